Background: an optimization exercise with open tools, aiming at small area. Do not read the settings as production practice. At most, simulation tests tie the RTL to the original design; equivalence was not proved. Runs are listed by start time; runs that overlapped did not see each other's results, and the first one shown may already differ from the original design. The series may have gaps, and a smaller design here may also do less where the tests do not look. For runs 5 to 8, only the layout was checked, not whether the RTL still works. No activity file was given, so power comes from the tool's default toggle rates. The flow treats the clock pin as an ideal source, which a real chip does not have.

==> design/flow/design.v <==
module jt6295_sh_rst #(parameter WIDTH=5, STAGES=32, RSTVAL=1'b0 )
(
	input					rst,	
	input 					clk,
	input					clk_en  ,
	input		[WIDTH-1:0]	din,
   	output		[WIDTH-1:0]	drop
);
reg [STAGES-1:0] bits[WIDTH-1:0];
genvar i;
generate
	for (i=0; i < WIDTH; i=i+1) begin: bit_shifter
		always @(posedge clk, posedge rst) 
			if( rst ) begin
				bits[i] <= {STAGES{RSTVAL}};
			end else if(clk_en) begin
				bits[i] <= {bits[i][STAGES-2:0], din[i]};
			end
		assign drop[i] = bits[i][STAGES-1];
	end
endgenerate
endmodule
module jt6295_timing(
    input       rst,
    input       clk,
    input       cen,
    input       ss,
    output reg  cen_sr,    
    output reg  cen_sr4,   
    output reg  cen_sr4b,  
    output reg  cen_sr32,
    output reg  cen_48k    
);
localparam [7:0] N48=8'd6, D48=8'd125;
reg  [2:0] base;
reg  [5:0] cnt;
wire [2:0] lim = ss ? 3'h3 : 3'h4;
reg  [7:0] cnt48;
wire       over48 = cnt48>=D48;
always @(posedge clk) begin
    if( rst ) begin
        cnt48   <= 8'd0;
        cen_48k <= 1'b0;
    end else begin
        if(cen) cnt48 <= over48 ? cnt48-(D48-N48) : cnt48+N48;
        cen_48k <= over48 && cen;
    end
end
always @(posedge clk) begin
    if( rst ) begin
        base <= 3'd0;
        cnt  <= 6'd0;
    end
    cen_sr4 <= 1'd0;
    cen_sr4b<= 1'd0;
    cen_sr  <= 1'd0;
    cen_sr32<= 1'b0;
    if( cen && !rst ) begin
        base    <= (base==lim) ? 3'd0 : base+3'd1;
        if(base==3'd0) cnt <= (cnt==6'd32) ? 6'd0 : cnt+6'd1;
        cen_sr32<= !cnt[5] && base==3'd0;
        cen_sr4 <= !cnt[5] && cnt[2:0] == 3'b000 && base == 3'd0;
        cen_sr4b<= !cnt[5] && cnt[2:0] == 3'b100 && base == 3'd0;
        cen_sr  <= {cnt,base} == 9'd0;
    end
end
endmodule
module jt6295_rom(
    input             rst,
    input             clk,
    input             cen4,
    input             cen32,
    input      [17:0] adpcm_addr,
    input      [17:0] ctrl_addr,
    output reg [ 7:0] adpcm_dout,
    output reg [ 7:0] ctrl_dout,
    output reg        ctrl_ok,
    output reg [17:0] rom_addr,
    input      [ 7:0] rom_data,
    input             rom_ok
);
reg [7:0] st;
reg [1:0] wait2;
always @(posedge clk) begin
    if( rst ) st <= 8'h0;
    else if(cen4 ) st <= 8'h80;
    else if(cen32) st <= { st[6:0], st[7] };
end
wire new_addr = rom_addr != ctrl_addr;
always @(posedge clk) begin
    case(st)
        8'b1,8'b10: begin
            rom_addr   <= adpcm_addr;
            adpcm_dout <= rom_data;
            ctrl_ok    <= 1'b0;
            wait2      <= 2'b0;
        end
        default: begin
            rom_addr   <= ctrl_addr;
            if(wait2==2'b11 && !new_addr) begin
                ctrl_ok   <= rom_ok;
                ctrl_dout <= rom_data;
            end else ctrl_ok <= 1'b0;
            if( new_addr )
                wait2 <= 2'b0;
            else
                wait2 <= {wait2[0],1'b1};
        end
    endcase
    if( rst ) begin
        ctrl_ok <= 1'b0;
        wait2   <= 2'b0;
    end
end
endmodule
module jt6295_ctrl(
    input                  rst,
    input                  clk,
    input                  cen4,
    input                  cen1,
    input                  wrn,
    input      [ 7:0]      din,
    output reg [17:0]      start_addr,
    output reg [17:0]      stop_addr,
    output reg [ 3:0]      att,
    output     [ 9:0]      rom_addr,
    input      [ 7:0]      rom_data,
    input                  rom_ok,
    output reg [ 3:0]      start,
    output reg [ 3:0]      stop,
    input      [ 3:0]      busy,
    input      [ 3:0]      ack,
    input                  zero
);
reg  last_wrn;
wire negedge_wrn  = !wrn && last_wrn;
reg [6:0] phrase;
reg       push, pull;
reg [3:0] ch, new_att;
reg       cmd;
always @(posedge clk) begin
    last_wrn <= wrn;
end
reg stop_clr;
always @(posedge clk) begin
    if( rst ) begin
        cmd      <= 1'b0;
        stop     <= 4'd0;
        ch       <= 4'd0;
        pull     <= 1'b1;
        phrase   <= 7'd0;
        new_att  <= 0;
    end else begin
        if( cen4 ) begin
            stop <= stop & busy;
        end
        if( push ) pull <= 1'b0;
        if( negedge_wrn  ) begin  
            if( cmd ) begin  
                ch      <= din[7:4];
                new_att <= din[3:0];
                cmd     <= 1'b0;
                pull    <= 1'b1;
            end
            else if( din[7] ) begin  
                phrase <= din[6:0];
                cmd    <= 1'b1;  
                stop   <= 4'd0;
            end else begin  
                stop   <= din[6:3];
            end
        end
    end
end
reg [17:0] new_start;
reg [17:8] new_stop;
reg [ 2:0] st, addr_lsb;
reg        wrom;
assign rom_addr = { phrase, addr_lsb };
always @(posedge clk) begin
    if( rst ) begin
        st         <= 7;
        att        <= 0;
        start_addr <= 0;
        stop_addr  <= 0;
        start      <= 0;
        push       <= 0;
        addr_lsb   <= 0;
    end else begin
        if( st!=7 ) begin
            wrom <= 0;
            if( !wrom && rom_ok ) begin
                st       <= st+3'd1;
                addr_lsb <= st;
                wrom     <= 1;
            end
        end
        case( st )
            7: begin
                start    <= start & ~ack;
                addr_lsb <= 0;
                if(pull) begin
                    st       <= 0;
                    wrom     <= 1;
                    push     <= 1;
                end
            end
            0:;
            1: new_start[17:16] <= rom_data[1:0];
            2: new_start[15: 8] <= rom_data;
            3: new_start[ 7: 0] <= rom_data;
            4: new_stop [17:16] <= rom_data[1:0];
            5: new_stop [15: 8] <= rom_data;
            6: begin
                start       <= ch;
                start_addr  <= new_start;
                stop_addr   <= {new_stop[17:8], rom_data} ;
                att         <= new_att;
                push        <= 0;
            end
        endcase
    end
end
endmodule
module jt6295_serial(
    input               rst,
    input               clk,
    input               cen,
    input               cen4,
    input      [17:0]   start_addr,
    input      [17:0]   stop_addr,
    input      [ 3:0]   att,
    input      [ 3:0]   start,
    input      [ 3:0]   stop,
    output reg [ 3:0]   busy,
    output reg [ 3:0]   ack,
    output              zero,
    output     [17:0]   rom_addr,
    input      [ 7:0]   rom_data,
    output reg          pipe_en,
    output reg [ 3:0]   pipe_att,
    output reg [ 3:0]   pipe_data
);
localparam CSRW = 18+19+4+1;
reg  [ 3:0] ch;
wire [ 3:0] att_in, att_out;
wire [18:0] cnt, cnt_next, cnt_in;
wire [17:0] ch_end, stop_in, stop_out;
wire        update;
wire        over, busy_in, busy_out, cont;
reg         up_start, up_stop;
always @(posedge clk, posedge rst) begin
    if(rst)
        ch <= 4'b1;
    else begin
        if(cen4) ch <= { ch[2:0], ch[3]  };
    end
end
always @(*) begin
    case( ch )
        4'b0001: { up_start, up_stop } = { start[0], stop[0] };
        4'b0010: { up_start, up_stop } = { start[1], stop[1] };
        4'b0100: { up_start, up_stop } = { start[2], stop[2] };
        4'b1000: { up_start, up_stop } = { start[3], stop[3] };
        default: { up_start, up_stop } = 2'b00;
    endcase
end
always @(posedge clk, posedge rst ) begin
    if( rst ) begin
        busy <= 4'd0;
        ack  <= 4'd0;
    end else begin
        case( ch )
            4'b0001: busy[0] <= busy_in;
            4'b0010: busy[1] <= busy_in;
            4'b0100: busy[2] <= busy_in;
            4'b1000: busy[3] <= busy_in;
            default: busy    <= 4'd0;
        endcase
        if( cen4 ) begin
            case( ch )
                4'b0001: ack <= up_start ? ch : 4'b0;
                4'b0010: ack <= up_start ? ch : 4'b0;
                4'b0100: ack <= up_start ? ch : 4'b0;
                4'b1000: ack <= up_start ? ch : 4'b0;
                default: ack <= 4'd0;
            endcase
        end
    end
end
assign zero     = ch[0];
assign update   = up_start | up_stop;
assign cont     = busy_out & ~over;
assign cnt_next = cont      ? cnt+19'd1 : cnt;
assign stop_in  = up_start  ? stop_addr : stop_out;
assign cnt_in   = up_start  ? {start_addr, 1'b0} : cnt_next;
assign att_in   = up_start  ? att : att_out;
assign busy_in  = update    ? (up_start & ~up_stop) : cont;
wire [CSRW-1:0] csr_in, csr_out;
assign csr_in = { stop_in, cnt_in, att_in, busy_in };
assign {stop_out, cnt, att_out, busy_out } = csr_out;
assign rom_addr = cnt[18:1];
assign over     = rom_addr >= stop_out;
jt6295_sh_rst #(.WIDTH(CSRW), .STAGES(4) ) u_cnt(
    .rst    ( rst       ),
    .clk    ( clk       ),
    .clk_en ( cen4      ),
    .din    ( csr_in    ),
    .drop   ( csr_out   )
);
always @(posedge clk, posedge rst) begin
    if(rst) begin
        pipe_data<= 4'd0;
        pipe_en  <= 1'b0;
        pipe_att <= 4'd0;
    end else if(cen4) begin
        pipe_data <= !cnt[0] ? rom_data[7:4] : rom_data[3:0];
        pipe_att  <= att_out;
        pipe_en   <= busy_out;
    end
end
endmodule
module jt6295_adpcm(
    input                    rst,
    input                    clk,
    input                    cen,
    input                    en,
    input             [ 3:0] att,
    input             [ 3:0] data,
    output reg signed [11:0] sound
);
reg [10:0] lut_I;
always @(*) begin
    case( delta_idx_I )
        6'd0: lut_I = 11'd16;
        6'd1: lut_I = 11'd17;
        6'd2: lut_I = 11'd19;
        6'd3: lut_I = 11'd21;
        6'd4: lut_I = 11'd23;
        6'd5: lut_I = 11'd25;
        6'd6: lut_I = 11'd28;
        6'd7: lut_I = 11'd31;
        6'd8: lut_I = 11'd34;
        6'd9: lut_I = 11'd37;
        6'd10: lut_I = 11'd41;
        6'd11: lut_I = 11'd45;
        6'd12: lut_I = 11'd50;
        6'd13: lut_I = 11'd55;
        6'd14: lut_I = 11'd60;
        6'd15: lut_I = 11'd66;
        6'd16: lut_I = 11'd73;
        6'd17: lut_I = 11'd80;
        6'd18: lut_I = 11'd88;
        6'd19: lut_I = 11'd97;
        6'd20: lut_I = 11'd107;
        6'd21: lut_I = 11'd118;
        6'd22: lut_I = 11'd130;
        6'd23: lut_I = 11'd143;
        6'd24: lut_I = 11'd157;
        6'd25: lut_I = 11'd173;
        6'd26: lut_I = 11'd190;
        6'd27: lut_I = 11'd209;
        6'd28: lut_I = 11'd230;
        6'd29: lut_I = 11'd253;
        6'd30: lut_I = 11'd279;
        6'd31: lut_I = 11'd307;
        6'd32: lut_I = 11'd337;
        6'd33: lut_I = 11'd371;
        6'd34: lut_I = 11'd408;
        6'd35: lut_I = 11'd449;
        6'd36: lut_I = 11'd494;
        6'd37: lut_I = 11'd544;
        6'd38: lut_I = 11'd598;
        6'd39: lut_I = 11'd658;
        6'd40: lut_I = 11'd724;
        6'd41: lut_I = 11'd796;
        6'd42: lut_I = 11'd876;
        6'd43: lut_I = 11'd963;
        6'd44: lut_I = 11'd1060;
        6'd45: lut_I = 11'd1166;
        6'd46: lut_I = 11'd1282;
        6'd47: lut_I = 11'd1411;
        6'd48: lut_I = 11'd1552;
        default: lut_I = 11'd0;
    endcase
end
reg [ 5:0] idx_inc_II;
reg [ 5:0] delta_idx_I,delta_idx_II, delta_idx_III, delta_idx_IV;
reg [ 2:0] factor_II, factor_III;
reg        factor_IV;
reg        sign_II, sign_III, sign_IV, sign_V;
reg [11:0] dn_II, qn_II, dn_III, qn_III, dn_IV, qn_IV, qn_V;
always @(posedge clk, posedge rst ) begin
    if(rst) begin
        idx_inc_II    <= 6'd0;
        delta_idx_I   <= 6'd0;
        delta_idx_II  <= 6'd0;
        delta_idx_III <= 6'd0;
        delta_idx_IV  <= 6'd0;
        factor_II  <= 3'd0;
        factor_III <= 0;
        factor_IV  <= 1'd0;
        { sign_II, sign_III, sign_IV, sign_V } <=4'd0;
        dn_II   <= 12'd0;
        qn_II   <= 12'd0;
        dn_III  <= 12'd0;
        qn_III  <= 12'd0;
        dn_IV   <= 12'd0;
        qn_IV   <= 12'd0;
        qn_V    <= 12'd0;
    end else if(cen) begin
        case( data[1:0] )
            2'd0: idx_inc_II <= 6'd2;
            2'd1: idx_inc_II <= 6'd4;
            2'd2: idx_inc_II <= 6'd6;
            2'd3: idx_inc_II <= 6'd8;
        endcase
        sign_II      <= data[3];
        delta_idx_II <= en ? delta_idx_I : 6'd0;
        factor_II    <= en ? data[2:0] : 3'd0;
        qn_II        <= { 1'd0, lut_I>>3};    
        dn_II        <= { 1'b0, lut_I };      
        sign_III      <= sign_II;
        delta_idx_III <= factor_II[2] ? (delta_idx_II+idx_inc_II) : (delta_idx_II-6'd1);
        qn_III        <= factor_II[2] ? qn_II + dn_II : qn_II;
        dn_III        <= dn_II>>1;
        factor_III    <= factor_II;
        sign_IV      <= sign_III;
        qn_IV        <= factor_III[1] ? qn_III + dn_III : qn_III;
        dn_IV        <= dn_III>>1;
        factor_IV    <= factor_III[0];
        delta_idx_IV <=  delta_idx_III>6'd48 ?
            (factor_III[2] ? 6'd48 : 6'd0) :
            delta_idx_III;
        sign_V      <= sign_IV;
        qn_V        <= factor_IV ? qn_IV + dn_IV : qn_IV;
        delta_idx_I <= delta_idx_IV;
    end
end
wire en_V;
jt6295_sh_rst #(.WIDTH(1), .STAGES(4) ) u_enable
(
    .rst    ( rst       ),
    .clk    ( clk       ),
    .clk_en ( cen       ),
    .din    ( en        ),
    .drop   ( en_V      )
);
wire [3:0] att_V;
jt6295_sh_rst #(.WIDTH(4), .STAGES(4) ) u_att
(
    .rst    ( rst       ),
    .clk    ( clk       ),
    .clk_en ( cen       ),
    .din    ( att       ),
    .drop   ( att_V     )
);
wire signed [11:0] snd_out;
reg  signed [11:0] snd_V, snd_VI;
reg  signed [12:0] unlim_V;
reg  signed [ 6:0] gain_V;
always @(*) begin
    case( att_V )
        4'd0: gain_V = 7'd32;
        4'd1: gain_V = 7'd22;
        4'd2: gain_V = 7'd16;
        4'd3: gain_V = 7'd11;
        4'd4: gain_V = 7'd8;
        4'd5: gain_V = 7'd6;
        4'd6: gain_V = 7'd4;
        4'd7: gain_V = 7'd3;
        4'd8: gain_V = 7'd2;
        4'd9: gain_V = 7'd0;
        4'd10: gain_V = 7'd0;
        4'd11: gain_V = 7'd0;
        4'd12: gain_V = 7'd0;
        4'd13: gain_V = 7'd0;
        4'd14: gain_V = 7'd0;
        4'd15: gain_V = 7'd0;
    endcase
end
reg  signed [ 6:0] gain_VI;  
reg                ov_V;
wire signed [16:0] mul_VI = snd_VI * gain_VI;  
always @(*) begin
    unlim_V =  sign_V ? { snd_out[11], snd_out } - qn_V :
                        { snd_out[11], snd_out } + qn_V;
    ov_V  = &{snd_out[11],sign_V,~unlim_V[11]}|&{~snd_out[11],~sign_V,unlim_V[11]};  
    if( ^unlim_V[12:11] ) ov_V=1;
    snd_V = !en_V ? 12'd0 :
             ov_V ? {unlim_V[12],{11{~unlim_V[12]}}} : unlim_V[11:0];  
end
always @(posedge clk, posedge rst) begin
    if(rst) begin
        snd_VI  <= 12'd0;
        gain_VI <= 7'd0;
        sound   <= 12'd0;
    end else if(cen) begin
        snd_VI  <= snd_V;
        gain_VI <= gain_V;
        sound   <= mul_VI[16:5];
    end
end
jt6295_sh_rst #(.WIDTH(12), .STAGES(4) ) u_sound(
    .rst    ( rst       ),
    .clk    ( clk       ),
    .clk_en ( cen       ),
    .din    ( snd_V     ),
    .drop   ( snd_out   )
);
endmodule
module jt6295_acc(
    input                rst,
    input                clk,
    input                cen,
    input                cen4,
    input  signed [11:0] sound_in,
    output signed [13:0] sound_out,
    output               sample
);
/*verilator lint_off WIDTH*/
parameter INTERPOL=0;  
reg signed [13:0] acc, sum;
always @(posedge clk, posedge rst) begin
    if( rst ) begin
        acc <= 14'd0;
    end else if(cen4) begin
        acc <= cen ? sound_in : acc + sound_in;
    end
end
always @(posedge clk, posedge rst) begin
    if( rst ) begin
        sum <= 14'd0;
    end else if(cen) begin
        sum <= acc;
    end
end
assign sound_out = sum;
assign sample    = cen;
/*verilator lint_on WIDTH*/
endmodule
module jt6295(
    input                  rst,
    input                  clk,
    input                  cen  ,
    input                  ss,         
    input                  wrn,   
    input         [ 7:0]   din,
    output        [ 7:0]   dout,
    output        [17:0]   rom_addr,
    input         [ 7:0]   rom_data,
    input                  rom_ok,
    output signed [13:0]   sound,
    output                 sample    
);
parameter INTERPOL=0;  
parameter SAMPLE=0;    
wire        cen_sr;   
wire        cen_sr4, cen_sr4b;  
wire        cen_sr32,  
            cen_48k,   
            cen_eff;   
wire [ 3:0] busy, ack, start, stop;
wire [17:0] start_addr, stop_addr ,
            ch_addr;
wire [ 9:0] ctrl_addr;
wire [ 7:0] ch_data, ctrl_data;
wire [ 3:0] data0, data1, data2, data3, pipe_data;
wire [ 3:0] att, pipe_att;
wire        ctrl_ok, ctrl_cs, zero;
wire        pipe_en;
wire signed [11:0] pipe_snd;
assign dout   = { 4'hf, busy | start };
assign sample = SAMPLE==0 ? cen_48k : cen_eff;
jt6295_timing u_timing(
    .rst        ( rst       ),
    .clk        ( clk       ),
    .cen        ( cen       ),
    .ss         ( ss        ),
    .cen_sr     ( cen_sr    ),
    .cen_sr4    ( cen_sr4   ),
    .cen_sr4b   ( cen_sr4b  ),
    .cen_sr32   ( cen_sr32  ),
    .cen_48k    ( cen_48k   )
);
jt6295_rom u_rom(
    .rst        ( rst           ),
    .clk        ( clk           ),
    .cen4       ( cen_sr4       ),
    .cen32      ( cen_sr32      ),
    .adpcm_addr ( ch_addr       ),
    .ctrl_addr  ( { 8'd0, ctrl_addr } ),
    .adpcm_dout ( ch_data       ),
    .ctrl_dout  ( ctrl_data     ),
    .ctrl_ok    ( ctrl_ok       ),
    .rom_addr   ( rom_addr      ),
    .rom_data   ( rom_data      ),
    .rom_ok     ( rom_ok        )
);
jt6295_ctrl u_ctrl(
    .rst        ( rst           ),
    .clk        ( clk           ),
    .cen1       ( cen_sr        ),
    .cen4       ( cen_sr4       ),
    .wrn        ( wrn           ),
    .din        ( din           ),
    .start_addr ( start_addr    ),
    .stop_addr  ( stop_addr     ),
    .att        ( att           ),
    .rom_addr   ( ctrl_addr     ),
    .rom_data   ( ctrl_data     ),
    .rom_ok     ( ctrl_ok       ),
    .start      ( start         ),
    .stop       ( stop          ),
    .busy       ( busy          ),
    .ack        ( ack           ),
    .zero       ( zero          )
);
jt6295_serial u_serial(
    .rst        ( rst           ),
    .clk        ( clk           ),
    .cen        ( cen_sr        ),
    .cen4       ( cen_sr4       ),
    .start_addr ( start_addr    ),
    .stop_addr  ( stop_addr     ),
    .att        ( att           ),
    .start      ( start         ),
    .stop       ( stop          ),
    .busy       ( busy          ),
    .ack        ( ack           ),
    .zero       ( zero          ),
    .rom_addr   ( ch_addr       ),
    .rom_data   ( ch_data       ),
    .pipe_en    ( pipe_en       ),
    .pipe_att   ( pipe_att      ),
    .pipe_data  ( pipe_data     )
);
jt6295_adpcm u_adpcm(
    .rst        ( rst           ),
    .clk        ( clk           ),
    .cen        ( cen_sr4       ),
    .en         ( pipe_en       ),
    .att        ( pipe_att      ),
    .data       ( pipe_data     ),
    .sound      ( pipe_snd      )
);
jt6295_acc #(.INTERPOL(INTERPOL)) u_acc(
    .rst        ( rst           ),
    .clk        ( clk           ),
    .cen        ( cen_sr        ),
    .cen4       ( cen_sr4       ),
    .sound_in   ( pipe_snd      ),
    .sound_out  ( sound         ),
    .sample     ( cen_eff       )
);
endmodule
==> design/flow/run.sh <==
#!/bin/bash
# synth_recipe.tcl (not shown) runs the flow's synth.tcl, then flattens the netlist and writes it again
# the make line also repeats each setting of config.mk as NAME=value (left out here)
make -C /OpenROAD-flow-scripts/flow DESIGN_CONFIG=/design/flow/config.mk WORK_HOME=/design/flow/orfs CLKGATE_MAP_FILE= SYNTH_SCRIPT=/design/flow/synth_recipe.tcl finish
==> design/flow/config.mk <==
export PLATFORM = sky130hd
export DESIGN_NAME = jt6295
export DESIGN_NICKNAME = jt6295
export VERILOG_FILES = /design/flow/design.v
export SDC_FILE = /design/flow/constraint.sdc
export NUM_CORES = 4
export LEC_CHECK = 0
export CAP_MARGIN = 20
export CORE_MARGIN = 2
export CORE_UTILIZATION = 40
export SLEW_MARGIN = 20
==> design/flow/constraint.sdc <==
create_clock -name core_clock -period 10.0 [get_ports {clk}]
set_input_delay 2.0000 -clock core_clock [delete_from_list [all_inputs] [get_ports {clk}]]
set_output_delay 2.0000 -clock core_clock [all_outputs]
set_load 0.01 [all_outputs]
==> impl_metrics.sql, run 1 <==
INSERT INTO impl_metrics (metric_group, metric, value, unit) VALUES
('power_and_ir_drop', 'comb_power_share', '25.8', '%'),
('setup_path', 'worstPathMaxFanout', '13', ''),
('setup_path', 'critPathLaunchType', 'flip-flop', ''),
('clock_tree', 'clkSinkCount', '575', ''),
('final_layout', 'antenna_cells_inserted', '0', ''),
('power_and_ir_drop', 'internal-power', '5.13', 'mW'),
('final_layout', 'layout-area-overhead-vs-synth', '12.3', '%'),
('setup_path', 'crit_required', '10.52', 'ns'),
('timing', 'worst_pin_slew', '1.03', 'ns'),
('synth', 'number_of_enable_type_register_cells_in_the_synthesized_netlist', '48', ''),
('timing', 'finalHoldWorstSlack', '0.440', 'ns'),
('setup_path', 'timing.critical_path.buf_inv', '4', ''),
('clock_tree', 'h_tree_depth_reported_by_cts', '2', ''),
('timing', 'finalSetupViolCount', '0', ''),
('routing', 'via_count', '20017', ''),
('setup_path', 'crit_slowest_cell', 'a221oi_1', ''),
('clock_tree', 'clock_tree.buffer_depth', '3', ''),
('timing', 'fin_setup_tns', '0', 'ns'),
('placed_design', 'gp_congestion', '0.824', ''),
('final_layout', 'stdcell_count', '3782', ''),
('die', 'top_level_ports', '63', ''),
('routing', 'drc', '0', ''),
('global_routing', 'grt_pass1_wl', '107000', 'µm'),
('final_layout', 'num-nets-final', '2987', ''),
('routing', 'route.detailed.vias_per_inst', '5.29', ''),
('die', 'die_height', '273', 'µm'),
('die', 'rows', '98', ''),
('setup_path', 'cp-end-kind', 'flip-flop', ''),
('die', 'fp.dieArea', '0.0744', 'mm²'),
('synth', 'postSynthAreaPerCell', '10.4', 'µm²'),
('timing', 'final.min_clock_period', '5.26', 'ns'),
('routing', 'drt_first_iter_violations', '1385', ''),
('synth', 'yosysTopAreaCellShare', '35.2', '%'),
('synth', 'synth-seq-cells', '575', ''),
('timing', 'final.period_utilization', '52.6', '%'),
('timing', 'timing.final.hold_violations', '0', ''),
('power_and_ir_drop', 'power.switching_fraction', '32.1', '%'),
('clock_tree', 'clk_pin_slew_worst_paths', '0.06', 'ns'),
('synth', 'syn-cell-area', '0.0289', 'mm²'),
('setup_path', 'critPathMaxStageDelay', '0.60', 'ns'),
('global_routing', 'vias_in_the_first_global_route', '20624', ''),
('synth', 'asyncSetResetFlopFracSynth', '70.8', '%'),
('power_and_ir_drop', 'max-vdd-ir-drop', '0.000145', 'V'),
('placed_design', 'dp.cells', '3668', ''),
('power_and_ir_drop', 'sequentialPowerShare', '42.4', '%'),
('synth', 'synthDistinctLibCells', '87', ''),
('setup_path', 'critical_path.top_delay_family', 'adder cells', ''),
('synth', 'library_cell_with_the_largest_summed_area_after_synthesis', 'dfrtp_1', ''),
('synth', 'most_frequently_used_flop_master_after_synthesis', 'dfrtp_1', ''),
('synth', 'ys_seq_area_share', '48.6', '%'),
('final_layout', 'fillcell_total', '6620', ''),
('power_and_ir_drop', 'power.density_cell_area', '233', 'mW/mm²'),
('die', 'core', '0.0715', 'mm²'),
('clock_tree', 'root_buffer', 'clkbuf_16', ''),
('clock_tree', 'cts_tree', 'yes', ''),
('hold_path', 'min-delay-path-class', 'flip-flop to flip-flop', ''),
('synth', 'ys_warn_count', '14', ''),
('clock_tree', 'post-cts-setup-buffer-count', '0', ''),
('clock_tree', 'cts_made_buffers', '61', ''),
('routing', 'detail_route.wl_per_cell', '16.9', 'µm'),
('timing', 'layout_setup_ws', '4.74', 'ns'),
('routing', 'route.final.wire_length', '64000', 'µm'),
('run_status', 'outcome', 'no timing/DRC/antenna violations', ''),
('placed_design', 'io_buffer_count', '58', ''),
('final_layout', 'final_layout_size_suffix_gt1_share', '13.4', '%'),
('global_routing', 'number_of_antenna_violations_at_the_first_check_in_global_routing', '0', ''),
('placed_design', 'preCtsSetupSlack', '4.69', 'ns'),
('timing', 'drv_slew', '0', ''),
('placed_design', 'dp_hpwl', '42900', 'µm'),
('timing', 'slew_headroom', '31.3', '%'),
('routing', 'postRouteAntennaNets', '0', '');
## tightest hold or removal path, delay by kind of cell (launching register included)
family | cells | cell delay (ns)
flip-flops | 1 | 0.31
AND/OR/NAND/NOR | 2 | 0.08
## layout by cell type, fill, tap and decap left out, types with 63 or more instances in the layout
master     n
dfrtp_1  406
a21oi_1  183
mux2_2   220
nand2_1  296
xnor2_1   73
inv_1    167
o21ai_0  144
ha_1     133
dfxtp_1  118
nor2_1   180
and2_1    69
nand3_1   63
## cells in the mapped netlist (all sizes together) (14+ instances only)
master	instances
a211oi	21
a21o	14
a21oi	183
a31oi	34
and2	71
and3	36
buf	27
clkbuf	115
dfrtp	406
dfxtp	120
edfxtp	48
fa	51
ha	133
inv	169
mux2	222
mux2i	49
nand2	297
nand2b	19
nand3	63
nand4	15
nor2	180
nor2b	20
nor3	45
o211ai	17
o21a	15
o21ai	150
xnor2	73
xor2	20
## registers in the layout (all words and copies together) (netlist names), 12 cells and up
signal	cells
u_adpcm.u_sound.bits	48
u_ctrl.new_start	18
u_adpcm.qn_V	12
u_adpcm.qn_IV	12
u_ctrl.stop_addr	18
u_acc.sum	14
u_acc.acc	14
u_adpcm.u_att.bits	16
u_ctrl.start_addr	18
u_rom.rom_addr	18
u_adpcm.sound	12
u_serial.u_cnt.bits	168
u_adpcm.qn_III	12
## power by group through the flow
stage | clock, mW | sequential, mW | combinational, mW
after floorplan | 0 | 3.08 | 1.56
after global placement | 0 | 3.23 | 1.89
after detailed placement | 0 | 3.24 | 1.95
after CTS | 2.47 | 3.21 | 1.96
after global routing | 2.56 | 3.27 | 2.22
final | 2.40 | 3.20 | 1.94
## worst paths after layout
| check | from | to | slack [ns] | depth (start not counted) |
|---|---|---|---|---|
| worst max-delay path | u_adpcm.gain_VI[3]$_DFFE_PP0P_ | u_adpcm.sound[9]$_DFFE_PP0P_ | 4.74 | 18 |
| worst min-delay path | u_rom.wait2[0]$_SDFF_PP0_ | u_rom.wait2[1]$_SDFF_PP0_ | 0.44 | 2 |
| worst max register to register | u_adpcm.gain_VI[3]$_DFFE_PP0P_ | u_adpcm.sound[9]$_DFFE_PP0P_ | 4.74 | 18 |
| worst min register to register | u_rom.wait2[0]$_SDFF_PP0_ | u_rom.wait2[1]$_SDFF_PP0_ | 0.44 | 2 |
| max in group asynchronous | rst | u_acc.sum[1]$_DFFE_PP0P_ | 6.15 | 5 |
| min in group asynchronous | rst | u_serial.u_cnt.bits[24][1]$_DFFE_PP0P_ | 1.80 | 3 |
## per-layer routing
metal / track usage (%) / share of wire (%) / up-vias
met5: 0 / 0 / -
met2: 29.8 / 48 / 387
li1: - / - / 9635
met4: 4.73 / 2.1 / 0
met3: 2.29 / 3.9 / 91
met1: 23.4 / 46 / 9904
## final cells by class
type / instances / area (µm²) / area share, %
repair buffers: 77 / 756 / 2.33
clock inverters: 33 / 454 / 1.40
well taps: 950 / 1190 / 3.67
inverters: 170 / 646 / 1.99
flip-flops and latches: 575 / 14000 / 43.3
clock buffers: 81 / 1690 / 5.22
multi-input cells: 1896 / 13700 / 42.1
## metrics by stage
step / total power, mW / area [µm²]
2_1_floorplan: 4.64 / 28900
3_3_place_gp: 5.12 / 30300
3_5_place_dp: 5.19 / 30300
4_1_cts: 7.64 / 32400
5_1_grt: 8.05 / 32400
6_report: 7.55 / 32400
## logic make-up after synthesis
group	count (synthesis)	share of synthesized area, %
flops	575	48.6
buf+inv	312	4.25
compound gates	540	11.6
fa+ha+maj	184	9.30
simple gates	803	13.1
mux	272	10.4
other cells	1	0.0130
xor+xnor	93	2.82
==> inputs of run 2 (changes only) <==
==> design/flow/design.v (replaced) <==
module jt6295_timing(
    input            rst,
    input            clk,
    input            cen,
    input            ss,
    output           cen_sr,      
    output           cen_sr4,     
    output           adpcm_slot,  
    output     [1:0] ch,          
    output reg       cen_48k
);
localparam [7:0] N48=8'd6, D48=8'd125;
reg  [2:0] base;
reg  [5:0] cnt;
reg        cen32;
wire [2:0] lim = ss ? 3'h3 : 3'h4;
reg  [7:0] cnt48;
wire       over48 = cnt48>=D48;
always @(posedge clk) begin
    if( rst ) begin
        cnt48   <= 8'd0;
        cen_48k <= 1'b0;
    end else begin
        if(cen) cnt48 <= over48 ? cnt48-(D48-N48) : cnt48+N48;
        cen_48k <= over48 && cen;
    end
end
always @(posedge clk) begin
    if( rst ) begin
        base  <= 3'd0;
        cnt   <= 6'd0;
        cen32 <= 1'b0;
    end else begin
        cen32 <= cen && !cnt[5] && base==3'd0;
        if( cen ) begin
            base <= (base==lim) ? 3'd0 : base+3'd1;
            if(base==3'd0) cnt <= (cnt==6'd32) ? 6'd0 : cnt+6'd1;
        end
    end
end
wire [4:0] q  = cnt[4:0] - {4'd0, cen32};
wire [4:0] qc = q + 5'd7;
assign cen_sr4    = cen32 && cnt[2:0]==3'd1;
assign cen_sr     = cen32 && cnt[4:0]==5'd1;
assign adpcm_slot = q[2:1]==2'b01;
assign ch         = qc[4:3];
endmodule
module jt6295_rom(
    input             rst,
    input             clk,
    input             adpcm_slot,
    input             nib_sel,
    input      [17:0] adpcm_addr,
    input      [ 9:0] ctrl_addr,
    output reg [ 3:0] adpcm_nib,
    output reg [ 7:0] ctrl_dout,
    output reg        ctrl_ok,
    output     [17:0] rom_addr,
    input      [ 7:0] rom_data,
    input             rom_ok
);
reg       slot_d;
reg [9:0] caddr_d;
reg [1:0] wait2;
assign rom_addr = slot_d ? adpcm_addr : { 8'd0, caddr_d };
wire new_addr = rom_addr != { 8'd0, ctrl_addr };
always @(posedge clk) begin
    slot_d  <= adpcm_slot;
    caddr_d <= ctrl_addr;
    if( adpcm_slot ) begin
        adpcm_nib <= nib_sel ? rom_data[3:0] : rom_data[7:4];
        ctrl_ok   <= 1'b0;
        wait2     <= 2'b0;
    end else begin
        if(wait2==2'b11 && !new_addr) begin
            ctrl_ok   <= rom_ok;
            ctrl_dout <= rom_data;
        end else ctrl_ok <= 1'b0;
        if( new_addr )
            wait2 <= 2'b0;
        else
            wait2 <= {wait2[0],1'b1};
    end
    if( rst ) begin
        ctrl_ok <= 1'b0;
        wait2   <= 2'b0;
    end
end
endmodule
module jt6295_ctrl(
    input                  rst,
    input                  clk,
    input                  cen4,
    input                  wrn,
    input      [ 7:0]      din,
    output reg [17:0]      start_addr,
    output reg [17:0]      stop_addr,
    output reg [ 3:0]      att,
    output     [ 9:0]      rom_addr,
    input      [ 7:0]      rom_data,
    input                  rom_ok,
    output reg [ 3:0]      start,
    output reg [ 3:0]      stop,
    input      [ 3:0]      busy,
    input      [ 3:0]      ack
);
reg  last_wrn;
wire negedge_wrn  = !wrn && last_wrn;
reg [6:0] phrase;
reg       push, pull;
reg [3:0] ch, new_att;
reg       cmd;
always @(posedge clk) begin
    last_wrn <= wrn;
end
always @(posedge clk) begin
    if( rst ) begin
        cmd      <= 1'b0;
        stop     <= 4'd0;
        ch       <= 4'd0;
        pull     <= 1'b1;
        phrase   <= 7'd0;
    end else begin
        if( cen4 ) begin
            stop <= stop & busy;
        end
        if( push ) pull <= 1'b0;
        if( negedge_wrn  ) begin  
            if( cmd ) begin  
                ch      <= din[7:4];
                cmd     <= 1'b0;
                pull    <= 1'b1;
            end
            else if( din[7] ) begin  
                phrase <= din[6:0];
                cmd    <= 1'b1;  
                stop   <= 4'd0;
            end else begin  
                stop   <= din[6:3];
            end
        end
    end
end
always @(posedge clk) begin
    if( negedge_wrn && cmd ) new_att <= din[3:0];
end
reg [17:0] new_start;
reg [17:8] new_stop;
reg [ 2:0] st, addr_lsb;
reg        wrom;
assign rom_addr = { phrase, addr_lsb };
always @(posedge clk) begin
    if( rst ) begin
        st         <= 7;
        start      <= 0;
        push       <= 0;
        addr_lsb   <= 0;
    end else begin
        if( st!=7 ) begin
            wrom <= 0;
            if( !wrom && rom_ok ) begin
                st       <= st+3'd1;
                addr_lsb <= st;
                wrom     <= 1;
            end
        end
        case( st )
            7: begin
                start    <= start & ~ack;
                addr_lsb <= 0;
                if(pull) begin
                    st       <= 0;
                    wrom     <= 1;
                    push     <= 1;
                end
            end
            6: begin
                start       <= ch;
                push        <= 0;
            end
            default:;
        endcase
    end
end
always @(posedge clk) begin
    case( st )
        1: new_start[17:16] <= rom_data[1:0];
        2: new_start[15: 8] <= rom_data;
        3: new_start[ 7: 0] <= rom_data;
        4: new_stop [17:16] <= rom_data[1:0];
        5: new_stop [15: 8] <= rom_data;
        6: begin
            start_addr  <= new_start;
            stop_addr   <= {new_stop[17:8], rom_data} ;
            att         <= new_att;
        end
        default:;
    endcase
end
endmodule
module jt6295_serial(
    input               rst,
    input               clk,
    input               cen4,
    input      [ 1:0]   ch,
    input      [17:0]   start_addr,
    input      [17:0]   stop_addr,
    input      [ 3:0]   att,
    input      [ 3:0]   start,
    input      [ 3:0]   stop,
    output reg [ 3:0]   busy,
    output reg          ack,
    output     [17:0]   rom_addr,
    output              nib_sel,
    input      [ 3:0]   rom_nib,
    output reg          pipe_en,
    output reg [ 3:0]   pipe_att,
    output reg [ 3:0]   pipe_data
);
reg  [75:0] cnt_sh;
reg  [71:0] stop_sh;
reg  [15:0] att_sh;
reg  [ 3:0] busy_sh;
wire [18:0] cnt      = cnt_sh[75:57];
wire [17:0] stop_out = stop_sh[71:54];
wire [ 3:0] att_out  = att_sh[15:12];
wire        busy_out = busy_sh[3];
wire        up_start = start[ch];
wire        up_stop  = stop[ch];
wire        update   = up_start | up_stop;
wire        over     = rom_addr >= stop_out;
wire        cont     = busy_out & ~over;
wire [18:0] cnt_next = cont      ? cnt+19'd1 : cnt;
wire [17:0] stop_in  = up_start  ? stop_addr : stop_out;
wire [18:0] cnt_in   = up_start  ? {start_addr, 1'b0} : cnt_next;
wire [ 3:0] att_in   = up_start  ? att : att_out;
wire        busy_in  = update    ? (up_start & ~up_stop) : cont;
assign rom_addr = cnt[18:1];
assign nib_sel  = cnt[0];
always @(posedge clk, posedge rst) begin
    if( rst ) begin
        busy <= 4'd0;
    end else begin
        busy[ch] <= busy_in;
    end
end
always @(posedge clk, posedge rst) begin
    if( rst ) begin
        cnt_sh  <= 76'd0;
        busy_sh <= 4'd0;
        ack     <= 1'b0;
        pipe_en <= 1'b0;
    end else if( cen4 ) begin
        cnt_sh  <= { cnt_sh[56:0], cnt_in };
        busy_sh <= { busy_sh[2:0], busy_in };
        ack     <= up_start;
        pipe_en <= busy_out;
    end
end
always @(posedge clk) begin
    if( cen4 ) begin
        stop_sh   <= { stop_sh[53:0], stop_in };
        att_sh    <= { att_sh[11:0], att_in };
        pipe_data <= rom_nib;
        pipe_att  <= att_out;
    end
end
endmodule
module jt6295_adpcm(
    input                    rst,
    input                    clk,
    input                    cen,
    input                    en,
    input             [ 3:0] att,
    input             [ 3:0] data,
    output reg signed [11:0] sound
);
reg        in_en;
reg  [3:0] in_data, in_att;
reg [23:0] idx_sh;
reg [47:0] snd_sh;
reg [15:0] att_sh;
wire [ 5:0] idx     = idx_sh[23:18];
wire [11:0] snd_old = snd_sh[47:36];
wire [11:0] snd_mul = snd_sh[47:36];
wire [ 3:0] att_mul = att_sh[15:12];
reg [10:0] lut;
always @(*) begin
    case( idx )
        6'd0: lut = 11'd16;
        6'd1: lut = 11'd17;
        6'd2: lut = 11'd19;
        6'd3: lut = 11'd21;
        6'd4: lut = 11'd23;
        6'd5: lut = 11'd25;
        6'd6: lut = 11'd28;
        6'd7: lut = 11'd31;
        6'd8: lut = 11'd34;
        6'd9: lut = 11'd37;
        6'd10: lut = 11'd41;
        6'd11: lut = 11'd45;
        6'd12: lut = 11'd50;
        6'd13: lut = 11'd55;
        6'd14: lut = 11'd60;
        6'd15: lut = 11'd66;
        6'd16: lut = 11'd73;
        6'd17: lut = 11'd80;
        6'd18: lut = 11'd88;
        6'd19: lut = 11'd97;
        6'd20: lut = 11'd107;
        6'd21: lut = 11'd118;
        6'd22: lut = 11'd130;
        6'd23: lut = 11'd143;
        6'd24: lut = 11'd157;
        6'd25: lut = 11'd173;
        6'd26: lut = 11'd190;
        6'd27: lut = 11'd209;
        6'd28: lut = 11'd230;
        6'd29: lut = 11'd253;
        6'd30: lut = 11'd279;
        6'd31: lut = 11'd307;
        6'd32: lut = 11'd337;
        6'd33: lut = 11'd371;
        6'd34: lut = 11'd408;
        6'd35: lut = 11'd449;
        6'd36: lut = 11'd494;
        6'd37: lut = 11'd544;
        6'd38: lut = 11'd598;
        6'd39: lut = 11'd658;
        6'd40: lut = 11'd724;
        6'd41: lut = 11'd796;
        6'd42: lut = 11'd876;
        6'd43: lut = 11'd963;
        6'd44: lut = 11'd1060;
        6'd45: lut = 11'd1166;
        6'd46: lut = 11'd1282;
        6'd47: lut = 11'd1411;
        6'd48: lut = 11'd1552;
        default: lut = 11'd0;
    endcase
end
wire [2:0] factor = in_en ? in_data[2:0] : 3'd0;
wire [5:0] idx_en = in_en ? idx : 6'd0;
wire [5:0] idx_inc = { 3'd0, in_data[1:0], 1'b0 } + 6'd2;
wire [5:0] idx_sum = factor[2] ? idx_en + idx_inc : idx_en - 6'd1;
wire [5:0] idx_new = idx_sum > 6'd48 ? (factor[2] ? 6'd48 : 6'd0) : idx_sum;
wire [11:0] step = { 1'b0, lut };
wire [11:0] qn = (step>>3) + (in_data[2] ? step : 12'd0)
               + (in_data[1] ? step>>1 : 12'd0) + (in_data[0] ? step>>2 : 12'd0);
reg  [12:0] unlim;
reg         ov;
reg  [11:0] snd_new;
always @(*) begin
    unlim = in_data[3] ? { snd_old[11], snd_old } - { 1'b0, qn } :
                         { snd_old[11], snd_old } + { 1'b0, qn };
    ov = &{snd_old[11],in_data[3],~unlim[11]}|&{~snd_old[11],~in_data[3],unlim[11]};
    if( ^unlim[12:11] ) ov=1;
    snd_new = !in_en ? 12'd0 :
              ov ? {unlim[12],{11{~unlim[12]}}} : unlim[11:0];  
end
wire signed [16:0] s1 = { {5{snd_mul[11]}}, snd_mul };
reg  signed [16:0] prod;
always @(*) begin
    case( att_mul )
        4'd0: prod = s1<<5;
        4'd1: prod = (s1<<4) + (s1<<2) + (s1<<1);
        4'd2: prod = s1<<4;
        4'd3: prod = (s1<<3) + (s1<<1) + s1;
        4'd4: prod = s1<<3;
        4'd5: prod = (s1<<2) + (s1<<1);
        4'd6: prod = s1<<2;
        4'd7: prod = (s1<<1) + s1;
        4'd8: prod = s1<<1;
        default: prod = 17'd0;
    endcase
end
always @(posedge clk, posedge rst) begin
    if(rst) begin
        in_en  <= 1'b0;
        snd_sh <= 48'd0;
        sound  <= 12'd0;
    end else if(cen) begin
        in_en  <= en;
        snd_sh <= { snd_sh[35:0], snd_new };
        sound  <= prod[16:5];
    end
end
always @(posedge clk) begin
    if(cen) begin
        in_data <= data;
        in_att  <= att;
        idx_sh  <= { idx_sh[17:0], idx_new };
        att_sh  <= { att_sh[11:0], in_att };
    end
end
endmodule
module jt6295_acc(
    input                rst,
    input                clk,
    input                cen,
    input                cen4,
    input  signed [11:0] sound_in,
    output signed [13:0] sound_out
);
reg signed [13:0] acc, sum;
always @(posedge clk, posedge rst) begin
    if( rst ) begin
        acc <= 14'd0;
    end else if(cen4) begin
        acc <= cen ? sound_in : acc + sound_in;
    end
end
always @(posedge clk, posedge rst) begin
    if( rst ) begin
        sum <= 14'd0;
    end else if(cen) begin
        sum <= acc;
    end
end
assign sound_out = sum;
endmodule
module jt6295(
    input                  rst,
    input                  clk,
    input                  cen  ,
    input                  ss,         
    input                  wrn,   
    input         [ 7:0]   din,
    output        [ 7:0]   dout,
    output        [17:0]   rom_addr,
    input         [ 7:0]   rom_data,
    input                  rom_ok,
    output signed [13:0]   sound,
    output                 sample    
);
wire        cen_sr, cen_sr4, cen_48k, adpcm_slot;
wire [ 1:0] ch;
wire [ 3:0] busy, start, stop;
reg  [ 3:0] ack;
wire        ack_bit;
wire [17:0] start_addr, stop_addr, ch_addr;
wire [ 9:0] ctrl_addr;
wire [ 7:0] ctrl_data;
wire [ 3:0] ch_nib, pipe_data;
wire [ 3:0] att, pipe_att;
wire        ctrl_ok, nib_sel;
wire        pipe_en;
wire signed [11:0] pipe_snd;
assign dout   = { 4'hf, busy | start };
assign sample = cen_48k;
always @(*) begin
    case( ch )
        2'd0: ack = { ack_bit, 3'd0 };
        2'd1: ack = { 3'd0, ack_bit };
        2'd2: ack = { 2'd0, ack_bit, 1'd0 };
        2'd3: ack = { 1'd0, ack_bit, 2'd0 };
    endcase
end
jt6295_timing u_timing(
    .rst        ( rst       ),
    .clk        ( clk       ),
    .cen        ( cen       ),
    .ss         ( ss        ),
    .cen_sr     ( cen_sr    ),
    .cen_sr4    ( cen_sr4   ),
    .adpcm_slot ( adpcm_slot),
    .ch         ( ch        ),
    .cen_48k    ( cen_48k   )
);
jt6295_rom u_rom(
    .rst        ( rst           ),
    .clk        ( clk           ),
    .adpcm_slot ( adpcm_slot    ),
    .nib_sel    ( nib_sel       ),
    .adpcm_addr ( ch_addr       ),
    .ctrl_addr  ( ctrl_addr     ),
    .adpcm_nib  ( ch_nib        ),
    .ctrl_dout  ( ctrl_data     ),
    .ctrl_ok    ( ctrl_ok       ),
    .rom_addr   ( rom_addr      ),
    .rom_data   ( rom_data      ),
    .rom_ok     ( rom_ok        )
);
jt6295_ctrl u_ctrl(
    .rst        ( rst           ),
    .clk        ( clk           ),
    .cen4       ( cen_sr4       ),
    .wrn        ( wrn           ),
    .din        ( din           ),
    .start_addr ( start_addr    ),
    .stop_addr  ( stop_addr     ),
    .att        ( att           ),
    .rom_addr   ( ctrl_addr     ),
    .rom_data   ( ctrl_data     ),
    .rom_ok     ( ctrl_ok       ),
    .start      ( start         ),
    .stop       ( stop          ),
    .busy       ( busy          ),
    .ack        ( ack           )
);
jt6295_serial u_serial(
    .rst        ( rst           ),
    .clk        ( clk           ),
    .cen4       ( cen_sr4       ),
    .ch         ( ch            ),
    .start_addr ( start_addr    ),
    .stop_addr  ( stop_addr     ),
    .att        ( att           ),
    .start      ( start         ),
    .stop       ( stop          ),
    .busy       ( busy          ),
    .ack        ( ack_bit       ),
    .rom_addr   ( ch_addr       ),
    .nib_sel    ( nib_sel       ),
    .rom_nib    ( ch_nib        ),
    .pipe_en    ( pipe_en       ),
    .pipe_att   ( pipe_att      ),
    .pipe_data  ( pipe_data     )
);
jt6295_adpcm u_adpcm(
    .rst        ( rst           ),
    .clk        ( clk           ),
    .cen        ( cen_sr4       ),
    .en         ( pipe_en       ),
    .att        ( pipe_att      ),
    .data       ( pipe_data     ),
    .sound      ( pipe_snd      )
);
jt6295_acc u_acc(
    .rst        ( rst           ),
    .clk        ( clk           ),
    .cen        ( cen_sr        ),
    .cen4       ( cen_sr4       ),
    .sound_in   ( pipe_snd      ),
    .sound_out  ( sound         )
);
endmodule
==> impl_metrics.sql, run 2 <==
INSERT INTO impl_metrics (metric_group, metric, value, unit) VALUES
('run_status', 'outcome', 'no timing/DRC/antenna violations', ''),
('clock_tree', 'root_buffer', 'clkbuf_16', ''),
('timing', 'worst_clock_skew', '0.0268', 'ns'),
('setup_path', 'critPathMaxStageDelay', '0.68', 'ns'),
('clock_tree', 'clkSinkCount', '477', ''),
('synth', 'ys_warn_count', '7', ''),
('die', 'core', '0.0578', 'mm²'),
('hold_path', 'hold_end', 'u_rom.caddr_d[8]$_DFF_P_', ''),
('final_layout', 'largest_reg_flops', '76', ''),
('placed_design', 'gp_congestion', '0.881', ''),
('global_routing', 'number_of_antenna_violations_at_the_first_check_in_global_routing', '1', ''),
('power_and_ir_drop', 'total_leakage_power', '11.3', 'nW'),
('synth', 'synth_top_cells_by_area', 'edfxtp_1 29%, dfrtp_1 19%, nand2_1 8.4%', ''),
('final_layout', 'num-nets-final', '2452', ''),
('placed_design', 'preCtsSetupSlack', '3.13', 'ns'),
('synth', 'postSynthAreaPerCell', '10.4', 'µm²'),
('timing', 'fin_setup_tns', '0', 'ns'),
('clock_tree', 'cts_made_buffers', '51', ''),
('timing', 'finalSetupViolCount', '0', ''),
('setup_path', 'worstPathMaxFanout', '24', ''),
('final_layout', 'final_design_area_no_fill', '0.0265', 'mm²'),
('routing', 'via_count', '16355', ''),
('clock_tree', 'cts_tree', 'yes', ''),
('hold_path', 'min-delay-path-class', 'flip-flop to flip-flop', ''),
('final_layout', 'antenna_cells_inserted', '0', ''),
('synth', 'synth-seq-cells', '477', ''),
('synth', 'library_cell_with_the_largest_summed_area_after_synthesis', 'edfxtp_1', ''),
('power_and_ir_drop', 'power.density_cell_area', '183', 'mW/mm²'),
('timing', 'timing.final.hold_violations', '0', ''),
('timing', 'maximum_operating_frequency', '0.144', 'GHz'),
('final_layout', 'max_flop_register', 'u_serial.cnt_sh', ''),
('placed_design', 'place_area', '0.0248', 'mm²'),
('die', 'die_height', '246', 'µm'),
('routing', 'postRouteAntennaNets', '0', ''),
('timing', 'finalHoldWorstSlack', '0.383', 'ns'),
('timing', 'drv_slew', '0', ''),
('synth', 'ys_seq_area_share', '54.3', '%'),
('placed_design', 'dp_hpwl', '33800', 'µm'),
('setup_path', 'crit_slowest_cell', 'edfxtp_1', ''),
('routing', 'route.final.wire_length', '50700', 'µm'),
('synth', 'synthDistinctLibCells', '82', ''),
('die', 'starting_density_of_the_core', '40.5', '%'),
('job', 'maxCapViolations', '0', ''),
('synth', 'yosysTopAreaCellShare', '29.3', '%'),
('power_and_ir_drop', 'max-vdd-ir-drop', '0.000125', 'V'),
('global_routing', 'grt_pass1_wl', '83600', 'µm'),
('final_layout', 'mostFrequentLayoutCell', 'nand2_1', ''),
('routing', 'detail_route.wl_per_cell', '16.4', 'µm'),
('die', 'top_level_ports', '63', ''),
('synth', 'syn-cell-area', '0.0234', 'mm²'),
('synth', 'asyncSetResetFlopFracSynth', '36.7', '%'),
('synth', 'synth.top_cells.by_count', '524 x nand2_1, 229 x edfxtp_1, 175 x dfrtp_1', ''),
('setup_path', 'timing.critical_path.mode_cell', 'fa_1', ''),
('hold_path', 'whs_path_depth', '0', ''),
('setup_path', 'worstReg2RegEnd', 'u_adpcm.snd_sh[10]$_DFFE_PP0P_', ''),
('final_layout', 'stdcell_count', '3095', ''),
('synth', 'synthMostInstantiatedCell', 'nand2_1', ''),
('die', 'fp.dieArea', '0.0605', 'mm²'),
('setup_path', 'crit_chain', 'and2_1 > fa_1 > inv_1 > fa_1 > inv_1 > ha_1 > fa_1 > a21o_1 > a21oi_1 > xnor2_1 > a2111oi_4 > and3_2 > nand2_1 > o21ai_0 > xor2_1 > ha_1 > or3_1 > a211oi_1 > or2_1 > nor4_1 > or4_1 > o211a_1 > a221o_2', ''),
('die', 'rows', '88', ''),
('routing', 'drc', '0', ''),
('synth', 'syn-instance-count', '2254', ''),
('setup_path', 'critPathLaunchType', 'flip-flop', ''),
('global_routing', 'maximum_number_of_pins_on_one_net_before_global_route_repair', '120', ''),
('synth', 'most_frequently_used_flop_master_after_synthesis', 'edfxtp_1', ''),
('setup_path', 'crit_required', '10.49', 'ns'),
('clock_tree', 'clock_tree.buffer_depth', '3', ''),
('setup_path', 'cp-end-kind', 'flip-flop', ''),
('setup_path', 'critical_path.top_delay_family', 'compound AO/OA/AOI/OAI gates', ''),
('setup_path', 'worst_r2r_startpoint', 'u_adpcm.in_data[2]$_DFFE_PP_', ''),
('setup_path', 'timing.critical_path.buf_inv', '2', ''),
('timing', 'slew_headroom', '34.8', '%'),
('clock_tree', 'h_tree_depth_reported_by_cts', '2', ''),
('timing', 'final.period_utilization', '69.3', '%'),
('final_layout', 'final_cell_mix', '524 x nand2_1, 229 x edfxtp_1, 175 x dfrtp_1', ''),
('placed_design', 'dp.cells', '3000', ''),
('final_layout', 'layout-area-overhead-vs-synth', '13.1', '%'),
('setup_path', 'worst-endpoint-arrival', '7.41', 'ns'),
('clock_tree', 'clk_pin_slew_worst_paths', '0.06', 'ns'),
('final_layout', 'finalCoreUtilization', '45.9', '%'),
('routing', 'firstDrtPassIters', '6', ''),
('power_and_ir_drop', 'totalPowerFinal', '4.86', 'mW'),
('timing', 'worst_pin_slew', '0.978', 'ns'),
('timing', 'layout_setup_ws', '3.07', 'ns'),
('global_routing', 'vias_in_the_first_global_route', '15949', ''),
('final_layout', 'biggestRegsByFlops', 'u_serial.cnt_sh (76), u_serial.stop_sh (72), u_adpcm.snd_sh (48)', ''),
('timing', 'final.min_clock_period', '6.93', 'ns'),
('setup_path', 'timing.reg2reg.worst_path_depth', '23', ''),
('clock_tree', 'clkLatencyLatePin', '0.60', 'ns'),
('clock_tree', 'cts-resized-gates', '0', ''),
('clock_tree', 'holdBufCountCts', '0', ''),
('die', 'chipWidth', '246', 'µm'),
('routing', 'route.detailed.vias_per_inst', '5.28', ''),
('global_routing', 'grt.total_usage', '16.9', '%'),
('placed_design', 'io_buffer_count', '58', ''),
('setup_path', 'timing.setup.critical_path_class', 'flip-flop to flip-flop', ''),
('routing', 'drt_first_iter_violations', '1248', ''),
('timing', 'rsz_0062_raised_after_global_routing', 'no', ''),
('final_layout', 'final_layout_size_suffix_gt1_share', '6.70', '%'),
('clock_tree', 'post-cts-setup-buffer-count', '0', ''),
('setup_path', 'timing.reg2reg.setup_slack', '3.07', 'ns'),
('synth', 'number_of_enable_type_register_cells_in_the_synthesized_netlist', '229', ''),
('hold_path', 'beginning_of_the_worst_hold_path', 'u_ctrl.phrase[5]$_SDFFE_PP0P_', ''),
('global_routing', 'grt-ovfl-total', '0', '');
run 2: changes by cell type in the layout (fill, tap and decap cells not counted), sizes merged, moves of 62 or more:
cell / before / now
nand2: 297 / 524
a21oi: 183 / 87
inv: 170 / 108
mux2: 222 / 21
edfxtp: 48 / 229
dfrtp: 406 / 175
nor2: 180 / 107
run 2: worst max path at each step:
stage	startpoint	slack, ns	end	cells past startpoint
finish	u_adpcm.in_data[2]$_DFFE_PP_	3.07	u_adpcm.snd_sh[10]$_DFFE_PP0P_	23
global route	u_adpcm.in_data[2]$_DFFE_PP_	2.65	u_adpcm.snd_sh[10]$_DFFE_PP0P_	23
CTS	u_adpcm.in_data[2]$_DFFE_PP_	3.11	u_adpcm.snd_sh[10]$_DFFE_PP0P_	23
detailed placement	u_adpcm.in_data[2]$_DFFE_PP_	3.13	u_adpcm.snd_sh[10]$_DFFE_PP0P_	23
global placement	u_adpcm.in_data[2]$_DFFE_PP_	3.29	u_adpcm.snd_sh[10]$_DFFE_PP0P_	23
floorplan	rst	2.94	u_timing.cnt[0]$_SDFFE_PP0P_	4
run 2: kinds of logic (layout without fill, tap and decap cells):
| group | count (synthesis) | after routing | share of synthesized area [%] |
|---|---|---|---|
| flip-flops | 477 | 477 | 54.3 |
| AO/OA/AOI/OAI | 414 | 414 | 11.6 |
| AND/OR/NAND/NOR | 875 | 875 | 16.5 |
| adder cells (fa/ha/maj) | 142 | 142 | 8.51 |
| XOR/XNOR | 94 | 94 | 3.54 |
| buffers and inverters | 202 | 275 | 3.35 |
| multiplexers | 49 | 49 | 2.20 |
| other | 1 | 4 | 0.0160 |
run 2: power breakdown:
group	internal (mW)	switching, mW	total, mW
combinational	0.222	0.365	0.587
clock	1.16	0.796	1.95
sequential	2.23	0.0918	2.32
total	3.61	1.25	4.86
run 2: final cells by class:
cell class	count	area [µm²]
fill	5397	31300
sequential	477	12700
multi-input combinational	1578	9980
clock buffer	72	1430
tap	765	957
timing repair buffer	76	711
inverter	104	405
clock inverter	23	314
run 2: worst reg2reg max path: stages (launching register included):
cell and delay [ns]:
edfxtp_1 0.68, and2_1 0.29, fa_1 0.54, inv_1 0.05, fa_1 0.49, inv_1 0.04, ha_1 0.21, fa_1 0.44
a21o_1 0.21, a21oi_1 0.18, xnor2_1 0.18, a2111oi_4 0.47, and3_2 0.27, nand2_1 0.05, o21ai_0 0.19, xor2_1 0.10
ha_1 0.23, or3_1 0.36, a211oi_1 0.37, or2_1 0.26, nor4_1 0.08, or4_1 0.49, o211a_1 0.28, a221o_2 0.39
run 2: layer usage:
metal  vias to the layer above  share of wire, %  global-route usage, %
li1                       7974                 -                      -
met1                      7972                47                   23.4
met2                       316                47                   27.2
met3                        91               3.9                   2.69
met4                         2               2.4                   4.90
met5                         -             0.026                      0
==> inputs of run 3 (changes only) <==
--- a/design/flow/design.v
+++ b/design/flow/design.v
@@ -5,23 +5,45 @@
     input            ss,
     output           cen_sr,      
     output           cen_sr4,     
+    output reg       cen32,       
+    output     [2:0] slot,        
     output           adpcm_slot,  
     output     [1:0] ch,          
     output reg       cen_48k
 );
 localparam [7:0] N48=8'd6, D48=8'd125;
+function [19:0] radd(input [19:0] a, input [19:0] b, input ci);
+    integer i;
+    reg c;
+    begin
+        c = ci;
+        for( i=0; i<20; i=i+1 ) begin
+            radd[i] = a[i]^b[i]^c;
+            c = (a[i]&b[i]) | (c&(a[i]^b[i]));
+        end
+    end
+endfunction
+function rge(input [19:0] a, input [19:0] b);
+    integer i;
+    reg c;
+    begin
+        c = 1'b1;
+        for( i=0; i<20; i=i+1 )
+            c = (a[i]&~b[i]) | (c&~(a[i]^b[i]));
+        rge = c;
+    end
+endfunction
 reg  [2:0] base;
 reg  [5:0] cnt;
-reg        cen32;
 wire [2:0] lim = ss ? 3'h3 : 3'h4;
 reg  [7:0] cnt48;
-wire       over48 = cnt48>=D48;
+wire       over48 = rge( cnt48, D48 );
 always @(posedge clk) begin
     if( rst ) begin
         cnt48   <= 8'd0;
         cen_48k <= 1'b0;
     end else begin
-        if(cen) cnt48 <= over48 ? cnt48-(D48-N48) : cnt48+N48;
+        if(cen) cnt48 <= radd( cnt48, over48 ? 8'd137 : N48, 1'b0 );
         cen_48k <= over48 && cen;
     end
 end
@@ -33,17 +55,18 @@
     end else begin
         cen32 <= cen && !cnt[5] && base==3'd0;
         if( cen ) begin
-            base <= (base==lim) ? 3'd0 : base+3'd1;
-            if(base==3'd0) cnt <= (cnt==6'd32) ? 6'd0 : cnt+6'd1;
+            base <= (base==lim) ? 3'd0 : radd( base, 3'd0, 1'b1 );
+            if(base==3'd0) cnt <= (cnt==6'd32) ? 6'd0 : radd( cnt, 6'd0, 1'b1 );
         end
     end
 end
-wire [4:0] q  = cnt[4:0] - {4'd0, cen32};
-wire [4:0] qc = q + 5'd7;
+wire [4:0] q  = radd( cnt[4:0], {5{cen32}}, 1'b0 );
+wire [4:0] qc = radd( q, 5'd7, 1'b0 );
 assign cen_sr4    = cen32 && cnt[2:0]==3'd1;
 assign cen_sr     = cen32 && cnt[4:0]==5'd1;
 assign adpcm_slot = q[2:1]==2'b01;
 assign ch         = qc[4:3];
+assign slot       = cnt[2:0];
 endmodule
 module jt6295_rom(
     input             rst,
@@ -217,6 +240,27 @@
     output reg [ 3:0]   pipe_att,
     output reg [ 3:0]   pipe_data
 );
+function [19:0] radd(input [19:0] a, input [19:0] b, input ci);
+    integer i;
+    reg c;
+    begin
+        c = ci;
+        for( i=0; i<20; i=i+1 ) begin
+            radd[i] = a[i]^b[i]^c;
+            c = (a[i]&b[i]) | (c&(a[i]^b[i]));
+        end
+    end
+endfunction
+function rge(input [19:0] a, input [19:0] b);
+    integer i;
+    reg c;
+    begin
+        c = 1'b1;
+        for( i=0; i<20; i=i+1 )
+            c = (a[i]&~b[i]) | (c&~(a[i]^b[i]));
+        rge = c;
+    end
+endfunction
 reg  [75:0] cnt_sh;
 reg  [71:0] stop_sh;
 reg  [15:0] att_sh;
@@ -228,9 +272,9 @@
 wire        up_start = start[ch];
 wire        up_stop  = stop[ch];
 wire        update   = up_start | up_stop;
-wire        over     = rom_addr >= stop_out;
+wire        over     = rge( rom_addr, stop_out );
 wire        cont     = busy_out & ~over;
-wire [18:0] cnt_next = cont      ? cnt+19'd1 : cnt;
+wire [18:0] cnt_next = radd( cnt, 20'd0, cont );
 wire [17:0] stop_in  = up_start  ? stop_addr : stop_out;
 wire [18:0] cnt_in   = up_start  ? {start_addr, 1'b0} : cnt_next;
 wire [ 3:0] att_in   = up_start  ? att : att_out;
@@ -270,11 +314,34 @@
     input                    rst,
     input                    clk,
     input                    cen,
+    input                    cen32,
+    input             [ 2:0] slot,
     input                    en,
     input             [ 3:0] att,
     input             [ 3:0] data,
     output reg signed [11:0] sound
 );
+function [19:0] radd(input [19:0] a, input [19:0] b, input ci);
+    integer i;
+    reg c;
+    begin
+        c = ci;
+        for( i=0; i<20; i=i+1 ) begin
+            radd[i] = a[i]^b[i]^c;
+            c = (a[i]&b[i]) | (c&(a[i]^b[i]));
+        end
+    end
+endfunction
+function rge(input [19:0] a, input [19:0] b);
+    integer i;
+    reg c;
+    begin
+        c = 1'b1;
+        for( i=0; i<20; i=i+1 )
+            c = (a[i]&~b[i]) | (c&~(a[i]^b[i]));
+        rge = c;
+    end
+endfunction
 reg        in_en;
 reg  [3:0] in_data, in_att;
 reg [23:0] idx_sh;
@@ -282,8 +349,8 @@
 reg [15:0] att_sh;
 wire [ 5:0] idx     = idx_sh[23:18];
 wire [11:0] snd_old = snd_sh[47:36];
-wire [11:0] snd_mul = snd_sh[47:36];
 wire [ 3:0] att_mul = att_sh[15:12];
+wire [11:0] snd_mul = snd_sh[47:36];
 reg [10:0] lut;
 always @(*) begin
     case( idx )
@@ -342,37 +409,33 @@
 wire [2:0] factor = in_en ? in_data[2:0] : 3'd0;
 wire [5:0] idx_en = in_en ? idx : 6'd0;
 wire [5:0] idx_inc = { 3'd0, in_data[1:0], 1'b0 } + 6'd2;
-wire [5:0] idx_sum = factor[2] ? idx_en + idx_inc : idx_en - 6'd1;
-wire [5:0] idx_new = idx_sum > 6'd48 ? (factor[2] ? 6'd48 : 6'd0) : idx_sum;
+wire [5:0] idx_sum = radd( idx_en, factor[2] ? idx_inc : 6'h3f, 1'b0 );
+wire [5:0] idx_new = rge( idx_sum, 6'd49 ) ? (factor[2] ? 6'd48 : 6'd0) : idx_sum;
 wire [11:0] step = { 1'b0, lut };
-wire [11:0] qn = (step>>3) + (in_data[2] ? step : 12'd0)
-               + (in_data[1] ? step>>1 : 12'd0) + (in_data[0] ? step>>2 : 12'd0);
+wire [11:0] qa = radd( step>>3, in_data[2] ? step : 12'd0, 1'b0 );
+wire [11:0] qb = radd( qa, in_data[1] ? step>>1 : 12'd0, 1'b0 );
+wire [11:0] qn = radd( qb, in_data[0] ? step>>2 : 12'd0, 1'b0 );
 reg  [12:0] unlim;
 reg         ov;
 reg  [11:0] snd_new;
 always @(*) begin
-    unlim = in_data[3] ? { snd_old[11], snd_old } - { 1'b0, qn } :
-                         { snd_old[11], snd_old } + { 1'b0, qn };
+    unlim = radd( { snd_old[11], snd_old }, { 1'b0, qn } ^ {13{in_data[3]}}, in_data[3] );
     ov = &{snd_old[11],in_data[3],~unlim[11]}|&{~snd_old[11],~in_data[3],unlim[11]};
     if( ^unlim[12:11] ) ov=1;
     snd_new = !in_en ? 12'd0 :
               ov ? {unlim[12],{11{~unlim[12]}}} : unlim[11:0];  
 end
-wire signed [16:0] s1 = { {5{snd_mul[11]}}, snd_mul };
-reg  signed [16:0] prod;
-always @(*) begin
-    case( att_mul )
-        4'd0: prod = s1<<5;
-        4'd1: prod = (s1<<4) + (s1<<2) + (s1<<1);
-        4'd2: prod = s1<<4;
-        4'd3: prod = (s1<<3) + (s1<<1) + s1;
-        4'd4: prod = s1<<3;
-        4'd5: prod = (s1<<2) + (s1<<1);
-        4'd6: prod = s1<<2;
-        4'd7: prod = (s1<<1) + s1;
-        4'd8: prod = s1<<1;
-        default: prod = 17'd0;
-    endcase
+wire [16:0] s1   = { {5{snd_mul[11]}}, snd_mul };
+wire [16:0] s3   = radd( s1, s1<<1, 1'b0 );
+wire [16:0] m11  = radd( s3, !att_mul[2] ? s1<<3 : 17'd0, 1'b0 );
+wire        pow2 = !att_mul[0];
+wire        mute = att_mul>4'd8;
+wire [11:0] load = mute ? 12'd0 : pow2 ? snd_mul : m11[15:4];
+wire [ 2:0] sh_load = pow2 ? att_mul[3:1] : { 2'b0, att_mul[1] };
+reg  [ 2:0] sh;
+wire        do_shift = cen32 && slot>=3'd2 && (slot-3'd2) < sh;
+always @(posedge clk) begin
+    if( cen ) sh <= sh_load;
 end
 always @(posedge clk, posedge rst) begin
     if(rst) begin
@@ -382,7 +445,9 @@
     end else if(cen) begin
         in_en  <= en;
         snd_sh <= { snd_sh[35:0], snd_new };
-        sound  <= prod[16:5];
+        sound  <= load;
+    end else if( do_shift ) begin
+        sound  <= { sound[11], sound[11:1] };
     end
 end
 always @(posedge clk) begin
@@ -402,12 +467,34 @@
     input  signed [11:0] sound_in,
     output signed [13:0] sound_out
 );
+function [19:0] radd(input [19:0] a, input [19:0] b, input ci);
+    integer i;
+    reg c;
+    begin
+        c = ci;
+        for( i=0; i<20; i=i+1 ) begin
+            radd[i] = a[i]^b[i]^c;
+            c = (a[i]&b[i]) | (c&(a[i]^b[i]));
+        end
+    end
+endfunction
+function rge(input [19:0] a, input [19:0] b);
+    integer i;
+    reg c;
+    begin
+        c = 1'b1;
+        for( i=0; i<20; i=i+1 )
+            c = (a[i]&~b[i]) | (c&~(a[i]^b[i]));
+        rge = c;
+    end
+endfunction
 reg signed [13:0] acc, sum;
+wire [13:0] acc_sum = radd( acc, { {2{sound_in[11]}}, sound_in }, 1'b0 );
 always @(posedge clk, posedge rst) begin
     if( rst ) begin
         acc <= 14'd0;
     end else if(cen4) begin
-        acc <= cen ? sound_in : acc + sound_in;
+        acc <= cen ? { {2{sound_in[11]}}, sound_in } : acc_sum;
     end
 end
 always @(posedge clk, posedge rst) begin
@@ -433,7 +520,8 @@
     output signed [13:0]   sound,
     output                 sample    
 );
-wire        cen_sr, cen_sr4, cen_48k, adpcm_slot;
+wire        cen_sr, cen_sr4, cen_sr32, cen_48k, adpcm_slot;
+wire [ 2:0] slot;
 wire [ 1:0] ch;
 wire [ 3:0] busy, start, stop;
 reg  [ 3:0] ack;
@@ -463,6 +551,8 @@
     .ss         ( ss        ),
     .cen_sr     ( cen_sr    ),
     .cen_sr4    ( cen_sr4   ),
+    .cen32      ( cen_sr32  ),
+    .slot       ( slot      ),
     .adpcm_slot ( adpcm_slot),
     .ch         ( ch        ),
     .cen_48k    ( cen_48k   )
@@ -521,6 +611,8 @@
     .rst        ( rst           ),
     .clk        ( clk           ),
     .cen        ( cen_sr4       ),
+    .cen32      ( cen_sr32      ),
+    .slot       ( slot          ),
     .en         ( pipe_en       ),
     .att        ( pipe_att      ),
     .data       ( pipe_data     ),
==> impl_metrics.sql, run 3 <==
INSERT INTO impl_metrics (metric_group, metric, value, unit) VALUES
('run_status', 'outcome', 'no timing/DRC/antenna violations', ''),
('hold_path', 'min-delay-path-class', 'flip-flop to flip-flop', ''),
('power_and_ir_drop', 'power.switching_fraction', '25.9', '%'),
('global_routing', 'grt-ovfl-total', '0', ''),
('setup_path', 'timing.setup.critical_path_class', 'flip-flop to flip-flop', ''),
('power_and_ir_drop', 'power.density_cell_area', '197', 'mW/mm²'),
('final_layout', 'largest_reg_flops', '76', ''),
('final_layout', 'biggestRegsByFlops', 'u_serial.cnt_sh (76), u_serial.stop_sh (72), u_adpcm.snd_sh (48)', ''),
('placed_design', 'io_buffer_count', '58', ''),
('final_layout', 'num-nets-final', '2069', ''),
('setup_path', 'crit_slowest_cell', 'edfxtp_1', ''),
('routing', 'drt_first_iter_violations', '928', ''),
('final_layout', 'final_layout_size_suffix_gt1_share', '7.46', '%'),
('clock_tree', 'holdBufCountCts', '0', ''),
('placed_design', 'preCtsSetupSlack', '1.27', 'ns'),
('routing', 'wl_met1', '20800', 'µm'),
('global_routing', 'grt_pass1_wl', '69700', 'µm'),
('setup_path', 'critPathMaxStageDelay', '0.68', 'ns'),
('power_and_ir_drop', 'sequentialPowerShare', '49.5', '%'),
('clock_tree', 'cts_tree', 'yes', ''),
('final_layout', 'antenna_cells_inserted', '0', ''),
('synth', 'postSynthAreaPerCell', '11.7', 'µm²'),
('synth', 'library_cell_with_the_largest_summed_area_after_synthesis', 'edfxtp_1', ''),
('synth', 'synthMostInstantiatedCell', 'nand2_1', ''),
('clock_tree', 'clkSinkCount', '480', ''),
('die', 'die_height', '236', 'µm'),
('timing', 'final.period_utilization', '86.8', '%'),
('die', 'fp.dieArea', '0.0559', 'mm²'),
('clock_tree', 'h_tree_depth_reported_by_cts', '2', ''),
('power_and_ir_drop', 'max-vdd-ir-drop', '0.000135', 'V'),
('synth', 'synth-seq-cells', '480', ''),
('final_layout', 'finalCoreUtilization', '45.6', '%'),
('timing', 'timing.final.hold_violations', '0', ''),
('clock_tree', 'clock_tree.buffer_depth', '3', ''),
('timing', 'layout_setup_ws', '1.32', 'ns'),
('power_and_ir_drop', 'total_leakage_power', '10.2', 'nW'),
('synth', 'syn-cell-area', '0.0216', 'mm²'),
('setup_path', 'worstPathMaxFanout', '17', ''),
('power_and_ir_drop', 'internal-power', '3.58', 'mW'),
('setup_path', 'setup.worst_path.start', 'u_adpcm.in_data[2]$_DFFE_PP_', ''),
('power_and_ir_drop', 'clock_power_share', '38.2', '%'),
('synth', 'synth_top_cells_by_area', 'edfxtp_1 32%, dfrtp_1 20%, nand2_1 7.9%', ''),
('timing', 'maximum_operating_frequency', '0.115', 'GHz'),
('timing', 'worst_pin_slew', '1.09', 'ns'),
('power_and_ir_drop', 'comb_power_share', '12.3', '%'),
('final_layout', 'mostFrequentLayoutCell', 'nand2_1', ''),
('final_layout', 'max_flop_register', 'u_serial.cnt_sh', ''),
('die', 'starting_density_of_the_core', '40.3', '%'),
('clock_tree', 'cts-resized-gates', '0', ''),
('placed_design', 'dp.cells', '2535', ''),
('setup_path', 'timing.reg2reg.worst_path_depth', '24', ''),
('clock_tree', 'clkLatencyLatePin', '0.59', 'ns'),
('setup_path', 'timing.critical_path.mode_cell', 'fa_1', ''),
('setup_path', 'worst_r2r_startpoint', 'u_adpcm.in_data[2]$_DFFE_PP_', ''),
('global_routing', 'number_of_antenna_violations_at_the_first_check_in_global_routing', '1', ''),
('setup_path', 'worst-endpoint-arrival', '9.17', 'ns'),
('routing', 'via_count', '13036', ''),
('synth', 'yosysTopAreaCellShare', '32.3', '%'),
('job', 'maxCapViolations', '0', ''),
('routing', 'highest-signal-layer', 'met4', ''),
('routing', 'route.detailed.vias_per_inst', '4.96', ''),
('routing', 'drc', '0', ''),
('clock_tree', 'post-cts-setup-buffer-count', '0', ''),
('timing', 'finalSetupViolCount', '0', ''),
('timing', 'drv_slew', '0', ''),
('routing', 'met3RoutedLength', '1690', 'µm'),
('routing', 'detail_route.wl_per_cell', '16.2', 'µm'),
('synth', 'most_frequently_used_flop_master_after_synthesis', 'edfxtp_1', ''),
('global_routing', 'vias_in_the_first_global_route', '12907', ''),
('setup_path', 'cp-end-kind', 'flip-flop', ''),
('setup_path', 'crit_required', '10.49', 'ns'),
('setup_path', 'critPathLaunchType', 'flip-flop', ''),
('setup_path', 'worst_setup_path_endpoint', 'u_adpcm.snd_sh[6]$_DFFE_PP0P_', ''),
('timing', 'rsz_0062_raised_after_global_routing', 'no', ''),
('clock_tree', 'cts_made_buffers', '49', ''),
('timing', 'worst_clock_skew', '0.0228', 'ns'),
('placed_design', 'gp_congestion', '0.813', ''),
('clock_tree', 'clk_pin_slew_worst_paths', '0.06', 'ns'),
('die', 'chipWidth', '236', 'µm'),
('die', 'rows', '85', ''),
('timing', 'slew_headroom', '26.8', '%'),
('routing', 'firstDrtPassIters', '6', ''),
('synth', 'ys_seq_area_share', '59.3', '%'),
('synth', 'number_of_enable_type_register_cells_in_the_synthesized_netlist', '232', ''),
('power_and_ir_drop', 'power_switching', '1.25', 'mW'),
('setup_path', 'crit_chain', 'and2_1 > ha_1 > inv_1 > fa_1 > fa_1 > fa_1 > inv_1 > fa_1 > fa_1 > fa_1 > fa_1 > fa_1 > fa_1 > fa_1 > xor2_1 > fa_1 > inv_1 > fa_1 > fa_1 > fa_1 > xnor2_1 > a21oi_1 > o21ai_0 > o21ai_0', ''),
('synth', 'syn-instance-count', '1851', ''),
('placed_design', 'dp_hpwl', '28200', 'µm'),
('global_routing', 'maximum_number_of_pins_on_one_net_before_global_route_repair', '207', ''),
('power_and_ir_drop', 'totalPowerFinal', '4.82', 'mW'),
('die', 'core', '0.0536', 'mm²'),
('synth', 'asyncSetResetFlopFracSynth', '36.5', '%'),
('setup_path', 'worstReg2RegEnd', 'u_adpcm.snd_sh[6]$_DFFE_PP0P_', ''),
('timing', 'final.min_clock_period', '8.68', 'ns'),
('die', 'top_level_ports', '63', ''),
('final_layout', 'final_cell_mix', '455 x nand2_1, 232 x edfxtp_1, 175 x dfrtp_1', ''),
('routing', 'postRouteAntennaNets', '0', ''),
('setup_path', 'timing.reg2reg.setup_slack', '1.32', 'ns'),
('final_layout', 'layout-area-overhead-vs-synth', '13.2', '%'),
('global_routing', 'grt.total_usage', '15.6', '%'),
('synth', 'synth.top_cells.by_count', '455 x nand2_1, 232 x edfxtp_1, 175 x dfrtp_1', ''),
('synth', 'ys_warn_count', '7', ''),
('routing', 'route.final.wire_length', '42600', 'µm'),
('routing', 'dr_wl_met2', '19400', 'µm'),
('clock_tree', 'root_buffer', 'clkbuf_16', ''),
('synth', 'synthDistinctLibCells', '66', ''),
('final_layout', 'stdcell_count', '2626', ''),
('timing', 'fin_setup_tns', '0', 'ns');
==> run 3: changes by cell type in the layout (fill, tap and decap cells not counted), sizes merged, moves of 22 or more <==
cell   previous run  this run
xnor2            53        13
nand2           524       455
a21oi            87        62
nor2            107        73
ha              113        80
nor3             32        10
fa               29        77
==> run 3: cell type report <==
type                       instances  area, µm²
clock buffer                      70       1470
fill                            4889      29200
sequential                       480      12800
clock inverter                    21        181
multi-input combinational       1181       8010
timing repair buffer              71        686
tap                              696        871
inverter                         107        417
==> run 3: kinds of logic after synthesis <==
logic type	share of synthesized area (%)
AOI/OAI and AO/OA	7.39
xor gates and xnor gates	1.48
adders and majority gates	11.8
buffers and inverters	3.69
DFF	59.3
muxes	3.41
other	0.0174
and+or+nand+nor	12.9
==> run 3: worst min-delay path by stage <==
stage,from,end,slack [ns],cells after the start
after floorplan,u_ctrl.addr_lsb[0]$_SDFFE_PP0P_,u_rom.caddr_d[0]$_DFF_P_,0.36,0
after global placement,u_ctrl.phrase[0]$_SDFFE_PP0P_,u_rom.caddr_d[3]$_DFF_P_,0.37,0
after detailed placement,u_ctrl.addr_lsb[0]$_SDFFE_PP0P_,u_rom.caddr_d[0]$_DFF_P_,0.38,0
after CTS,u_ctrl.addr_lsb[0]$_SDFFE_PP0P_,u_rom.caddr_d[0]$_DFF_P_,0.39,0
after global routing,u_ctrl.addr_lsb[2]$_SDFFE_PP0P_,u_rom.caddr_d[2]$_DFF_P_,0.40,0
final,u_ctrl.addr_lsb[0]$_SDFFE_PP0P_,u_rom.caddr_d[0]$_DFF_P_,0.39,0
==> run 3: power by group through the flow <==
stage               combinational, mW  clock [mW]  sequential (mW)
floorplan                       0.428           0             2.40
global placement                0.587           0             2.42
detailed placement              0.603           0             2.43
CTS                             0.607        1.89             2.39
global route                    0.687        1.97             2.41
finish                          0.595        1.84             2.39
==> run 3: metal layers <==
metal	GRT usage, %	vias to the layer above
met4	4.22	0
li1	-	6342
met3	2.29	50
met2	24.3	229
met5	0	-
met1	22.8	6415
==> run 3: worst max-delay path: cells and delay by family, from the launching register on <==
kind,cells,cell delay (ns)
xor+xnor,2,0.38
buf+inv,3,0.15
compound gates,3,0.85
simple gates,1,0.21
flops,1,0.68
fa+ha+maj,15,6.32
==> run 3: metrics by stage <==
| stage | area [µm²] | hold WS (ns) |
|---|---|---|
| final | 24400 | 0.388 |
| after global routing | 24400 | 0.396 |
| after CTS | 24400 | 0.387 |
| after detailed placement | 22800 | 0.381 |
| after global placement | 22800 | 0.375 |
| after floorplan | 21600 | 0.362 |
==> inputs of run 4 (changes only) <==
--- a/design/flow/config.mk
+++ b/design/flow/config.mk
@@ -8,4 +8,5 @@
 export CAP_MARGIN = 20
 export CORE_MARGIN = 2
 export CORE_UTILIZATION = 40
+export CTS_BUF_LIST = sky130_fd_sc_hd__clkbuf_4
 export SLEW_MARGIN = 20
==> impl_metrics.sql, run 4 <==
INSERT INTO impl_metrics (metric_group, metric, value, unit) VALUES
('run_status', 'outcome', 'no timing/DRC/antenna violations', ''),
('hold_path', 'beginning_of_the_worst_hold_path', 'u_ctrl.phrase[1]$_SDFFE_PP0P_', ''),
('timing', 'worst_clock_skew', '0.0784', 'ns'),
('routing', 'firstDrtPassIters', '5', ''),
('final_layout', 'num-nets-final', '2139', ''),
('synth', 'syn-cell-area', '0.0216', 'mm²'),
('placed_design', 'dp_hpwl', '28200', 'µm'),
('clock_tree', 'post-cts-setup-buffer-count', '0', ''),
('global_routing', 'grt-ovfl-total', '0', ''),
('timing', 'rsz_0062_raised_after_global_routing', 'no', ''),
('final_layout', 'final_layout_size_suffix_gt1_share', '12.9', '%'),
('timing', 'maximum_operating_frequency', '0.116', 'GHz'),
('power_and_ir_drop', 'power.density_cell_area', '191', 'mW/mm²'),
('routing', 'route.final.wire_length', '43100', 'µm'),
('power_and_ir_drop', 'total_leakage_power', '10.4', 'nW'),
('synth', 'number_of_enable_type_register_cells_in_the_synthesized_netlist', '232', ''),
('die', 'core', '0.0536', 'mm²'),
('setup_path', 'timing.reg2reg.setup_slack', '1.35', 'ns'),
('power_and_ir_drop', 'power.switching_fraction', '26.7', '%'),
('routing', 'drc', '0', ''),
('synth', 'synth.top_cells.by_count', '455 x nand2_1, 232 x edfxtp_1, 175 x dfrtp_1', ''),
('global_routing', 'maximum_number_of_pins_on_one_net_before_global_route_repair', '207', ''),
('clock_tree', 'clock_tree.buffer_depth', '3', ''),
('synth', 'synthDistinctLibCells', '66', ''),
('die', 'fp.dieArea', '0.0559', 'mm²'),
('synth', 'synthMostInstantiatedCell', 'nand2_1', ''),
('final_layout', 'finalCoreUtilization', '45.5', '%'),
('clock_tree', 'h_tree_depth_reported_by_cts', '3', ''),
('timing', 'worst_pin_slew', '1.05', 'ns'),
('power_and_ir_drop', 'max-vdd-ir-drop', '0.000115', 'V'),
('global_routing', 'vias_in_the_first_global_route', '13520', ''),
('setup_path', 'crit_required', '10.72', 'ns'),
('setup_path', 'critPathMaxStageDelay', '0.67', 'ns'),
('final_layout', 'largest_reg_flops', '76', ''),
('clock_tree', 'holdBufCountCts', '0', ''),
('setup_path', 'timing.reg2reg.worst_path_depth', '24', ''),
('final_layout', 'mostFrequentLayoutCell', 'nand2_1', ''),
('final_layout', 'biggestRegsByFlops', 'u_serial.cnt_sh (76), u_serial.stop_sh (72), u_adpcm.snd_sh (48)', ''),
('synth', 'ys_seq_area_share', '59.3', '%'),
('setup_path', 'worstPathMaxFanout', '17', ''),
('routing', 'route.detailed.vias_per_inst', '4.91', ''),
('routing', 'via_count', '13541', ''),
('synth', 'asyncSetResetFlopFracSynth', '36.5', '%'),
('power_and_ir_drop', 'comb_power_share', '12.8', '%'),
('synth', 'library_cell_with_the_largest_summed_area_after_synthesis', 'edfxtp_1', ''),
('global_routing', 'grt_pass1_wl', '70900', 'µm'),
('timing', 'slew_headroom', '29.5', '%'),
('die', 'starting_density_of_the_core', '40.3', '%'),
('final_layout', 'layout-area-overhead-vs-synth', '13.0', '%'),
('setup_path', 'worst_setup_path_endpoint', 'u_adpcm.snd_sh[0]$_DFFE_PP0P_', ''),
('die', 'chipWidth', '236', 'µm'),
('synth', 'synth_top_cells_by_area', 'edfxtp_1 32%, dfrtp_1 20%, nand2_1 7.9%', ''),
('global_routing', 'number_of_antenna_violations_at_the_first_check_in_global_routing', '3', ''),
('synth', 'postSynthAreaPerCell', '11.7', 'µm²'),
('final_layout', 'max_flop_register', 'u_serial.cnt_sh', ''),
('power_and_ir_drop', 'clock_power_share', '36.1', '%'),
('global_routing', 'grt.total_usage', '15.9', '%'),
('setup_path', 'setup.worst_path.start', 'u_adpcm.in_data[2]$_DFFE_PP_', ''),
('timing', 'final.min_clock_period', '8.65', 'ns'),
('timing', 'timing.final.hold_violations', '0', ''),
('synth', 'syn-instance-count', '1851', ''),
('setup_path', 'cp-end-kind', 'flip-flop', ''),
('setup_path', 'critPathLaunchType', 'flip-flop', ''),
('setup_path', 'cp_num_cells', '24', ''),
('clock_tree', 'cts_tree', 'yes', ''),
('placed_design', 'io_buffer_count', '58', ''),
('clock_tree', 'clkSinkCount', '480', ''),
('power_and_ir_drop', 'power_switching', '1.24', 'mW'),
('routing', 'drt_first_iter_violations', '1004', ''),
('timing', 'fin_setup_tns', '0', 'ns'),
('clock_tree', 'clk_pin_slew_worst_paths', '0.06', 'ns'),
('synth', 'yosysTopAreaCellShare', '32.3', '%'),
('synth', 'most_frequently_used_flop_master_after_synthesis', 'edfxtp_1', ''),
('job', 'maxCapViolations', '0', ''),
('die', 'die_height', '236', 'µm'),
('clock_tree', 'root_buffer', 'clkbuf_4', ''),
('setup_path', 'timing.setup.critical_path_class', 'flip-flop to flip-flop', ''),
('timing', 'final.period_utilization', '86.5', '%'),
('die', 'rows', '85', ''),
('final_layout', 'final_cell_mix', '455 x nand2_1, 232 x edfxtp_1, 195 x clkbuf_4', ''),
('timing', 'drv_slew', '0', ''),
('placed_design', 'gp_congestion', '0.813', ''),
('setup_path', 'crit_slowest_cell', 'edfxtp_1', ''),
('routing', 'detail_route.wl_per_cell', '15.6', 'µm'),
('hold_path', 'min-delay-path-class', 'flip-flop to flip-flop', ''),
('setup_path', 'crit_chain', 'and2_1 > ha_1 > inv_1 > fa_1 > fa_1 > fa_1 > inv_1 > fa_1 > fa_1 > fa_1 > fa_1 > fa_1 > fa_1 > fa_1 > xor2_1 > fa_1 > inv_1 > fa_1 > fa_1 > fa_1 > xnor2_1 > a21oi_1 > o21ai_0 > o21ai_0', ''),
('setup_path', 'worst-endpoint-arrival', '9.36', 'ns'),
('setup_path', 'timing.critical_path.buf_inv', '3', ''),
('die', 'top_level_ports', '63', ''),
('synth', 'synth-seq-cells', '480', ''),
('setup_path', 'worstReg2RegEnd', 'u_adpcm.snd_sh[0]$_DFFE_PP0P_', ''),
('setup_path', 'worst_r2r_startpoint', 'u_adpcm.in_data[2]$_DFFE_PP_', ''),
('synth', 'ys_warn_count', '7', ''),
('power_and_ir_drop', 'internal-power', '3.42', 'mW'),
('timing', 'finalSetupViolCount', '0', ''),
('clock_tree', 'cts-resized-gates', '0', ''),
('setup_path', 'timing.critical_path.mode_cell', 'fa_1', ''),
('routing', 'postRouteAntennaNets', '0', ''),
('setup_path', 'critical_path.top_delay_family', 'adder cells', ''),
('power_and_ir_drop', 'sequentialPowerShare', '51.1', '%'),
('clock_tree', 'clkLatencyLatePin', '0.87', 'ns'),
('clock_tree', 'cts_made_buffers', '119', '');
## run 4: how the worst min path moves through the flow
stage,to,cells past startpoint
after floorplan,u_rom.caddr_d[0]$_DFF_P_,0
after global placement,u_rom.caddr_d[3]$_DFF_P_,0
after detailed placement,u_rom.caddr_d[0]$_DFF_P_,0
after CTS,u_rom.caddr_d[4]$_DFF_P_,0
after global routing,u_rom.caddr_d[4]$_DFF_P_,0
final,u_rom.caddr_d[4]$_DFF_P_,0
## run 4: cells by family after synthesis
| logic type | Yosys count | share of synthesized area, % |
|---|---|---|
| AOI/OAI and AO/OA | 265 | 7.39 |
| and+or+nand+nor | 655 | 12.9 |
| other | 1 | 0.0174 |
| DFF | 480 | 59.3 |
| buffers and inverters | 193 | 3.69 |
| muxes | 66 | 3.41 |
| adders and majority gates | 157 | 11.8 |
| xor gates and xnor gates | 34 | 1.48 |
## run 4: cell type report
type / count / area [µm²]
clock buffer: 195 / 1460
sequential: 480 / 12800
clock inverter: 25 / 139
tap: 696 / 871
timing repair buffer: 71 / 686
fill: 4996 / 29200
antenna: 2 / 5.00
multi-input combinational: 1181 / 8010
inverter: 107 / 417
## run 4: metal layers
layer	global-route usage, %	part of all wire [%]
met1	22.4	49
met5	0	0
met2	24.4	46
met4	4.64	1.5
met3	3.63	4.2
## run 4: power by group through the flow
| stage | combinational, mW | sequential (mW) | clock [mW] |
|---|---|---|---|
| floorplan | 0.428 | 2.40 | 0 |
| global placement | 0.587 | 2.42 | 0 |
| detailed placement | 0.603 | 2.43 | 0 |
| CTS | 0.607 | 2.39 | 1.74 |
| global route | 0.687 | 2.41 | 1.85 |
| finish | 0.595 | 2.38 | 1.68 |
## run 4: through the flow
| step | cell area [µm²] | worst slack (ns) | std cells | hold slack, ns | power [mW] |
|---|---|---|---|---|---|
| floorplan | 21600 | 1.63 | 1854 | 0.362 | 2.83 |
| global placement | 22800 | 1.42 | 2535 | 0.375 | 3.01 |
| detailed placement | 22800 | 1.27 | 2535 | 0.381 | 3.03 |
| CTS | 24400 | 1.28 | 2755 | 0.387 | 4.74 |
| global route | 24400 | 0.810 | 2757 | 0.394 | 4.94 |
| finish | 24400 | 1.35 | 2757 | 0.380 | 4.66 |
==> inputs of run 5 (changes only) <==
--- a/design/flow/design.v
+++ b/design/flow/design.v
@@ -290,18 +290,20 @@
 end
 always @(posedge clk, posedge rst) begin
     if( rst ) begin
-        cnt_sh  <= 76'd0;
-        busy_sh <= 4'd0;
         ack     <= 1'b0;
         pipe_en <= 1'b0;
     end else if( cen4 ) begin
-        cnt_sh  <= { cnt_sh[56:0], cnt_in };
-        busy_sh <= { busy_sh[2:0], busy_in };
         ack     <= up_start;
         pipe_en <= busy_out;
     end
 end
 always @(posedge clk) begin
+    if( cen4 || rst ) begin
+        cnt_sh  <= { cnt_sh[56:0], rst ? 19'd0 : cnt_in };
+        busy_sh <= { busy_sh[2:0], busy_in & ~rst };
+    end
+end
+always @(posedge clk) begin
     if( cen4 ) begin
         stop_sh   <= { stop_sh[53:0], stop_in };
         att_sh    <= { att_sh[11:0], att_in };
@@ -403,7 +405,7 @@
         6'd46: lut = 11'd1282;
         6'd47: lut = 11'd1411;
         6'd48: lut = 11'd1552;
-        default: lut = 11'd0;
+        default: lut = 11'bx;  
     endcase
 end
 wire [2:0] factor = in_en ? in_data[2:0] : 3'd0;
@@ -422,7 +424,7 @@
     unlim = radd( { snd_old[11], snd_old }, { 1'b0, qn } ^ {13{in_data[3]}}, in_data[3] );
     ov = &{snd_old[11],in_data[3],~unlim[11]}|&{~snd_old[11],~in_data[3],unlim[11]};
     if( ^unlim[12:11] ) ov=1;
-    snd_new = !in_en ? 12'd0 :
+    snd_new = (!in_en || rst) ? 12'd0 :
               ov ? {unlim[12],{11{~unlim[12]}}} : unlim[11:0];  
 end
 wire [16:0] s1   = { {5{snd_mul[11]}}, snd_mul };
@@ -437,14 +439,15 @@
 always @(posedge clk) begin
     if( cen ) sh <= sh_load;
 end
+always @(posedge clk) begin
+    if( cen || rst ) snd_sh <= { snd_sh[35:0], snd_new };
+end
 always @(posedge clk, posedge rst) begin
     if(rst) begin
         in_en  <= 1'b0;
-        snd_sh <= 48'd0;
         sound  <= 12'd0;
     end else if(cen) begin
         in_en  <= en;
-        snd_sh <= { snd_sh[35:0], snd_new };
         sound  <= load;
     end else if( do_shift ) begin
         sound  <= { sound[11], sound[11:1] };
--- a/design/flow/config.mk
+++ b/design/flow/config.mk
@@ -8,5 +8,6 @@
 export CAP_MARGIN = 20
 export CORE_MARGIN = 2
 export CORE_UTILIZATION = 40
-export CTS_BUF_LIST = sky130_fd_sc_hd__clkbuf_4
+export CTS_CLUSTER_DIAMETER = 150
+export CTS_CLUSTER_SIZE = 30
 export SLEW_MARGIN = 20
==> impl_metrics.sql, run 5 <==
INSERT INTO impl_metrics (metric_group, metric, value, unit) VALUES
('clock_tree', 'h_tree_depth_reported_by_cts', '1', ''),
('synth', 'syn-cell-area', '0.0209', 'mm²'),
('final_layout', 'final_design_area_no_fill', '0.0227', 'mm²'),
('setup_path', 'cp-end-kind', 'flip-flop', ''),
('final_layout', 'final_cell_mix', '360 x edfxtp_1, 212 x nand2_1, 107 x inv_1', ''),
('setup_path', 'crit_slowest_cell', 'edfxtp_1', ''),
('timing', 'timing.final.hold_violations', '0', ''),
('timing', 'final.min_clock_period', '8.79', 'ns'),
('run_status', 'outcome', 'no timing/DRC/antenna violations', ''),
('setup_path', 'timing.reg2reg.setup_slack', '1.21', 'ns'),
('timing', 'worst_pin_slew', '1.03', 'ns'),
('final_layout', 'largest_reg_flops', '76', ''),
('timing', 'slew_headroom', '31.0', '%'),
('timing', 'finalHoldWorstSlack', '0.386', 'ns'),
('synth', 'library_cell_with_the_largest_summed_area_after_synthesis', 'edfxtp_1', ''),
('synth', 'synth.top_cells.by_count', '360 x edfxtp_1, 213 x nand2_1, 108 x inv_1', ''),
('setup_path', 'critPathMaxStageDelay', '0.68', 'ns'),
('placed_design', 'gp_congestion', '0.822', ''),
('global_routing', 'grt.total_usage', '14.2', '%'),
('hold_path', 'beginning_of_the_worst_hold_path', 'u_ctrl.addr_lsb[2]$_SDFFE_PP0P_', ''),
('clock_tree', 'clkSinkCount', '480', ''),
('setup_path', 'worstPathMaxFanout', '17', ''),
('setup_path', 'timing.setup.critical_path_class', 'flip-flop to flip-flop', ''),
('setup_path', 'critPathLaunchType', 'flip-flop', ''),
('final_layout', 'multi_input_comb_area', '0.00683', 'mm²'),
('routing', 'route.final.wire_length', '37600', 'µm'),
('setup_path', 'timing.reg2reg.worst_path_depth', '24', ''),
('final_layout', 'num-nets-final', '1749', ''),
('routing', 'route.detailed.vias_per_inst', '4.99', ''),
('die', 'fp.dieArea', '0.0541', 'mm²'),
('synth', 'synth-seq-cells', '480', ''),
('placed_design', 'io_buffer_count', '58', ''),
('power_and_ir_drop', 'power.density_cell_area', '183', 'mW/mm²'),
('power_and_ir_drop', 'max-vdd-ir-drop', '0.000125', 'V'),
('synth', 'synth_top_cells_by_area', 'edfxtp_1 52%, fa_1 7.4%, dfxtp_1 7.0%', ''),
('final_layout', 'max_flop_register', 'u_serial.cnt_sh', ''),
('placed_design', 'dp_hpwl', '25700', 'µm'),
('timing', 'layout_setup_ws', '1.21', 'ns'),
('final_layout', 'final_layout_size_suffix_gt1_share', '5.06', '%'),
('setup_path', 'timing.critical_path.mode_cell', 'fa_1', ''),
('timing', 'maximum_operating_frequency', '0.114', 'GHz'),
('die', 'die_height', '233', 'µm'),
('final_layout', 'register_area', '0.0134', 'mm²'),
('setup_path', 'worstReg2RegEnd', 'u_adpcm.snd_sh[0]$_SDFFCE_PP0P_', ''),
('synth', 'asyncSetResetFlopFracSynth', '9.79', '%'),
('clock_tree', 'cts-resized-gates', '0', ''),
('clock_tree', 'holdBufCountCts', '0', ''),
('die', 'rows', '83', ''),
('power_and_ir_drop', 'total_leakage_power', '8.59', 'nW'),
('timing', 'rsz_0062_raised_after_global_routing', 'no', ''),
('timing', 'worst_clock_skew', '0.0205', 'ns'),
('job', 'maxCapViolations', '0', ''),
('final_layout', 'finalCoreUtilization', '44.1', '%'),
('clock_tree', 'post-cts-setup-buffer-count', '0', ''),
('placed_design', 'preCtsSetupSlack', '1.09', 'ns'),
('routing', 'via_count', '11290', ''),
('synth', 'most_frequently_used_flop_master_after_synthesis', 'edfxtp_1', ''),
('placed_design', 'place_area', '0.0222', 'mm²'),
('timing', 'fin_setup_tns', '0', 'ns'),
('clock_tree', 'clk_pin_slew_worst_paths', '0.12', 'ns'),
('synth', 'postSynthAreaPerCell', '13.6', 'µm²'),
('die', 'starting_density_of_the_core', '40.6', '%'),
('setup_path', 'crit_chain', 'and2_1 > ha_1 > inv_1 > fa_1 > inv_1 > fa_1 > fa_1 > xnor2_1 > fa_1 > fa_1 > fa_1 > fa_1 > fa_1 > fa_1 > fa_1 > fa_1 > fa_1 > inv_1 > fa_1 > fa_1 > nor2b_1 > mux2i_1 > nor2_1 > o21a_1', ''),
('final_layout', 'antenna_cells_inserted', '0', ''),
('routing', 'drc', '0', ''),
('synth', 'synthDistinctLibCells', '65', ''),
('synth', 'yosysTopAreaCellShare', '51.7', '%'),
('global_routing', 'maximum_number_of_pins_on_one_net_before_global_route_repair', '87', ''),
('hold_path', 'hold_end', 'u_rom.caddr_d[2]$_DFF_P_', ''),
('final_layout', 'biggestRegsByFlops', 'u_serial.cnt_sh (76), u_serial.stop_sh (72), u_adpcm.snd_sh (48)', ''),
('synth', 'ys_seq_area_share', '64.3', '%'),
('synth', 'number_of_enable_type_register_cells_in_the_synthesized_netlist', '360', ''),
('clock_tree', 'cts_tree', 'yes', ''),
('global_routing', 'vias_in_the_first_global_route', '11284', ''),
('clock_tree', 'cts_made_buffers', '19', ''),
('final_layout', 'mostFrequentLayoutCell', 'edfxtp_1', ''),
('hold_path', 'min-delay-path-class', 'flip-flop to flip-flop', ''),
('die', 'chipWidth', '233', 'µm'),
('synth', 'syn-instance-count', '1538', ''),
('setup_path', 'critical_path.top_delay_family', 'adder cells', ''),
('hold_path', 'whs_path_depth', '0', ''),
('global_routing', 'number_of_antenna_violations_at_the_first_check_in_global_routing', '0', ''),
('synth', 'ys_warn_count', '7', ''),
('setup_path', 'setup.worst_path.start', 'u_adpcm.in_data[2]$_DFFE_PP_', ''),
('global_routing', 'grt_pass1_wl', '61300', 'µm'),
('timing', 'drv_slew', '0', ''),
('clock_tree', 'clkLatencyLatePin', '0.55', 'ns'),
('final_layout', 'layout-area-overhead-vs-synth', '8.67', '%'),
('routing', 'postRouteAntennaNets', '0', ''),
('timing', 'finalSetupViolCount', '0', ''),
('die', 'core', '0.0515', 'mm²'),
('setup_path', 'crit_required', '10.32', 'ns'),
('routing', 'detail_route.wl_per_cell', '16.6', 'µm'),
('die', 'top_level_ports', '63', ''),
('timing', 'final.period_utilization', '87.9', '%'),
('clock_tree', 'root_buffer', 'clkbuf_16', ''),
('routing', 'drt_first_iter_violations', '912', ''),
('routing', 'firstDrtPassIters', '5', ''),
('clock_tree', 'clock_tree.buffer_depth', '3', ''),
('setup_path', 'worst-endpoint-arrival', '9.11', 'ns'),
('setup_path', 'timing.critical_path.buf_inv', '3', ''),
('synth', 'synthMostInstantiatedCell', 'edfxtp_1', ''),
('setup_path', 'worst_r2r_startpoint', 'u_adpcm.in_data[2]$_DFFE_PP_', ''),
('global_routing', 'grt-ovfl-total', '0', ''),
('final_layout', 'fillcell_total', '4719', '');
## run 5: cell count changes after synthesis, sizes merged, moves of 4 or more
| cell | before | now |
|---|---|---|
| nand3 | 25 | 18 |
| a211oi | 5 | 9 |
| o21ai | 109 | 67 |
| xnor2 | 13 | 20 |
| nand2 | 455 | 213 |
| o21a | 2 | 13 |
| dfrtp | 175 | 47 |
| mux2i | 38 | 31 |
| clkbuf | 60 | 36 |
| edfxtp | 232 | 360 |
| xor2 | 21 | 14 |
| a22oi | 12 | 0 |
| o22ai | 17 | 13 |
| mux2 | 26 | 35 |
## run 5: report_power, final
part | internal [mW] | leakage [nW] | switching [mW]
registers | 2.37 | 4.63 | 0.111
logic | 0.307 | 3.71 | 0.422
clock network | 0.369 | 0.255 | 0.575
## run 5: kinds of logic (layout without fill, tap and decap cells)
kind of cell	count (synthesis)	in the layout	synth area share (%)
compound gates	224	224	6.61
xor+xnor	34	34	1.55
fa+ha+maj	158	158	12.2
buf+inv	170	211	3.20
flops	480	480	64.3
mux	66	66	3.40
other cells	1	4	0.0179
simple gates	405	405	8.70
## run 5: metrics by stage
| step | power, mW | instances |
|---|---|---|
| 2_1_floorplan | 3.03 | 1541 |
| 3_3_place_gp | 3.24 | 2228 |
| 3_5_place_dp | 3.27 | 2228 |
| 4_1_cts | 4.22 | 2262 |
| 5_1_grt | 4.40 | 2262 |
| 6_report | 4.15 | 2262 |
## run 5: worst max-delay path by stage
| stage | end | slack, ns | cells after the start |
|---|---|---|---|
| after floorplan | u_adpcm.snd_sh[0]$_SDFFCE_PP0P_ | 1.66 | 27 |
| after global placement | u_adpcm.snd_sh[0]$_SDFFCE_PP0P_ | 1.41 | 24 |
| after detailed placement | u_adpcm.snd_sh[0]$_SDFFCE_PP0P_ | 1.09 | 24 |
| after CTS | u_adpcm.snd_sh[0]$_SDFFCE_PP0P_ | 1.09 | 24 |
| after global routing | u_adpcm.snd_sh[0]$_SDFFCE_PP0P_ | 0.64 | 24 |
| final | u_adpcm.snd_sh[0]$_SDFFCE_PP0P_ | 1.21 | 24 |
## run 5: layout make-up
class | count | area share [%]
clock buffer | 33 | 2.32
inverter | 109 | 1.82
multi-input combinational | 891 | 30.0
timing repair buffer | 68 | 2.86
clock inverter | 1 | 0.0385
tap | 680 | 3.74
sequential | 480 | 59.2
## run 5: routing by layer
layer / part of all wire, % / wire (µm) / up-vias / GRT usage (%)
met4: 1.2 / 442 / 0 / 2.73
met2: 47 / 17700 / 180 / 23.1
met1: 48 / 18200 / 5645 / 20.8
li1: - / - / 5430 / -
met5: 0 / 0 / - / 0
met3: 3.2 / 1200 / 35 / 1.37
==> inputs of run 6 (changes only) <==
--- a/design/flow/config.mk
+++ b/design/flow/config.mk
@@ -9,5 +9,5 @@
 export CORE_MARGIN = 2
 export CORE_UTILIZATION = 40
 export CTS_CLUSTER_DIAMETER = 150
-export CTS_CLUSTER_SIZE = 30
+export CTS_CLUSTER_SIZE = 25
 export SLEW_MARGIN = 20
==> impl_metrics.sql, run 6 <==
INSERT INTO impl_metrics (metric_group, metric, value, unit) VALUES
('final_layout', 'num-nets-final', '1753', ''),
('setup_path', 'timing.critical_path.buf_inv', '3', ''),
('power_and_ir_drop', 'sequentialPowerShare', '58.0', '%'),
('clock_tree', 'cts_made_buffers', '23', ''),
('synth', 'ys_seq_area_share', '64.3', '%'),
('global_routing', 'grt_pass1_wl', '61600', 'µm'),
('final_layout', 'final_cell_mix', '360 x edfxtp_1, 212 x nand2_1, 107 x inv_1', ''),
('synth', 'most_frequently_used_flop_master_after_synthesis', 'edfxtp_1', ''),
('power_and_ir_drop', 'comb_power_share', '17.1', '%'),
('setup_path', 'crit_chain', 'and2_1 > ha_1 > inv_1 > fa_1 > fa_1 > fa_1 > fa_1 > fa_1 > fa_1 > inv_1 > fa_1 > fa_1 > fa_1 > fa_1 > ha_1 > xnor2_1 > fa_1 > inv_1 > fa_1 > fa_1 > xor2_1 > mux2i_1 > nor2_1 > o21a_1', ''),
('timing', 'maximum_operating_frequency', '0.113', 'GHz'),
('timing', 'drv_slew', '0', ''),
('power_and_ir_drop', 'max-vdd-ir-drop', '0.000133', 'V'),
('clock_tree', 'post-cts-setup-buffer-count', '0', ''),
('routing', 'postRouteAntennaNets', '0', ''),
('placed_design', 'dp_hpwl', '25700', 'µm'),
('synth', 'syn-cell-area', '0.0209', 'mm²'),
('setup_path', 'worstPathMaxFanout', '17', ''),
('routing', 'drc', '0', ''),
('power_and_ir_drop', 'power.density_cell_area', '187', 'mW/mm²'),
('final_layout', 'stdcell_count', '2270', ''),
('setup_path', 'cp-end-kind', 'flip-flop', ''),
('hold_path', 'min-delay-path-class', 'flip-flop to flip-flop', ''),
('clock_tree', 'holdBufCountCts', '0', ''),
('setup_path', 'crit_slowest_cell', 'mux2i_1', ''),
('final_layout', 'fillcell_total', '4709', ''),
('power_and_ir_drop', 'total_leakage_power', '8.66', 'nW'),
('clock_tree', 'clkLatencyLatePin', '0.58', 'ns'),
('timing', 'fin_setup_tns', '0', 'ns'),
('synth', 'ys_warn_count', '7', ''),
('synth', 'synthMostInstantiatedCell', 'edfxtp_1', ''),
('die', 'chipWidth', '233', 'µm'),
('clock_tree', 'clk_pin_slew_worst_paths', '0.10', 'ns'),
('setup_path', 'critPathLaunchType', 'flip-flop', ''),
('final_layout', 'final_layout_size_suffix_gt1_share', '5.35', '%'),
('clock_tree', 'root_buffer', 'clkbuf_16', ''),
('timing', 'worst_clock_skew', '0.0281', 'ns'),
('die', 'fp.dieArea', '0.0541', 'mm²'),
('power_and_ir_drop', 'totalPowerFinal', '4.27', 'mW'),
('synth', 'syn-instance-count', '1538', ''),
('die', 'starting_density_of_the_core', '40.6', '%'),
('setup_path', 'worst-endpoint-arrival', '9.16', 'ns'),
('routing', 'detail_route.wl_per_cell', '16.6', 'µm'),
('timing', 'worst_pin_slew', '1.04', 'ns'),
('timing', 'slew_headroom', '30.4', '%'),
('clock_tree', 'cts_tree', 'yes', ''),
('synth', 'asyncSetResetFlopFracSynth', '9.79', '%'),
('routing', 'route.final.wire_length', '37700', 'µm'),
('synth', 'synth-seq-cells', '480', ''),
('setup_path', 'timing.critical_path.mode_cell', 'fa_1', ''),
('job', 'maxCapViolations', '0', ''),
('timing', 'finalSetupViolCount', '0', ''),
('setup_path', 'critPathMaxStageDelay', '0.78', 'ns'),
('setup_path', 'timing.setup.critical_path_class', 'flip-flop to flip-flop', ''),
('final_layout', 'largest_reg_flops', '76', ''),
('power_and_ir_drop', 'power_switching', '1.15', 'mW'),
('final_layout', 'mostFrequentLayoutCell', 'edfxtp_1', ''),
('global_routing', 'vias_in_the_first_global_route', '11314', ''),
('synth', 'postSynthAreaPerCell', '13.6', 'µm²'),
('clock_tree', 'cts-resized-gates', '0', ''),
('timing', 'final.min_clock_period', '8.82', 'ns'),
('clock_tree', 'h_tree_depth_reported_by_cts', '1', ''),
('die', 'die_height', '233', 'µm'),
('placed_design', 'dp.cells', '2228', ''),
('final_layout', 'antenna_cells_inserted', '0', ''),
('synth', 'synthDistinctLibCells', '65', ''),
('die', 'top_level_ports', '63', ''),
('final_layout', 'max_flop_register', 'u_serial.cnt_sh', ''),
('final_layout', 'biggestRegsByFlops', 'u_serial.cnt_sh (76), u_serial.stop_sh (72), u_adpcm.snd_sh (48)', ''),
('final_layout', 'layout-area-overhead-vs-synth', '9.36', '%'),
('run_status', 'outcome', 'no timing/DRC/antenna violations', ''),
('global_routing', 'maximum_number_of_pins_on_one_net_before_global_route_repair', '87', ''),
('routing', 'firstDrtPassIters', '5', ''),
('routing', 'route.detailed.vias_per_inst', '4.97', ''),
('die', 'rows', '83', ''),
('setup_path', 'critical_path.top_delay_family', 'adder cells', ''),
('power_and_ir_drop', 'internal-power', '3.13', 'mW'),
('global_routing', 'grt.total_usage', '14.3', '%'),
('timing', 'timing.final.hold_violations', '0', ''),
('placed_design', 'gp_congestion', '0.822', ''),
('global_routing', 'grt-ovfl-total', '0', ''),
('setup_path', 'crit_required', '10.33', 'ns'),
('synth', 'yosysTopAreaCellShare', '51.7', '%'),
('synth', 'library_cell_with_the_largest_summed_area_after_synthesis', 'edfxtp_1', ''),
('synth', 'synth_top_cells_by_area', 'edfxtp_1 52%, fa_1 7.4%, dfxtp_1 7.0%', ''),
('routing', 'via_count', '11290', ''),
('clock_tree', 'clock_tree.buffer_depth', '3', ''),
('clock_tree', 'clkSinkCount', '480', ''),
('power_and_ir_drop', 'power.switching_fraction', '26.9', '%'),
('timing', 'final.period_utilization', '88.2', '%'),
('routing', 'drt_first_iter_violations', '775', ''),
('die', 'core', '0.0515', 'mm²'),
('final_layout', 'multi_input_comb_area', '0.00683', 'mm²'),
('timing', 'rsz_0062_raised_after_global_routing', 'no', ''),
('global_routing', 'number_of_antenna_violations_at_the_first_check_in_global_routing', '0', ''),
('placed_design', 'io_buffer_count', '58', ''),
('synth', 'number_of_enable_type_register_cells_in_the_synthesized_netlist', '360', ''),
('final_layout', 'register_area', '0.0134', 'mm²'),
('power_and_ir_drop', 'clock_power_share', '24.9', '%'),
('synth', 'synth.top_cells.by_count', '360 x edfxtp_1, 213 x nand2_1, 108 x inv_1', '');
[run 6: cell types whose count changed in the layout (fill, tap and decap cells not counted), sizes merged]
cell    change
clkbuf      +7
inv         +1
[run 6: layout make-up]
type | instances | share of cell area, %
Clock buffer | 40 | 2.80
Multi-Input combinational cell | 891 | 29.9
Tap cell | 680 | 3.72
Clock inverter | 2 | 0.175
Inverter | 109 | 1.81
Timing Repair Buffer | 68 | 2.84
Sequential cell | 480 | 58.8
[run 6: layer usage]
layer | vias up | share of wire [%] | track usage, %
li1 | 5438 | - | -
met1 | 5637 | 48 | 20.9
met2 | 182 | 47 | 23.2
met3 | 33 | 3.3 | 1.50
met4 | 0 | 1.3 | 2.85
met5 | - | 0 | 0
[run 6: cell families (layout without fill, tap and decap cells)]
family                     count (synthesis)  in the layout  share of synthesized area, %
muxes                                     66             66                          3.40
AOI/OAI and AO/OA                        224            224                          6.61
buffers and inverters                    170            219                          3.20
and+or+nand+nor                          405            405                          8.70
other                                      1              4                        0.0179
xor gates and xnor gates                  34             34                          1.55
adders and majority gates                158            158                          12.2
DFF                                      480            480                          64.3
[run 6: path summary, 6_finish.rpt]
check                                                   start                               to  slack (ns)  depth (start not counted)
min in group asynchronous                                 rst     u_serial.pipe_en$_DFFE_PP0P_        2.15                          4
worst min register to register  u_ctrl.phrase[2]$_SDFFE_PP0P_         u_rom.caddr_d[5]$_DFF_P_        0.39                          0
worst max register to register   u_adpcm.in_data[2]$_DFFE_PP_  u_adpcm.snd_sh[0]$_SDFFCE_PP0P_        1.18                         24
worst max-delay path             u_adpcm.in_data[2]$_DFFE_PP_  u_adpcm.snd_sh[0]$_SDFFCE_PP0P_        1.18                         24
max in group asynchronous                                 rst         u_acc.sum[1]$_DFFE_PP0P_        7.37                          4
worst min-delay path            u_ctrl.phrase[2]$_SDFFE_PP0P_         u_rom.caddr_d[5]$_DFF_P_        0.39                          0
[run 6: metrics by stage]
stage | setup slack (ns) | hold slack (ns) | cell area [µm²] | utilization [%]
after global placement | 1.41 | 0.373 | 22200 | 43.1
after global routing | 0.630 | 0.400 | 22900 | 44.4
after CTS | 1.08 | 0.392 | 22900 | 44.4
after floorplan | 1.66 | 0.362 | 20900 | -
final | 1.18 | 0.389 | 22900 | 44.4
after detailed placement | 1.09 | 0.379 | 22200 | 43.1
[run 6: power groups by stage]
stage | combinational (mW) | clock [mW] | sequential, mW
floorplan | 0.547 | 0 | 2.48
global placement | 0.722 | 0 | 2.52
detailed placement | 0.741 | 0 | 2.53
CTS | 0.746 | 1.11 | 2.48
global route | 0.843 | 1.17 | 2.50
finish | 0.729 | 1.06 | 2.48
==> inputs of run 7 (changes only) <==
==> design/flow/flow/run.sh (new file) <==
#!/bin/bash
# Standard layout, with the smallest buffer on the ports.
set -euo pipefail
bash standard.sh "BUFFER_PORTS_ARGS=-buffer_cell sky130_fd_sc_hd__buf_1" finish > standard.log 2>&1
==> design/flow/standard.sh (new file) <==
#!/bin/bash
# synth_recipe.tcl (not shown) runs the flow's synth.tcl, then flattens the netlist and writes it again
# the make line also repeats each setting of config.mk as NAME=value (left out here)
make -C /OpenROAD-flow-scripts/flow DESIGN_CONFIG=/design/flow/config.mk WORK_HOME=/design/flow/orfs CLKGATE_MAP_FILE= SYNTH_SCRIPT=/design/flow/synth_recipe.tcl "${@:-finish}"
removed: design/flow/run.sh
==> impl_metrics.sql, run 7 <==
INSERT INTO impl_metrics (metric_group, metric, value, unit) VALUES
('die', 'starting_density_of_the_core', '40.6', '%'),
('final_layout', 'largest_reg_flops', '76', ''),
('setup_path', 'worst_r2r_startpoint', 'u_adpcm.in_data[2]$_DFFE_PP_', ''),
('clock_tree', 'clkLatencyLatePin', '0.58', 'ns'),
('clock_tree', 'clock_tree.buffer_depth', '3', ''),
('timing', 'finalSetupViolCount', '0', ''),
('synth', 'post_synth_xor_area_fraction', '1.55', '%'),
('synth', 'compound_gate_portion_of_the_synthesized_area', '6.61', '%'),
('synth', 'postSynthAreaPerCell', '13.6', 'µm²'),
('global_routing', 'number_of_antenna_violations_at_the_first_check_in_global_routing', '0', ''),
('timing', 'fin_setup_tns', '0', 'ns'),
('routing', 'route.detailed.vias_per_inst', '5.00', ''),
('timing', 'slew_headroom', '29.4', '%'),
('global_routing', 'grt_pass1_wl', '61100', 'µm'),
('routing', 'firstDrtPassIters', '5', ''),
('synth', 'synth_simple_gate_area_share', '8.70', '%'),
('hold_path', 'whs_path_depth', '0', ''),
('synth', 'ys_warn_count', '7', ''),
('job', 'maxCapViolations', '0', ''),
('synth', 'library_cell_with_the_largest_summed_area_after_synthesis', 'edfxtp_1', ''),
('die', 'rows', '83', ''),
('setup_path', 'worstReg2RegEnd', 'u_adpcm.snd_sh[10]$_SDFFCE_PP0P_', ''),
('final_layout', 'fillcell_total', '4765', ''),
('synth', 'synth_top_cells_by_area', 'edfxtp_1 52%, fa_1 7.4%, dfxtp_1 7.0%', ''),
('setup_path', 'timing.reg2reg.worst_path_depth', '24', ''),
('synth', 'yosysTopAreaCellShare', '51.7', '%'),
('timing', 'layout_setup_ws', '1.20', 'ns'),
('routing', 'route.final.wire_length', '38100', 'µm'),
('run_status', 'outcome', 'no timing/DRC/antenna violations', ''),
('synth', 'synth.top_cells.by_count', '360 x edfxtp_1, 213 x nand2_1, 108 x inv_1', ''),
('power_and_ir_drop', 'total_leakage_power', '8.52', 'nW'),
('hold_path', 'beginning_of_the_worst_hold_path', 'u_ctrl.phrase[0]$_SDFFE_PP0P_', ''),
('final_layout', 'biggestRegsByFlops', 'u_serial.cnt_sh (76), u_serial.stop_sh (72), u_adpcm.snd_sh (48)', ''),
('power_and_ir_drop', 'power.density_cell_area', '189', 'mW/mm²'),
('clock_tree', 'post-cts-setup-buffer-count', '0', ''),
('setup_path', 'critPathLaunchType', 'flip-flop', ''),
('clock_tree', 'root_buffer', 'clkbuf_16', ''),
('timing', 'rsz_0062_raised_after_global_routing', 'no', ''),
('timing', 'drv_slew', '0', ''),
('setup_path', 'crit_required', '10.34', 'ns'),
('final_layout', 'register_area', '0.0134', 'mm²'),
('synth', 'synthMuxAreaShare', '3.40', '%'),
('clock_tree', 'cts_made_buffers', '23', ''),
('placed_design', 'gp_congestion', '0.767', ''),
('die', 'core', '0.0515', 'mm²'),
('timing', 'final.min_clock_period', '8.80', 'ns'),
('global_routing', 'grt-ovfl-total', '0', ''),
('synth', 'syn-instance-count', '1538', ''),
('timing', 'worst_clock_skew', '0.0283', 'ns'),
('timing', 'timing.final.hold_violations', '0', ''),
('setup_path', 'timing.setup.critical_path_class', 'flip-flop to flip-flop', ''),
('clock_tree', 'clkSinkCount', '480', ''),
('setup_path', 'timing.reg2reg.setup_slack', '1.20', 'ns'),
('synth', 'syn-cell-area', '0.0209', 'mm²'),
('final_layout', 'final_cell_mix', '360 x edfxtp_1, 212 x nand2_1, 107 x inv_1', ''),
('final_layout', 'max_flop_register', 'u_serial.cnt_sh', ''),
('placed_design', 'preCtsSetupSlack', '1.15', 'ns'),
('clock_tree', 'clk_pin_slew_worst_paths', '0.11', 'ns'),
('clock_tree', 'holdBufCountCts', '0', ''),
('synth', 'most_frequently_used_flop_master_after_synthesis', 'edfxtp_1', ''),
('final_layout', 'antenna_cells_inserted', '0', ''),
('placed_design', 'dp_hpwl', '25800', 'µm'),
('global_routing', 'grt.total_usage', '14.2', '%'),
('setup_path', 'cp-end-kind', 'flip-flop', ''),
('synth', 'synthMostInstantiatedCell', 'edfxtp_1', ''),
('clock_tree', 'cts-resized-gates', '0', ''),
('die', 'chipWidth', '233', 'µm'),
('timing', 'final.period_utilization', '88.0', '%'),
('final_layout', 'num-nets-final', '1754', ''),
('global_routing', 'maximum_number_of_pins_on_one_net_before_global_route_repair', '88', ''),
('final_layout', 'final_layout_size_suffix_gt1_share', '5.47', '%'),
('synth', 'number_of_enable_type_register_cells_in_the_synthesized_netlist', '360', ''),
('final_layout', 'layout-area-overhead-vs-synth', '7.71', '%'),
('routing', 'via_count', '11349', ''),
('synth', 'synthAdderAreaFrac', '12.2', '%'),
('hold_path', 'min-delay-path-class', 'flip-flop to flip-flop', ''),
('routing', 'drc', '0', ''),
('routing', 'drt_first_iter_violations', '902', ''),
('synth', 'synth-seq-cells', '480', ''),
('setup_path', 'worst-endpoint-arrival', '9.14', 'ns'),
('synth', 'ys_seq_area_share', '64.3', '%'),
('final_layout', 'mostFrequentLayoutCell', 'edfxtp_1', ''),
('hold_path', 'hold_end', 'u_rom.caddr_d[3]$_DFF_P_', ''),
('clock_tree', 'cts_tree', 'yes', ''),
('routing', 'postRouteAntennaNets', '0', ''),
('synth', 'combinational_family_with_the_most_area_after_synthesis', 'adder cells', ''),
('final_layout', 'finalCoreUtilization', '43.7', '%'),
('clock_tree', 'h_tree_depth_reported_by_cts', '1', ''),
('die', 'die_height', '233', 'µm'),
('die', 'top_level_ports', '63', ''),
('routing', 'detail_route.wl_per_cell', '16.8', 'µm'),
('synth', 'asyncSetResetFlopFracSynth', '9.79', '%'),
('timing', 'maximum_operating_frequency', '0.114', 'GHz'),
('final_layout', 'multi_input_comb_area', '0.00683', 'mm²'),
('synth', 'synthDistinctLibCells', '65', ''),
('power_and_ir_drop', 'max-vdd-ir-drop', '0.000154', 'V'),
('timing', 'worst_pin_slew', '1.06', 'ns'),
('placed_design', 'io_buffer_count', '58', ''),
('global_routing', 'vias_in_the_first_global_route', '11192', ''),
('setup_path', 'worstPathMaxFanout', '17', ''),
('die', 'fp.dieArea', '0.0541', 'mm²');
run 7: cell counts after synthesis:
No cell type changed its count.
run 7: cells by family (layout without fill, tap and decap cells):
kind of cell,Yosys count,after routing
other,1,4
AOI/OAI and AO/OA,224,224
muxes,66,66
and+or+nand+nor,405,405
adders and majority gates,158,158
DFF,480,480
buffers and inverters,170,220
xor gates and xnor gates,34,34
run 7: worst max-delay path by stage:
stage,startpoint,end,cells after the start
floorplan,u_adpcm.in_data[2]$_DFFE_PP_,u_adpcm.snd_sh[0]$_SDFFCE_PP0P_,27
global placement,u_adpcm.in_data[2]$_DFFE_PP_,u_adpcm.snd_sh[0]$_SDFFCE_PP0P_,24
detailed placement,u_adpcm.in_data[2]$_DFFE_PP_,u_adpcm.snd_sh[10]$_SDFFCE_PP0P_,24
CTS,u_adpcm.in_data[2]$_DFFE_PP_,u_adpcm.snd_sh[6]$_SDFFCE_PP0P_,24
global route,u_adpcm.in_data[2]$_DFFE_PP_,u_adpcm.snd_sh[6]$_SDFFCE_PP0P_,24
finish,u_adpcm.in_data[2]$_DFFE_PP_,u_adpcm.snd_sh[10]$_SDFFCE_PP0P_,24
run 7: through the flow:
step                std cells  power, mW  area (µm²)  hold WS (ns)
floorplan                1541       3.03       20900         0.362
global placement         2229       3.21       21800         0.376
detailed placement       2229       3.24       21800         0.375
CTS                      2271       4.31       22500         0.389
global route             2271       4.49       22500         0.395
finish                   2271       4.25       22500         0.385
run 7: routing by layer:
| metal | up-vias | global-route usage, % | wire length [µm] |
|---|---|---|---|
| met4 | 0 | 3.11 | 545 |
| met2 | 186 | 22.6 | 17800 |
| met3 | 35 | 1.51 | 1220 |
| li1 | 5449 | - | - |
| met5 | - | 0 | 0 |
| met1 | 5679 | 21.1 | 18500 |
run 7: cell type report:
type                            instances  area share, %
Timing Repair Buffer                   69           1.34
Sequential cell                       480           59.7
Tap cell                              680           3.78
Clock inverter                          2          0.178
Clock buffer                           40           2.84
Inverter                              109           1.84
Multi-Input combinational cell        891           30.3
run 7: critical path, cell delays in order (launching register included):
cell and delay, ns:
edfxtp_1 0.70, and2_1 0.21, ha_1 0.14, inv_1 0.05, fa_1 0.41, fa_1 0.44, fa_1 0.43, fa_1 0.42
fa_1 0.51, inv_1 0.05, fa_1 0.51, fa_1 0.51, xnor2_1 0.16, fa_1 0.47, fa_1 0.42, fa_1 0.42
fa_1 0.42, fa_1 0.39, inv_1 0.09, fa_1 0.21, fa_1 0.43, nor2b_1 0.15, mux2i_1 0.69, nor2b_1 0.11
o21a_1 0.20
run 7: power by group:
group | switching (mW) | internal, mW | leakage, nW
registers | 0.110 | 2.37 | 4.63
logic | 0.424 | 0.278 | 3.57
clock network | 0.622 | 0.450 | 0.323
==> inputs of run 8 (changes only) <==
==> design/flow/flow/run.sh (replaced) <==
#!/bin/bash
# Standard layout, with the smallest buffer on the ports and no dummy clock loads.
set -euo pipefail
bash standard.sh "BUFFER_PORTS_ARGS=-buffer_cell sky130_fd_sc_hd__buf_1" \
  "CTS_ARGS=-sink_clustering_enable -repair_clock_nets -dont_use_dummy_load -sink_clustering_size 30 -sink_clustering_max_diameter 150" \
  finish > standard.log 2>&1
--- a/design/flow/config.mk
+++ b/design/flow/config.mk
@@ -9,5 +9,5 @@
 export CORE_MARGIN = 2
 export CORE_UTILIZATION = 40
 export CTS_CLUSTER_DIAMETER = 150
-export CTS_CLUSTER_SIZE = 25
+export CTS_CLUSTER_SIZE = 30
 export SLEW_MARGIN = 20
==> impl_metrics.sql, run 8 <==
INSERT INTO impl_metrics (metric_group, metric, value, unit) VALUES
('run_status', 'outcome', 'no timing/DRC/antenna violations', ''),
('power_and_ir_drop', 'internal-power', '2.99', 'mW'),
('synth', 'yosysTopAreaCellShare', '51.7', '%'),
('final_layout', 'num-nets-final', '1750', ''),
('placed_design', 'io_buffer_count', '58', ''),
('power_and_ir_drop', 'sequentialPowerShare', '60.5', '%'),
('timing', 'final.min_clock_period', '8.82', 'ns'),
('timing', 'worst_clock_skew', '0.0364', 'ns'),
('setup_path', 'crit_required', '10.30', 'ns'),
('final_layout', 'finalCoreUtilization', '43.3', '%'),
('timing', 'timing.final.hold_violations', '0', ''),
('routing', 'postRouteAntennaNets', '0', ''),
('clock_tree', 'root_buffer', 'clkbuf_16', ''),
('die', 'starting_density_of_the_core', '40.6', '%'),
('final_layout', 'mostFrequentLayoutCell', 'edfxtp_1', ''),
('clock_tree', 'cts-resized-gates', '0', ''),
('power_and_ir_drop', 'total_leakage_power', '8.43', 'nW'),
('timing', 'fin_setup_tns', '0', 'ns'),
('final_layout', 'largest_reg_flops', '76', ''),
('hold_path', 'whs_path_depth', '0', ''),
('final_layout', 'biggestRegsByFlops', 'u_serial.cnt_sh (76), u_serial.stop_sh (72), u_adpcm.snd_sh (48)', ''),
('final_layout', 'final_cell_mix', '360 x edfxtp_1, 212 x nand2_1, 107 x inv_1', ''),
('hold_path', 'hold_end', 'u_rom.caddr_d[3]$_DFF_P_', ''),
('synth', 'synthDistinctLibCells', '65', ''),
('die', 'chipWidth', '233', 'µm'),
('setup_path', 'worstReg2RegEnd', 'u_adpcm.snd_sh[6]$_SDFFCE_PP0P_', ''),
('clock_tree', 'clkSinkCount', '480', ''),
('routing', 'route.detailed.vias_per_inst', '5.02', ''),
('synth', 'combinational_family_with_the_most_area_after_synthesis', 'adder cells', ''),
('timing', 'worst_pin_slew', '1.05', 'ns'),
('synth', 'synth_simple_gate_area_share', '8.70', '%'),
('synth', 'ys_warn_count', '7', ''),
('synth', 'compound_gate_portion_of_the_synthesized_area', '6.61', '%'),
('timing', 'drv_slew', '0', ''),
('timing', 'slew_headroom', '30.1', '%'),
('clock_tree', 'post-cts-setup-buffer-count', '0', ''),
('global_routing', 'number_of_antenna_violations_at_the_first_check_in_global_routing', '0', ''),
('timing', 'rsz_0062_raised_after_global_routing', 'no', ''),
('die', 'fp.dieArea', '0.0541', 'mm²'),
('setup_path', 'timing.reg2reg.worst_path_depth', '24', ''),
('setup_path', 'critPathLaunchType', 'flip-flop', ''),
('power_and_ir_drop', 'comb_power_share', '17.2', '%'),
('synth', 'synthMuxAreaShare', '3.40', '%'),
('die', 'core', '0.0515', 'mm²'),
('power_and_ir_drop', 'power.switching_fraction', '26.9', '%'),
('final_layout', 'final_design_area_no_fill', '0.0223', 'mm²'),
('synth', 'synth.top_cells.by_count', '360 x edfxtp_1, 213 x nand2_1, 108 x inv_1', ''),
('synth', 'ys_seq_area_share', '64.3', '%'),
('synth', 'asyncSetResetFlopFracSynth', '9.79', '%'),
('clock_tree', 'clk_pin_slew_worst_paths', '0.12', 'ns'),
('placed_design', 'dp_hpwl', '25800', 'µm'),
('timing', 'final.period_utilization', '88.2', '%'),
('synth', 'synth_top_cells_by_area', 'edfxtp_1 52%, fa_1 7.4%, dfxtp_1 7.0%', ''),
('job', 'maxCapViolations', '0', ''),
('global_routing', 'grt-ovfl-total', '0', ''),
('synth', 'library_cell_with_the_largest_summed_area_after_synthesis', 'edfxtp_1', ''),
('synth', 'synthMostInstantiatedCell', 'edfxtp_1', ''),
('die', 'die_height', '233', 'µm'),
('power_and_ir_drop', 'max-vdd-ir-drop', '0.000126', 'V'),
('clock_tree', 'h_tree_depth_reported_by_cts', '1', ''),
('global_routing', 'grt_pass1_wl', '60800', 'µm'),
('routing', 'drc', '0', ''),
('timing', 'finalSetupViolCount', '0', ''),
('power_and_ir_drop', 'power.density_cell_area', '184', 'mW/mm²'),
('setup_path', 'worstPathMaxFanout', '17', ''),
('setup_path', 'worst_r2r_startpoint', 'u_adpcm.in_data[2]$_DFFE_PP_', ''),
('routing', 'detail_route.wl_per_cell', '16.9', 'µm'),
('power_and_ir_drop', 'clock_power_share', '22.3', '%'),
('final_layout', 'max_flop_register', 'u_serial.cnt_sh', ''),
('routing', 'drt_first_iter_violations', '874', ''),
('synth', 'syn-cell-area', '0.0209', 'mm²'),
('die', 'top_level_ports', '63', ''),
('power_and_ir_drop', 'power_switching', '1.10', 'mW'),
('timing', 'finalHoldWorstSlack', '0.387', 'ns'),
('global_routing', 'vias_in_the_first_global_route', '11219', ''),
('synth', 'number_of_enable_type_register_cells_in_the_synthesized_netlist', '360', ''),
('clock_tree', 'cts_made_buffers', '19', ''),
('setup_path', 'timing.setup.critical_path_class', 'flip-flop to flip-flop', ''),
('setup_path', 'worst-endpoint-arrival', '9.12', 'ns'),
('synth', 'synth-seq-cells', '480', ''),
('setup_path', 'timing.reg2reg.setup_slack', '1.18', 'ns'),
('final_layout', 'antenna_cells_inserted', '0', ''),
('synth', 'post_synth_xor_area_fraction', '1.55', '%'),
('global_routing', 'maximum_number_of_pins_on_one_net_before_global_route_repair', '88', ''),
('hold_path', 'beginning_of_the_worst_hold_path', 'u_ctrl.phrase[0]$_SDFFE_PP0P_', ''),
('placed_design', 'gp_congestion', '0.767', ''),
('routing', 'route.final.wire_length', '37900', 'µm'),
('setup_path', 'setup.worst_path.start', 'u_adpcm.in_data[2]$_DFFE_PP_', ''),
('die', 'rows', '83', ''),
('placed_design', 'place_area', '0.0218', 'mm²'),
('clock_tree', 'clkLatencyLatePin', '0.56', 'ns'),
('synth', 'postSynthAreaPerCell', '13.6', 'µm²'),
('final_layout', 'final_layout_size_suffix_gt1_share', '5.17', '%'),
('synth', 'syn-instance-count', '1538', ''),
('setup_path', 'cp-end-kind', 'flip-flop', ''),
('synth', 'synthAdderAreaFrac', '12.2', '%'),
('clock_tree', 'clock_tree.buffer_depth', '3', ''),
('global_routing', 'grt.total_usage', '14.1', '%'),
('synth', 'most_frequently_used_flop_master_after_synthesis', 'edfxtp_1', ''),
('clock_tree', 'holdBufCountCts', '0', ''),
('routing', 'via_count', '11291', ''),
('routing', 'firstDrtPassIters', '5', ''),
('clock_tree', 'cts_tree', 'yes', ''),
('hold_path', 'min-delay-path-class', 'flip-flop to flip-flop', ''),
('final_layout', 'layout-area-overhead-vs-synth', '6.73', '%'),
('timing', 'maximum_operating_frequency', '0.113', 'GHz');
## run 8: stage by stage
stage                     std cells  power [mW]  setup WS [ns]
after CTS                      2248        4.15           1.12
after detailed placement       2229        3.24           1.15
after global routing           2248        4.32          0.641
after global placement         2229        3.21           1.40
final                          2248        4.10           1.18
after floorplan                1541        3.03           1.66
## run 8: cells by family (layout without fill, tap and decap cells)
family | count (synthesis) | after routing
buffers and inverters | 170 | 197
AOI/OAI and AO/OA | 224 | 224
and+or+nand+nor | 405 | 405
DFF | 480 | 480
adders and majority gates | 158 | 158
xor gates and xnor gates | 34 | 34
other | 1 | 4
muxes | 66 | 66
## run 8: worst max-delay path by stage
| stage | endpoint | cells after the start |
|---|---|---|
| 2_1_floorplan | u_adpcm.snd_sh[0]$_SDFFCE_PP0P_ | 27 |
| 3_3_place_gp | u_adpcm.snd_sh[0]$_SDFFCE_PP0P_ | 24 |
| 3_5_place_dp | u_adpcm.snd_sh[10]$_SDFFCE_PP0P_ | 24 |
| 4_1_cts | u_adpcm.snd_sh[6]$_SDFFCE_PP0P_ | 24 |
| 5_1_grt | u_adpcm.snd_sh[6]$_SDFFCE_PP0P_ | 24 |
| 6_report | u_adpcm.snd_sh[6]$_SDFFCE_PP0P_ | 24 |
## run 8: area by class of cell
class,count,area (µm²)
sequential,480,13400
inverter,109,414
multi-input combinational,891,6830
fill,4769,29200
timing repair buffer,69,302
clock buffer,19,475
tap,680,851
## run 8: power by group through the flow
stage	clock network [mW]	logic (mW)	registers [mW]
3_3_place_gp	0	0.694	2.52
4_1_cts	0.952	0.719	2.48
3_5_place_dp	0	0.715	2.52
5_1_grt	1.00	0.813	2.50
6_report	0.915	0.703	2.48
2_1_floorplan	0	0.547	2.48
## run 8: per-layer routing
metal  global-route usage, %  part of all wire, %  up-vias
met3                    1.36                  3.1       37
li1                        -                    -     5417
met2                    22.9                   47      151
met4                    3.24                  1.6        0
met1                    20.7                   49     5686
met5                       0                    0        -
## run 8: critical path: stages, from the launching register on
cell	delay, ns
edfxtp_1	0.70
and2_1	0.21
ha_1	0.14
inv_1	0.05
fa_1	0.41
fa_1	0.44
fa_1	0.43
fa_1	0.42
fa_1	0.51
inv_1	0.05
fa_1	0.51
fa_1	0.51
xnor2_1	0.16
fa_1	0.47
fa_1	0.42
fa_1	0.42
fa_1	0.42
fa_1	0.39
inv_1	0.09
fa_1	0.21
fa_1	0.43
nor2b_1	0.15
mux2i_1	0.69
nor2_1	0.10
o21a_1	0.20
==> inputs of run 9 (changes only) <==
--- a/design/flow/design.v
+++ b/design/flow/design.v
@@ -405,7 +405,7 @@
         6'd46: lut = 11'd1282;
         6'd47: lut = 11'd1411;
         6'd48: lut = 11'd1552;
-        default: lut = 11'bx;  
+        default: lut = 11'd1552;  
     endcase
 end
 wire [2:0] factor = in_en ? in_data[2:0] : 3'd0;
==> design/flow/flow/run.sh (replaced) <==
#!/bin/bash
# The standard layout, with two changes: the smallest buffer on the ports
# (buf_1), and a clock tree with larger sink clusters and no dummy loads.
set -euo pipefail
bash standard.sh "BUFFER_PORTS_ARGS=-buffer_cell sky130_fd_sc_hd__buf_1" \
  "CTS_ARGS=-sink_clustering_enable -repair_clock_nets -dont_use_dummy_load -sink_clustering_size 27 -sink_clustering_max_diameter 150" \
  finish > standard.log 2>&1
--- a/design/flow/config.mk
+++ b/design/flow/config.mk
@@ -8,6 +8,4 @@
 export CAP_MARGIN = 20
 export CORE_MARGIN = 2
 export CORE_UTILIZATION = 40
-export CTS_CLUSTER_DIAMETER = 150
-export CTS_CLUSTER_SIZE = 30
 export SLEW_MARGIN = 20
==> impl_metrics.sql, run 9 <==
INSERT INTO impl_metrics (metric_group, metric, value, unit) VALUES
('run_status', 'outcome', 'no timing/DRC/antenna violations', ''),
('clock_tree', 'clk_pin_slew_worst_paths', '0.10', 'ns'),
('setup_path', 'critPathLaunchType', 'flip-flop', ''),
('timing', 'timing.final.hold_violations', '0', ''),
('die', 'chipWidth', '233', 'µm'),
('placed_design', 'gp_congestion', '0.767', ''),
('die', 'rows', '83', ''),
('setup_path', 'worstPathMaxFanout', '17', ''),
('power_and_ir_drop', 'total_leakage_power', '8.46', 'nW'),
('routing', 'via_count', '11338', ''),
('synth', 'synth_top_cells_by_area', 'edfxtp_1 52%, fa_1 7.4%, dfxtp_1 7.0%', ''),
('job', 'maxCapViolations', '0', ''),
('final_layout', 'antenna_cells_inserted', '0', ''),
('clock_tree', 'root_buffer', 'clkbuf_16', ''),
('final_layout', 'mostFrequentLayoutCell', 'edfxtp_1', ''),
('timing', 'rsz_0062_raised_after_global_routing', 'no', ''),
('power_and_ir_drop', 'totalPowerFinal', '4.14', 'mW'),
('hold_path', 'whs_path_depth', '0', ''),
('clock_tree', 'cts_made_buffers', '21', ''),
('global_routing', 'grt-ovfl-total', '0', ''),
('synth', 'number_of_enable_type_register_cells_in_the_synthesized_netlist', '360', ''),
('synth', 'postSynthAreaPerCell', '13.6', 'µm²'),
('routing', 'firstDrtPassIters', '5', ''),
('clock_tree', 'cts-resized-gates', '0', ''),
('synth', 'library_cell_with_the_largest_summed_area_after_synthesis', 'edfxtp_1', ''),
('die', 'fp.dieArea', '0.0541', 'mm²'),
('synth', 'ys_warn_count', '7', ''),
('routing', 'drt_first_iter_violations', '1011', ''),
('setup_path', 'timing.setup.critical_path_class', 'flip-flop to flip-flop', ''),
('global_routing', 'grt_pass1_wl', '60800', 'µm'),
('synth', 'syn-cell-area', '0.0209', 'mm²'),
('final_layout', 'final_cell_mix', '360 x edfxtp_1, 212 x nand2_1, 107 x inv_1', ''),
('final_layout', 'max_flop_register', 'u_serial.cnt_sh', ''),
('timing', 'final.min_clock_period', '8.82', 'ns'),
('timing', 'fin_setup_tns', '0', 'ns'),
('synth', 'most_frequently_used_flop_master_after_synthesis', 'edfxtp_1', ''),
('setup_path', 'critPathMaxStageDelay', '0.71', 'ns'),
('global_routing', 'number_of_antenna_violations_at_the_first_check_in_global_routing', '0', ''),
('routing', 'postRouteAntennaNets', '0', ''),
('synth', 'yosysTopAreaCellShare', '51.7', '%'),
('timing', 'slew_headroom', '29.6', '%'),
('die', 'die_height', '233', 'µm'),
('routing', 'route.detailed.vias_per_inst', '5.04', ''),
('clock_tree', 'cts_tree', 'yes', ''),
('timing', 'drv_slew', '0', ''),
('timing', 'final.period_utilization', '88.2', '%'),
('synth', 'synthMostInstantiatedCell', 'edfxtp_1', ''),
('timing', 'worst_pin_slew', '1.06', 'ns'),
('global_routing', 'maximum_number_of_pins_on_one_net_before_global_route_repair', '88', ''),
('clock_tree', 'clkLatencyLatePin', '0.56', 'ns'),
('setup_path', 'cp-end-kind', 'flip-flop', ''),
('synth', 'syn-instance-count', '1538', ''),
('clock_tree', 'h_tree_depth_reported_by_cts', '1', ''),
('routing', 'route.final.wire_length', '37900', 'µm'),
('global_routing', 'grt.total_usage', '14.2', '%'),
('synth', 'synth.top_cells.by_count', '360 x edfxtp_1, 213 x nand2_1, 108 x inv_1', ''),
('die', 'top_level_ports', '63', ''),
('clock_tree', 'clock_tree.buffer_depth', '3', ''),
('final_layout', 'biggestRegsByFlops', 'u_serial.cnt_sh (76), u_serial.stop_sh (72), u_adpcm.snd_sh (48)', ''),
('clock_tree', 'clkSinkCount', '480', ''),
('global_routing', 'vias_in_the_first_global_route', '11184', ''),
('timing', 'maximum_operating_frequency', '0.113', 'GHz'),
('hold_path', 'min-delay-path-class', 'flip-flop to flip-flop', ''),
('synth', 'synthDistinctLibCells', '65', ''),
('setup_path', 'timing.reg2reg.worst_path_depth', '24', ''),
('timing', 'worst_clock_skew', '0.0289', 'ns'),
('setup_path', 'crit_required', '10.30', 'ns'),
('power_and_ir_drop', 'max-vdd-ir-drop', '0.000127', 'V'),
('synth', 'asyncSetResetFlopFracSynth', '9.79', '%'),
('final_layout', 'final_layout_size_suffix_gt1_share', '5.29', '%'),
('synth', 'synth-seq-cells', '480', ''),
('die', 'starting_density_of_the_core', '40.6', '%'),
('setup_path', 'crit_chain', 'and2_1 > ha_1 > inv_1 > fa_1 > fa_1 > fa_1 > fa_1 > fa_1 > inv_1 > fa_1 > fa_1 > xnor2_1 > fa_1 > fa_1 > fa_1 > fa_1 > fa_1 > inv_1 > fa_1 > fa_1 > nor2b_1 > mux2i_1 > nor2_1 > o21a_1', ''),
('power_and_ir_drop', 'power.density_cell_area', '185', 'mW/mm²'),
('placed_design', 'dp_hpwl', '25800', 'µm'),
('timing', 'finalSetupViolCount', '0', ''),
('setup_path', 'worst-endpoint-arrival', '9.12', 'ns'),
('final_layout', 'layout-area-overhead-vs-synth', '6.97', '%'),
('routing', 'drc', '0', ''),
('setup_path', 'timing.critical_path.mode_cell', 'fa_1', ''),
('clock_tree', 'post-cts-setup-buffer-count', '0', ''),
('placed_design', 'io_buffer_count', '58', ''),
('setup_path', 'crit_slowest_cell', 'edfxtp_1', ''),
('routing', 'detail_route.wl_per_cell', '16.8', 'µm'),
('synth', 'ys_seq_area_share', '64.3', '%'),
('final_layout', 'largest_reg_flops', '76', ''),
('final_layout', 'num-nets-final', '1752', ''),
('clock_tree', 'holdBufCountCts', '0', ''),
('die', 'core', '0.0515', 'mm²');
-- run 9: logic make-up after synthesis --
group | share of synthesized area, %
xor gates and xnor gates | 1.55
other | 0.0179
adders and majority gates | 12.2
DFF | 64.3
buffers and inverters | 3.20
muxes | 3.40
and+or+nand+nor | 8.70
AOI/OAI and AO/OA | 6.61
-- run 9: path summary, 6_finish.rpt --
| kind | slack, ns | start | endpoint |
|---|---|---|---|
| worst max-delay path | 1.18 | u_adpcm.in_data[2]$_DFFE_PP_ | u_adpcm.snd_sh[6]$_SDFFCE_PP0P_ |
| worst min-delay path | 0.39 | u_ctrl.phrase[0]$_SDFFE_PP0P_ | u_rom.caddr_d[3]$_DFF_P_ |
| worst max register to register | 1.18 | u_adpcm.in_data[2]$_DFFE_PP_ | u_adpcm.snd_sh[6]$_SDFFCE_PP0P_ |
| worst min register to register | 0.39 | u_ctrl.phrase[0]$_SDFFE_PP0P_ | u_rom.caddr_d[3]$_DFF_P_ |
| max in group asynchronous | 7.43 | rst | u_acc.acc[0]$_DFFE_PP0P_ |
| min in group asynchronous | 2.08 | rst | u_serial.busy[2]$_DFF_PP0_ |
-- run 9: final cells by class --
| cell class | instances | area, µm² |
|---|---|---|
| multi-input cells | 891 | 6830 |
| well taps | 680 | 851 |
| repair buffers | 69 | 302 |
| clock buffers | 21 | 526 |
| fillers | 4764 | 29100 |
| flip-flops and latches | 480 | 13400 |
| inverters | 109 | 414 |
-- run 9: metal layers --
layer  global-route usage [%]  vias to the layer above  share of wire [%]  routed length, µm
li1                         -                     5428                  -                  -
met2                     22.7                      148                 47              17800
met5                        0                        -                  0                  0
met3                     1.37                       39                2.8               1080
met4                     3.24                        0                1.6                601
met1                     20.9                     5723                 49              18400
-- run 9: per-stage QoR --
stage | instances | utilization (%) | setup WS [ns] | cell area (µm²) | hold slack, ns
2_1_floorplan | 1541 | - | 1.66 | 20900 | 0.362
3_3_place_gp | 2229 | 42.4 | 1.40 | 21800 | 0.376
3_5_place_dp | 2229 | 42.4 | 1.15 | 21800 | 0.375
4_1_cts | 2250 | 43.4 | 1.12 | 22400 | 0.390
5_1_grt | 2250 | 43.4 | 0.644 | 22400 | 0.397
6_report | 2250 | 43.4 | 1.18 | 22400 | 0.386
-- run 9: critical path, delay by kind of cell (launching register included) --
| kind | cells | cell delay [ns] |
|---|---|---|
| adders and majority gates | 15 | 6.13 |
| DFF | 1 | 0.71 |
| muxes | 1 | 0.69 |
| and+or+nand+nor | 3 | 0.46 |
| AOI/OAI and AO/OA | 1 | 0.20 |
| buffers and inverters | 3 | 0.19 |
| xor gates and xnor gates | 1 | 0.16 |
-- run 9: report_power, final --
part | total (mW) | switching, mW | leakage (nW) | internal (mW)
sequential | 2.48 | 0.110 | 4.63 | 2.37
clock | 0.954 | 0.574 | 0.259 | 0.380
combinational | 0.704 | 0.425 | 3.57 | 0.278
==> inputs of run 10 (changes only) <==
--- a/design/flow/design.v
+++ b/design/flow/design.v
@@ -11,7 +11,6 @@
     output     [1:0] ch,          
     output reg       cen_48k
 );
-localparam [7:0] N48=8'd6, D48=8'd125;
 function [19:0] radd(input [19:0] a, input [19:0] b, input ci);
     integer i;
     reg c;
@@ -36,15 +35,16 @@
 reg  [2:0] base;
 reg  [5:0] cnt;
 wire [2:0] lim = ss ? 3'h3 : 3'h4;
-reg  [7:0] cnt48;
-wire       over48 = rge( cnt48, D48 );
+reg  [6:0] n48;
+wire       hit48 = n48==7'd0  || n48==7'd21 || n48==7'd42 ||
+                   n48==7'd63 || n48==7'd84 || n48==7'd105;
 always @(posedge clk) begin
     if( rst ) begin
-        cnt48   <= 8'd0;
+        n48     <= 7'd125;
         cen_48k <= 1'b0;
     end else begin
-        if(cen) cnt48 <= radd( cnt48, over48 ? 8'd137 : N48, 1'b0 );
-        cen_48k <= over48 && cen;
+        if(cen) n48 <= &n48[6:2] ? { 6'd0, n48[0] } : radd( n48, 7'd0, 1'b1 );
+        cen_48k <= hit48 && cen;
     end
 end
 always @(posedge clk) begin
@@ -431,7 +431,7 @@
 wire [16:0] s3   = radd( s1, s1<<1, 1'b0 );
 wire [16:0] m11  = radd( s3, !att_mul[2] ? s1<<3 : 17'd0, 1'b0 );
 wire        pow2 = !att_mul[0];
-wire        mute = att_mul>4'd8;
+wire        mute = att_mul>4'd8 || rst;
 wire [11:0] load = mute ? 12'd0 : pow2 ? snd_mul : m11[15:4];
 wire [ 2:0] sh_load = pow2 ? att_mul[3:1] : { 2'b0, att_mul[1] };
 reg  [ 2:0] sh;
@@ -445,9 +445,12 @@
 always @(posedge clk, posedge rst) begin
     if(rst) begin
         in_en  <= 1'b0;
-        sound  <= 12'd0;
     end else if(cen) begin
         in_en  <= en;
+    end
+end
+always @(posedge clk) begin
+    if( cen || rst ) begin
         sound  <= load;
     end else if( do_shift ) begin
         sound  <= { sound[11], sound[11:1] };
@@ -492,20 +495,13 @@
     end
 endfunction
 reg signed [13:0] acc, sum;
-wire [13:0] acc_sum = radd( acc, { {2{sound_in[11]}}, sound_in }, 1'b0 );
-always @(posedge clk, posedge rst) begin
-    if( rst ) begin
-        acc <= 14'd0;
-    end else if(cen4) begin
-        acc <= cen ? { {2{sound_in[11]}}, sound_in } : acc_sum;
-    end
+wire        restart = cen | rst;
+wire [13:0] acc_sum = radd( restart ? 14'd0 : acc, { {2{sound_in[11]}}, sound_in }, 1'b0 );
+always @(posedge clk) begin
+    if( cen4 || rst ) acc <= acc_sum;
 end
-always @(posedge clk, posedge rst) begin
-    if( rst ) begin
-        sum <= 14'd0;
-    end else if(cen) begin
-        sum <= acc;
-    end
+always @(posedge clk) begin
+    if( cen || rst ) sum <= acc;
 end
 assign sound_out = sum;
 endmodule
==> impl_metrics.sql, run 10 <==
INSERT INTO impl_metrics (metric_group, metric, value, unit) VALUES
('die', 'top_level_ports', '63', ''),
('final_layout', 'stdcell_count', '2121', ''),
('synth', 'synth.top_cells.by_count', '400 x edfxtp_1, 107 x nand2_1, 96 x inv_1', ''),
('routing', 'firstDrtPassIters', '5', ''),
('synth', 'postSynthAreaPerCell', '14.7', 'µm²'),
('placed_design', 'dp.cells', '2099', ''),
('final_layout', 'register_area', '0.0136', 'mm²'),
('global_routing', 'grt.total_usage', '13.9', '%'),
('job', 'maxCapViolations', '0', ''),
('clock_tree', 'clkSinkCount', '479', ''),
('synth', 'synthMostInstantiatedCell', 'edfxtp_1', ''),
('power_and_ir_drop', 'power.switching_fraction', '26.6', '%'),
('global_routing', 'grt-ovfl-total', '0', ''),
('clock_tree', 'h_tree_depth_reported_by_cts', '1', ''),
('routing', 'postRouteAntennaNets', '0', ''),
('routing', 'route.final.wire_length', '36800', 'µm'),
('synth', 'number_of_enable_type_register_cells_in_the_synthesized_netlist', '400', ''),
('clock_tree', 'clkLatencyLatePin', '0.57', 'ns'),
('timing', 'worst_pin_slew', '0.915', 'ns'),
('synth', 'library_cell_with_the_largest_summed_area_after_synthesis', 'edfxtp_1', ''),
('power_and_ir_drop', 'internal-power', '3.07', 'mW'),
('power_and_ir_drop', 'max-vdd-ir-drop', '0.000115', 'V'),
('clock_tree', 'cts_tree', 'yes', ''),
('setup_path', 'worst-endpoint-arrival', '8.97', 'ns'),
('power_and_ir_drop', 'sequentialPowerShare', '60.1', '%'),
('routing', 'detail_route.wl_per_cell', '17.3', 'µm'),
('hold_path', 'beginning_of_the_worst_hold_path', 'u_ctrl.phrase[0]$_SDFFE_PP0P_', ''),
('clock_tree', 'post-cts-setup-buffer-count', '0', ''),
('die', 'starting_density_of_the_core', '40.3', '%'),
('synth', 'synth-seq-cells', '479', ''),
('synth', 'syn-cell-area', '0.0206', 'mm²'),
('placed_design', 'gp_congestion', '0.806', ''),
('synth', 'ys_seq_area_share', '66.2', '%'),
('synth', 'synthDistinctLibCells', '67', ''),
('clock_tree', 'cts_made_buffers', '21', ''),
('power_and_ir_drop', 'power_switching', '1.11', 'mW'),
('setup_path', 'setup.worst_path.start', 'u_adpcm.in_data[2]$_DFFE_PP_', ''),
('setup_path', 'critPathLaunchType', 'flip-flop', ''),
('timing', 'finalSetupViolCount', '0', ''),
('routing', 'via_count', '10507', ''),
('global_routing', 'maximum_number_of_pins_on_one_net_before_global_route_repair', '87', ''),
('die', 'core', '0.0511', 'mm²'),
('power_and_ir_drop', 'clock_power_share', '22.7', '%'),
('clock_tree', 'clock_tree.buffer_depth', '3', ''),
('clock_tree', 'clk_pin_slew_worst_paths', '0.10', 'ns'),
('die', 'fp.dieArea', '0.0533', 'mm²'),
('timing', 'drv_slew', '0', ''),
('synth', 'yosysTopAreaCellShare', '58.4', '%'),
('die', 'rows', '83', ''),
('global_routing', 'number_of_antenna_violations_at_the_first_check_in_global_routing', '3', ''),
('timing', 'rsz_0062_raised_after_global_routing', 'no', ''),
('final_layout', 'multi_input_comb_area', '0.00637', 'mm²'),
('run_status', 'outcome', 'no timing/DRC/antenna violations', ''),
('die', 'die_height', '231', 'µm'),
('global_routing', 'grt_pass1_wl', '58400', 'µm'),
('placed_design', 'dp_hpwl', '25200', 'µm'),
('routing', 'drc', '0', ''),
('placed_design', 'io_buffer_count', '58', ''),
('final_layout', 'mostFrequentLayoutCell', 'edfxtp_1', ''),
('synth', 'syn-instance-count', '1396', ''),
('final_layout', 'final_cell_mix', '400 x edfxtp_1, 107 x nand2_1, 93 x inv_1', ''),
('hold_path', 'whs_path_depth', '0', ''),
('timing', 'final.period_utilization', '86.4', '%'),
('final_layout', 'fillcell_total', '4615', ''),
('timing', 'fin_setup_tns', '0', 'ns'),
('die', 'chipWidth', '231', 'µm'),
('timing', 'layout_setup_ws', '1.36', 'ns'),
('timing', 'final.min_clock_period', '8.64', 'ns'),
('clock_tree', 'holdBufCountCts', '0', ''),
('synth', 'synth_top_cells_by_area', 'edfxtp_1 58%, fa_1 7.2%, dfxtp_1 7.0%', ''),
('final_layout', 'layout-area-overhead-vs-synth', '7.20', '%'),
('hold_path', 'min-delay-path-class', 'flip-flop to flip-flop', ''),
('clock_tree', 'cts-resized-gates', '0', ''),
('global_routing', 'vias_in_the_first_global_route', '10525', ''),
('setup_path', 'timing.reg2reg.worst_path_depth', '25', ''),
('timing', 'timing.final.hold_violations', '0', ''),
('placed_design', 'preCtsSetupSlack', '1.26', 'ns'),
('timing', 'maximum_operating_frequency', '0.116', 'GHz'),
('clock_tree', 'root_buffer', 'clkbuf_16', ''),
('power_and_ir_drop', 'power.density_cell_area', '189', 'mW/mm²'),
('power_and_ir_drop', 'comb_power_share', '17.2', '%'),
('setup_path', 'worstPathMaxFanout', '17', ''),
('routing', 'route.detailed.vias_per_inst', '4.95', ''),
('synth', 'most_frequently_used_flop_master_after_synthesis', 'edfxtp_1', ''),
('final_layout', 'final_layout_size_suffix_gt1_share', '5.35', '%'),
('timing', 'worst_clock_skew', '0.0518', 'ns'),
('synth', 'asyncSetResetFlopFracSynth', '1.46', '%'),
('final_layout', 'max_flop_register', 'u_serial.cnt_sh', ''),
('routing', 'drt_first_iter_violations', '865', ''),
('setup_path', 'crit_required', '10.33', 'ns'),
('final_layout', 'biggestRegsByFlops', 'u_serial.cnt_sh (76), u_serial.stop_sh (72), u_adpcm.snd_sh (48)', ''),
('power_and_ir_drop', 'total_leakage_power', '7.95', 'nW'),
('setup_path', 'cp-end-kind', 'flip-flop', ''),
('final_layout', 'largest_reg_flops', '76', ''),
('synth', 'ys_warn_count', '7', ''),
('setup_path', 'worst_r2r_startpoint', 'u_adpcm.in_data[2]$_DFFE_PP_', ''),
('final_layout', 'num-nets-final', '1622', ''),
('setup_path', 'timing.setup.critical_path_class', 'flip-flop to flip-flop', ''),
('timing', 'slew_headroom', '37.3', '%');
-- run 10: cell types whose count changed after synthesis, moves of 8 or more --
cell | before | now
nand2_1 | 213 | 107
dfrtp_1 | 47 | 7
edfxtp_1 | 360 | 400
a21oi_1 | 61 | 43
o21ai_0 | 67 | 50
inv_1 | 108 | 96
and2_1 | 39 | 50
o22ai_1 | 13 | 5
-- run 10: cell families (layout without fill, tap and decap cells) --
group                    after synthesis  after routing  synth area share, %
AO/OA/AOI/OAI                        185            185                 5.83
XOR/XNOR                              37             37                 1.61
adder cells (fa/ha/maj)              158            158                 12.3
buffers and inverters                146            187                 2.83
flip-flops                           479            479                 66.2
multiplexers                          67             67                 3.61
other                                  1              5               0.0182
AND/OR/NAND/NOR                      323            323                 7.55
-- run 10: cell type report --
cell class                 count  area share (%)
sequential                   479            61.8
multi-input combinational    774            28.9
tap                          680            3.86
clock buffer                  21            2.38
inverter                      98            1.71
timing repair buffer          68            1.34
antenna                        1          0.0113
-- run 10: through the flow --
| step | hold slack (ns) | utilization, % | total power, mW | area (µm²) |
|---|---|---|---|---|
| 2_1_floorplan | 0.362 | - | 3.06 | 20600 |
| 4_1_cts | 0.352 | 43.2 | 4.23 | 22000 |
| 5_1_grt | 0.358 | 43.2 | 4.41 | 22100 |
| 3_5_place_dp | 0.376 | 42.1 | 3.28 | 21500 |
| 6_report | 0.358 | 43.2 | 4.18 | 22100 |
| 3_3_place_gp | 0.374 | 42.1 | 3.26 | 21500 |
-- run 10: critical path, stage by stage, from the launching register on --
cell and delay [ns]:
edfxtp_1 0.68, and2_1 0.21, ha_1 0.14, inv_1 0.05
fa_1 0.41, fa_1 0.44, fa_1 0.43, fa_1 0.43
fa_1 0.43, fa_1 0.52, inv_1 0.06, fa_1 0.43
fa_1 0.47, fa_1 0.46, fa_1 0.38, ha_1 0.32
xnor2_1 0.20, fa_1 0.21, inv_1 0.06, fa_1 0.42
fa_1 0.41, xnor2_1 0.28, nor2_1 0.07, a22oi_1 0.61
nor2_1 0.11, o21a_1 0.21
-- run 10: metal layers --
layer	up-vias	GRT usage [%]	share of wire, %
met2	188	21.1	44
met5	-	0	0.063
met4	4	2.74	1.7
met1	5231	21.1	50
met3	36	2.25	4.6
li1	5048	-	-
-- run 10: final timing paths --
kind	to	slack (ns)
setup / recovery	u_adpcm.snd_sh[2]$_SDFFCE_PP0N_	1.36
hold / removal	u_rom.caddr_d[3]$_DFF_P_	0.36
setup reg to reg	u_adpcm.snd_sh[2]$_SDFFCE_PP0N_	1.36
hold reg to reg	u_rom.caddr_d[3]$_DFF_P_	0.36
max in group asynchronous	u_serial.busy[3]$_DFF_PP0_	7.72
min in group asynchronous	u_adpcm.in_en$_DFFE_PP0P_	1.92
-- run 10: power by group through the flow --
stage | sequential, mW | clock, mW | combinational [mW]
floorplan | 2.52 | 0 | 0.541
global placement | 2.55 | 0 | 0.708
detailed placement | 2.56 | 0 | 0.723
CTS | 2.51 | 0.986 | 0.732
global route | 2.53 | 1.05 | 0.833
finish | 2.51 | 0.948 | 0.717
==> inputs of run 11 (changes only) <==
==> design/flow/flow/run.sh (replaced) <==
#!/bin/bash
# The standard layout, with: the smallest buffer on the ports (buf_1), a
# clock tree with larger sink clusters and no dummy loads, and power
# recovery (downsizing of gates off the critical paths) after global route.
set -euo pipefail
bash standard.sh "BUFFER_PORTS_ARGS=-buffer_cell sky130_fd_sc_hd__buf_1" \
  "CTS_ARGS=-sink_clustering_enable -repair_clock_nets -dont_use_dummy_load -sink_clustering_size 27 -sink_clustering_max_diameter 150" \
  RECOVER_POWER=100 MATCH_CELL_FOOTPRINT=0 \
  finish > standard.log 2>&1
==> impl_metrics.sql, run 11 <==
INSERT INTO impl_metrics (metric_group, metric, value, unit) VALUES
('final_layout', 'largest_reg_flops', '76', ''),
('synth', 'ys_seq_area_share', '66.2', '%'),
('routing', 'postRouteAntennaNets', '0', ''),
('routing', 'firstDrtPassIters', '6', ''),
('power_and_ir_drop', 'total_leakage_power', '7.90', 'nW'),
('power_and_ir_drop', 'internal-power', '3.07', 'mW'),
('synth', 'most_frequently_used_flop_master_after_synthesis', 'edfxtp_1', ''),
('clock_tree', 'h_tree_depth_reported_by_cts', '1', ''),
('final_layout', 'finalCoreUtilization', '43.0', '%'),
('setup_path', 'critPathLaunchType', 'flip-flop', ''),
('routing', 'route.detailed.vias_per_inst', '4.98', ''),
('routing', 'via_count', '10567', ''),
('run_status', 'violatedChecks', 'max-capacitance violations, max-slew violations', ''),
('setup_path', 'worstPathMaxFanout', '17', ''),
('final_layout', 'layout-area-overhead-vs-synth', '6.91', '%'),
('setup_path', 'timing.reg2reg.setup_slack', '1.33', 'ns'),
('final_layout', 'num-nets-final', '1622', ''),
('die', 'starting_density_of_the_core', '40.3', '%'),
('setup_path', 'cp-end-kind', 'flip-flop', ''),
('global_routing', 'grt.total_usage', '13.9', '%'),
('clock_tree', 'holdBufCountCts', '0', ''),
('timing', 'rsz_0062_raised_after_global_routing', 'no', ''),
('synth', 'synthMostInstantiatedCell', 'edfxtp_1', ''),
('job', 'maxCapViolations', '5', ''),
('power_and_ir_drop', 'clock_power_share', '22.7', '%'),
('synth', 'synth_top_cells_by_area', 'edfxtp_1 58%, fa_1 7.2%, dfxtp_1 7.0%', ''),
('clock_tree', 'post-cts-setup-buffer-count', '0', ''),
('global_routing', 'number_of_antenna_violations_at_the_first_check_in_global_routing', '3', ''),
('synth', 'library_cell_with_the_largest_summed_area_after_synthesis', 'edfxtp_1', ''),
('setup_path', 'timing.critical_path.buf_inv', '3', ''),
('timing', 'worst_pin_slew', '3.89', 'ns'),
('final_layout', 'antenna_cells_inserted', '0', ''),
('clock_tree', 'clkSinkCount', '479', ''),
('setup_path', 'worstReg2RegEnd', 'u_adpcm.snd_sh[0]$_SDFFCE_PP0N_', ''),
('setup_path', 'cp_num_cells', '25', ''),
('setup_path', 'crit_slowest_cell', 'edfxtp_1', ''),
('clock_tree', 'clk_pin_slew_worst_paths', '0.11', 'ns'),
('timing', 'fin_setup_tns', '0', 'ns'),
('routing', 'route.final.wire_length', '36800', 'µm'),
('synth', 'synth.top_cells.by_count', '400 x edfxtp_1, 107 x nand2_1, 96 x inv_1', ''),
('final_layout', 'final_layout_size_suffix_gt1_share', '3.61', '%'),
('setup_path', 'worst-endpoint-arrival', '8.99', 'ns'),
('setup_path', 'critPathMaxStageDelay', '0.68', 'ns'),
('setup_path', 'worst_setup_path_endpoint', 'u_adpcm.snd_sh[0]$_SDFFCE_PP0N_', ''),
('routing', 'drt_first_iter_violations', '826', ''),
('final_layout', 'max_flop_register', 'u_serial.cnt_sh', ''),
('synth', 'syn-instance-count', '1396', ''),
('placed_design', 'preCtsSetupSlack', '1.27', 'ns'),
('synth', 'synthDistinctLibCells', '67', ''),
('placed_design', 'dp_hpwl', '25200', 'µm'),
('synth', 'ys_warn_count', '7', ''),
('setup_path', 'setup.worst_path.start', 'u_adpcm.in_data[2]$_DFFE_PP_', ''),
('timing', 'slew_headroom', '-161', '%'),
('power_and_ir_drop', 'max-vdd-ir-drop', '0.000116', 'V'),
('synth', 'synth-seq-cells', '479', ''),
('timing', 'maximum_operating_frequency', '0.115', 'GHz'),
('die', 'fp.dieArea', '0.0533', 'mm²'),
('run_status', 'outcome', 'complete, but fails checks', ''),
('clock_tree', 'cts_tree', 'yes', ''),
('clock_tree', 'root_buffer', 'clkbuf_16', ''),
('power_and_ir_drop', 'sequentialPowerShare', '60.3', '%'),
('final_layout', 'mostFrequentLayoutCell', 'edfxtp_1', ''),
('synth', 'postSynthAreaPerCell', '14.7', 'µm²'),
('synth', 'asyncSetResetFlopFracSynth', '1.46', '%'),
('final_layout', 'biggestRegsByFlops', 'u_serial.cnt_sh (76), u_serial.stop_sh (72), u_adpcm.snd_sh (48)', ''),
('setup_path', 'timing.critical_path.mode_cell', 'fa_1', ''),
('clock_tree', 'clock_tree.buffer_depth', '3', ''),
('setup_path', 'worst_r2r_startpoint', 'u_adpcm.in_data[2]$_DFFE_PP_', ''),
('final_layout', 'final_cell_mix', '400 x edfxtp_1, 107 x nand2_1, 94 x inv_1', ''),
('placed_design', 'gp_congestion', '0.806', ''),
('global_routing', 'grt-ovfl-total', '0', ''),
('setup_path', 'crit_required', '10.32', 'ns'),
('routing', 'drc', '0', ''),
('timing', 'worst_clock_skew', '0.0548', 'ns'),
('setup_path', 'critical_path.top_delay_family', 'adder cells', ''),
('timing', 'drv_slew', '363', ''),
('global_routing', 'maximum_number_of_pins_on_one_net_before_global_route_repair', '87', ''),
('timing', 'timing.final.hold_violations', '0', ''),
('synth', 'yosysTopAreaCellShare', '58.4', '%'),
('power_and_ir_drop', 'power.switching_fraction', '26.5', '%'),
('power_and_ir_drop', 'comb_power_share', '17.0', '%'),
('clock_tree', 'clkLatencyLatePin', '0.56', 'ns'),
('die', 'die_height', '231', 'µm'),
('power_and_ir_drop', 'power_switching', '1.11', 'mW'),
('timing', 'finalSetupViolCount', '0', ''),
('global_routing', 'vias_in_the_first_global_route', '10492', ''),
('timing', 'final.period_utilization', '86.7', '%'),
('setup_path', 'timing.setup.critical_path_class', 'flip-flop to flip-flop', ''),
('clock_tree', 'cts_made_buffers', '21', ''),
('die', 'rows', '83', ''),
('hold_path', 'min-delay-path-class', 'flip-flop to flip-flop', ''),
('routing', 'detail_route.wl_per_cell', '17.3', 'µm'),
('setup_path', 'timing.reg2reg.worst_path_depth', '25', ''),
('placed_design', 'io_buffer_count', '58', ''),
('timing', 'layout_setup_ws', '1.33', 'ns'),
('die', 'top_level_ports', '63', ''),
('timing', 'final.min_clock_period', '8.67', 'ns'),
('global_routing', 'grt_pass1_wl', '58600', 'µm'),
('power_and_ir_drop', 'power.density_cell_area', '190', 'mW/mm²'),
('die', 'core', '0.0511', 'mm²'),
('die', 'chipWidth', '231', 'µm'),
('clock_tree', 'cts-resized-gates', '0', ''),
('synth', 'syn-cell-area', '0.0206', 'mm²'),
('synth', 'number_of_enable_type_register_cells_in_the_synthesized_netlist', '400', '');
run 11: cell counts after synthesis:
No cell type changed its count.
run 11: cells by family (layout without fill, tap and decap cells):
group | count (synthesis) | count (layout) | share of synthesized area [%]
simple gates | 323 | 323 | 7.55
fa+ha+maj | 158 | 158 | 12.3
buf+inv | 146 | 187 | 2.83
flops | 479 | 479 | 66.2
other cells | 1 | 4 | 0.0182
mux | 67 | 67 | 3.61
xor+xnor | 37 | 37 | 1.61
compound gates | 185 | 185 | 5.83
run 11: worst register-to-register path: cells and delay by family (launching register included):
family          cells  cell delay (ns)
xor+xnor            2             0.48
buf+inv             3             0.17
flops               1             0.68
simple gates        3             0.39
fa+ha+maj          15             5.90
compound gates      2             0.86
run 11: power by group through the flow:
stage	clock network, mW	logic, mW	registers [mW]
5_1_grt	1.05	0.826	2.54
3_3_place_gp	0	0.708	2.55
6_report	0.947	0.709	2.52
2_1_floorplan	0	0.541	2.52
4_1_cts	0.985	0.731	2.51
3_5_place_dp	0	0.722	2.56
run 11: per-layer routing:
| metal | vias up | routed length [µm] | part of all wire (%) | global-route usage [%] |
|---|---|---|---|---|
| met1 | 5312 | 18600 | 51 | 21.1 |
| met2 | 168 | 16200 | 44 | 21.4 |
| met5 | - | 25 | 0.068 | 0 |
| met4 | 4 | 621 | 1.7 | 2.64 |
| li1 | 5044 | - | - | - |
| met3 | 39 | 1330 | 3.6 | 2.11 |
run 11: final cells by class:
class	count	area, µm²
Inverter	98	374
Fill cell	4627	29100
Clock buffer	21	526
Multi-Input combinational cell	774	6350
Tap cell	680	851
Sequential cell	479	13600
Timing Repair Buffer	68	268
run 11: through the flow:
stage	power, mW	area, µm²	cells	hold WS [ns]
after floorplan	3.06	20600	1399	0.362
after global placement	3.26	21500	2098	0.374
after detailed placement	3.28	21500	2099	0.376
after CTS	4.23	22000	2120	0.355
after global routing	4.41	22000	2120	0.372
final	4.17	22000	2120	0.361
run 11: worst min-delay path by stage:
stage | startpoint | endpoint | slack (ns) | cells past startpoint
final | u_ctrl.phrase[4]$_SDFFE_PP0P_ | u_rom.caddr_d[7]$_DFF_P_ | 0.36 | 0
after global routing | u_ctrl.phrase[4]$_SDFFE_PP0P_ | u_rom.caddr_d[7]$_DFF_P_ | 0.37 | 0
after CTS | u_ctrl.phrase[4]$_SDFFE_PP0P_ | u_rom.caddr_d[7]$_DFF_P_ | 0.35 | 0
after detailed placement | u_ctrl.phrase[5]$_SDFFE_PP0P_ | u_rom.caddr_d[8]$_DFF_P_ | 0.38 | 0
after global placement | u_ctrl.phrase[0]$_SDFFE_PP0P_ | u_rom.caddr_d[3]$_DFF_P_ | 0.37 | 0
after floorplan | u_ctrl.addr_lsb[0]$_SDFFE_PP0P_ | u_rom.caddr_d[0]$_DFF_P_ | 0.36 | 0
==> inputs of run 12 (changes only) <==
--- a/design/flow/design.v
+++ b/design/flow/design.v
@@ -264,11 +264,11 @@
 reg  [75:0] cnt_sh;
 reg  [71:0] stop_sh;
 reg  [15:0] att_sh;
-reg  [ 3:0] busy_sh;
+reg         bt;       
 wire [18:0] cnt      = cnt_sh[75:57];
 wire [17:0] stop_out = stop_sh[71:54];
 wire [ 3:0] att_out  = att_sh[15:12];
-wire        busy_out = busy_sh[3];
+wire        busy_out = bt;
 wire        up_start = start[ch];
 wire        up_stop  = stop[ch];
 wire        update   = up_start | up_stop;
@@ -300,9 +300,12 @@
 always @(posedge clk) begin
     if( cen4 || rst ) begin
         cnt_sh  <= { cnt_sh[56:0], rst ? 19'd0 : cnt_in };
-        busy_sh <= { busy_sh[2:0], busy_in & ~rst };
     end
 end
+wire [1:0] ch_next = ch + 2'd1;
+always @(posedge clk) begin
+    if( cen4 || rst ) bt <= busy[ch_next] & ~rst;
+end
 always @(posedge clk) begin
     if( cen4 ) begin
         stop_sh   <= { stop_sh[53:0], stop_in };
==> design/flow/flow/run.sh (replaced) <==
#!/bin/bash
# The standard layout, with two changes: the smallest buffer on the ports
# (buf_1), and a clock tree with larger sink clusters and no dummy loads.
set -euo pipefail
bash standard.sh "BUFFER_PORTS_ARGS=-buffer_cell sky130_fd_sc_hd__buf_1" \
  "CTS_ARGS=-sink_clustering_enable -repair_clock_nets -dont_use_dummy_load -sink_clustering_size 27 -sink_clustering_max_diameter 150" \
  finish > standard.log 2>&1
==> impl_metrics.sql, run 12 <==
INSERT INTO impl_metrics (metric_group, metric, value, unit) VALUES
('placed_design', 'dp_hpwl', '25200', 'µm'),
('clock_tree', 'post-cts-setup-buffer-count', '0', ''),
('run_status', 'outcome', 'no timing/DRC/antenna violations', ''),
('clock_tree', 'root_buffer', 'clkbuf_16', ''),
('synth', 'synthMuxAreaShare', '2.81', '%'),
('routing', 'via_count', '10746', ''),
('timing', 'worst_pin_slew', '0.970', 'ns'),
('timing', 'rsz_0062_raised_after_global_routing', 'no', ''),
('final_layout', 'register_area', '0.0135', 'mm²'),
('clock_tree', 'clkLatencyLatePin', '0.55', 'ns'),
('setup_path', 'cp-end-kind', 'flip-flop', ''),
('synth', 'synth.top_cells.by_count', '397 x edfxtp_1, 163 x nand2_1, 102 x inv_1', ''),
('synth', 'synth_top_cells_by_area', 'edfxtp_1 58%, fa_1 7.2%, dfxtp_1 7.0%', ''),
('power_and_ir_drop', 'comb_power_share', '17.1', '%'),
('timing', 'timing.final.hold_violations', '0', ''),
('placed_design', 'io_buffer_count', '58', ''),
('synth', 'library_cell_with_the_largest_summed_area_after_synthesis', 'edfxtp_1', ''),
('synth', 'combinational_family_with_the_most_area_after_synthesis', 'adder cells', ''),
('power_and_ir_drop', 'power.switching_fraction', '26.5', '%'),
('setup_path', 'critPathMaxStageDelay', '0.71', 'ns'),
('synth', 'synth_simple_gate_area_share', '8.24', '%'),
('clock_tree', 'clk_pin_slew_worst_paths', '0.10', 'ns'),
('placed_design', 'gp_congestion', '0.780', ''),
('die', 'die_height', '231', 'µm'),
('routing', 'detail_route.wl_per_cell', '17.0', 'µm'),
('power_and_ir_drop', 'power.density_cell_area', '188', 'mW/mm²'),
('global_routing', 'grt-ovfl-total', '0', ''),
('routing', 'route.final.wire_length', '36800', 'µm'),
('power_and_ir_drop', 'clock_power_share', '22.8', '%'),
('clock_tree', 'clock_tree.buffer_depth', '3', ''),
('routing', 'postRouteAntennaNets', '0', ''),
('global_routing', 'maximum_number_of_pins_on_one_net_before_global_route_repair', '81', ''),
('synth', 'ys_warn_count', '7', ''),
('die', 'starting_density_of_the_core', '40.3', '%'),
('synth', 'postSynthAreaPerCell', '14.3', 'µm²'),
('die', 'fp.dieArea', '0.0533', 'mm²'),
('power_and_ir_drop', 'max-vdd-ir-drop', '0.000112', 'V'),
('setup_path', 'worst-endpoint-arrival', '9.02', 'ns'),
('routing', 'drc', '0', ''),
('final_layout', 'layout-area-overhead-vs-synth', '7.08', '%'),
('synth', 'asyncSetResetFlopFracSynth', '1.47', '%'),
('power_and_ir_drop', 'totalPowerFinal', '4.15', 'mW'),
('global_routing', 'vias_in_the_first_global_route', '10362', ''),
('clock_tree', 'clkSinkCount', '476', ''),
('die', 'core', '0.0511', 'mm²'),
('setup_path', 'timing.setup.critical_path_class', 'flip-flop to flip-flop', ''),
('timing', 'finalSetupViolCount', '0', ''),
('setup_path', 'worstPathMaxFanout', '17', ''),
('job', 'maxCapViolations', '0', ''),
('timing', 'worst_clock_skew', '0.0498', 'ns'),
('final_layout', 'largest_reg_flops', '76', ''),
('setup_path', 'critPathLaunchType', 'flip-flop', ''),
('final_layout', 'multi_input_comb_area', '0.00646', 'mm²'),
('routing', 'route.detailed.vias_per_inst', '4.98', ''),
('routing', 'firstDrtPassIters', '8', ''),
('final_layout', 'num-nets-final', '1661', ''),
('final_layout', 'fillcell_total', '4638', ''),
('global_routing', 'number_of_antenna_violations_at_the_first_check_in_global_routing', '0', ''),
('synth', 'synthMostInstantiatedCell', 'edfxtp_1', ''),
('final_layout', 'mostFrequentLayoutCell', 'edfxtp_1', ''),
('clock_tree', 'cts-resized-gates', '0', ''),
('timing', 'final.min_clock_period', '8.71', 'ns'),
('timing', 'slew_headroom', '33.5', '%'),
('global_routing', 'grt.total_usage', '13.7', '%'),
('power_and_ir_drop', 'internal-power', '3.05', 'mW'),
('synth', 'yosysTopAreaCellShare', '57.9', '%'),
('timing', 'final.period_utilization', '87.1', '%'),
('setup_path', 'crit_chain', 'and2_1 > ha_1 > inv_1 > fa_1 > inv_1 > fa_1 > fa_1 > xnor2_1 > fa_1 > fa_1 > fa_1 > fa_1 > fa_1 > fa_1 > fa_1 > fa_1 > fa_1 > inv_1 > fa_1 > fa_1 > nor2b_1 > mux2i_1 > nor2_1 > o21a_1', ''),
('routing', 'drt_first_iter_violations', '923', ''),
('timing', 'maximum_operating_frequency', '0.115', 'GHz'),
('synth', 'syn-cell-area', '0.0206', 'mm²'),
('synth', 'synthDistinctLibCells', '71', ''),
('die', 'top_level_ports', '63', ''),
('power_and_ir_drop', 'power_switching', '1.10', 'mW'),
('final_layout', 'max_flop_register', 'u_serial.cnt_sh', ''),
('synth', 'syn-instance-count', '1441', ''),
('synth', 'most_frequently_used_flop_master_after_synthesis', 'edfxtp_1', ''),
('final_layout', 'antenna_cells_inserted', '0', ''),
('die', 'chipWidth', '231', 'µm'),
('final_layout', 'biggestRegsByFlops', 'u_serial.cnt_sh (76), u_serial.stop_sh (72), u_adpcm.snd_sh (48)', ''),
('synth', 'post_synth_xor_area_fraction', '1.65', '%'),
('setup_path', 'crit_required', '10.32', 'ns'),
('synth', 'ys_seq_area_share', '65.7', '%'),
('setup_path', 'timing.critical_path.mode_cell', 'fa_1', ''),
('setup_path', 'crit_slowest_cell', 'edfxtp_1', ''),
('synth', 'synthAdderAreaFrac', '12.4', '%'),
('synth', 'number_of_enable_type_register_cells_in_the_synthesized_netlist', '397', ''),
('timing', 'fin_setup_tns', '0', 'ns'),
('power_and_ir_drop', 'sequentialPowerShare', '60.1', '%'),
('die', 'rows', '83', ''),
('clock_tree', 'cts_made_buffers', '21', ''),
('timing', 'drv_slew', '0', ''),
('clock_tree', 'cts_tree', 'yes', ''),
('clock_tree', 'holdBufCountCts', '0', ''),
('global_routing', 'grt_pass1_wl', '57900', 'µm'),
('synth', 'synth-seq-cells', '476', ''),
('clock_tree', 'h_tree_depth_reported_by_cts', '1', ''),
('hold_path', 'min-delay-path-class', 'flip-flop to flip-flop', ''),
('final_layout', 'final_layout_size_suffix_gt1_share', '5.01', '%'),
('synth', 'compound_gate_portion_of_the_synthesized_area', '6.15', '%'),
('final_layout', 'final_cell_mix', '397 x edfxtp_1, 163 x nand2_1, 100 x inv_1', ''),
('power_and_ir_drop', 'total_leakage_power', '8.08', 'nW');
[run 12: cell count changes after synthesis, sizes merged, moves of 4 or more]
cell	before	now
a21oi	43	63
inv	97	102
nand2	107	163
mux2	32	26
nor2	73	56
mux2i	34	26
nor2b	14	10
nor3	15	11
buf	14	23
o21ai	50	46
[run 12: worst max-delay path: cells and delay by family (launching register included)]
| family | cells | cell delay, ns |
|---|---|---|
| AOI/OAI and AO/OA | 1 | 0.20 |
| xor gates and xnor gates | 1 | 0.16 |
| adders and majority gates | 15 | 6.12 |
| buffers and inverters | 3 | 0.19 |
| DFF | 1 | 0.71 |
| muxes | 1 | 0.63 |
| and+or+nand+nor | 3 | 0.47 |
[run 12: path summary, 6_finish.rpt]
check,startpoint,end,slack [ns],cells after the start
min in group asynchronous,rst,u_serial.pipe_en$_DFFE_PP0P_,1.98,3
max in group asynchronous,rst,u_serial.busy[0]$_DFF_PP0_,7.62,3
worst min register to register,u_ctrl.phrase[0]$_SDFFE_PP0P_,u_rom.caddr_d[3]$_DFF_P_,0.37,0
worst max register to register,u_adpcm.in_data[2]$_DFFE_PP_,u_adpcm.snd_sh[0]$_SDFFCE_PP0N_,1.29,24
worst min-delay path,u_ctrl.phrase[0]$_SDFFE_PP0P_,u_rom.caddr_d[3]$_DFF_P_,0.37,0
worst max-delay path,u_adpcm.in_data[2]$_DFFE_PP_,u_adpcm.snd_sh[0]$_SDFFCE_PP0N_,1.29,24
[run 12: power by group through the flow]
stage	sequential (mW)	clock (mW)	combinational (mW)
2_1_floorplan	2.51	0	0.545
3_3_place_gp	2.53	0	0.707
3_5_place_dp	2.54	0	0.715
4_1_cts	2.49	0.982	0.725
5_1_grt	2.52	1.04	0.821
6_report	2.49	0.946	0.710
[run 12: cell type report]
cell class	instances	share of cell area, %
tap	680	3.86
timing repair buffer	67	1.30
multi-input combinational	811	29.3
sequential	476	61.4
inverter	103	1.80
clock buffer	21	2.38
[run 12: cell families (layout without fill, tap and decap cells)]
family | after synthesis | in the layout
AO/OA/AOI/OAI | 200 | 200
XOR/XNOR | 35 | 35
adder cells (fa/ha/maj) | 159 | 159
buffers and inverters | 157 | 191
flip-flops | 476 | 476
multiplexers | 53 | 53
other | 1 | 4
AND/OR/NAND/NOR | 360 | 360
[run 12: layer usage]
layer  routed length (µm)  up-vias  GRT usage (%)
met1                18400     5345           20.8
met4                  598        0           2.58
met2                16300      220           21.4
met5                    0        -              0
li1                     -     5150              -
met3                 1440       31           1.49
[run 12: metrics by stage]
step                worst slack, ns  cell area (µm²)  utilization [%]  hold WS, ns  cells
floorplan                      1.66            20600                -        0.362   1444
global route                  0.726            22100             43.2        0.371   2158
detailed placement             1.19            21500             42.1        0.373   2137
CTS                            1.20            22100             43.2        0.356   2158
global placement               1.36            21500             42.1        0.373   2137
finish                         1.29            22100             43.2        0.372   2158
==> inputs of run 13 (changes only) <==
==> design/flow/flow/run.sh (replaced) <==
#!/bin/bash
# The standard layout, with two changes: the smallest buffer on the ports
# (buf_1), and a clock tree with larger sink clusters and no dummy loads.
set -euo pipefail
bash standard.sh "BUFFER_PORTS_ARGS=-buffer_cell sky130_fd_sc_hd__buf_1" \
  "CTS_ARGS=-sink_clustering_enable -repair_clock_nets -dont_use_dummy_load -sink_clustering_size 33 -sink_clustering_max_diameter 60" \
  finish > standard.log 2>&1
==> impl_metrics.sql, run 13 <==
INSERT INTO impl_metrics (metric_group, metric, value, unit) VALUES
('hold_path', 'whs_path_depth', '0', ''),
('clock_tree', 'cts_made_buffers', '34', ''),
('final_layout', 'layout-area-overhead-vs-synth', '8.65', '%'),
('synth', 'synth.top_cells.by_count', '397 x edfxtp_1, 163 x nand2_1, 102 x inv_1', ''),
('setup_path', 'timing.setup.critical_path_class', 'flip-flop to flip-flop', ''),
('routing', 'route.detailed.vias_per_inst', '5.00', ''),
('placed_design', 'io_buffer_count', '58', ''),
('synth', 'ys_warn_count', '7', ''),
('setup_path', 'worstReg2RegEnd', 'u_adpcm.snd_sh[0]$_SDFFCE_PP0N_', ''),
('synth', 'most_frequently_used_flop_master_after_synthesis', 'edfxtp_1', ''),
('global_routing', 'vias_in_the_first_global_route', '10489', ''),
('synth', 'asyncSetResetFlopFracSynth', '1.47', '%'),
('die', 'core', '0.0511', 'mm²'),
('setup_path', 'crit_required', '10.30', 'ns'),
('synth', 'synth-seq-cells', '476', ''),
('power_and_ir_drop', 'power.density_cell_area', '198', 'mW/mm²'),
('final_layout', 'mostFrequentLayoutCell', 'edfxtp_1', ''),
('setup_path', 'worstPathMaxFanout', '17', ''),
('routing', 'drc', '0', ''),
('final_layout', 'final_layout_size_suffix_gt1_share', '5.84', '%'),
('global_routing', 'maximum_number_of_pins_on_one_net_before_global_route_repair', '81', ''),
('placed_design', 'dp_hpwl', '25200', 'µm'),
('global_routing', 'grt.total_usage', '14.0', '%'),
('clock_tree', 'clkSinkCount', '476', ''),
('synth', 'number_of_enable_type_register_cells_in_the_synthesized_netlist', '397', ''),
('power_and_ir_drop', 'total_leakage_power', '8.24', 'nW'),
('setup_path', 'critPathLaunchType', 'flip-flop', ''),
('setup_path', 'worst_r2r_startpoint', 'u_adpcm.in_data[2]$_DFFE_PP_', ''),
('die', 'starting_density_of_the_core', '40.3', '%'),
('clock_tree', 'holdBufCountCts', '0', ''),
('job', 'maxCapViolations', '0', ''),
('routing', 'dr_wl_met2', '16500', 'µm'),
('final_layout', 'num-nets-final', '1674', ''),
('routing', 'route.final.wire_length', '37200', 'µm'),
('setup_path', 'timing.reg2reg.worst_path_depth', '24', ''),
('setup_path', 'worst-endpoint-arrival', '9.00', 'ns'),
('routing', 'drt_first_iter_violations', '854', ''),
('synth', 'postSynthAreaPerCell', '14.3', 'µm²'),
('timing', 'final.period_utilization', '87.0', '%'),
('final_layout', 'biggestRegsByFlops', 'u_serial.cnt_sh (76), u_serial.stop_sh (72), u_adpcm.snd_sh (48)', ''),
('timing', 'fin_setup_tns', '0', 'ns'),
('clock_tree', 'h_tree_depth_reported_by_cts', '2', ''),
('timing', 'maximum_operating_frequency', '0.115', 'GHz'),
('run_status', 'outcome', 'no timing/DRC/antenna violations', ''),
('timing', 'worst_clock_skew', '0.0560', 'ns'),
('synth', 'synthMostInstantiatedCell', 'edfxtp_1', ''),
('final_layout', 'antenna_cells_inserted', '0', ''),
('timing', 'timing.final.hold_violations', '0', ''),
('timing', 'finalSetupViolCount', '0', ''),
('die', 'rows', '83', ''),
('global_routing', 'grt-ovfl-total', '0', ''),
('timing', 'rsz_0062_raised_after_global_routing', 'no', ''),
('routing', 'via_count', '10852', ''),
('clock_tree', 'clkLatencyLatePin', '0.57', 'ns'),
('timing', 'drv_slew', '0', ''),
('global_routing', 'number_of_antenna_violations_at_the_first_check_in_global_routing', '0', ''),
('final_layout', 'final_cell_mix', '397 x edfxtp_1, 163 x nand2_1, 100 x inv_1', ''),
('setup_path', 'timing.reg2reg.setup_slack', '1.30', 'ns'),
('global_routing', 'grt_pass1_wl', '58300', 'µm'),
('routing', 'postRouteAntennaNets', '0', ''),
('routing', 'highest-signal-layer', 'met4', ''),
('timing', 'layout_setup_ws', '1.30', 'ns'),
('final_layout', 'fillcell_total', '4609', ''),
('die', 'die_height', '231', 'µm'),
('die', 'fp.dieArea', '0.0533', 'mm²'),
('die', 'chipWidth', '231', 'µm'),
('clock_tree', 'post-cts-setup-buffer-count', '0', ''),
('setup_path', 'cp-end-kind', 'flip-flop', ''),
('synth', 'ys_seq_area_share', '65.7', '%'),
('timing', 'worst_pin_slew', '0.954', 'ns'),
('clock_tree', 'clock_tree.buffer_depth', '3', ''),
('final_layout', 'max_flop_register', 'u_serial.cnt_sh', ''),
('routing', 'firstDrtPassIters', '5', ''),
('placed_design', 'gp_congestion', '0.780', ''),
('hold_path', 'min-delay-path-class', 'flip-flop to flip-flop', ''),
('power_and_ir_drop', 'max-vdd-ir-drop', '0.000102', 'V'),
('final_layout', 'largest_reg_flops', '76', ''),
('setup_path', 'setup.worst_path.start', 'u_adpcm.in_data[2]$_DFFE_PP_', ''),
('timing', 'finalHoldWorstSlack', '0.360', 'ns'),
('hold_path', 'beginning_of_the_worst_hold_path', 'u_serial.cnt_sh[0]$_SDFFCE_PP0N_', ''),
('synth', 'yosysTopAreaCellShare', '57.9', '%'),
('synth', 'library_cell_with_the_largest_summed_area_after_synthesis', 'edfxtp_1', ''),
('synth', 'synth_top_cells_by_area', 'edfxtp_1 58%, fa_1 7.2%, dfxtp_1 7.0%', ''),
('timing', 'final.min_clock_period', '8.70', 'ns'),
('synth', 'syn-cell-area', '0.0206', 'mm²'),
('routing', 'wl_met1', '18300', 'µm'),
('die', 'top_level_ports', '63', ''),
('routing', 'detail_route.wl_per_cell', '17.1', 'µm'),
('clock_tree', 'clk_pin_slew_worst_paths', '0.10', 'ns'),
('clock_tree', 'cts-resized-gates', '0', ''),
('timing', 'slew_headroom', '34.6', '%'),
('placed_design', 'preCtsSetupSlack', '1.19', 'ns'),
('hold_path', 'hold_end', 'u_serial.cnt_sh[19]$_DFFE_PN_', ''),
('routing', 'met3RoutedLength', '1810', 'µm'),
('clock_tree', 'root_buffer', 'clkbuf_16', ''),
('synth', 'syn-instance-count', '1441', ''),
('clock_tree', 'cts_tree', 'yes', ''),
('synth', 'synthDistinctLibCells', '71', '');
## run 13: routing by layer
metal | vias up | track usage, %
met5 | - | 0
met4 | 0 | 3.17
met3 | 48 | 2.93
met2 | 240 | 21.4
met1 | 5374 | 20.5
li1 | 5190 | -
## run 13: cells by family (layout without fill, tap and decap cells)
family                     after synthesis  after routing  synth area share (%)
AOI/OAI and AO/OA                      200            200                  6.15
xor gates and xnor gates                35             35                  1.65
muxes                                   53             53                  2.81
buffers and inverters                  157            204                  3.05
other                                    1              4                0.0182
DFF                                    476            476                  65.7
and+or+nand+nor                        360            360                  8.24
adders and majority gates              159            159                  12.4
## run 13: worst max path at each step
stage | cells after the start | endpoint
CTS | 24 | u_adpcm.snd_sh[0]$_SDFFCE_PP0N_
floorplan | 27 | u_adpcm.snd_sh[0]$_SDFFCE_PP0N_
finish | 24 | u_adpcm.snd_sh[0]$_SDFFCE_PP0N_
global placement | 24 | u_adpcm.snd_sh[0]$_SDFFCE_PP0N_
global route | 24 | u_adpcm.snd_sh[0]$_SDFFCE_PP0N_
detailed placement | 24 | u_adpcm.snd_sh[0]$_SDFFCE_PP0N_
## run 13: per-stage QoR
step / util, % / power (mW) / cell area, µm² / std cells
2_1_floorplan: - / 3.05 / 20600 / 1444
3_3_place_gp: 42.1 / 3.24 / 21500 / 2137
5_1_grt: 43.8 / 4.67 / 22400 / 2171
6_report: 43.8 / 4.42 / 22400 / 2171
4_1_cts: 43.8 / 4.48 / 22400 / 2171
3_5_place_dp: 42.1 / 3.26 / 21500 / 2137
## run 13: critical path: stages, from the launching register on
cell	delay [ns]
edfxtp_1	0.69
and2_1	0.21
ha_1	0.15
inv_1	0.05
fa_1	0.50
inv_1	0.06
fa_1	0.50
fa_1	0.50
xnor2_1	0.16
fa_1	0.47
fa_1	0.44
fa_1	0.43
fa_1	0.43
fa_1	0.43
fa_1	0.42
fa_1	0.42
fa_1	0.42
fa_1	0.39
inv_1	0.08
fa_1	0.19
fa_1	0.43
nor2b_1	0.14
mux2i_1	0.63
nor2_1	0.11
o21a_1	0.19
## run 13: cell type report
cell class                 count  area, µm²  area share (%)
tap                          680        851            3.80
inverter                     103        397            1.77
clock buffer                  34        851            3.80
sequential                   476      13500            60.5
timing repair buffer          67        287            1.28
multi-input combinational    811       6460            28.9
## run 13: where the power goes
part,switching (mW),internal [mW]
combinational,0.433,0.279
sequential,0.101,2.39
clock,0.613,0.603
==> inputs of run 14 (changes only) <==
==> design/flow/flow/run.sh (replaced) <==
#!/bin/bash
# The standard layout, with two changes: the smallest buffer on the ports
# (buf_1), and a clock tree with larger sink clusters and no dummy loads.
set -euo pipefail
bash standard.sh "BUFFER_PORTS_ARGS=-buffer_cell sky130_fd_sc_hd__buf_1" \
  "CTS_ARGS=-sink_clustering_enable -repair_clock_nets -dont_use_dummy_load -sink_clustering_size 28 -sink_clustering_max_diameter 250" \
  finish > standard.log 2>&1
==> impl_metrics.sql, run 14 <==
INSERT INTO impl_metrics (metric_group, metric, value, unit) VALUES
('final_layout', 'final_cell_mix', '397 x edfxtp_1, 163 x nand2_1, 100 x inv_1', ''),
('clock_tree', 'holdBufCountCts', '0', ''),
('timing', 'final.min_clock_period', '8.73', 'ns'),
('final_layout', 'antenna_cells_inserted', '0', ''),
('final_layout', 'max_flop_register', 'u_serial.cnt_sh', ''),
('clock_tree', 'cts-resized-gates', '0', ''),
('clock_tree', 'clock_tree.buffer_depth', '3', ''),
('power_and_ir_drop', 'total_leakage_power', '8.06', 'nW'),
('synth', 'ys_warn_count', '7', ''),
('placed_design', 'dp.cells', '2137', ''),
('placed_design', 'gp_congestion', '0.780', ''),
('die', 'starting_density_of_the_core', '40.3', '%'),
('hold_path', 'hold_end', 'u_rom.caddr_d[7]$_DFF_P_', ''),
('synth', 'compound_gate_portion_of_the_synthesized_area', '6.15', '%'),
('final_layout', 'biggestRegsByFlops', 'u_serial.cnt_sh (76), u_serial.stop_sh (72), u_adpcm.snd_sh (48)', ''),
('timing', 'finalSetupViolCount', '0', ''),
('run_status', 'outcome', 'no timing/DRC/antenna violations', ''),
('synth', 'ys_seq_area_share', '65.7', '%'),
('synth', 'synthMostInstantiatedCell', 'edfxtp_1', ''),
('setup_path', 'setup.worst_path.start', 'u_adpcm.in_data[2]$_DFFE_PP_', ''),
('timing', 'layout_setup_ws', '1.27', 'ns'),
('power_and_ir_drop', 'max-vdd-ir-drop', '0.000112', 'V'),
('setup_path', 'worstReg2RegEnd', 'u_adpcm.snd_sh[0]$_SDFFCE_PP0N_', ''),
('final_layout', 'fillcell_total', '4637', ''),
('routing', 'via_count', '10720', ''),
('setup_path', 'timing.reg2reg.setup_slack', '1.27', 'ns'),
('routing', 'drt_first_iter_violations', '806', ''),
('routing', 'route.final.wire_length', '36800', 'µm'),
('synth', 'synth_top_cells_by_area', 'edfxtp_1 58%, fa_1 7.2%, dfxtp_1 7.0%', ''),
('global_routing', 'grt_pass1_wl', '57900', 'µm'),
('synth', 'synthAdderAreaFrac', '12.4', '%'),
('synth', 'asyncSetResetFlopFracSynth', '1.47', '%'),
('setup_path', 'crit_chain', 'and2_1 > ha_1 > inv_1 > fa_1 > inv_1 > fa_1 > fa_1 > xnor2_1 > fa_1 > fa_1 > fa_1 > fa_1 > fa_1 > fa_1 > fa_1 > fa_1 > fa_1 > inv_1 > fa_1 > fa_1 > nor2b_1 > mux2i_1 > nor2_1 > o21a_1', ''),
('hold_path', 'whs_path_depth', '0', ''),
('power_and_ir_drop', 'totalPowerFinal', '4.13', 'mW'),
('timing', 'worst_pin_slew', '0.970', 'ns'),
('timing', 'drv_slew', '0', ''),
('routing', 'route.detailed.vias_per_inst', '4.97', ''),
('global_routing', 'number_of_antenna_violations_at_the_first_check_in_global_routing', '0', ''),
('global_routing', 'maximum_number_of_pins_on_one_net_before_global_route_repair', '81', ''),
('setup_path', 'timing.setup.critical_path_class', 'flip-flop to flip-flop', ''),
('final_layout', 'mostFrequentLayoutCell', 'edfxtp_1', ''),
('synth', 'post_synth_xor_area_fraction', '1.65', '%'),
('synth', 'synth-seq-cells', '476', ''),
('clock_tree', 'clk_pin_slew_worst_paths', '0.11', 'ns'),
('setup_path', 'timing.critical_path.mode_cell', 'fa_1', ''),
('synth', 'library_cell_with_the_largest_summed_area_after_synthesis', 'edfxtp_1', ''),
('synth', 'synthMuxAreaShare', '2.81', '%'),
('clock_tree', 'cts_made_buffers', '20', ''),
('timing', 'finalHoldWorstSlack', '0.388', 'ns'),
('timing', 'rsz_0062_raised_after_global_routing', 'no', ''),
('setup_path', 'critPathLaunchType', 'flip-flop', ''),
('synth', 'synthDistinctLibCells', '71', ''),
('hold_path', 'beginning_of_the_worst_hold_path', 'u_ctrl.phrase[4]$_SDFFE_PP0P_', ''),
('routing', 'postRouteAntennaNets', '0', ''),
('clock_tree', 'clkLatencyLatePin', '0.56', 'ns'),
('die', 'chipWidth', '231', 'µm'),
('final_layout', 'register_area', '0.0135', 'mm²'),
('placed_design', 'io_buffer_count', '58', ''),
('global_routing', 'grt.total_usage', '13.7', '%'),
('final_layout', 'multi_input_comb_area', '0.00646', 'mm²'),
('setup_path', 'crit_slowest_cell', 'edfxtp_1', ''),
('routing', 'drc', '0', ''),
('clock_tree', 'cts_tree', 'yes', ''),
('timing', 'maximum_operating_frequency', '0.115', 'GHz'),
('die', 'fp.dieArea', '0.0533', 'mm²'),
('final_layout', 'largest_reg_flops', '76', ''),
('placed_design', 'dp_hpwl', '25200', 'µm'),
('setup_path', 'crit_required', '10.29', 'ns'),
('timing', 'final.period_utilization', '87.3', '%'),
('setup_path', 'worst-endpoint-arrival', '9.02', 'ns'),
('clock_tree', 'root_buffer', 'clkbuf_16', ''),
('global_routing', 'vias_in_the_first_global_route', '10389', ''),
('power_and_ir_drop', 'power.density_cell_area', '187', 'mW/mm²'),
('die', 'rows', '83', ''),
('synth', 'synth.top_cells.by_count', '397 x edfxtp_1, 163 x nand2_1, 102 x inv_1', ''),
('setup_path', 'worstPathMaxFanout', '17', ''),
('synth', 'most_frequently_used_flop_master_after_synthesis', 'edfxtp_1', ''),
('setup_path', 'critPathMaxStageDelay', '0.71', 'ns'),
('setup_path', 'worst_r2r_startpoint', 'u_adpcm.in_data[2]$_DFFE_PP_', ''),
('timing', 'timing.final.hold_violations', '0', ''),
('final_layout', 'stdcell_count', '2157', ''),
('routing', 'firstDrtPassIters', '5', ''),
('synth', 'synth_simple_gate_area_share', '8.24', '%'),
('die', 'top_level_ports', '63', ''),
('clock_tree', 'clkSinkCount', '476', ''),
('timing', 'worst_clock_skew', '0.0448', 'ns'),
('final_layout', 'final_layout_size_suffix_gt1_share', '4.94', '%'),
('setup_path', 'cp-end-kind', 'flip-flop', ''),
('synth', 'number_of_enable_type_register_cells_in_the_synthesized_netlist', '397', ''),
('setup_path', 'timing.reg2reg.worst_path_depth', '24', ''),
('hold_path', 'min-delay-path-class', 'flip-flop to flip-flop', ''),
('timing', 'fin_setup_tns', '0', 'ns'),
('job', 'maxCapViolations', '0', ''),
('synth', 'combinational_family_with_the_most_area_after_synthesis', 'adder cells', ''),
('die', 'die_height', '231', 'µm'),
('timing', 'slew_headroom', '33.5', '%'),
('synth', 'syn-instance-count', '1441', ''),
('die', 'core', '0.0511', 'mm²'),
('final_layout', 'layout-area-overhead-vs-synth', '6.95', '%'),
('clock_tree', 'h_tree_depth_reported_by_cts', '1', ''),
('placed_design', 'preCtsSetupSlack', '1.19', 'ns'),
('synth', 'yosysTopAreaCellShare', '57.9', '%'),
('final_layout', 'num-nets-final', '1660', ''),
('global_routing', 'grt-ovfl-total', '0', ''),
('synth', 'postSynthAreaPerCell', '14.3', 'µm²'),
('clock_tree', 'post-cts-setup-buffer-count', '0', ''),
('synth', 'syn-cell-area', '0.0206', 'mm²'),
('routing', 'detail_route.wl_per_cell', '17.0', 'µm');
## run 14: changes by cell type in the layout (fill, tap and decap cells not counted), sizes merged
cell | previous run | this run
clkbuf | 35 | 21
## run 14: per-layer routing
layer  vias up  routed length [µm]  global-route usage, %
met5         -                   0                      0
met2       207               16300                   21.4
met4         0                 526                   2.66
met1      5324               18400                   20.7
met3        35                1490                   1.72
li1       5154                   -                      -
## run 14: critical path, delay by kind of cell, from the launching register on
kind	cells	cell delay, ns
xor gates and xnor gates	1	0.16
buffers and inverters	3	0.19
AOI/OAI and AO/OA	1	0.19
and+or+nand+nor	3	0.47
DFF	1	0.71
muxes	1	0.63
adders and majority gates	15	6.12
## run 14: logic make-up after synthesis
family,count (synthesis)
compound gates,200
buf+inv,157
mux,53
xor+xnor,35
flops,476
other cells,1
fa+ha+maj,159
simple gates,360
## run 14: how the worst max path moves through the flow
stage | depth (start not counted) | endpoint | slack (ns)
after floorplan | 27 | u_adpcm.snd_sh[0]$_SDFFCE_PP0N_ | 1.66
after global placement | 24 | u_adpcm.snd_sh[0]$_SDFFCE_PP0N_ | 1.36
after detailed placement | 24 | u_adpcm.snd_sh[0]$_SDFFCE_PP0N_ | 1.19
after CTS | 24 | u_adpcm.snd_sh[0]$_SDFFCE_PP0N_ | 1.16
after global routing | 24 | u_adpcm.snd_sh[0]$_SDFFCE_PP0N_ | 0.69
final | 24 | u_adpcm.snd_sh[0]$_SDFFCE_PP0N_ | 1.27
## run 14: metrics by stage
| stage | instance area [µm²] | util (%) |
|---|---|---|
| detailed placement | 21500 | 42.1 |
| CTS | 22000 | 43.1 |
| global route | 22000 | 43.1 |
| global placement | 21500 | 42.1 |
| floorplan | 20600 | - |
| finish | 22000 | 43.1 |
## run 14: cell type report
| cell class | count | area share, % |
|---|---|---|
| clock buffer | 20 | 2.27 |
| inverter | 103 | 1.80 |
| multi-input combinational | 811 | 29.3 |
| sequential | 476 | 61.4 |
| tap | 680 | 3.86 |
| timing repair buffer | 67 | 1.30 |
## run 14: power by group
part           switching (mW)  internal, mW
registers               0.101          2.39
clock network           0.560         0.362
logic                   0.431         0.279
==> inputs of run 15 (changes only) <==
==> design/flow/flow/run.sh (replaced) <==
#!/bin/bash
# The standard layout, with two changes: the smallest buffer on the ports
# (buf_1), and a clock tree with larger sink clusters and no dummy loads.
set -euo pipefail
bash standard.sh "BUFFER_PORTS_ARGS=-buffer_cell sky130_fd_sc_hd__buf_1" \
  "CTS_ARGS=-sink_clustering_enable -repair_clock_nets -dont_use_dummy_load -sink_clustering_size 27 -sink_clustering_max_diameter 150" \
  finish > standard.log 2>&1
--- a/design/flow/config.mk
+++ b/design/flow/config.mk
@@ -5,7 +5,7 @@
 export SDC_FILE = /design/flow/constraint.sdc
 export NUM_CORES = 4
 export LEC_CHECK = 0
-export CAP_MARGIN = 20
+export CAP_MARGIN = 5
 export CORE_MARGIN = 2
 export CORE_UTILIZATION = 40
-export SLEW_MARGIN = 20
+export SLEW_MARGIN = 5
==> impl_metrics.sql, run 15 <==
INSERT INTO impl_metrics (metric_group, metric, value, unit) VALUES
('timing', 'finalSetupViolCount', '0', ''),
('clock_tree', 'cts-resized-gates', '0', ''),
('final_layout', 'final_layout_size_suffix_gt1_share', '4.94', '%'),
('clock_tree', 'clkSinkCount', '476', ''),
('routing', 'detail_route.wl_per_cell', '17.0', 'µm'),
('timing', 'timing.final.hold_violations', '0', ''),
('synth', 'ys_warn_count', '7', ''),
('synth', 'syn-instance-count', '1441', ''),
('die', 'die_height', '231', 'µm'),
('power_and_ir_drop', 'power.density_cell_area', '188', 'mW/mm²'),
('final_layout', 'finalCoreUtilization', '43.2', '%'),
('hold_path', 'whs_path_depth', '0', ''),
('timing', 'slew_headroom', '19.4', '%'),
('routing', 'firstDrtPassIters', '5', ''),
('global_routing', 'grt_pass1_wl', '57900', 'µm'),
('setup_path', 'cp_num_cells', '24', ''),
('timing', 'drv_slew', '0', ''),
('final_layout', 'largest_reg_flops', '76', ''),
('global_routing', 'grt_busiest_layer', 'met2', ''),
('die', 'rows', '83', ''),
('clock_tree', 'post-cts-setup-buffer-count', '0', ''),
('final_layout', 'stdcell_count', '2158', ''),
('setup_path', 'timing.critical_path.mode_cell', 'fa_1', ''),
('global_routing', 'groute.layer.met1.usage', '20.8', '%'),
('setup_path', 'critPathLaunchType', 'flip-flop', ''),
('synth', 'synthDistinctLibCells', '71', ''),
('routing', 'drt_first_iter_violations', '909', ''),
('synth', 'synth-seq-cells', '476', ''),
('synth', 'syn-cell-area', '0.0206', 'mm²'),
('global_routing', 'gr_layer_usage_met2', '21.4', '%'),
('synth', 'synthMostInstantiatedCell', 'edfxtp_1', ''),
('clock_tree', 'cts_made_buffers', '21', ''),
('final_layout', 'max_flop_register', 'u_serial.cnt_sh', ''),
('power_and_ir_drop', 'max-vdd-ir-drop', '0.000112', 'V'),
('synth', 'ys_seq_area_share', '65.7', '%'),
('setup_path', 'cp-end-kind', 'flip-flop', ''),
('global_routing', 'vias_in_the_first_global_route', '10362', ''),
('setup_path', 'worstPathMaxFanout', '17', ''),
('die', 'starting_density_of_the_core', '40.3', '%'),
('die', 'chipWidth', '231', 'µm'),
('setup_path', 'timing.reg2reg.worst_path_depth', '24', ''),
('setup_path', 'crit_required', '10.32', 'ns'),
('global_routing', 'maximum_number_of_pins_on_one_net_before_global_route_repair', '81', ''),
('routing', 'route.detailed.vias_per_inst', '4.98', ''),
('synth', 'postSynthAreaPerCell', '14.3', 'µm²'),
('routing', 'route.final.wire_length', '36800', 'µm'),
('timing', 'final.min_clock_period', '8.70', 'ns'),
('synth', 'number_of_enable_type_register_cells_in_the_synthesized_netlist', '397', ''),
('synth', 'synth_top_cells_by_area', 'edfxtp_1 58%, fa_1 7.2%, dfxtp_1 7.0%', ''),
('clock_tree', 'h_tree_depth_reported_by_cts', '1', ''),
('clock_tree', 'clkLatencyLatePin', '0.55', 'ns'),
('final_layout', 'antenna_cells_inserted', '0', ''),
('hold_path', 'min-delay-path-class', 'flip-flop to flip-flop', ''),
('global_routing', 'met3_usage', '1.49', '%'),
('final_layout', 'biggestRegsByFlops', 'u_serial.cnt_sh (76), u_serial.stop_sh (72), u_adpcm.snd_sh (48)', ''),
('global_routing', 'number_of_antenna_violations_at_the_first_check_in_global_routing', '0', ''),
('setup_path', 'timing.reg2reg.setup_slack', '1.30', 'ns'),
('final_layout', 'final_cell_mix', '397 x edfxtp_1, 163 x nand2_1, 100 x inv_1', ''),
('timing', 'rsz_0062_raised_after_global_routing', 'no', ''),
('final_layout', 'fillcell_total', '4640', ''),
('run_status', 'outcome', 'no timing/DRC/antenna violations', ''),
('final_layout', 'num-nets-final', '1661', ''),
('synth', 'synth.top_cells.by_count', '397 x edfxtp_1, 163 x nand2_1, 102 x inv_1', ''),
('clock_tree', 'clock_tree.buffer_depth', '3', ''),
('clock_tree', 'holdBufCountCts', '0', ''),
('die', 'top_level_ports', '63', ''),
('setup_path', 'critPathMaxStageDelay', '0.71', 'ns'),
('die', 'fp.dieArea', '0.0533', 'mm²'),
('setup_path', 'worst-endpoint-arrival', '9.02', 'ns'),
('final_layout', 'layout-area-overhead-vs-synth', '7.06', '%'),
('timing', 'maximum_operating_frequency', '0.115', 'GHz'),
('placed_design', 'dp_hpwl', '25200', 'µm'),
('synth', 'most_frequently_used_flop_master_after_synthesis', 'edfxtp_1', ''),
('setup_path', 'crit_slowest_cell', 'edfxtp_1', ''),
('clock_tree', 'root_buffer', 'clkbuf_16', ''),
('routing', 'postRouteAntennaNets', '0', ''),
('routing', 'drc', '0', ''),
('global_routing', 'grt-ovfl-total', '0', ''),
('setup_path', 'critical_path.top_delay_family', 'adder cells', ''),
('final_layout', 'mostFrequentLayoutCell', 'edfxtp_1', ''),
('timing', 'fin_setup_tns', '0', 'ns'),
('timing', 'final.period_utilization', '87.0', '%'),
('synth', 'yosysTopAreaCellShare', '57.9', '%'),
('job', 'maxCapViolations', '0', ''),
('timing', 'worst_clock_skew', '0.0502', 'ns'),
('synth', 'library_cell_with_the_largest_summed_area_after_synthesis', 'edfxtp_1', ''),
('placed_design', 'io_buffer_count', '58', ''),
('placed_design', 'dp.cells', '2137', ''),
('setup_path', 'timing.setup.critical_path_class', 'flip-flop to flip-flop', ''),
('routing', 'via_count', '10744', ''),
('power_and_ir_drop', 'total_leakage_power', '8.08', 'nW'),
('global_routing', 'grt.total_usage', '13.7', '%'),
('synth', 'asyncSetResetFlopFracSynth', '1.47', '%'),
('setup_path', 'timing.critical_path.buf_inv', '3', ''),
('placed_design', 'gp_congestion', '0.780', ''),
('clock_tree', 'cts_tree', 'yes', ''),
('clock_tree', 'clk_pin_slew_worst_paths', '0.10', 'ns'),
('timing', 'worst_pin_slew', '1.18', 'ns'),
('setup_path', 'crit_chain', 'and2_1 > ha_1 > inv_1 > fa_1 > inv_1 > fa_1 > fa_1 > xnor2_1 > fa_1 > fa_1 > fa_1 > fa_1 > fa_1 > fa_1 > fa_1 > fa_1 > fa_1 > inv_1 > fa_1 > fa_1 > nor2b_1 > mux2i_1 > nor2_1 > o21a_1', ''),
('die', 'core', '0.0511', 'mm²');
==> run 15: worst reg2reg max path, cell delays in order (launching register included) <==
cell,delay [ns]
edfxtp_1,0.71
and2_1,0.22
ha_1,0.15
inv_1,0.05
fa_1,0.50
inv_1,0.06
fa_1,0.50
fa_1,0.50
xnor2_1,0.16
fa_1,0.47
fa_1,0.44
fa_1,0.43
fa_1,0.43
fa_1,0.43
fa_1,0.42
fa_1,0.42
fa_1,0.42
fa_1,0.39
inv_1,0.08
fa_1,0.19
fa_1,0.43
nor2b_1,0.14
mux2i_1,0.63
nor2_1,0.11
o21a_1,0.20
==> run 15: power breakdown <==
group / leakage, nW / total, mW / internal, mW / switching, mW
combinational: 3.37 / 0.709 / 0.279 / 0.431
sequential: 4.45 / 2.49 / 2.39 / 0.101
clock: 0.259 / 0.944 / 0.379 / 0.565
total: 8.08 / 4.15 / 3.05 / 1.10
==> run 15: kinds of logic after synthesis <==
| group | share of synthesized area, % |
|---|---|
| XOR/XNOR | 1.65 |
| multiplexers | 2.81 |
| other | 0.0182 |
| flip-flops | 65.7 |
| AO/OA/AOI/OAI | 6.15 |
| adder cells (fa/ha/maj) | 12.4 |
| AND/OR/NAND/NOR | 8.24 |
| buffers and inverters | 3.05 |
==> run 15: final cells by class <==
class | instances | area (µm²) | area share [%]
well taps | 680 | 851 | 3.86
multi-input cells | 811 | 6460 | 29.3
flip-flops and latches | 476 | 13500 | 61.4
inverters | 103 | 397 | 1.80
repair buffers | 67 | 287 | 1.30
clock buffers | 21 | 526 | 2.38
==> run 15: metal layers <==
| layer | up-vias | routed length (µm) |
|---|---|---|
| met5 | - | 0 |
| met4 | 0 | 605 |
| met3 | 34 | 1540 |
| met2 | 227 | 16400 |
| met1 | 5330 | 18300 |
| li1 | 5153 | - |
==> run 15: final timing paths <==
path / endpoint / startpoint
hold / removal: u_rom.caddr_d[3]$_DFF_P_ / u_ctrl.phrase[0]$_SDFFE_PP0P_
setup / recovery: u_adpcm.snd_sh[0]$_SDFFCE_PP0N_ / u_adpcm.in_data[2]$_DFFE_PP_
min in group asynchronous: u_serial.pipe_en$_DFFE_PP0P_ / rst
setup reg to reg: u_adpcm.snd_sh[0]$_SDFFCE_PP0N_ / u_adpcm.in_data[2]$_DFFE_PP_
hold reg to reg: u_rom.caddr_d[3]$_DFF_P_ / u_ctrl.phrase[0]$_SDFFE_PP0P_
max in group asynchronous: u_serial.busy[0]$_DFF_PP0_ / rst
==> run 15: metrics by stage <==
stage / power, mW / hold slack, ns / area, µm² / setup WS, ns
after detailed placement: 3.26 / 0.373 / 21500 / 1.19
after floorplan: 3.05 / 0.362 / 20600 / 1.66
after global placement: 3.24 / 0.373 / 21500 / 1.36
after CTS: 4.20 / 0.356 / 22100 / 1.20
final: 4.15 / 0.369 / 22100 / 1.30
after global routing: 4.38 / 0.371 / 22100 / 0.726

==> separate check: timing with driven ports <==
How much do the figures lean on ideal ports? The routed layouts below were timed once more, with nothing changed but the port constraints. Step 1 assumes that a clkbuf_16 drives the clock port and a buf_2 every other input. Step 2 times the ports against the registers' clock, not the clock port: input delays grow and output delays shrink by t, the midpoint of the rising clock arrivals with the driver on. a / b / c = no drivers / after step 1 / after step 2; a / b = the first two.
run	shift t [ns]	setup WS [ns]	cell pins on the clock port's net
run 1	0.678	4.739 / 4.739 / 4.739	1
run 2	0.643	3.073 / 3.073 / 3.073	1
run 3	0.636	1.317 / 1.317 / 1.317	1
run 4	0.875	1.354 / 1.354 / 1.354	1
run 5	0.597	1.207 / 1.207 / 1.207	1
run 6	0.626	1.179 / 1.179 / 1.179	1
run 7	0.620	1.198 / 1.198 / 1.198	1
run 8	0.595	1.184 / 1.184 / 1.184	1
run 9	0.595	1.182 / 1.182 / 1.182	1
run 10	0.592	1.355 / 1.355 / 1.355	1
run 11	0.586	1.330 / 1.330 / 1.330	1
run 12	0.580	1.295 / 1.295 / 1.295	1
run 13	0.596	1.303 / 1.303 / 1.303	1
run 14	0.593	1.270 / 1.270 / 1.270	1
run 15	0.579	1.297 / 1.297 / 1.297	1
